Context: an optimization exercise on an open-source flow, tuned for small area. The choices shown serve that exercise and are no tape-out recipe.
RTL that was checked went through simulation tests only; none was proved equivalent to the original.
Order is by start time. A run may have started before the one above it ended, and the first run may already hold edits.
The series may have gaps, and a smaller design here may also do less where the tests do not look.
Function not checked in runs 2 to 5: the RTL went through the layout flow alone.
In runs 5 to 17 the design's own scripts or RTL, not TritonCTS, make the clock network.
The clock input has no modelled driver; a real chip could not lean on it and would need a root buffer or a full tree.
Power figures rest on the tool's default switching activity, not on a simulated workload.

==> design/flow/design.v <==
module sync_fifo(input clk,reset,we,re,input [7:0]data_in, output empty,full,output reg [7:0]data_out);
reg [7:0] mem [15:0];
reg [4:0] count;
integer i;
assign full  = count[4];
assign empty = (count == 5'd0);
wire wr = we & ~full;
wire rd = re & ~empty;
always @(posedge clk) begin
  if (wr) begin
    mem[0] <= data_in;
    for (i = 1; i < 16; i = i + 1) mem[i] <= mem[i-1];
  end
end
always @(posedge clk or posedge reset) begin
  if (reset) count <= 5'd0;
  else if (wr & ~rd) count <= count + 5'd1;
  else if (rd & ~wr) count <= count - 5'd1;
end
always @(posedge clk or posedge reset) begin
  if (reset) data_out <= 8'd0;
  else if (rd) data_out <= mem[count[3:0] - 4'd1];
end
endmodule
==> design/flow/run.sh <==
#!/bin/bash
# synth_recipe.tcl (not shown) runs the flow's synth.tcl, then flattens the netlist and writes it again
# the make line also repeats each setting of config.mk as NAME=value (left out here)
make -C /OpenROAD-flow-scripts/flow DESIGN_CONFIG=/design/flow/config.mk WORK_HOME=/design/flow/orfs CLKGATE_MAP_FILE= SYNTH_SCRIPT=/design/flow/synth_recipe.tcl finish
==> design/flow/config.mk <==
export PLATFORM = sky130hd
export DESIGN_NAME = sync_fifo
export DESIGN_NICKNAME = sync_fifo
export VERILOG_FILES = /design/flow/design.v
export SDC_FILE = /design/flow/constraint.sdc
export NUM_CORES = 4
export LEC_CHECK = 0
export ABC_AREA = 1
export CAP_MARGIN = 20
export CORE_MARGIN = 2
export CORE_UTILIZATION = 40
export SLEW_MARGIN = 20
==> design/flow/constraint.sdc <==
create_clock -name core_clock -period 4.0 [get_ports {clk}]
set_input_delay 0.8000 -clock core_clock [delete_from_list [all_inputs] [get_ports {clk}]]
set_output_delay 0.8000 -clock core_clock [all_outputs]
set_load 0.01 [all_outputs]
==> load_flow_metrics.sql, run 1 <==
INSERT INTO impl_metrics (metric_group, metric, value, unit) VALUES
('run_status', 'run_status', 'complete, no violations', ''),
('drt', 'wl_per_cell', '15.1', 'um'),
('worst_setup_path', 'critical_path_buffers_and_inverters', '1', ''),
('yosys', 'post-synth-top-count-cell', 'sky130_fd_sc_hd__nor2_1', ''),
('yosys', 'synth_seq_cells', '141', ''),
('sta', 'max_slew_margin', '47.9', '%'),
('clock_network', 'clk_latency', '0.42', 'ns'),
('pwr', 'p_leak', '2.91', 'nW'),
('final_layout', 'nFillCells', '1340', ''),
('clock_network', 'cts_htree_levels', '4', ''),
('yosys', 'ys.warnings.count', '2', ''),
('worst_setup_path', 'critical_path.slowest_cell', 'sky130_fd_sc_hd__o21ai_2', ''),
('sta', 'rsz_0062_raised_after_global_routing', 'false', ''),
('final_layout', 'layout.cells.non_filler', '766', ''),
('worst_setup_path', 'startpoint_type', 'flip-flop', ''),
('place', 'routabilityCongestion', '0.849', ''),
('sta', 'worst_pin_slew', '0.781', 'ns'),
('yosys', 'synth_area', '0.00585', 'sq mm'),
('clock_network', 'cts-buffers-inserted', '17', ''),
('yosys', 'postSynthAreaPerCell', '10.9', 'sq um'),
('global_routing', 'global_route.overflow_total', '0', ''),
('pwr', 'vdd.ir_drop.worst', '0.617', 'mV'),
('worst_setup_path', 'cp_max_fo', '17', ''),
('sta', 'setup-violations-final', '0', ''),
('floorplan', 'core.rowCount', '44', ''),
('sta', 'period_minus_slack', '3.19', 'ns'),
('yosys', 'synth_enable_flop_cells', '128', ''),
('global_routing', 'first_global_vias', '3554', ''),
('drt', 'drcViolationCount', '0', ''),
('yosys', 'async_set_or_reset_flop_fraction_in_the_synthesized_netlist', '9.22', '%'),
('drt', 'first_iter_violations', '434', ''),
('worst_setup_path', 'max_stage_delay', '0.56', 'ns'),
('final_layout', 'final_nets', '586', ''),
('drt', 'drt-total-wl', '11.6', 'mm'),
('hold_path', 'timing.hold.worst_path_depth', '0', ''),
('drt', 'via_count_normalized_by_instance_count', '4.74', ''),
('floorplan', 'starting_density', '40.5', '%'),
('clock_network', 'clockBufferDepth', '2', ''),
('worst_setup_path', 'worstPathRequired', '4.30', 'ns'),
('yosys', 'netlist_instances', '535', ''),
('sta', 'pins_over_slew_limit', '0', ''),
('clock_network', 'cts_tree', 'done', ''),
('global_routing', 'initial_antenna_violation_count', '0', ''),
('global_routing', 'grt_max_degree', '129', ''),
('final_layout', 'num_antenna_cells', '0', ''),
('floorplan', 'die_height', '125', 'um'),
('yosys', 'ys_dominant_reg_cell', 'sky130_fd_sc_hd__edfxtp_1', ''),
('drt', 'ant_nets', '0', ''),
('yosys', 'synth_sequential_area_ratio', '71.3', '%'),
('worst_setup_path', 'worst-path-stages', '11', ''),
('sta', 'clock.fmax', '0.313', 'GHz'),
('floorplan', 'num_io_pins', '22', ''),
('floorplan', 'floorplan_core_area', '0.0144', 'sq mm'),
('clock_network', 'ctsResizeCount', '0', ''),
('clock_network', 'clock_sink_count', '141', ''),
('yosys', 'synthDistinctLibCells', '21', ''),
('yosys', 'synth_top_cell_by_area', 'sky130_fd_sc_hd__edfxtp_1', ''),
('final_layout', 'area_delta_synth_final', '18.3', '%'),
('worst_setup_path', 'timing.critical_path.max_delay_family', 'compound AO/OA/AOI/OAI gates', ''),
('final_layout', 'final-seq-area', '0.00417', 'sq mm'),
('clock_network', 'clock_tree.root_cell', 'sky130_fd_sc_hd__clkbuf_16', ''),
('hold_path', 'timing.hold.worst.class', 'flip-flop to flip-flop', ''),
('drt', 'routed-via-count', '3634', ''),
('place', 'dp_hpwl', '7.61', 'mm'),
('final_layout', 'multi_input_area', '0.00135', 'sq mm'),
('sta', 'fin_skew', '0.00778', 'ns'),
('drt', 'dr.pass1.iters', '5', ''),
('worst_setup_path', 'crit_path_end_kind', 'flip-flop', ''),
('global_routing', 'grt_usage', '16.0', '%'),
('pwr', 'power_density', '757', 'mW/mm^2'),
('yosys', 'syn-num-nets', '552', '');
-- power by group --
group / internal [mW] / switching (mW) / total [mW] / leakage [nW]
Clock: 1.05 / 0.600 / 1.65 / 0.304
Sequential: 2.09 / 0.255 / 2.34 / 1.36
Combinational: 0.415 / 0.830 / 1.25 / 1.25
Total: 3.55 / 1.69 / 5.24 / 2.91
-- path summary, 6_finish.rpt --
| kind | slack [ns] | endpoint | startpoint |
|---|---|---|---|
| setup / recovery | 0.81 | count[4] | count[2] |
| hold / removal | 0.45 | mem[10][3] | mem[9][3] |
| setup reg to reg | 0.81 | count[4] | count[2] |
| hold reg to reg | 0.45 | mem[10][3] | mem[9][3] |
| max in group asynchronous | 2.96 | data_out[6] | reset |
| min in group asynchronous | 0.71 | data_out[4] | reset |
-- registers in the layout, indices dropped and copies added (netlist names) --
name	count
count	5
data_out	8
mem	128
-- cell families after synthesis --
group / after synthesis / synth area share (%)
buffers and inverters: 92 / 6.19
and+or+nand+nor: 283 / 19.9
AOI/OAI and AO/OA: 12 / 1.13
DFF: 141 / 71.3
xor gates and xnor gates: 2 / 0.300
adders and majority gates: 5 / 1.20
-- cell usage in the layout (no fill, tap or decap), drive strengths merged --
cell / n
clkinv: 4
clkbuf: 23
nand3b: 4
clkinvlp: 1
bufinv: 3
buf: 1
a21oi: 5
nand4: 10
nor3: 1
dfrtp: 13
edfxtp: 128
clkdlybuf4s50: 21
o21a: 1
ha: 4
nand3: 34
xnor2: 2
o21ai: 6
inv: 86
fa: 1
nand2: 89
nor2: 145
-- routing by layer --
metal / global-route usage [%] / routed length (um)
met5: 0 / 0
met4: 7.06 / 260
met3: 5.54 / 647
met2: 22.6 / 4970
met1: 22.3 / 5690
-- metrics by stage --
step / power, mW / setup WS, ns / TNS, ns / utilization [%] / instance area (sq um)
CTS: 5.27 / 0.808 / 0 / 48.0 / 6920
detailed placement: 3.60 / 0.826 / 0 / 43.6 / 6290
floorplan: 3.14 / -0.232 / -0.232 / - / 5880
global placement: 3.57 / 0.946 / 0 / 43.6 / 6290
finish: 5.24 / 0.805 / 0 / 48.0 / 6920
global route: 5.54 / 0.499 / 0 / 48.0 / 6920
-- layout make-up --
type / count / area share [%]
clock buffer: 23 / 7.05
clock inverter: 9 / 1.94
inverter: 85 / 4.61
multi-input combinational: 302 / 19.5
sequential: 141 / 60.3
tap: 184 / 3.33
timing repair buffer: 22 / 3.33
==> inputs of run 2 (changes only) <==
--- a/design/flow/design.v
+++ b/design/flow/design.v
@@ -17,8 +17,18 @@
   else if (wr & ~rd) count <= count + 5'd1;
   else if (rd & ~wr) count <= count - 5'd1;
 end
+wire [15:0] sel;
+genvar k;
+generate for (k = 0; k < 16; k = k + 1) begin : g
+  assign sel[k] = (count[3:0] == ((k + 1) % 16));
+end endgenerate
+reg [7:0] rdata;
+always @* begin
+  rdata = 8'd0;
+  for (i = 0; i < 16; i = i + 1) rdata = rdata | (mem[i] & {8{sel[i]}});
+end
 always @(posedge clk or posedge reset) begin
   if (reset) data_out <= 8'd0;
-  else if (rd) data_out <= mem[count[3:0] - 4'd1];
+  else if (rd) data_out <= rdata;
 end
 endmodule
--- a/design/flow/config.mk
+++ b/design/flow/config.mk
@@ -8,5 +8,8 @@
 export ABC_AREA = 1
 export CAP_MARGIN = 20
 export CORE_MARGIN = 2
-export CORE_UTILIZATION = 40
+export CORE_UTILIZATION = 60
+export CTS_BUF_LIST = sky130_fd_sc_hd__clkbuf_8
+export CTS_CLUSTER_DIAMETER = 100
+export CTS_CLUSTER_SIZE = 30
 export SLEW_MARGIN = 20
==> run 2 against run 1 <==
Effect of this change:
- routed wire length is 3.9% higher
- non-clock buffer count is 2 higher
- sequential power hardly changed
- worst hold slack hardly changed
- sequential cell count stayed put
- critical path type is now flip-flop to primary output
- critical endpoint is now empty
- largest cell class unchanged
==> load_flow_metrics.sql, run 2 <==
INSERT INTO impl_metrics (metric_group, metric, value, unit) VALUES
('worst_setup_path', 'startpoint_type', 'flip-flop', ''),
('sta', 'max_slew_margin', '35.5', '%'),
('yosys', 'synthMuxAreaShare', '0', '%'),
('sta', 'setup-violations-final', '0', ''),
('pwr', 'seq_power_share', '47.6', '%'),
('final_layout', 'largestRegisters', 'mem: 128 flops, data_out: 8 flops, count: 5 flops', ''),
('sta', 'pins_over_slew_limit', '0', ''),
('pwr', 'vdd.ir_drop.worst', '0.550', 'mV'),
('drt', 'wl_per_cell', '18.3', 'um'),
('drt', 'dr.pass1.iters', '5', ''),
('floorplan', 'floorplan.die_area', '0.0103', 'sq mm'),
('pwr', 'netSwitchingFraction', '34.7', '%'),
('yosys', 'synth_enable_flop_cells', '128', ''),
('yosys', 'simple_gate_share_of_the_synthesized_area', '22.0', '%'),
('final_layout', 'largest_reg_flops', '128', ''),
('pwr', 'power_switching', '1.70', 'mW'),
('global_routing', 'grt_max_degree', '129', ''),
('final_layout', 'layout_common_cells', '139 x sky130_fd_sc_hd__nand2_1, 128 x sky130_fd_sc_hd__edfxtp_1, 87 x sky130_fd_sc_hd__nand3_1', ''),
('floorplan', 'die_height', '101', 'um'),
('sta', 'final-hold-violation-count', '0', ''),
('yosys', 'synth.top_cell.area_share', '67.5', '%'),
('yosys', 'synth_xor_area_share', '0.462', '%'),
('yosys', 'synthTopCellsByArea', 'sky130_fd_sc_hd__edfxtp_1 68%, sky130_fd_sc_hd__nand2_1 9.2%, sky130_fd_sc_hd__nand3_1 7.6%', ''),
('final_layout', 'final_nets', '532', ''),
('drt', 'via_count_normalized_by_instance_count', '5.62', ''),
('yosys', 'netlist_instances', '485', ''),
('sta', 'finalHoldWorstSlack', '0.446', 'ns'),
('worst_setup_path', 'reg2regPathDepth', '15', ''),
('worst_setup_path', 'path_class', 'flip-flop to primary output', ''),
('clock_network', 'cts.clk_slew.worst_paths', '0.07', 'ns'),
('global_routing', 'grt_first_pass_wirelength', '18.9', 'mm'),
('yosys', 'async_set_or_reset_flop_fraction_in_the_synthesized_netlist', '9.22', '%'),
('hold_path', 'timing.hold.worst_path_depth', '0', ''),
('sta', 'period_minus_slack', '3.12', 'ns'),
('yosys', 'largest_family_of_logic_cells_by_synthesized_area', 'simple AND/OR/NAND/NOR gates', ''),
('drt', 'ant_nets', '0', ''),
('yosys', 'syn-num-nets', '502', ''),
('drt', 'drt-total-wl', '12.0', 'mm'),
('pwr', 'internal_power', '3.21', 'mW'),
('sta', 'fin_skew', '0.00631', 'ns'),
('yosys', 'ys.warnings.count', '2', ''),
('drt', 'drcViolationCount', '0', ''),
('place', 'routabilityCongestion', '0.827', ''),
('clock_network', 'clk_latency', '0.44', 'ns'),
('pwr', 'power_density', '757', 'mW/mm^2'),
('clock_network', 'clock_tree.root_cell', 'sky130_fd_sc_hd__clkbuf_8', ''),
('drt', 'first_iter_violations', '368', ''),
('yosys', 'yosys-top-cells-count', '139 x sky130_fd_sc_hd__nand2_1, 128 x sky130_fd_sc_hd__edfxtp_1, 87 x sky130_fd_sc_hd__nand3_1, 70 x sky130_fd_sc_hd__nor2_1', ''),
('clock_network', 'ctsResizeCount', '0', ''),
('clock_network', 'cts-buffers-inserted', '17', ''),
('yosys', 'synth_compound_gate_area_share', '0.615', '%'),
('clock_network', 'cts_hold_repair.buffers', '0', ''),
('clock_network', 'cts_setup_buffers', '0', ''),
('floorplan', 'core.rowCount', '35', ''),
('final_layout', 'utilization', '70.1', '%'),
('pwr', 'power.share.combinational', '27.7', '%'),
('worst_setup_path', 'worstPathRequired', '3.20', 'ns'),
('job', 'maxCapViolations', '0', ''),
('worst_setup_path', 'cp_max_fo', '33', ''),
('sta', 'min_period_over_period', '78.0', '%'),
('run_status', 'run_status', 'complete, no violations', ''),
('final_layout', 'most_frequent_standard_cell_in_the_layout_excluding_fill_and_tap_cells', 'sky130_fd_sc_hd__nand2_1', ''),
('final_layout', 'register_ranked_first_by_flip_flop_count', 'mem', ''),
('global_routing', 'grt_usage', '25.6', '%'),
('yosys', 'synth_seq_cells', '141', ''),
('floorplan', 'starting_density', '61.6', '%'),
('hold_path', 'timing.hold.worst.class', 'flip-flop to flip-flop', ''),
('worst_setup_path', 'crit_path_end_kind', 'primary output', ''),
('clock_network', 'clockBufferDepth', '2', ''),
('place', 'dp_hpwl', '6.99', 'mm'),
('global_routing', 'initial_antenna_violation_count', '0', ''),
('drt', 'routed-via-count', '3691', ''),
('sta', 'rsz_0062_raised_after_global_routing', 'false', ''),
('yosys', 'synthDistinctLibCells', '20', ''),
('yosys', 'synth_sequential_area_ratio', '73.2', '%'),
('yosys', 'post-synth-top-count-cell', 'sky130_fd_sc_hd__nand2_1', ''),
('yosys', 'synth-adder-area-share', '1.23', '%'),
('clock_network', 'cts_htree_levels', '4', ''),
('global_routing', 'global_route.overflow_total', '0', ''),
('floorplan', 'floorplan_core_area', '0.00924', 'sq mm'),
('final_layout', 'num_antenna_cells', '0', ''),
('clock_network', 'clock_sink_count', '141', ''),
('yosys', 'postSynthAreaPerCell', '11.7', 'sq um'),
('sta', 'worst_pin_slew', '0.967', 'ns'),
('yosys', 'ys_dominant_reg_cell', 'sky130_fd_sc_hd__edfxtp_1', ''),
('yosys', 'synth_top_cell_by_area', 'sky130_fd_sc_hd__edfxtp_1', ''),
('global_routing', 'first_global_vias', '3552', ''),
('worst_setup_path', 'arrival_time_of_the_worst_setup_path', '2.32', 'ns'),
('floorplan', 'num_io_pins', '22', ''),
('yosys', 'synth_area', '0.00569', 'sq mm'),
('pwr', 'p_leak', '2.57', 'nW'),
('sta', 'clock.fmax', '0.321', 'GHz'),
('final_layout', 'drive_above_1_share', '8.90', '%'),
('floorplan', 'chipWidth', '101', 'um'),
('pwr', 'p_clk_share', '24.7', '%'),
('clock_network', 'cts_tree', 'done', ''),
('final_layout', 'area_delta_synth_final', '13.8', '%'),
('place', 'port_buffers', '21', '');
-- run 2: cell types whose count changed after synthesis, moves of 4 or more --
cell,change
sky130_fd_sc_hd__nor2_1,-72
sky130_fd_sc_hd__inv_1,-72
sky130_fd_sc_hd__inv_2,+4
sky130_fd_sc_hd__nand2_1,+51
sky130_fd_sc_hd__nand4_1,-10
sky130_fd_sc_hd__nand3_1,+53
sky130_fd_sc_hd__nand3b_1,-4
sky130_fd_sc_hd__buf_2,+7
-- run 2: area by class of cell --
cell class | instances | area, sq um
timing repair buffer | 24 | 245
sequential | 141 | 4170
clock buffer | 18 | 248
inverter | 17 | 66.3
multi-input combinational | 314 | 1420
fill | 665 | 2760
tap | 129 | 161
clock inverter | 14 | 176
-- run 2: logic make-up (layout without fill, tap and decap cells) --
group / Yosys count / after routing
AND/OR/NAND/NOR: 300 / 300
flip-flops: 141 / 141
buffers and inverters: 30 / 73
AO/OA/AOI/OAI: 6 / 6
adder cells (fa/ha/maj): 5 / 5
XOR/XNOR: 3 / 3
-- run 2: path summary, 6_finish.rpt --
| kind | from | endpoint | slack (ns) |
|---|---|---|---|
| max | count[0] | empty | 0.88 |
| min | mem[13][3] | mem[14][3] | 0.45 |
| max reg2reg | count[0] | count[4] | 1.33 |
| min reg2reg | mem[13][3] | mem[14][3] | 0.45 |
| max in group asynchronous | reset | data_out[3] | 2.78 |
| min in group asynchronous | reset | data_out[2] | 0.77 |
-- run 2: through the flow --
stage	setup TNS (ns)	instance area, sq um	cells	setup slack [ns]	total power, mW
after floorplan	-0.162	5720	485	-0.162	3.21
after global placement	0	6060	625	1.28	3.66
after detailed placement	0	6060	625	1.23	3.71
after CTS	0	6480	657	0.863	4.92
after global routing	0	6480	657	0.716	5.18
final	0	6480	657	0.880	4.91
-- run 2: routing by layer --
metal  share of wire [%]  routed length, um  vias up  track usage, %
met5                   0                  0        -               0
met2                  44               5310      156            36.4
met3                 7.2                870       31            7.04
met1                  45               5470     1774            37.6
li1                    -                  -     1730               -
met4                 3.2                380        0            11.5
-- run 2: power by group through the flow --
| stage | Sequential, mW | Combinational (mW) | Clock, mW |
|---|---|---|---|
| after floorplan | 2.30 | 0.910 | 0 |
| after global placement | 2.34 | 1.32 | 0 |
| after detailed placement | 2.36 | 1.35 | 0 |
| after CTS | 2.33 | 1.35 | 1.23 |
| after global routing | 2.38 | 1.51 | 1.29 |
| final | 2.33 | 1.36 | 1.21 |
-- run 2: critical path: stages (launching register included) --
cell and delay (ns):
sky130_fd_sc_hd__dfrtp_1 0.52, sky130_fd_sc_hd__nor2_2 0.17, sky130_fd_sc_hd__buf_4 0.38, sky130_fd_sc_hd__inv_2 0.04, sky130_fd_sc_hd__nor2_1 0.12, sky130_fd_sc_hd__nand2_1 0.08
sky130_fd_sc_hd__inv_1 0.06, sky130_fd_sc_hd__clkdlybuf4s50_1 0.52
==> inputs of run 3 (changes only) <==
--- a/design/flow/design.v
+++ b/design/flow/design.v
@@ -3,24 +3,33 @@
 reg [4:0] count;
 integer i;
 assign full  = count[4];
-assign empty = (count == 5'd0);
+assign empty = ~|count;
 wire wr = we & ~full;
 wire rd = re & ~empty;
+wire up = wr & ~rd;
+wire dn = rd & ~wr;
 always @(posedge clk) begin
   if (wr) begin
     mem[0] <= data_in;
     for (i = 1; i < 16; i = i + 1) mem[i] <= mem[i-1];
   end
 end
+wire [4:0] t;
+assign t[0] = up | dn;
+assign t[1] = (up &  count[0])             | (dn & ~count[0]);
+assign t[2] = (up & &count[1:0])           | (dn & ~|count[1:0]);
+assign t[3] = (up & &count[2:0])           | (dn & ~|count[2:0]);
+assign t[4] = (up & &count[3:0])           | (dn & ~|count[3:0]);
 always @(posedge clk or posedge reset) begin
   if (reset) count <= 5'd0;
-  else if (wr & ~rd) count <= count + 5'd1;
-  else if (rd & ~wr) count <= count - 5'd1;
+  else count <= count ^ t;
 end
+wire [3:0] lo = {count[1:0] == 2'd3, count[1:0] == 2'd2, count[1:0] == 2'd1, count[1:0] == 2'd0};
+wire [3:0] hi = {count[3:2] == 2'd3, count[3:2] == 2'd2, count[3:2] == 2'd1, count[3:2] == 2'd0};
 wire [15:0] sel;
 genvar k;
 generate for (k = 0; k < 16; k = k + 1) begin : g
-  assign sel[k] = (count[3:0] == ((k + 1) % 16));
+  assign sel[k] = lo[(k + 1) % 4] & hi[((k + 1) % 16) / 4];
 end endgenerate
 reg [7:0] rdata;
 always @* begin
==> design/flow/flow/run.sh (new file) <==
#!/bin/bash
# Own layout flow: the standard ORFS flow, with
#  - an area-oriented ABC mapping script (ORFS's abc_area.script maps for delay),
#  - port buffers of the smallest buffer, buf_1,
#  - CTS without dummy loads and with one clock buffer type.
# Each step's full output goes to a log file in the work folder.
set -euo pipefail
W=$PWD
rm -rf "$W/scripts"
cp -r "$FLOW_HOME/scripts" "$W/scripts"
cp "$W/flow/abc_area.script" "$W/scripts/abc_area.script"
export BUFFER_PORTS_ARGS="-buffer_cell sky130_fd_sc_hd__buf_1"
export CTS_ARGS="-sink_clustering_enable -repair_clock_nets -dont_use_dummy_load -buf_list sky130_fd_sc_hd__clkbuf_8"
bash standard.sh SCRIPTS_DIR="$W/scripts" synth > "$W/synth.log" 2>&1
bash standard.sh SCRIPTS_DIR="$W/scripts" finish > "$W/finish.log" 2>&1
==> design/flow/flow/abc_area.script (new file) <==
strash
&get -n
&fraig -x
&put
scorr
dc2
strash
&get -n
&dch -f
&nf
&put
==> design/flow/standard.sh (new file) <==
#!/bin/bash
# synth_recipe.tcl (not shown) runs the flow's synth.tcl, then flattens the netlist and writes it again
# the make line also repeats each setting of config.mk as NAME=value (left out here)
make -C /OpenROAD-flow-scripts/flow DESIGN_CONFIG=/design/flow/config.mk WORK_HOME=/design/flow/orfs CLKGATE_MAP_FILE= SYNTH_SCRIPT=/design/flow/synth_recipe.tcl "${@:-finish}"
--- a/design/flow/config.mk
+++ b/design/flow/config.mk
@@ -9,7 +9,4 @@
 export CAP_MARGIN = 20
 export CORE_MARGIN = 2
 export CORE_UTILIZATION = 60
-export CTS_BUF_LIST = sky130_fd_sc_hd__clkbuf_8
-export CTS_CLUSTER_DIAMETER = 100
-export CTS_CLUSTER_SIZE = 30
 export SLEW_MARGIN = 20
removed: design/flow/run.sh
==> run 3 against run 2 <==
Effect of this change:
- sequential power rose by 2%
- first-iteration DRC count rose by 14%
- register-to-register slack got worse by 0.27 ns
- worst hold slack got worse by 0.090 ns
- clock power fell by 33%
- design area fell by 12%
- count of clock-buffer cells in the layout fell by 1
- critical path type is now flip-flop to flip-flop
- global-route usage rose by 0.54 points
- die area fell by 9.9%
- largest cell class unchanged
- combinational power fell by 36%
==> load_flow_metrics.sql, run 3 <==
INSERT INTO impl_metrics (metric_group, metric, value, unit) VALUES
('drt', 'via_count_normalized_by_instance_count', '6.84', ''),
('yosys', 'synth_sequential_area_ratio', '81.7', '%'),
('worst_setup_path', 'regToRegSetupSlack', '1.06', 'ns'),
('job', 'maxCapViolations', '0', ''),
('worst_setup_path', 'worstPathRequired', '4.26', 'ns'),
('floorplan', 'starting_density', '62.1', '%'),
('clock_network', 'cts.clk_slew.worst_paths', '0.07', 'ns'),
('clock_network', 'clock_sink_count', '141', ''),
('worst_setup_path', 'cp_max_fo', '20', ''),
('floorplan', 'chipWidth', '96.2', 'um'),
('sta', 'min_period_over_period', '73.5', '%'),
('worst_setup_path', 'crit_path_frequent_cell', 'sky130_fd_sc_hd__a21oi_1', ''),
('drt', 'ant_nets', '0', ''),
('sta', 'worst_pin_slew', '1.05', 'ns'),
('final_layout', 'final_design_area_no_fill', '0.00568', 'sq mm'),
('pwr', 'power_density', '716', 'mW/mm^2'),
('sta', 'clock.fmax', '0.340', 'GHz'),
('clock_network', 'cts_tree', 'done', ''),
('final_layout', 'nFillCells', '538', ''),
('floorplan', 'die_height', '96.2', 'um'),
('clock_network', 'clockBufferDepth', '2', ''),
('sta', 'finalHoldWorstSlack', '0.356', 'ns'),
('final_layout', 'final_nets', '337', ''),
('yosys', 'synth.top_cell.area_share', '75.3', '%'),
('final_layout', 'register_ranked_first_by_flip_flop_count', 'mem', ''),
('worst_setup_path', 'path_class', 'flip-flop to flip-flop', ''),
('sta', 'fin_skew', '0.0255', 'ns'),
('worst_setup_path', 'worst_path_cell_chain', 'or4_1 > o21ai_0 > buf_4 > clkinv_1 > ha_1 > a21oi_1 > a21oi_1 > xor2_1', ''),
('sta', 'period_minus_slack', '2.94', 'ns'),
('yosys', 'synth_top_cell_by_area', 'sky130_fd_sc_hd__edfxtp_1', ''),
('floorplan', 'floorplan_core_area', '0.00822', 'sq mm'),
('floorplan', 'num_io_pins', '22', ''),
('drt', 'drt-total-wl', '11.0', 'mm'),
('final_layout', 'final-seq-area', '0.00417', 'sq mm'),
('place', 'place_inst', '409', ''),
('drt', 'dr.pass1.iters', '5', ''),
('yosys', 'synthDistinctLibCells', '26', ''),
('global_routing', 'global_route.overflow_total', '0', ''),
('clock_network', 'cts_setup_buffers', '0', ''),
('worst_setup_path', 'reg2regPathDepth', '8', ''),
('yosys', 'netlist_instances', '270', ''),
('final_layout', 'largestRegisters', 'mem: 128 flops, data_out: 8 flops, count: 5 flops', ''),
('yosys', 'post-synth-top-count-cell', 'sky130_fd_sc_hd__edfxtp_1', ''),
('floorplan', 'floorplan.die_area', '0.00926', 'sq mm'),
('yosys', 'postSynthAreaPerCell', '18.9', 'sq um'),
('sta', 'setup-violations-final', '0', ''),
('run_status', 'run_status', 'complete, no violations', ''),
('place', 'routabilityCongestion', '0.827', ''),
('yosys', 'synth_enable_flop_cells', '128', ''),
('global_routing', 'first_global_vias', '2807', ''),
('yosys', 'ys_dominant_reg_cell', 'sky130_fd_sc_hd__edfxtp_1', ''),
('global_routing', 'grt_max_degree', '81', ''),
('pwr', 'vdd.ir_drop.worst', '0.351', 'mV'),
('yosys', 'ys.warnings.count', '2', ''),
('drt', 'first_iter_violations', '418', ''),
('final_layout', 'largest_reg_flops', '128', ''),
('sta', 'final-hold-violation-count', '0', ''),
('sta', 'max_slew_margin', '29.0', '%'),
('pwr', 'p_leak', '1.89', 'nW'),
('yosys', 'synth_area', '0.00510', 'sq mm'),
('clock_network', 'cts-buffers-inserted', '17', ''),
('place', 'port_buffers', '21', ''),
('floorplan', 'core.rowCount', '33', ''),
('final_layout', 'drive_above_1_share', '10.6', '%'),
('global_routing', 'grt_usage', '26.2', '%'),
('drt', 'drcViolationCount', '0', ''),
('global_routing', 'initial_antenna_violation_count', '0', ''),
('final_layout', 'layout.cells.non_filler', '426', ''),
('worst_setup_path', 'max_stage_delay', '0.61', 'ns'),
('final_layout', 'num_antenna_cells', '0', ''),
('yosys', 'yosys-top-cells-count', '128 x sky130_fd_sc_hd__edfxtp_1, 24 x sky130_fd_sc_hd__a222oi_1, 18 x sky130_fd_sc_hd__a22oi_1, 13 x sky130_fd_sc_hd__dfrtp_1', ''),
('sta', 'rsz_0062_raised_after_global_routing', 'false', ''),
('clock_network', 'clk_latency', '0.43', 'ns'),
('clock_network', 'ctsResizeCount', '0', ''),
('yosys', 'synthTopCellsByArea', 'sky130_fd_sc_hd__edfxtp_1 75%, sky130_fd_sc_hd__dfrtp_1 6.4%, sky130_fd_sc_hd__a222oi_1 4.7%', ''),
('yosys', 'synth_seq_cells', '141', ''),
('sta', 'finalSetupTns', '0', 'ns'),
('clock_network', 'clock_tree.root_cell', 'sky130_fd_sc_hd__clkbuf_8', ''),
('global_routing', 'grt_first_pass_wirelength', '16.6', 'mm'),
('worst_setup_path', 'arrival_time_of_the_worst_setup_path', '3.20', 'ns'),
('final_layout', 'multi_input_area', '942', 'sq um'),
('place', 'placed_instance_area', '0.00545', 'sq mm'),
('final_layout', 'layout_common_cells', '128 x sky130_fd_sc_hd__edfxtp_1, 24 x sky130_fd_sc_hd__a222oi_1, 21 x sky130_fd_sc_hd__buf_1', ''),
('drt', 'routed-via-count', '2912', ''),
('hold_path', 'timing.hold.worst.class', 'input pin to asynchronous set/reset pin', ''),
('final_layout', 'area_delta_synth_final', '11.3', '%'),
('drt', 'wl_per_cell', '25.7', 'um'),
('sta', 'pins_over_slew_limit', '0', ''),
('clock_network', 'cts_hold_repair.buffers', '0', ''),
('yosys', 'syn-num-nets', '284', ''),
('clock_network', 'cts_htree_levels', '4', ''),
('yosys', 'async_set_or_reset_flop_fraction_in_the_synthesized_netlist', '9.22', '%'),
('place', 'dp_hpwl', '6.60', 'mm'),
('worst_setup_path', 'startpoint_type', 'flip-flop', ''),
('worst_setup_path', 'critical_path.slowest_cell', 'sky130_fd_sc_hd__or4_1', ''),
('worst_setup_path', 'crit_path_end_kind', 'flip-flop', ''),
('final_layout', 'most_frequent_standard_cell_in_the_layout_excluding_fill_and_tap_cells', 'sky130_fd_sc_hd__edfxtp_1', '');
-- run 3: logic make-up (layout without fill, tap and decap cells) --
family	after synthesis	count (layout)	share of synthesized area (%)
AOI/OAI and AO/OA	64	64	10.2
xor gates and xnor gates	5	5	0.858
adders and majority gates	2	2	0.490
buffers and inverters	3	54	0.221
DFF	141	141	81.7
muxes	1	1	0.196
and+or+nand+nor	54	54	6.35
-- run 3: report_power, final --
group          internal (mW)  switching [mW]
registers               2.09           0.289
logic                  0.341           0.535
clock network          0.375           0.435
-- run 3: cell type report --
class                           instances  share of cell area [%]
Clock buffer                           17                    4.12
Inverter                                3                   0.242
Multi-Input combinational cell        126                    16.6
Sequential cell                       141                    73.4
Tap cell                              105                    2.31
Timing Repair Buffer                   34                    3.33
-- run 3: layer usage --
layer / routed length [um] / share of wire, % / vias up / global-route usage [%]
met2: 4990 / 46 / 171 / 36.3
met4: 159 / 1.5 / 0 / 9.17
met5: 0 / 0 / - / 0
li1: - / - / 1270 / -
met3: 1130 / 10 / 14 / 7.44
met1: 4670 / 43 / 1457 / 40.1
-- run 3: stage by stage --
step | power, mW | setup slack [ns] | utilization [%]
global placement | 3.24 | 1.22 | 66.3
floorplan | 2.86 | 0.699 | -
finish | 4.07 | 1.06 | 69.1
detailed placement | 3.27 | 1.15 | 66.3
global route | 4.27 | 0.834 | 69.1
CTS | 4.07 | 1.12 | 69.1
-- run 3: path summary, 6_finish.rpt --
check                           start     endpoint
max                          count[1]     count[3]
min                             reset  data_out[0]
max reg2reg                  count[1]     count[3]
min reg2reg                mem[12][1]   mem[13][1]
max in group asynchronous       reset     count[0]
min in group core_clock    mem[12][1]   mem[13][1]
-- run 3: worst max-delay path, delay by kind of cell, from the launching register on --
| kind | cells | cell delay, ns |
|---|---|---|
| XOR/XNOR | 1 | 0.17 |
| AND/OR/NAND/NOR | 1 | 0.61 |
| flip-flops | 1 | 0.58 |
| adder cells (fa/ha/maj) | 1 | 0.43 |
| AO/OA/AOI/OAI | 3 | 0.39 |
| buffers and inverters | 2 | 0.61 |
==> inputs of run 4 (changes only) <==
==> design/flow/design.v (replaced) <==
module sync_fifo(input clk,reset,we,re,input [7:0]data_in, output empty,full,output reg [7:0]data_out);
reg [7:0] mem [15:0];
reg [4:0] count;
integer i;
assign full  = count[4];
assign empty = (count == 5'd0);
wire wr = we & ~full;
wire rd = re & ~empty;
always @(posedge clk) begin
  if (wr) begin
    mem[0] <= data_in;
    for (i = 1; i < 16; i = i + 1) mem[i] <= mem[i-1];
  end
end
always @(posedge clk or posedge reset) begin
  if (reset) count <= 5'd0;
  else if (wr & ~rd) count <= count + 5'd1;
  else if (rd & ~wr) count <= count - 5'd1;
end
wire [15:0] sel;
genvar k;
generate for (k = 0; k < 16; k = k + 1) begin : g
  assign sel[k] = (count[3:0] == ((k + 1) % 16));
end endgenerate
reg [7:0] rdata;
always @* begin
  rdata = 8'd0;
  for (i = 0; i < 16; i = i + 1) rdata = rdata | (mem[i] & {8{sel[i]}});
end
always @(posedge clk or posedge reset) begin
  if (reset) data_out <= 8'd0;
  else if (rd) data_out <= rdata;
end
endmodule
==> run 4 against run 3 <==
Effect of this change:
- area after synthesis is 0.66% higher
- sequential cell count did not move
- core utilization rose by 0.46 points
- still clean
- design area grew 1.2%
==> load_flow_metrics.sql, run 4 <==
INSERT INTO impl_metrics (metric_group, metric, value, unit) VALUES
('sta', 'setup-violations-final', '0', ''),
('floorplan', 'chipWidth', '96.5', 'um'),
('yosys', 'synthMuxAreaShare', '0.219', '%'),
('drt', 'dr.pass1.iters', '5', ''),
('drt', 'ant_nets', '0', ''),
('global_routing', 'grt_max_degree', '73', ''),
('yosys', 'netlist_instances', '263', ''),
('run_status', 'run_status', 'complete, no violations', ''),
('yosys', 'synth_top_cell_by_area', 'sky130_fd_sc_hd__edfxtp_1', ''),
('worst_setup_path', 'worstPathRequired', '4.35', 'ns'),
('yosys', 'synth_sequential_area_ratio', '81.1', '%'),
('drt', 'wl_per_cell', '26.0', 'um'),
('final_layout', 'most_frequent_standard_cell_in_the_layout_excluding_fill_and_tap_cells', 'sky130_fd_sc_hd__edfxtp_1', ''),
('clock_network', 'clock_sink_count', '141', ''),
('yosys', 'ys.warnings.count', '2', ''),
('worst_setup_path', 'critical_path.reg2reg.startpoint', 'count[0]', ''),
('worst_setup_path', 'worst_setup_path_startpoint', 'count[0]', ''),
('floorplan', 'starting_density', '62.2', '%'),
('yosys', 'synth_area', '0.00514', 'sq mm'),
('drt', 'routed-via-count', '2937', ''),
('place', 'dp_hpwl', '6.80', 'mm'),
('yosys', 'async_set_or_reset_flop_fraction_in_the_synthesized_netlist', '9.22', '%'),
('yosys', 'synth-adder-area-share', '1.36', '%'),
('yosys', 'synth_enable_flop_cells', '128', ''),
('final_layout', 'final_design_area_no_fill', '0.00575', 'sq mm'),
('yosys', 'synth_xor_area_share', '0.682', '%'),
('sta', 'max_slew_margin', '33.6', '%'),
('clock_network', 'ctsResizeCount', '0', ''),
('worst_setup_path', 'crit_path_end_kind', 'flip-flop', ''),
('sta', 'worst_pin_slew', '0.982', 'ns'),
('yosys', 'ys_dominant_reg_cell', 'sky130_fd_sc_hd__edfxtp_1', ''),
('pwr', 'netSwitchingFraction', '31.3', '%'),
('final_layout', 'largestRegisters', 'mem: 128 flops, data_out: 8 flops, count: 5 flops', ''),
('worst_setup_path', 'path_class', 'flip-flop to flip-flop', ''),
('clock_network', 'cts_setup_buffers', '0', ''),
('final_layout', 'layout_common_cells', '128 x sky130_fd_sc_hd__edfxtp_1, 31 x sky130_fd_sc_hd__a222oi_1, 21 x sky130_fd_sc_hd__buf_1', ''),
('clock_network', 'cts_htree_levels', '4', ''),
('yosys', 'largest_family_of_logic_cells_by_synthesized_area', 'compound AO/OA/AOI/OAI gates', ''),
('yosys', 'postSynthAreaPerCell', '19.5', 'sq um'),
('pwr', 'power_switching', '1.31', 'mW'),
('pwr', 'power_density', '727', 'mW/mm^2'),
('global_routing', 'global_route.overflow_total', '0', ''),
('sta', 'layout_setup_ws', '0.746', 'ns'),
('pwr', 'internal_power', '2.87', 'mW'),
('global_routing', 'grt_first_pass_wirelength', '16.3', 'mm'),
('final_layout', 'register_ranked_first_by_flip_flop_count', 'mem', ''),
('pwr', 'seq_power_share', '57.1', '%'),
('drt', 'drt-total-wl', '11.0', 'mm'),
('sta', 'rsz_0062_raised_after_global_routing', 'false', ''),
('yosys', 'synthTopCellsByArea', 'sky130_fd_sc_hd__edfxtp_1 75%, sky130_fd_sc_hd__dfrtp_1 6.3%, sky130_fd_sc_hd__a222oi_1 6.0%', ''),
('yosys', 'post-synth-top-count-cell', 'sky130_fd_sc_hd__edfxtp_1', ''),
('floorplan', 'num_io_pins', '22', ''),
('clock_network', 'clockBufferDepth', '2', ''),
('yosys', 'synth.top_cell.area_share', '74.8', '%'),
('place', 'placement.setup.worst_slack', '0.749', 'ns'),
('worst_setup_path', 'arrival_time_of_the_worst_setup_path', '3.60', 'ns'),
('yosys', 'simple_gate_share_of_the_synthesized_area', '5.58', '%'),
('yosys', 'syn-num-nets', '280', ''),
('floorplan', 'die_height', '96.5', 'um'),
('clock_network', 'clk_latency', '0.44', 'ns'),
('drt', 'first_iter_violations', '448', ''),
('clock_network', 'clock_tree.root_cell', 'sky130_fd_sc_hd__clkbuf_8', ''),
('clock_network', 'cts.clk_slew.worst_paths', '0.08', 'ns'),
('sta', 'period_minus_slack', '3.25', 'ns'),
('final_layout', 'drive_above_1_share', '13.2', '%'),
('sta', 'finalSetupTns', '0', 'ns'),
('yosys', 'synth_seq_cells', '141', ''),
('sta', 'fin_skew', '0.0260', 'ns'),
('sta', 'min_period_over_period', '81.3', '%'),
('pwr', 'p_leak', '1.90', 'nW'),
('yosys', 'synthDistinctLibCells', '32', ''),
('pwr', 'power.share.combinational', '23.2', '%'),
('floorplan', 'floorplan.die_area', '0.00932', 'sq mm'),
('floorplan', 'core.rowCount', '33', ''),
('yosys', 'synth_compound_gate_area_share', '10.8', '%'),
('final_layout', 'final_nets', '336', ''),
('sta', 'final-hold-violation-count', '0', ''),
('pwr', 'p_clk_share', '19.7', '%'),
('final_layout', 'num_antenna_cells', '0', ''),
('sta', 'clock.fmax', '0.307', 'GHz'),
('worst_setup_path', 'startpoint_type', 'flip-flop', ''),
('yosys', 'yosys-top-cells-count', '128 x sky130_fd_sc_hd__edfxtp_1, 31 x sky130_fd_sc_hd__a222oi_1, 13 x sky130_fd_sc_hd__dfrtp_1, 12 x sky130_fd_sc_hd__nand2_1, 9 x sky130_fd_sc_hd__a22oi_1', ''),
('global_routing', 'first_global_vias', '2791', ''),
('global_routing', 'grt_usage', '25.8', '%'),
('floorplan', 'floorplan_core_area', '0.00826', 'sq mm'),
('worst_setup_path', 'cp_max_fo', '20', ''),
('final_layout', 'area_delta_synth_final', '11.8', '%'),
('global_routing', 'initial_antenna_violation_count', '0', ''),
('hold_path', 'timing.hold.worst.class', 'input pin to asynchronous set/reset pin', ''),
('job', 'maxCapViolations', '0', ''),
('sta', 'pins_over_slew_limit', '0', ''),
('clock_network', 'cts-buffers-inserted', '17', ''),
('place', 'placed_instance_area', '0.00551', 'sq mm'),
('clock_network', 'cts_hold_repair.buffers', '0', ''),
('place', 'routabilityCongestion', '0.803', ''),
('place', 'port_buffers', '21', ''),
('final_layout', 'largest_reg_flops', '128', ''),
('drt', 'drcViolationCount', '0', ''),
('pwr', 'vdd.ir_drop.worst', '0.372', 'mV'),
('drt', 'via_count_normalized_by_instance_count', '6.96', ''),
('clock_network', 'cts_tree', 'done', '');
## run 4: cell types whose count changed after synthesis, moves of 2 or more
| cell | delta |
|---|---|
| sky130_fd_sc_hd__a21oi_1 | -7 |
| sky130_fd_sc_hd__nand4_1 | +2 |
| sky130_fd_sc_hd__a22oi_1 | -9 |
| sky130_fd_sc_hd__nand2_1 | +4 |
| sky130_fd_sc_hd__o22a_1 | +2 |
| sky130_fd_sc_hd__a22o_1 | -2 |
| sky130_fd_sc_hd__nand3_1 | -7 |
| sky130_fd_sc_hd__a21o_1 | +2 |
| sky130_fd_sc_hd__nor2_1 | -8 |
| sky130_fd_sc_hd__a222oi_1 | +7 |
| sky130_fd_sc_hd__o21ai_0 | +2 |
| sky130_fd_sc_hd__ha_1 | +2 |
## run 4: per-layer routing
layer	track usage (%)	vias up	wire length (um)
li1	-	1272	-
met1	37.6	1457	4560
met2	37.3	185	5130
met3	6.67	23	1040
met4	11.0	0	235
met5	0	-	0
## run 4: cell families (layout without fill, tap and decap cells)
kind of cell             count (synthesis)  in the layout
XOR/XNOR                                 4              4
flip-flops                             141            141
AND/OR/NAND/NOR                         45             45
buffers and inverters                    3             57
adder cells (fa/ha/maj)                  5              5
multiplexers                             1              1
AO/OA/AOI/OAI                           64             64
## run 4: path summary, 6_finish.rpt
check / end / slack [ns] / depth (start not counted)
worst min-delay path: data_out[6] / 0.33 / 2
min in group core_clock: mem[2][7] / 0.43 / 0
worst min register to register: mem[2][7] / 0.43 / 0
worst max register to register: count[4] / 0.75 / 11
max in group asynchronous: data_out[0] / 3.32 / 2
worst max-delay path: count[4] / 0.75 / 11
## run 4: critical path, stage by stage (launching register included)
cell and delay [ns]:
sky130_fd_sc_hd__dfrtp_1 0.60, sky130_fd_sc_hd__or4_1 0.62, sky130_fd_sc_hd__o21a_1 0.40, sky130_fd_sc_hd__clkinv_1 0.21
sky130_fd_sc_hd__ha_1 0.23, sky130_fd_sc_hd__clkinv_2 0.12, sky130_fd_sc_hd__fa_2 0.38, sky130_fd_sc_hd__a21o_1 0.17
sky130_fd_sc_hd__a21oi_2 0.13, sky130_fd_sc_hd__a21oi_1 0.08, sky130_fd_sc_hd__o21ai_1 0.10, sky130_fd_sc_hd__xnor2_1 0.13
## run 4: power by group through the flow
stage	combinational (mW)	sequential [mW]	clock, mW
2_1_floorplan	0.619	2.32	0
3_3_place_gp	0.953	2.39	0
3_5_place_dp	0.969	2.40	0
4_1_cts	0.969	2.38	0.834
5_1_grt	1.05	2.43	0.891
6_report	0.969	2.38	0.823
## run 4: stage by stage
stage	hold slack (ns)	total power [mW]	util (%)	cells
2_1_floorplan	0.425	2.94	-	263
3_3_place_gp	0.430	3.34	66.7	405
6_report	0.328	4.18	69.6	422
4_1_cts	0.318	4.18	69.6	422
3_5_place_dp	0.431	3.37	66.7	405
5_1_grt	0.342	4.37	69.6	422
## run 4: cell type report
class                           count  area, sq um
Multi-Input combinational cell    119         1000
Clock buffer                       17          234
Timing Repair Buffer               37          199
Fill cell                         539         2510
Inverter                            3         12.5
Sequential cell                   141         4170
Tap cell                          105          131
==> inputs of run 5 (changes only) <==
--- a/design/flow/design.v
+++ b/design/flow/design.v
@@ -3,24 +3,33 @@
 reg [4:0] count;
 integer i;
 assign full  = count[4];
-assign empty = (count == 5'd0);
+assign empty = ~|count;
 wire wr = we & ~full;
 wire rd = re & ~empty;
+wire up = wr & ~rd;
+wire dn = rd & ~wr;
 always @(posedge clk) begin
   if (wr) begin
     mem[0] <= data_in;
     for (i = 1; i < 16; i = i + 1) mem[i] <= mem[i-1];
   end
 end
+wire [4:0] t;
+assign t[0] = up | dn;
+assign t[1] = (up &  count[0])             | (dn & ~count[0]);
+assign t[2] = (up & &count[1:0])           | (dn & ~|count[1:0]);
+assign t[3] = (up & &count[2:0])           | (dn & ~|count[2:0]);
+assign t[4] = (up & &count[3:0])           | (dn & ~|count[3:0]);
 always @(posedge clk or posedge reset) begin
   if (reset) count <= 5'd0;
-  else if (wr & ~rd) count <= count + 5'd1;
-  else if (rd & ~wr) count <= count - 5'd1;
+  else count <= count ^ t;
 end
+wire [3:0] lo = {count[1:0] == 2'd3, count[1:0] == 2'd2, count[1:0] == 2'd1, count[1:0] == 2'd0};
+wire [3:0] hi = {count[3:2] == 2'd3, count[3:2] == 2'd2, count[3:2] == 2'd1, count[3:2] == 2'd0};
 wire [15:0] sel;
 genvar k;
 generate for (k = 0; k < 16; k = k + 1) begin : g
-  assign sel[k] = (count[3:0] == ((k + 1) % 16));
+  assign sel[k] = lo[(k + 1) % 4] & hi[((k + 1) % 16) / 4];
 end endgenerate
 reg [7:0] rdata;
 always @* begin
==> design/flow/flow/run.sh (replaced) <==
#!/bin/bash
# Own layout flow: the standard ORFS flow (standard.sh), with
#  - an area-oriented ABC mapping script (ORFS's abc_area.script maps for delay),
#  - port buffers of the smallest buffer, buf_1,
#  - a one-level clock tree built by flow/manual_cts.tcl in place of TritonCTS:
#    the clock port drives one root inverter, which drives CTS_NBUF leaf
#    inverters, each at the centre of a cluster of flip-flops.
# Each step's full output goes to a log file in the work folder.
set -euo pipefail
W=$PWD
rm -rf "$W/scripts"
cp -r "$FLOW_HOME/scripts" "$W/scripts"
cp "$W/flow/abc_area.script" "$W/scripts/abc_area.script"
grep -q 'log_cmd clock_tree_synthesis {\*}$cts_args' "$W/scripts/cts.tcl"
sed -i "s#log_cmd clock_tree_synthesis {\*}\$cts_args#source $W/flow/manual_cts.tcl; manual_cts_sized \$::env(CTS_NBUF) \$::env(CTS_SIZES) \$::env(CTS_ROOT) \$::env(CTS_SLEW_TARGET)#" "$W/scripts/cts.tcl"
export BUFFER_PORTS_ARGS="-buffer_cell sky130_fd_sc_hd__buf_1"
export CTS_NBUF=8
export CTS_SIZES="sky130_fd_sc_hd__inv_6 sky130_fd_sc_hd__inv_8 sky130_fd_sc_hd__inv_12 sky130_fd_sc_hd__inv_16"
export CTS_ROOT=sky130_fd_sc_hd__inv_8
export CTS_SLEW_TARGET=0.105
bash standard.sh SCRIPTS_DIR="$W/scripts" synth > "$W/synth.log" 2>&1
bash standard.sh SCRIPTS_DIR="$W/scripts" finish > "$W/finish.log" 2>&1
==> design/flow/flow/manual_cts.tcl (new file) <==
# Manual one-level clock tree: the clock port drives NBUF clock buffers, each
# placed at the centre of a k-means cluster of flip-flop clock pins.
proc manual_cts {nbuf bufcell {rootcell ""}} {
  set block [ord::get_db_block]
  set clknet [$block findNet clk]
  set sinks {}
  foreach it [$clknet getITerms] {
    set inst [$it getInst]
    set bb [$inst getBBox]
    lappend sinks [list $it [expr {([$bb xMin]+[$bb xMax])/2.0}] [expr {([$bb yMin]+[$bb yMax])/2.0}]]
  }
  set n [llength $sinks]
  # initial centres: sinks spread along a sort by x+y
  set sorted [lsort -real -index 1 $sinks]
  set cx {}; set cy {}
  for {set k 0} {$k < $nbuf} {incr k} {
    set s [lindex $sorted [expr {int(($k + 0.5) * $n / $nbuf)}]]
    lappend cx [lindex $s 1]; lappend cy [lindex $s 2]
  }
  # size-capped k-means
  set cap [expr {int(ceil(double($n) / $nbuf * 1.15))}]
  for {set iter 0} {$iter < 30} {incr iter} {
    # assign sinks to nearest centre with capacity, in order of distance
    set pairs {}
    set i 0
    foreach s $sinks {
      for {set k 0} {$k < $nbuf} {incr k} {
        set d [expr {abs([lindex $s 1]-[lindex $cx $k]) + abs([lindex $s 2]-[lindex $cy $k])}]
        lappend pairs [list $i $k $d]
      }
      incr i
    }
    set pairs [lsort -real -index 2 $pairs]
    array unset asg; array unset cnt
    for {set k 0} {$k < $nbuf} {incr k} {set cnt($k) 0}
    foreach p $pairs {
      lassign $p i k d
      if {[info exists asg($i)]} continue
      if {$cnt($k) >= $cap} continue
      set asg($i) $k; incr cnt($k)
    }
    set ncx {}; set ncy {}
    for {set k 0} {$k < $nbuf} {incr k} {set sx($k) 0.0; set sy($k) 0.0}
    for {set i 0} {$i < $n} {incr i} {
      set k $asg($i); set s [lindex $sinks $i]
      set sx($k) [expr {$sx($k) + [lindex $s 1]}]; set sy($k) [expr {$sy($k) + [lindex $s 2]}]
    }
    for {set k 0} {$k < $nbuf} {incr k} {
      if {$cnt($k) > 0} {
        lappend ncx [expr {$sx($k)/$cnt($k)}]; lappend ncy [expr {$sy($k)/$cnt($k)}]
      } else { lappend ncx [lindex $cx $k]; lappend ncy [lindex $cy $k] }
    }
    set cx $ncx; set cy $ncy
  }
  set master [[ord::get_db] findMaster $bufcell]
  set dbu [$block getDbUnitsPerMicron]
  set srcnet $clknet
  if {$rootcell ne ""} {
    set rmaster [[ord::get_db] findMaster $rootcell]
    set rinst [odb::dbInst_create $block $rmaster "cts_root"]
    set srcnet [odb::dbNet_create $block "cts_clk_root"]
    $srcnet setSigType CLOCK
    [$rinst findITerm A] connect $clknet
    [$rinst getFirstOutput] connect $srcnet
    set mx 0.0; set my 0.0
    for {set k 0} {$k < $nbuf} {incr k} {set mx [expr {$mx + [lindex $cx $k]}]; set my [expr {$my + [lindex $cy $k]}]}
    $rinst setLocation [expr {int($mx/$nbuf)}] [expr {int($my/$nbuf)}]
    $rinst setPlacementStatus PLACED
  }
  for {set k 0} {$k < $nbuf} {incr k} {
    set inst [odb::dbInst_create $block $master "cts_buf_$k"]
    set net [odb::dbNet_create $block "cts_clk_$k"]
    $net setSigType CLOCK
    [$inst findITerm A] connect $srcnet
    [$inst getFirstOutput] connect $net
    $inst setLocation [expr {int([lindex $cx $k])}] [expr {int([lindex $cy $k])}]
    $inst setPlacementStatus PLACED
    set bnet($k) $net
  }
  for {set i 0} {$i < $n} {incr i} {
    set it [lindex [lindex $sinks $i] 0]
    $it disconnect
    $it connect $bnet($asg($i))
  }
  $clknet setSigType CLOCK
  for {set k 0} {$k < $nbuf} {incr k} { puts "cts_buf_$k: $cnt($k) sinks" }
}

# Worst slew over flip-flop clock pins, with placement parasitics.
proc cts_worst_clk_slew {} {
  estimate_parasitics -placement
  set worst 0
  foreach pin [get_pins -hierarchical */CLK] {
    set s [get_property $pin slew_max]
    if {$s > $worst} {set worst $s}
  }
  return $worst
}

# Build the tree, then step the leaf cells up a size list until the clock-pin
# slew estimate is below the target.
proc manual_cts_sized {nbuf sizes rootcell target} {
  manual_cts $nbuf [lindex $sizes 0] $rootcell
  set_propagated_clock [all_clocks]
  set db [ord::get_db]
  set block [ord::get_db_block]
  foreach cell $sizes {
    set master [$db findMaster $cell]
    for {set k 0} {$k < $nbuf} {incr k} { [$block findInst "cts_buf_$k"] swapMaster $master }
    set w [cts_worst_clk_slew]
    puts "manual CTS: $nbuf x $cell, worst clock-pin slew $w"
    if {$w <= $target} break
  }
}
==> run 5 against run 4 <==
Effect of this change:
- maximum frequency is 11% higher
- via count is 2.8% lower
- area after synthesis is 0.66% lower
- total power shrank 8.9%
- sequential share of layout area rose by 2.6 points
- critical path type unchanged
==> load_flow_metrics.sql, run 5 <==
INSERT INTO impl_metrics (metric_group, metric, value, unit) VALUES
('floorplan', 'chipWidth', '96.2', 'um'),
('yosys', 'yosys-top-cells-count', '128 x sky130_fd_sc_hd__edfxtp_1, 24 x sky130_fd_sc_hd__a222oi_1, 18 x sky130_fd_sc_hd__a22oi_1, 13 x sky130_fd_sc_hd__dfrtp_1', ''),
('floorplan', 'num_io_pins', '22', ''),
('worst_setup_path', 'worst_path_cell_chain', 'or4_1 > o21ai_0 > buf_4 > clkinv_1 > ha_1 > a21oi_1 > a21oi_1 > xor2_1', ''),
('yosys', 'synth.top_cell.area_share', '75.3', '%'),
('drt', 'drt-total-wl', '10.7', 'mm'),
('worst_setup_path', 'worstPathRequired', '4.06', 'ns'),
('yosys', 'syn-num-nets', '284', ''),
('place', 'port_buffers', '21', ''),
('drt', 'via_count_normalized_by_instance_count', '6.83', ''),
('final_layout', 'largestRegisters', 'mem: 128 flops, data_out: 8 flops, count: 5 flops', ''),
('final_layout', 'register_ranked_first_by_flip_flop_count', 'mem', ''),
('yosys', 'synthDistinctLibCells', '26', ''),
('global_routing', 'first_global_vias', '2740', ''),
('drt', 'dr.pass1.iters', '7', ''),
('clock_network', 'clk_latency', '0.22', 'ns'),
('yosys', 'synth_area', '0.00510', 'sq mm'),
('place', 'placed_instance_area', '0.00545', 'sq mm'),
('yosys', 'synthTopCellsByArea', 'sky130_fd_sc_hd__edfxtp_1 75%, sky130_fd_sc_hd__dfrtp_1 6.4%, sky130_fd_sc_hd__a222oi_1 4.7%', ''),
('worst_setup_path', 'path_class', 'flip-flop to flip-flop', ''),
('global_routing', 'initial_antenna_violation_count', '0', ''),
('sta', 'min_period_over_period', '73.3', '%'),
('final_layout', 'largest_reg_flops', '128', ''),
('final_layout', 'final_design_area_no_fill', '0.00555', 'sq mm'),
('global_routing', 'global_route.overflow_total', '0', ''),
('worst_setup_path', 'crit_path_frequent_cell', 'sky130_fd_sc_hd__a21oi_1', ''),
('floorplan', 'die_height', '96.2', 'um'),
('clock_network', 'cts.clk_slew.worst_paths', '0.10', 'ns'),
('sta', 'clock.fmax', '0.341', 'GHz'),
('sta', 'finalSetupTns', '0', 'ns'),
('final_layout', 'drive_above_1_share', '8.31', '%'),
('yosys', 'synth_top_cell_by_area', 'sky130_fd_sc_hd__edfxtp_1', ''),
('worst_setup_path', 'arrival_time_of_the_worst_setup_path', '3.00', 'ns'),
('worst_setup_path', 'worst_setup_path_startpoint', 'count[0]', ''),
('floorplan', 'core.rowCount', '33', ''),
('yosys', 'async_set_or_reset_flop_fraction_in_the_synthesized_netlist', '9.22', '%'),
('sta', 'rsz_0062_raised_after_global_routing', 'false', ''),
('global_routing', 'grt_first_pass_wirelength', '16.3', 'mm'),
('worst_setup_path', 'timing.critical_path.max_delay_family', 'flip-flops', ''),
('final_layout', 'area_delta_synth_final', '8.68', '%'),
('sta', 'worst_pin_slew', '1.08', 'ns'),
('sta', 'fin_skew', '0.0263', 'ns'),
('worst_setup_path', 'crit_path_end_kind', 'flip-flop', ''),
('place', 'routabilityCongestion', '0.827', ''),
('final_layout', 'utilization', '67.5', '%'),
('drt', 'first_iter_violations', '468', ''),
('final_layout', 'most_frequent_standard_cell_in_the_layout_excluding_fill_and_tap_cells', 'sky130_fd_sc_hd__edfxtp_1', ''),
('final_layout', 'num_antenna_cells', '0', ''),
('yosys', 'synth_sequential_area_ratio', '81.7', '%'),
('final_layout', 'layout.cells.non_filler', '418', ''),
('yosys', 'synth_seq_cells', '141', ''),
('sta', 'finalHoldWorstSlack', '0.447', 'ns'),
('global_routing', 'grt_max_degree', '81', ''),
('job', 'maxCapViolations', '0', ''),
('worst_setup_path', 'cp_max_fo', '21', ''),
('floorplan', 'floorplan_core_area', '0.00822', 'sq mm'),
('drt', 'wl_per_cell', '25.5', 'um'),
('pwr', 'power_density', '686', 'mW/mm^2'),
('floorplan', 'starting_density', '62.1', '%'),
('yosys', 'postSynthAreaPerCell', '18.9', 'sq um'),
('worst_setup_path', 'startpoint_type', 'flip-flop', ''),
('worst_setup_path', 'max_stage_delay', '0.61', 'ns'),
('sta', 'setup-violations-final', '0', ''),
('clock_network', 'cts_setup_buffers', '0', ''),
('yosys', 'ys.warnings.count', '2', ''),
('worst_setup_path', 'regToRegSetupSlack', '1.07', 'ns'),
('yosys', 'ys_dominant_reg_cell', 'sky130_fd_sc_hd__edfxtp_1', ''),
('place', 'place_inst', '409', ''),
('yosys', 'netlist_instances', '270', ''),
('clock_network', 'ctsResizeCount', '0', ''),
('sta', 'max_slew_margin', '27.6', '%'),
('final_layout', 'layout_common_cells', '128 x sky130_fd_sc_hd__edfxtp_1, 24 x sky130_fd_sc_hd__a222oi_1, 21 x sky130_fd_sc_hd__buf_1', ''),
('clock_network', 'cts_hold_repair.buffers', '0', ''),
('sta', 'pins_over_slew_limit', '0', ''),
('worst_setup_path', 'critical_path.slowest_cell', 'sky130_fd_sc_hd__dfrtp_1', ''),
('place', 'placement.setup.worst_slack', '1.15', 'ns'),
('yosys', 'synth_enable_flop_cells', '128', ''),
('run_status', 'run_status', 'complete, no violations', ''),
('hold_path', 'hold_path.startpoint', 'mem[13][3]', ''),
('drt', 'routed-via-count', '2855', ''),
('sta', 'layout_setup_ws', '1.07', 'ns'),
('sta', 'period_minus_slack', '2.93', 'ns'),
('pwr', 'vdd.ir_drop.worst', '0.361', 'mV'),
('hold_path', 'timing.hold.worst.class', 'flip-flop to flip-flop', ''),
('drt', 'drcViolationCount', '0', ''),
('global_routing', 'grt_usage', '24.2', '%'),
('final_layout', 'final_nets', '329', ''),
('place', 'dp_hpwl', '6.60', 'mm'),
('yosys', 'post-synth-top-count-cell', 'sky130_fd_sc_hd__edfxtp_1', ''),
('drt', 'ant_nets', '0', ''),
('floorplan', 'floorplan.die_area', '0.00926', 'sq mm'),
('pwr', 'total_power', '3.80', 'mW'),
('sta', 'final-hold-violation-count', '0', ''),
('worst_setup_path', 'critical_path.reg2reg.startpoint', 'count[0]', ''),
('pwr', 'p_leak', '1.82', 'nW'),
('worst_setup_path', 'critical_path_buffers_and_inverters', '2', '');
-- run 5: changes by cell type in the layout (fill, tap and decap cells not counted), moves of 4 or more --
cell	previous run	this run
sky130_fd_sc_hd__clkbuf_8	17	0
sky130_fd_sc_hd__a21oi_1	2	11
sky130_fd_sc_hd__a22oi_1	9	18
sky130_fd_sc_hd__inv_8	0	9
sky130_fd_sc_hd__nor2_1	4	12
sky130_fd_sc_hd__a222oi_1	31	24
sky130_fd_sc_hd__nand3_1	5	12
sky130_fd_sc_hd__buf_4	16	12
sky130_fd_sc_hd__nand2_1	12	8
-- run 5: kinds of logic after synthesis --
| family | count (synthesis) | synth area share (%) |
|---|---|---|
| AO/OA/AOI/OAI | 64 | 10.2 |
| AND/OR/NAND/NOR | 54 | 6.35 |
| flip-flops | 141 | 81.7 |
| XOR/XNOR | 5 | 0.858 |
| multiplexers | 1 | 0.196 |
| adder cells (fa/ha/maj) | 2 | 0.490 |
| buffers and inverters | 3 | 0.221 |
-- run 5: worst paths after layout --
path	end	cells after the start
worst max-delay path	count[3]	8
worst min-delay path	mem[14][3]	0
worst max register to register	count[3]	8
worst min register to register	mem[14][3]	0
max in group asynchronous	count[3]	2
min in group asynchronous	count[4]	2
-- run 5: power by group --
| group | internal, mW | switching [mW] | total, mW |
|---|---|---|---|
| Clock | 0.0795 | 0.475 | 0.555 |
| Combinational | 0.341 | 0.533 | 0.874 |
| Sequential | 2.09 | 0.289 | 2.38 |
-- run 5: area by class of cell --
| cell class | instances | area (sq um) |
|---|---|---|
| tap | 105 | 131 |
| inverter | 12 | 115 |
| timing repair buffer | 34 | 189 |
| multi-input combinational | 126 | 942 |
| fill | 557 | 2670 |
| sequential | 141 | 4170 |
-- run 5: per-layer routing --
layer,wire (um),GRT usage [%]
met1,4740,39.6
met3,874,2.27
met4,202,4.76
met5,0,0
met2,4850,36.2
==> inputs of run 6 (changes only) <==
--- a/design/flow/design.v
+++ b/design/flow/design.v
@@ -24,7 +24,7 @@
   if (reset) count <= 5'd0;
   else count <= count ^ t;
 end
-wire [3:0] lo = {count[1:0] == 2'd3, count[1:0] == 2'd2, count[1:0] == 2'd1, count[1:0] == 2'd0};
+wire [3:0] lo = {4{rd}} & {count[1:0] == 2'd3, count[1:0] == 2'd2, count[1:0] == 2'd1, count[1:0] == 2'd0};
 wire [3:0] hi = {count[3:2] == 2'd3, count[3:2] == 2'd2, count[3:2] == 2'd1, count[3:2] == 2'd0};
 wire [15:0] sel;
 genvar k;
@@ -33,11 +33,11 @@
 end endgenerate
 reg [7:0] rdata;
 always @* begin
-  rdata = 8'd0;
+  rdata = data_out & {8{~rd}};
   for (i = 0; i < 16; i = i + 1) rdata = rdata | (mem[i] & {8{sel[i]}});
 end
 always @(posedge clk or posedge reset) begin
   if (reset) data_out <= 8'd0;
-  else if (rd) data_out <= rdata;
+  else data_out <= rdata;
 end
 endmodule
--- a/design/flow/config.mk
+++ b/design/flow/config.mk
@@ -9,4 +9,5 @@
 export CAP_MARGIN = 20
 export CORE_MARGIN = 2
 export CORE_UTILIZATION = 60
+export GPL_TIMING_DRIVEN = 0
 export SLEW_MARGIN = 20
==> run 6 against run 5 <==
Effect of this change:
- sequential share of layout area increased by 1.6 points
- total power fell by 8.0%
- routed wire length down 4.5%
- register-to-register slack improved by 0.32 ns
- largest power group unchanged
- first-iteration DRC count down 13%
- synthesized cell count fell by 3.7%
- clock skew up 0.010 ns
- area after synthesis decreased by 1.0%
- sequential power decreased by 3%
- design area down 2.1%
- setup slack gained 0.32 ns
==> load_flow_metrics.sql, run 6 <==
INSERT INTO impl_metrics (metric_group, metric, value, unit) VALUES
('run_status', 'run_status', 'complete, no violations', ''),
('sta', 'finalHoldWorstSlack', '0.447', 'ns'),
('sta', 'layout_setup_ws', '1.39', 'ns'),
('clock_network', 'clk_latency', '0.22', 'ns'),
('global_routing', 'initial_antenna_violation_count', '0', ''),
('drt', 'routed-via-count', '2704', ''),
('sta', 'rsz_0062_raised_after_global_routing', 'false', ''),
('global_routing', 'grt_usage', '23.1', '%'),
('worst_setup_path', 'worst-path-stages', '7', ''),
('global_routing', 'first_global_vias', '2678', ''),
('worst_setup_path', 'reg2regPathDepth', '7', ''),
('place', 'dp_hpwl', '6.30', 'mm'),
('yosys', 'ys_dominant_reg_cell', 'sky130_fd_sc_hd__edfxtp_1', ''),
('place', 'port_buffers', '21', ''),
('clock_network', 'cts_hold_repair.buffers', '0', ''),
('final_layout', 'register_ranked_first_by_flip_flop_count', 'mem', ''),
('yosys', 'synthTopCellsByArea', 'sky130_fd_sc_hd__edfxtp_1 76%, sky130_fd_sc_hd__dfrtp_1 6.4%, sky130_fd_sc_hd__a222oi_1 4.8%', ''),
('sta', 'max_slew_margin', '35.7', '%'),
('clock_network', 'ctsResizeCount', '0', ''),
('yosys', 'synth.top_cell.area_share', '76.1', '%'),
('sta', 'min_period_over_period', '65.4', '%'),
('pwr', 'vdd.ir_drop.worst', '0.420', 'mV'),
('final_layout', 'largestRegisters', 'mem: 128 flops, data_out: 8 flops, count: 5 flops', ''),
('yosys', 'async_set_or_reset_flop_fraction_in_the_synthesized_netlist', '9.22', '%'),
('yosys', 'synth_top_cell_by_area', 'sky130_fd_sc_hd__edfxtp_1', ''),
('sta', 'setup-violations-final', '0', ''),
('place', 'routabilityCongestion', '0.769', ''),
('pwr', 'p_leak', '1.71', 'nW'),
('sta', 'final-hold-violation-count', '0', ''),
('worst_setup_path', 'critical_path.slowest_cell', 'sky130_fd_sc_hd__or4_1', ''),
('worst_setup_path', 'path_class', 'flip-flop to flip-flop', ''),
('sta', 'clock.fmax', '0.382', 'GHz'),
('yosys', 'simple_gate_share_of_the_synthesized_area', '5.15', '%'),
('drt', 'drt-total-wl', '10.2', 'mm'),
('floorplan', 'floorplan_core_area', '0.00818', 'sq mm'),
('final_layout', 'largest_reg_flops', '128', ''),
('yosys', 'synth_area', '0.00505', 'sq mm'),
('yosys', 'synth_xor_area_share', '0.867', '%'),
('worst_setup_path', 'worst_path_cell_chain', 'or4_1 > o21ai_1 > buf_4 > ha_1 > nand3_1 > a21oi_1 > xor2_1', ''),
('floorplan', 'core.rowCount', '33', ''),
('final_layout', 'layout_common_cells', '128 x sky130_fd_sc_hd__edfxtp_1, 24 x sky130_fd_sc_hd__a222oi_1, 21 x sky130_fd_sc_hd__buf_1', ''),
('yosys', 'post-synth-top-count-cell', 'sky130_fd_sc_hd__edfxtp_1', ''),
('final_layout', 'layout.cells.non_filler', '398', ''),
('floorplan', 'die_height', '95.8', 'um'),
('yosys', 'postSynthAreaPerCell', '19.4', 'sq um'),
('yosys', 'synth_enable_flop_cells', '128', ''),
('clock_network', 'cts.clk_slew.worst_paths', '0.10', 'ns'),
('floorplan', 'floorplan.die_area', '0.00917', 'sq mm'),
('sta', 'fin_skew', '0.0367', 'ns'),
('hold_path', 'timing.hold.worst_path_depth', '0', ''),
('clock_network', 'cts_setup_buffers', '0', ''),
('place', 'place_inst', '389', ''),
('yosys', 'netlist_instances', '260', ''),
('yosys', 'synth_compound_gate_area_share', '10.3', '%'),
('final_layout', 'most_frequent_standard_cell_in_the_layout_excluding_fill_and_tap_cells', 'sky130_fd_sc_hd__edfxtp_1', ''),
('pwr', 'total_power', '3.50', 'mW'),
('worst_setup_path', 'max_stage_delay', '0.61', 'ns'),
('yosys', 'synth_sequential_area_ratio', '82.5', '%'),
('final_layout', 'utilization', '66.4', '%'),
('worst_setup_path', 'arrival_time_of_the_worst_setup_path', '2.76', 'ns'),
('final_layout', 'drive_above_1_share', '5.80', '%'),
('final_layout', 'final_nets', '309', ''),
('floorplan', 'num_io_pins', '22', ''),
('sta', 'worst_pin_slew', '0.961', 'ns'),
('job', 'maxCapViolations', '0', ''),
('yosys', 'synthMuxAreaShare', '0.198', '%'),
('yosys', 'syn-num-nets', '274', ''),
('final_layout', 'num_antenna_cells', '0', ''),
('drt', 'dr.pass1.iters', '6', ''),
('yosys', 'synth_seq_cells', '141', ''),
('floorplan', 'starting_density', '61.8', '%'),
('worst_setup_path', 'timing.critical_path.max_delay_family', 'simple AND/OR/NAND/NOR gates', ''),
('worst_setup_path', 'critical_path_buffers_and_inverters', '1', ''),
('worst_setup_path', 'startpoint_type', 'flip-flop', ''),
('pwr', 'power_density', '645', 'mW/mm^2'),
('global_routing', 'grt_first_pass_wirelength', '15.4', 'mm'),
('drt', 'first_iter_violations', '409', ''),
('sta', 'pins_over_slew_limit', '0', ''),
('drt', 'via_count_normalized_by_instance_count', '6.79', ''),
('yosys', 'yosys-top-cells-count', '128 x sky130_fd_sc_hd__edfxtp_1, 24 x sky130_fd_sc_hd__a222oi_1, 16 x sky130_fd_sc_hd__a22oi_1, 13 x sky130_fd_sc_hd__dfrtp_1, 11 x sky130_fd_sc_hd__nor2_1', ''),
('yosys', 'ys.warnings.count', '2', ''),
('drt', 'ant_nets', '0', ''),
('global_routing', 'global_route.overflow_total', '0', ''),
('global_routing', 'grt_max_degree', '79', ''),
('worst_setup_path', 'worstPathRequired', '4.15', 'ns'),
('worst_setup_path', 'regToRegSetupSlack', '1.39', 'ns'),
('yosys', 'synth-adder-area-share', '0.495', '%'),
('yosys', 'synthDistinctLibCells', '23', ''),
('sta', 'period_minus_slack', '2.61', 'ns'),
('floorplan', 'chipWidth', '95.8', 'um'),
('drt', 'drcViolationCount', '0', ''),
('worst_setup_path', 'cp_max_fo', '11', ''),
('yosys', 'largest_family_of_logic_cells_by_synthesized_area', 'compound AO/OA/AOI/OAI gates', ''),
('place', 'placement.setup.worst_slack', '1.23', 'ns'),
('final_layout', 'area_delta_synth_final', '7.50', '%'),
('hold_path', 'timing.hold.worst.class', 'flip-flop to flip-flop', ''),
('drt', 'wl_per_cell', '25.6', 'um'),
('worst_setup_path', 'crit_path_end_kind', 'flip-flop', '');
## run 6: changes by cell type in the layout (fill, tap and decap cells not counted), sizes merged, moves of 3 or more
| cell | delta |
|---|---|
| nand2 | -4 |
| a22o | +5 |
| nand4 | -4 |
| a221oi | +5 |
| o22a | -3 |
| buf | -10 |
| and4 | +8 |
| a21oi | -9 |
| nor3 | +4 |
| nor4bb | -6 |
| nor4b | -4 |
| clkinv | +4 |
## run 6: power breakdown
group,switching (mW),total [mW],leakage (nW),internal (mW)
Sequential,0.232,2.31,1.36,2.08
Clock,0.478,0.557,0.0545,0.0796
Combinational,0.408,0.630,0.297,0.222
Total,1.12,3.50,1.71,2.38
## run 6: cell families (layout without fill, tap and decap cells)
logic type | Yosys count | count (layout)
buffers and inverters | 6 | 39
XOR/XNOR | 5 | 5
flip-flops | 141 | 141
adder cells (fa/ha/maj) | 2 | 2
AO/OA/AOI/OAI | 60 | 60
AND/OR/NAND/NOR | 45 | 45
multiplexers | 1 | 1
## run 6: worst paths after layout
path                             from          to
max                          count[3]    count[3]
min                        mem[14][1]  mem[15][1]
max reg2reg                  count[3]    count[3]
min reg2reg                mem[14][1]  mem[15][1]
max in group asynchronous       reset    count[1]
min in group asynchronous       reset    count[4]
## run 6: cell type report
class	count	area (sq um)
fillers	575	2740
inverters	15	129
multi-input cells	113	881
flip-flops and latches	141	4170
well taps	105	131
repair buffers	24	121
## run 6: worst reg2reg max path, cell delays in order, from the launching register on
cell                      delay (ns)
sky130_fd_sc_hd__dfrtp_1        0.52
sky130_fd_sc_hd__or4_1          0.61
sky130_fd_sc_hd__o21ai_1        0.44
sky130_fd_sc_hd__buf_4          0.27
sky130_fd_sc_hd__ha_1           0.19
sky130_fd_sc_hd__nand3_1        0.13
sky130_fd_sc_hd__a21oi_1        0.21
sky130_fd_sc_hd__xor2_1         0.16
## run 6: layer usage
metal  vias to the layer above  GRT usage, %  wire length, um
met3                        16          2.82              859
met4                         0          3.57              206
li1                       1201             -                -
met5                         -             0                0
met1                      1354          35.6             4290
met2                       133          36.9             4820
## run 6: through the flow
step | instance area, sq um | setup TNS, ns
after floorplan | 5050 | 0
after global placement | 5260 | -0.0183
after detailed placement | 5330 | 0
after CTS | 5430 | 0
after global routing | 5430 | 0
final | 5430 | 0
==> inputs of run 7 (changes only) <==
--- a/design/flow/config.mk
+++ b/design/flow/config.mk
@@ -8,6 +8,6 @@
 export ABC_AREA = 1
 export CAP_MARGIN = 20
 export CORE_MARGIN = 2
-export CORE_UTILIZATION = 60
+export CORE_UTILIZATION = 75
 export GPL_TIMING_DRIVEN = 0
 export SLEW_MARGIN = 20
==> run 7 against run 6 <==
Effect of this change:
- die area down 19%
- area after synthesis did not move
- setup slack better by 0.038 ns
- core utilization grew 17 points
==> load_flow_metrics.sql, run 7 <==
INSERT INTO impl_metrics (metric_group, metric, value, unit) VALUES
('run_status', 'run_status', 'complete, no violations', ''),
('sta', 'finalHoldWorstSlack', '0.440', 'ns'),
('worst_setup_path', 'startpoint_type', 'input pin', ''),
('drt', 'drt-total-wl', '10.1', 'mm'),
('final_layout', 'register_ranked_first_by_flip_flop_count', 'mem', ''),
('yosys', 'synth_seq_cells', '141', ''),
('yosys', 'synth_xor_area_share', '0.867', '%'),
('sta', 'min_period_over_period', '64.4', '%'),
('sta', 'worst_pin_slew', '1.04', 'ns'),
('yosys', 'postSynthAreaPerCell', '19.4', 'sq um'),
('floorplan', 'num_io_pins', '22', ''),
('final_layout', 'final_design_area_no_fill', '0.00539', 'sq mm'),
('yosys', 'synth_compound_gate_area_share', '10.3', '%'),
('clock_network', 'clk_latency', '0.21', 'ns'),
('yosys', 'synthMuxAreaShare', '0.198', '%'),
('yosys', 'synthDistinctLibCells', '23', ''),
('place', 'routabilityCongestion', '0.828', ''),
('floorplan', 'floorplan.die_area', '0.00741', 'sq mm'),
('sta', 'clock.fmax', '0.388', 'GHz'),
('yosys', 'post-synth-top-count-cell', 'sky130_fd_sc_hd__edfxtp_1', ''),
('global_routing', 'first_global_vias', '2710', ''),
('final_layout', 'area_delta_synth_final', '6.66', '%'),
('yosys', 'synthTopCellsByArea', 'sky130_fd_sc_hd__edfxtp_1 76%, sky130_fd_sc_hd__dfrtp_1 6.4%, sky130_fd_sc_hd__a222oi_1 4.8%', ''),
('place', 'placed_instance_area', '0.00529', 'sq mm'),
('pwr', 'power_switching', '1.12', 'mW'),
('worst_setup_path', 'worstPathRequired', '4.12', 'ns'),
('worst_setup_path', 'arrival_time_of_the_worst_setup_path', '2.70', 'ns'),
('yosys', 'yosys-top-cells-count', '128 x sky130_fd_sc_hd__edfxtp_1, 24 x sky130_fd_sc_hd__a222oi_1, 16 x sky130_fd_sc_hd__a22oi_1, 13 x sky130_fd_sc_hd__dfrtp_1, 11 x sky130_fd_sc_hd__nor2_1', ''),
('pwr', 'vdd.ir_drop.worst', '0.412', 'mV'),
('place', 'port_buffers', '21', ''),
('hold_path', 'timing.hold.worst.class', 'flip-flop to flip-flop', ''),
('yosys', 'simple_gate_share_of_the_synthesized_area', '5.15', '%'),
('place', 'place_inst', '360', ''),
('sta', 'rsz_0062_raised_after_global_routing', 'false', ''),
('yosys', 'synth_sequential_area_ratio', '82.5', '%'),
('clock_network', 'ctsResizeCount', '0', ''),
('place', 'placement.setup.worst_slack', '1.34', 'ns'),
('yosys', 'ys_dominant_reg_cell', 'sky130_fd_sc_hd__edfxtp_1', ''),
('final_layout', 'final_nets', '308', ''),
('final_layout', 'layout_common_cells', '128 x sky130_fd_sc_hd__edfxtp_1, 24 x sky130_fd_sc_hd__a222oi_1, 21 x sky130_fd_sc_hd__buf_1', ''),
('pwr', 'p_leak', '1.70', 'nW'),
('floorplan', 'die_height', '86.1', 'um'),
('floorplan', 'chipWidth', '86.1', 'um'),
('worst_setup_path', 'path_class', 'input pin to flip-flop', ''),
('sta', 'pins_over_slew_limit', '0', ''),
('yosys', 'synth-adder-area-share', '0.495', '%'),
('drt', 'ant_nets', '0', ''),
('pwr', 'netSwitchingFraction', '32.0', '%'),
('final_layout', 'num_antenna_cells', '0', ''),
('clock_network', 'cts_setup_buffers', '0', ''),
('yosys', 'syn-num-nets', '274', ''),
('final_layout', 'layout.cells.non_filler', '369', ''),
('job', 'maxCapViolations', '0', ''),
('drt', 'dr.pass1.iters', '6', ''),
('yosys', 'largest_family_of_logic_cells_by_synthesized_area', 'compound AO/OA/AOI/OAI gates', ''),
('sta', 'max_slew_margin', '30.2', '%'),
('drt', 'wl_per_cell', '27.4', 'um'),
('yosys', 'netlist_instances', '260', ''),
('final_layout', 'nFillCells', '296', ''),
('clock_network', 'cts_hold_repair.buffers', '0', ''),
('pwr', 'power_density', '651', 'mW/mm^2'),
('drt', 'drcViolationCount', '0', ''),
('floorplan', 'starting_density', '78.7', '%'),
('yosys', 'synth_top_cell_by_area', 'sky130_fd_sc_hd__edfxtp_1', ''),
('pwr', 'p_clk_share', '15.4', '%'),
('final_layout', 'final-seq-area', '0.00417', 'sq mm'),
('pwr', 'power.share.combinational', '18.3', '%'),
('floorplan', 'core.rowCount', '29', ''),
('final_layout', 'largest_reg_flops', '128', ''),
('drt', 'via_count_normalized_by_instance_count', '7.61', ''),
('sta', 'final-hold-violation-count', '0', ''),
('yosys', 'synth_area', '0.00505', 'sq mm'),
('sta', 'layout_setup_ws', '1.42', 'ns'),
('clock_network', 'cts.clk_slew.worst_paths', '0.10', 'ns'),
('final_layout', 'most_frequent_standard_cell_in_the_layout_excluding_fill_and_tap_cells', 'sky130_fd_sc_hd__edfxtp_1', ''),
('global_routing', 'grt_usage', '27.8', '%'),
('final_layout', 'utilization', '83.9', '%'),
('worst_setup_path', 'crit_path_end_kind', 'flip-flop', ''),
('yosys', 'async_set_or_reset_flop_fraction_in_the_synthesized_netlist', '9.22', '%'),
('global_routing', 'global_route.overflow_total', '0', ''),
('global_routing', 'grt_max_degree', '68', ''),
('floorplan', 'floorplan_core_area', '0.00642', 'sq mm'),
('yosys', 'synth_enable_flop_cells', '128', ''),
('drt', 'first_iter_violations', '485', ''),
('global_routing', 'grt_first_pass_wirelength', '15.1', 'mm'),
('sta', 'period_minus_slack', '2.58', 'ns'),
('yosys', 'ys.warnings.count', '2', ''),
('sta', 'fin_skew', '0.0311', 'ns'),
('drt', 'routed-via-count', '2808', ''),
('pwr', 'seq_power_share', '66.3', '%'),
('sta', 'finalSetupTns', '0', 'ns'),
('final_layout', 'drive_above_1_share', '5.48', '%'),
('final_layout', 'multi_input_area', '881', 'sq um'),
('worst_setup_path', 'cp_max_fo', '8', ''),
('sta', 'setup-violations-final', '0', ''),
('final_layout', 'largestRegisters', 'mem: 128 flops, data_out: 8 flops, count: 5 flops', ''),
('yosys', 'synth.top_cell.area_share', '76.1', '%'),
('pwr', 'total_power', '3.51', 'mW'),
('place', 'dp_hpwl', '6.25', 'mm'),
('pwr', 'internal_power', '2.38', 'mW'),
('global_routing', 'initial_antenna_violation_count', '0', '');
## run 7: cell counts after synthesis
No cell type changed its count.
## run 7: worst max-delay path: stages
cell and delay (ns):
sky130_fd_sc_hd__buf_1 0.24, sky130_fd_sc_hd__nand3b_1 0.20, sky130_fd_sc_hd__nor2_1 0.84, sky130_fd_sc_hd__a222oi_1 0.26
sky130_fd_sc_hd__and4_1 0.27, sky130_fd_sc_hd__nand3_1 0.08
## run 7: final timing paths
path | startpoint | to | cells past startpoint | slack [ns]
max in group asynchronous | reset | data_out[6] | 2 | 3.15
min in group asynchronous | reset | count[4] | 2 | 0.53
worst min-delay path | mem[10][2] | mem[11][2] | 0 | 0.44
worst max register to register | count[3] | count[3] | 8 | 1.45
worst max-delay path | re | data_out[4] | 6 | 1.42
worst min register to register | mem[10][2] | mem[11][2] | 0 | 0.44
## run 7: cell type report
class                   count  area share [%]
inverters                  15            2.39
multi-input cells         113            16.3
flip-flops and latches    141            77.4
well taps                  77            1.79
repair buffers             23            2.11
## run 7: logic make-up (layout without fill, tap and decap cells)
logic type / Yosys count / count (layout)
AOI/OAI and AO/OA: 60 / 60
xor gates and xnor gates: 5 / 5
adders and majority gates: 2 / 2
buffers and inverters: 6 / 38
DFF: 141 / 141
muxes: 1 / 1
and+or+nand+nor: 45 / 45
## run 7: power groups by stage
stage	clock network [mW]	logic, mW	registers [mW]
after floorplan	0	0.402	2.29
after global placement	0	0.574	2.34
after detailed placement	0	0.635	2.34
after CTS	0.550	0.635	2.32
after global routing	0.595	0.694	2.36
final	0.540	0.642	2.32
## run 7: routing by layer
metal,track usage (%),routed length [um],vias to the layer above
li1,-,-,1200
met1,41.6,3800,1391
met2,41.8,4900,193
met3,4.43,1170,24
met4,12.6,244,0
met5,0,0,-
==> inputs of run 8 (changes only) <==
--- a/design/flow/design.v
+++ b/design/flow/design.v
@@ -24,20 +24,29 @@
   if (reset) count <= 5'd0;
   else count <= count ^ t;
 end
-wire [3:0] lo = {4{rd}} & {count[1:0] == 2'd3, count[1:0] == 2'd2, count[1:0] == 2'd1, count[1:0] == 2'd0};
-wire [3:0] hi = {count[3:2] == 2'd3, count[3:2] == 2'd2, count[3:2] == 2'd1, count[3:2] == 2'd0};
+wire [3:0] lo_n, hi_n;
+genvar k;
+generate for (k = 0; k < 4; k = k + 1) begin : pd
+  assign lo_n[k] = ~(rd & (count[1:0] == k));
+  assign hi_n[k] = ~(count[3:2] == k);
+end endgenerate
 wire [15:0] sel;
-genvar k;
 generate for (k = 0; k < 16; k = k + 1) begin : g
-  assign sel[k] = lo[(k + 1) % 4] & hi[((k + 1) % 16) / 4];
+  assign sel[k] = ~(lo_n[(k + 1) % 4] | hi_n[((k + 1) % 16) / 4]);
 end endgenerate
-reg [7:0] rdata;
+wire hold = ~rd;
+reg [7:0] next_out;
 always @* begin
-  rdata = data_out & {8{~rd}};
-  for (i = 0; i < 16; i = i + 1) rdata = rdata | (mem[i] & {8{sel[i]}});
+  for (i = 0; i < 8; i = i + 1)
+    next_out[i] = ~(~((mem[0][i] & sel[0]) | (mem[1][i] & sel[1]) | (mem[2][i] & sel[2])) &
+                    ~((mem[3][i] & sel[3]) | (mem[4][i] & sel[4]) | (mem[5][i] & sel[5])) &
+                    ~((mem[6][i] & sel[6]) | (mem[7][i] & sel[7]) | (mem[8][i] & sel[8]))) |
+                  ~(~((mem[9][i] & sel[9]) | (mem[10][i] & sel[10]) | (mem[11][i] & sel[11])) &
+                    ~((mem[12][i] & sel[12]) | (mem[13][i] & sel[13]) | (mem[14][i] & sel[14])) &
+                    ~((mem[15][i] & sel[15]) | (data_out[i] & hold)));
 end
 always @(posedge clk or posedge reset) begin
   if (reset) data_out <= 8'd0;
-  else data_out <= rdata;
+  else data_out <= next_out;
 end
 endmodule
--- a/design/flow/flow/run.sh
+++ b/design/flow/flow/run.sh
@@ -1,6 +1,7 @@
 #!/bin/bash
 # Own layout flow: the standard ORFS flow (standard.sh), with
-#  - an area-oriented ABC mapping script (ORFS's abc_area.script maps for delay),
+#  - an area-oriented ABC mapping script that keeps the RTL's logic structure
+#    (ORFS's abc_area.script maps for delay),
 #  - port buffers of the smallest buffer, buf_1,
 #  - a one-level clock tree built by flow/manual_cts.tcl in place of TritonCTS:
 #    the clock port drives one root inverter, which drives CTS_NBUF leaf
==> design/flow/flow/abc_area.script (replaced) <==
strash
&get -n
&nf -R 1000
&put
==> run 8 against run 7 <==
Effect of this change:
- still clean on timing, DRC and antenna
- clock power fell by 1%
- synthesized cell count fell by 3.1%
- worst hold slack improved by 0.0055 ns
- critical path type is now flip-flop to flip-flop
- largest cell class unchanged
==> load_flow_metrics.sql, run 8 <==
INSERT INTO impl_metrics (metric_group, metric, value, unit) VALUES
('worst_setup_path', 'startpoint_type', 'flip-flop', ''),
('floorplan', 'floorplan.die_area', '0.00731', 'sq mm'),
('worst_setup_path', 'critical_path.reg2reg.startpoint', 'count[2]', ''),
('drt', 'via_count_normalized_by_instance_count', '7.16', ''),
('final_layout', 'drive_above_1_share', '3.89', '%'),
('run_status', 'run_status', 'complete, no violations', ''),
('final_layout', 'largestRegisters', 'mem: 128 flops, data_out: 8 flops, count: 5 flops', ''),
('worst_setup_path', 'crit_path_end_kind', 'flip-flop', ''),
('pwr', 'vdd.ir_drop.worst', '0.649', 'mV'),
('worst_setup_path', 'worstPathRequired', '4.06', 'ns'),
('sta', 'setup-violations-final', '0', ''),
('job', 'maxCapViolations', '0', ''),
('global_routing', 'global_route.usage.met1', '34.5', '%'),
('clock_network', 'cts.clk_slew.worst_paths', '0.09', 'ns'),
('clock_network', 'ctsResizeCount', '0', ''),
('sta', 'clock.fmax', '0.311', 'GHz'),
('final_layout', 'nFillCells', '302', ''),
('worst_setup_path', 'worst_setup_path_startpoint', 'count[2]', ''),
('final_layout', 'final_nets', '299', ''),
('place', 'placed_instance_area', '0.00519', 'sq mm'),
('final_layout', 'area_delta_synth_final', '6.20', '%'),
('hold_path', 'timing.hold.worst.class', 'flip-flop to flip-flop', ''),
('global_routing', 'grt_first_pass_wirelength', '12.6', 'mm'),
('sta', 'period_minus_slack', '3.22', 'ns'),
('worst_setup_path', 'worst_path_cell_chain', 'nor2_1 > nand2_1 > o21ai_1 > clkinv_1 > nand2_1 > nor2_1 > a222oi_1 > nand2_1 > a221oi_1 > nand4_1', ''),
('yosys', 'synthTopCellsByArea', 'sky130_fd_sc_hd__edfxtp_1 77%, sky130_fd_sc_hd__a222oi_1 8.0%, sky130_fd_sc_hd__dfrtp_1 6.5%', ''),
('worst_setup_path', 'timing.critical_path.max_delay_family', 'compound AO/OA/AOI/OAI gates', ''),
('floorplan', 'core.rowCount', '29', ''),
('global_routing', 'grt_usage', '21.9', '%'),
('worst_setup_path', 'max_stage_delay', '0.65', 'ns'),
('clock_network', 'cts_hold_repair.buffers', '0', ''),
('yosys', 'synthDistinctLibCells', '19', ''),
('sta', 'worst_pin_slew', '0.965', 'ns'),
('final_layout', 'register_ranked_first_by_flip_flop_count', 'mem', ''),
('global_routing', 'initial_antenna_violation_count', '0', ''),
('yosys', 'ys_dominant_reg_cell', 'sky130_fd_sc_hd__edfxtp_1', ''),
('drt', 'routed-via-count', '2578', ''),
('yosys', 'post-synth-top-count-cell', 'sky130_fd_sc_hd__edfxtp_1', ''),
('floorplan', 'starting_density', '78.0', '%'),
('floorplan', 'num_io_pins', '22', ''),
('yosys', 'postSynthAreaPerCell', '19.8', 'sq um'),
('worst_setup_path', 'regToRegSetupSlack', '0.78', 'ns'),
('floorplan', 'chipWidth', '85.5', 'um'),
('worst_setup_path', 'reg2regPathDepth', '10', ''),
('sta', 'fin_skew', '0.0122', 'ns'),
('place', 'port_buffers', '21', ''),
('global_routing', 'global_route.overflow_total', '0', ''),
('pwr', 'total_power', '3.43', 'mW'),
('pwr', 'power_density', '649', 'mW/mm^2'),
('worst_setup_path', 'crit_path_frequent_cell', 'sky130_fd_sc_hd__nand2_1', ''),
('sta', 'pins_over_slew_limit', '0', ''),
('global_routing', 'grt_max_degree', '97', ''),
('drt', 'first_iter_violations', '305', ''),
('place', 'place_inst', '351', ''),
('yosys', 'synth_enable_flop_cells', '128', ''),
('worst_setup_path', 'path_class', 'flip-flop to flip-flop', ''),
('yosys', 'synth.top_cell.area_share', '77.1', '%'),
('yosys', 'async_set_or_reset_flop_fraction_in_the_synthesized_netlist', '9.22', '%'),
('worst_setup_path', 'critical_path_buffers_and_inverters', '1', ''),
('floorplan', 'die_height', '85.5', 'um'),
('final_layout', 'num_antenna_cells', '0', ''),
('global_routing', 'gr-usage-met3', '2.50', '%'),
('place', 'dp_hpwl', '5.54', 'mm'),
('sta', 'final-hold-violation-count', '0', ''),
('drt', 'wl_per_cell', '22.3', 'um'),
('yosys', 'synth_top_cell_by_area', 'sky130_fd_sc_hd__edfxtp_1', ''),
('sta', 'layout_setup_ws', '0.783', 'ns'),
('clock_network', 'cts_setup_buffers', '0', ''),
('pwr', 'p_leak', '1.71', 'nW'),
('place', 'routabilityCongestion', '0.801', ''),
('final_layout', 'most_frequent_standard_cell_in_the_layout_excluding_fill_and_tap_cells', 'sky130_fd_sc_hd__edfxtp_1', ''),
('yosys', 'synth_sequential_area_ratio', '83.7', '%'),
('drt', 'ant_nets', '0', ''),
('yosys', 'netlist_instances', '252', ''),
('sta', 'min_period_over_period', '80.4', '%'),
('yosys', 'synth_area', '0.00498', 'sq mm'),
('clock_network', 'clk_latency', '0.20', 'ns'),
('worst_setup_path', 'worst_r2r_endpoint', 'data_out[7]', ''),
('worst_setup_path', 'critical_path.slowest_cell', 'sky130_fd_sc_hd__o21ai_1', ''),
('drt', 'dr.pass1.iters', '5', ''),
('hold_path', 'timing.hold.worst_path_depth', '0', ''),
('yosys', 'ys.warnings.count', '2', ''),
('floorplan', 'floorplan_core_area', '0.00639', 'sq mm'),
('hold_path', 'timing.hold.worst_endpoint', 'mem[4][6]', ''),
('sta', 'rsz_0062_raised_after_global_routing', 'false', ''),
('sta', 'finalSetupTns', '0', 'ns'),
('final_layout', 'largest_reg_flops', '128', ''),
('hold_path', 'hold_path.startpoint', 'mem[3][6]', ''),
('final_layout', 'layout.cells.non_filler', '360', ''),
('drt', 'drt-total-wl', '8.01', 'mm'),
('place', 'placement.setup.worst_slack', '0.810', 'ns'),
('drt', 'drcViolationCount', '0', ''),
('global_routing', 'met2_usage', '35.2', '%'),
('final_layout', 'final_design_area_no_fill', '0.00529', 'sq mm'),
('sta', 'max_slew_margin', '35.1', '%'),
('yosys', 'syn-num-nets', '266', ''),
('global_routing', 'first_global_vias', '2439', ''),
('yosys', 'synth_seq_cells', '141', ''),
('global_routing', 'grt_busiest_layer', 'met2', ''),
('worst_setup_path', 'arrival_time_of_the_worst_setup_path', '3.28', 'ns'),
('yosys', 'yosys-top-cells-count', '128 x sky130_fd_sc_hd__edfxtp_1, 40 x sky130_fd_sc_hd__a222oi_1, 15 x sky130_fd_sc_hd__nor2_1, 13 x sky130_fd_sc_hd__dfrtp_1, 12 x sky130_fd_sc_hd__nand2_1', ''),
('worst_setup_path', 'cp_max_fo', '12', ''),
('final_layout', 'layout_common_cells', '128 x sky130_fd_sc_hd__edfxtp_1, 40 x sky130_fd_sc_hd__a222oi_1, 21 x sky130_fd_sc_hd__buf_1', '');
[run 8: changes by cell type in the layout (fill, tap and decap cells not counted), sizes merged, moves of 2 or more]
cell and change:
a222oi +16, a22oi -15, nand3 -10, and4 -9, nand4 +9, a22o -8, nand2 +8, nor2 +4
a21oi -2, and4b -2, clkinv -2
[run 8: how the worst max path moves through the flow]
stage	to	slack, ns	cells past startpoint
6_report	data_out[7]	0.78	10
5_1_grt	data_out[7]	0.44	10
4_1_cts	data_out[3]	0.77	10
3_5_place_dp	data_out[3]	0.81	10
3_3_place_gp	count[3]	0.07	6
2_1_floorplan	count[4]	0.70	6
[run 8: logic make-up (layout without fill, tap and decap cells)]
group,Yosys count,in the layout,share of synthesized area [%]
simple gates,47,47,4.47
xor+xnor,5,5,0.879
compound gates,52,52,9.97
buf+inv,4,35,0.301
fa+ha+maj,2,2,0.502
mux,1,1,0.201
flops,141,141,83.7
[run 8: power by group]
part	total (mW)	internal (mW)	switching, mW
clock	0.533	0.0796	0.453
combinational	0.590	0.205	0.385
sequential	2.31	2.09	0.223
[run 8: layout make-up]
type                            instances  area, sq um  share of cell area, %
Tap cell                               77         96.3                   1.82
Sequential cell                       141         4170                   78.8
Timing Repair Buffer                   22          106                   2.01
Inverter                               13          121                   2.29
Multi-Input combinational cell        107          798                   15.1
[run 8: metrics by stage]
| step | utilization (%) | hold WS (ns) |
|---|---|---|
| finish | 82.9 | 0.445 |
| global route | 82.9 | 0.460 |
| CTS | 82.9 | 0.453 |
| detailed placement | 81.3 | 0.433 |
| global placement | 80.8 | 0.427 |
| floorplan | - | 0.425 |
[run 8: per-layer routing]
| layer | wire (um) | share of wire, % | vias to the layer above |
|---|---|---|---|
| met5 | 0 | 0 | - |
| met4 | 96 | 1.2 | 0 |
| met3 | 506 | 6.3 | 6 |
| met2 | 4020 | 50 | 107 |
| met1 | 3390 | 42 | 1293 |
| li1 | - | - | 1172 |
==> inputs of run 9 (changes only) <==
==> design/flow/flow/run.sh (replaced) <==
#!/bin/bash
# Own layout flow: the standard ORFS flow (standard.sh), with
#  - an area-oriented ABC mapping script that keeps the RTL's logic structure
#    (ORFS's abc_area.script maps for delay),
#  - port buffers of the smallest buffer, buf_1,
#  - a two-level inverter clock tree built by flow/manual_cts.tcl in place of
#    TritonCTS: the clock port drives one root inverter, which drives leaf
#    inverters, each at the centre of a cluster of flip-flops. The leaf count
#    and the cell sizes are the smallest that keep the estimated flip-flop
#    clock-pin slew under CTS_SLEW_TARGET (ns).
# Each step's full output goes to a log file in the work folder.
set -euo pipefail
W=$PWD
rm -rf "$W/scripts"
cp -r "$FLOW_HOME/scripts" "$W/scripts"
cp "$W/flow/abc_area.script" "$W/scripts/abc_area.script"
grep -q 'log_cmd clock_tree_synthesis {\*}$cts_args' "$W/scripts/cts.tcl"
sed -i "s#log_cmd clock_tree_synthesis {\*}\$cts_args#source $W/flow/manual_cts.tcl; manual_cts_search \$::env(CTS_NBUFS) \$::env(CTS_SIZES) \$::env(CTS_SLEW_TARGET)#" "$W/scripts/cts.tcl"
export BUFFER_PORTS_ARGS="-buffer_cell sky130_fd_sc_hd__buf_1"
export CTS_NBUFS="4 5 6 7 8 9 10 12"
export CTS_SIZES="sky130_fd_sc_hd__inv_2 sky130_fd_sc_hd__inv_4 sky130_fd_sc_hd__inv_6 sky130_fd_sc_hd__inv_8 sky130_fd_sc_hd__inv_12 sky130_fd_sc_hd__inv_16"
export CTS_SLEW_TARGET=0.110
bash standard.sh SCRIPTS_DIR="$W/scripts" synth > "$W/synth.log" 2>&1
bash standard.sh SCRIPTS_DIR="$W/scripts" finish > "$W/finish.log" 2>&1
--- a/design/flow/flow/manual_cts.tcl
+++ b/design/flow/flow/manual_cts.tcl
@@ -7,11 +7,12 @@
   foreach it [$clknet getITerms] {
     set inst [$it getInst]
     set bb [$inst getBBox]
-    lappend sinks [list $it [expr {([$bb xMin]+[$bb xMax])/2.0}] [expr {([$bb yMin]+[$bb yMax])/2.0}]]
-  }
+    lappend sinks [list $it [expr {([$bb xMin]+[$bb xMax])/2.0}] [expr {([$bb yMin]+[$bb yMax])/2.0}] [$inst getName]]
+  }
+  set sinks [lsort -dictionary -index 3 $sinks]
   set n [llength $sinks]
   # initial centres: sinks spread along a sort by x+y
-  set sorted [lsort -real -index 1 $sinks]
+  set sorted [lsort -real -index 1 [lsort -dictionary -index 3 $sinks]]
   set cx {}; set cy {}
   for {set k 0} {$k < $nbuf} {incr k} {
     set s [lindex $sorted [expr {int(($k + 0.5) * $n / $nbuf)}]]
@@ -112,3 +113,96 @@
     if {$w <= $target} break
   }
 }
+
+# Undo manual_cts: sinks back on the clock net, tree cells and nets removed.
+proc manual_cts_undo {} {
+  set block [ord::get_db_block]
+  set clknet [$block findNet clk]
+  foreach inst [$block getInsts] {
+    set name [$inst getName]
+    if {![string match cts_buf_* $name]} continue
+    set onet [[$inst getFirstOutput] getNet]
+    foreach it [$onet getITerms] {
+      if {[$it getInst] eq $inst} continue
+      $it disconnect
+      $it connect $clknet
+    }
+  }
+  foreach inst [$block getInsts] {
+    if {[string match cts_* [$inst getName]]} { odb::dbInst_destroy $inst }
+  }
+  foreach net [$block getNets] {
+    if {[string match cts_clk_* [$net getName]]} { odb::dbNet_destroy $net }
+  }
+}
+
+proc cts_leaf_worst {block k} {
+  set inst [$block findInst "cts_buf_$k"]
+  set onet [[$inst getFirstOutput] getNet]
+  set worst 0
+  foreach it [$onet getITerms] {
+    if {[$it getInst] eq $inst} continue
+    set pin [get_pins "[[$it getInst] getName]/[[$it getMTerm] getName]"]
+    set s [get_property $pin slew_max]
+    if {$s > $worst} {set worst $s}
+  }
+  return $worst
+}
+
+# Build a tree of nbuf leaves and size each leaf, then the root, to the
+# smallest cells from sizes that keep every flip-flop clock-pin slew at or
+# below target. Returns the tree's cell area, or -1 if no sizing meets target.
+proc cts_build_sized {nbuf sizes target} {
+  set db [ord::get_db]
+  set block [ord::get_db_block]
+  manual_cts $nbuf [lindex $sizes 0] [lindex $sizes end]
+  set_propagated_clock [all_clocks]
+  for {set k 0} {$k < $nbuf} {incr k} { set lvl($k) 0 }
+  set ok 0
+  for {set pass 0} {$pass < 20} {incr pass} {
+    estimate_parasitics -placement
+    set changed 0; set stuck 0
+    for {set k 0} {$k < $nbuf} {incr k} {
+      if {[cts_leaf_worst $block $k] > $target} {
+        if {$lvl($k) < [llength $sizes] - 1} {
+          incr lvl($k)
+          [$block findInst "cts_buf_$k"] swapMaster [$db findMaster [lindex $sizes $lvl($k)]]
+          set changed 1
+        } else { set stuck 1 }
+      }
+    }
+    if {!$changed} { set ok [expr {!$stuck}]; break }
+  }
+  if {!$ok} { return -1 }
+  # smallest root that still meets target
+  set root [$block findInst cts_root]
+  for {set r 0} {$r < [llength $sizes]} {incr r} {
+    $root swapMaster [$db findMaster [lindex $sizes $r]]
+    if {[cts_worst_clk_slew] <= $target} break
+  }
+  if {[cts_worst_clk_slew] > $target} {
+    $root swapMaster [$db findMaster [lindex $sizes end]]
+  }
+  set area 0.0
+  foreach inst [$block getInsts] {
+    if {[string match cts_* [$inst getName]]} {
+      set m [$inst getMaster]
+      set area [expr {$area + [$m getWidth] * [$m getHeight] / 1e6}]
+    }
+  }
+  return $area
+}
+
+# Try each leaf count in nbufs; keep the tree with the least area.
+proc manual_cts_search {nbufs sizes target} {
+  set best -1; set bestn 0
+  foreach n $nbufs {
+    set a [cts_build_sized $n $sizes $target]
+    puts "manual CTS: $n leaves, tree area $a"
+    if {$a > 0 && ($best < 0 || $a < $best)} { set best $a; set bestn $n }
+    manual_cts_undo
+  }
+  if {$bestn == 0} { error "manual CTS: no tree meets the slew target" }
+  set a [cts_build_sized $bestn $sizes $target]
+  puts "manual CTS: chose $bestn leaves, tree area $a, worst clock-pin slew [cts_worst_clk_slew]"
+}
==> run 9 against run 8 <==
Effect of this change:
- worst hold slack gained 0.0018 ns
- area after synthesis is the same
- die area unchanged
- via count increased by 0.58%
- cell count is the same
- clock power shrank 6.4%
- sequential cell count unchanged
- synthesized cell count unchanged
- clock skew grew 0.0016 ns
- total power shrank 0.70%
- maximum frequency decreased by 1.6%
- largest cell class unchanged
- highest routed layer unchanged
==> load_flow_metrics.sql, run 9 <==
INSERT INTO impl_metrics (metric_group, metric, value, unit) VALUES
('hold_path', 'timing.hold.worst_endpoint', 'mem[2][5]', ''),
('worst_setup_path', 'crit_path_end_kind', 'flip-flop', ''),
('pwr', 'netSwitchingFraction', '30.8', '%'),
('drt', 'ant_nets', '0', ''),
('yosys', 'synth_seq_cells', '141', ''),
('global_routing', 'global_route.overflow_total', '0', ''),
('worst_setup_path', 'worstPathRequired', '4.06', 'ns'),
('hold_path', 'timing.hold.worst_path_depth', '0', ''),
('yosys', 'synthTopCellsByArea', 'sky130_fd_sc_hd__edfxtp_1 77%, sky130_fd_sc_hd__a222oi_1 8.0%, sky130_fd_sc_hd__dfrtp_1 6.5%', ''),
('worst_setup_path', 'worst_path_cell_chain', 'nor2_1 > nand2_1 > o21ai_1 > clkinv_1 > nand2_1 > nor2_1 > a222oi_1 > nand2_1 > a221oi_1 > nand4_1', ''),
('worst_setup_path', 'critical_path.reg2reg.startpoint', 'count[0]', ''),
('yosys', 'post-synth-top-count-cell', 'sky130_fd_sc_hd__edfxtp_1', ''),
('drt', 'wl_per_cell', '23.0', 'um'),
('pwr', 'power_switching', '1.05', 'mW'),
('job', 'maxCapViolations', '0', ''),
('worst_setup_path', 'reg2regPathDepth', '10', ''),
('yosys', 'synthDistinctLibCells', '19', ''),
('worst_setup_path', 'regToRegSetupSlack', '0.73', 'ns'),
('final_layout', 'largest_reg_flops', '128', ''),
('yosys', 'ys_dominant_reg_cell', 'sky130_fd_sc_hd__edfxtp_1', ''),
('yosys', 'synth_sequential_area_ratio', '83.7', '%'),
('drt', 'via_count_normalized_by_instance_count', '7.20', ''),
('final_layout', 'largestRegisters', 'mem: 128 flops, data_out: 8 flops, count: 5 flops', ''),
('pwr', 'p_leak', '1.71', 'nW'),
('floorplan', 'die_height', '85.5', 'um'),
('worst_setup_path', 'max_stage_delay', '0.65', 'ns'),
('clock_network', 'cts_setup_buffers', '0', ''),
('worst_setup_path', 'worst_r2r_endpoint', 'data_out[3]', ''),
('floorplan', 'starting_density', '78.0', '%'),
('pwr', 'internal_power', '2.36', 'mW'),
('yosys', 'syn-num-nets', '266', ''),
('worst_setup_path', 'timing.critical_path.max_delay_family', 'compound AO/OA/AOI/OAI gates', ''),
('final_layout', 'drive_above_1_share', '3.89', '%'),
('global_routing', 'initial_antenna_violation_count', '0', ''),
('place', 'routabilityCongestion', '0.801', ''),
('final_layout', 'num_antenna_cells', '0', ''),
('worst_setup_path', 'cp_max_fo', '10', ''),
('pwr', 'vdd.ir_drop.worst', '0.646', 'mV'),
('drt', 'dr_wl_met2', '4.12', 'mm'),
('hold_path', 'timing.hold.worst.class', 'flip-flop to flip-flop', ''),
('global_routing', 'grt_max_degree', '97', ''),
('sta', 'final-hold-violation-count', '0', ''),
('yosys', 'async_set_or_reset_flop_fraction_in_the_synthesized_netlist', '9.22', '%'),
('floorplan', 'floorplan.die_area', '0.00731', 'sq mm'),
('run_status', 'run_status', 'complete, no violations', ''),
('place', 'placed_instance_area', '0.00519', 'sq mm'),
('sta', 'finalSetupTns', '0', 'ns'),
('sta', 'max_slew_margin', '27.8', '%'),
('pwr', 'power_density', '646', 'mW/mm^2'),
('sta', 'worst_pin_slew', '1.07', 'ns'),
('yosys', 'yosys-top-cells-count', '128 x sky130_fd_sc_hd__edfxtp_1, 40 x sky130_fd_sc_hd__a222oi_1, 15 x sky130_fd_sc_hd__nor2_1, 13 x sky130_fd_sc_hd__dfrtp_1, 12 x sky130_fd_sc_hd__nand2_1', ''),
('yosys', 'synth_top_cell_by_area', 'sky130_fd_sc_hd__edfxtp_1', ''),
('global_routing', 'first_global_vias', '2483', ''),
('global_routing', 'grt_usage', '22.8', '%'),
('final_layout', 'final_nets', '299', ''),
('floorplan', 'num_io_pins', '22', ''),
('pwr', 'seq_power_share', '67.9', '%'),
('final_layout', 'register_ranked_first_by_flip_flop_count', 'mem', ''),
('clock_network', 'ctsResizeCount', '0', ''),
('place', 'port_buffers', '21', ''),
('worst_setup_path', 'arrival_time_of_the_worst_setup_path', '3.32', 'ns'),
('yosys', 'synth.top_cell.area_share', '77.1', '%'),
('worst_setup_path', 'crit_path_frequent_cell', 'sky130_fd_sc_hd__nand2_1', ''),
('clock_network', 'clk_latency', '0.19', 'ns'),
('floorplan', 'chipWidth', '85.5', 'um'),
('drt', 'dr.max_layer_used', 'met4', ''),
('worst_setup_path', 'critical_path.slowest_cell', 'sky130_fd_sc_hd__o21ai_1', ''),
('sta', 'setup-violations-final', '0', ''),
('worst_setup_path', 'startpoint_type', 'flip-flop', ''),
('yosys', 'netlist_instances', '252', ''),
('floorplan', 'core.rowCount', '29', ''),
('drt', 'drcViolationCount', '0', ''),
('sta', 'fin_skew', '0.0138', 'ns'),
('pwr', 'p_clk_share', '14.6', '%'),
('sta', 'min_period_over_period', '81.7', '%'),
('sta', 'rsz_0062_raised_after_global_routing', 'false', ''),
('drt', 'drt-total-wl', '8.29', 'mm'),
('place', 'place_inst', '351', ''),
('yosys', 'synth_area', '0.00498', 'sq mm'),
('yosys', 'synth_enable_flop_cells', '128', ''),
('worst_setup_path', 'critical_path_buffers_and_inverters', '1', ''),
('drt', 'first_iter_violations', '311', ''),
('floorplan', 'floorplan_core_area', '0.00639', 'sq mm'),
('sta', 'pins_over_slew_limit', '0', ''),
('final_layout', 'most_frequent_standard_cell_in_the_layout_excluding_fill_and_tap_cells', 'sky130_fd_sc_hd__edfxtp_1', ''),
('clock_network', 'cts_hold_repair.buffers', '0', ''),
('final_layout', 'layout.cells.non_filler', '360', ''),
('hold_path', 'hold_path.startpoint', 'mem[1][5]', ''),
('final_layout', 'final_design_area_no_fill', '0.00528', 'sq mm'),
('drt', 'dr.pass1.iters', '5', ''),
('drt', 'metal_1_wl', '3.53', 'mm'),
('sta', 'clock.fmax', '0.306', 'GHz'),
('clock_network', 'cts.clk_slew.worst_paths', '0.10', 'ns'),
('drt', 'routed-via-count', '2593', ''),
('global_routing', 'grt_first_pass_wirelength', '13.0', 'mm'),
('drt', 'met3RoutedLength', '471', 'um'),
('sta', 'period_minus_slack', '3.27', 'ns'),
('yosys', 'ys.warnings.count', '2', ''),
('worst_setup_path', 'path_class', 'flip-flop to flip-flop', ''),
('pwr', 'power.share.combinational', '17.5', '%'),
('yosys', 'postSynthAreaPerCell', '19.8', 'sq um'),
('final_layout', 'area_delta_synth_final', '5.90', '%'),
('place', 'dp_hpwl', '5.54', 'mm'),
('final_layout', 'layout_common_cells', '128 x sky130_fd_sc_hd__edfxtp_1, 40 x sky130_fd_sc_hd__a222oi_1, 21 x sky130_fd_sc_hd__buf_1', '');
## run 9: cell types whose count changed in the layout (fill, tap and decap cells not counted)
cell                    delta
sky130_fd_sc_hd__inv_6     +6
sky130_fd_sc_hd__inv_8     -6
## run 9: power groups by stage
| stage | logic (mW) | registers [mW] | clock network, mW |
|---|---|---|---|
| floorplan | 0.391 | 2.29 | 0 |
| global placement | 0.548 | 2.33 | 0 |
| detailed placement | 0.597 | 2.34 | 0 |
| CTS | 0.598 | 2.31 | 0.515 |
| global route | 0.652 | 2.35 | 0.556 |
| finish | 0.595 | 2.31 | 0.499 |
## run 9: worst reg2reg max path, delay by kind of cell (launching register included)
| kind | cells | cell delay (ns) |
|---|---|---|
| DFF | 1 | 0.48 |
| and+or+nand+nor | 6 | 0.95 |
| buffers and inverters | 1 | 0.30 |
| AOI/OAI and AO/OA | 3 | 1.41 |
## run 9: final cells by class
type                       count  area [sq um]
sequential                   141          4170
timing repair buffer          22           106
fill                         301          1110
tap                           77          96.3
inverter                      13           106
multi-input combinational    107           798
## run 9: worst max-delay path by stage
stage / from / depth (start not counted) / end
2_1_floorplan: we / 6 / count[4]
3_3_place_gp: we / 6 / count[3]
3_5_place_dp: count[2] / 10 / data_out[3]
4_1_cts: count[0] / 10 / data_out[7]
5_1_grt: count[0] / 10 / data_out[7]
6_report: count[0] / 10 / data_out[3]
## run 9: cells by family (layout without fill, tap and decap cells)
logic type	Yosys count	count (layout)	synth area share [%]
AO/OA/AOI/OAI	52	52	9.97
AND/OR/NAND/NOR	47	47	4.47
XOR/XNOR	5	5	0.879
multiplexers	1	1	0.201
adder cells (fa/ha/maj)	2	2	0.502
buffers and inverters	4	35	0.301
flip-flops	141	141	83.7
## run 9: per-stage QoR
step	hold WS, ns	setup slack (ns)	utilization [%]	total power [mW]
floorplan	0.425	0.696	-	2.69
detailed placement	0.433	0.810	81.3	2.93
global route	0.468	0.417	82.6	3.56
finish	0.447	0.731	82.6	3.41
global placement	0.427	0.0748	80.8	2.88
CTS	0.452	0.779	82.6	3.42
## run 9: layer usage
| metal | global-route usage, % | vias up |
|---|---|---|
| li1 | - | 1174 |
| met1 | 34.9 | 1314 |
| met2 | 37.4 | 93 |
| met3 | 2.31 | 12 |
| met4 | 4.76 | 0 |
| met5 | 0 | - |
==> inputs of run 10 (changes only) <==
--- a/design/flow/flow/run.sh
+++ b/design/flow/flow/run.sh
@@ -8,6 +8,8 @@
 #    inverters, each at the centre of a cluster of flip-flops. The leaf count
 #    and the cell sizes are the smallest that keep the estimated flip-flop
 #    clock-pin slew under CTS_SLEW_TARGET (ns).
+#  - after CTS, repair_timing's power recovery (flow/post_cts.tcl), which
+#    downsizes cells that have slack to spare.
 # Each step's full output goes to a log file in the work folder.
 set -euo pipefail
 W=$PWD
@@ -20,5 +22,6 @@
 export CTS_NBUFS="4 5 6 7 8 9 10 12"
 export CTS_SIZES="sky130_fd_sc_hd__inv_2 sky130_fd_sc_hd__inv_4 sky130_fd_sc_hd__inv_6 sky130_fd_sc_hd__inv_8 sky130_fd_sc_hd__inv_12 sky130_fd_sc_hd__inv_16"
 export CTS_SLEW_TARGET=0.110
+export POST_CTS_TCL="$W/flow/post_cts.tcl"
 bash standard.sh SCRIPTS_DIR="$W/scripts" synth > "$W/synth.log" 2>&1
 bash standard.sh SCRIPTS_DIR="$W/scripts" finish > "$W/finish.log" 2>&1
==> design/flow/flow/post_cts.tcl (new file) <==
# After CTS: downsize cells on paths with positive slack (repair_timing's
# power recovery, which also gives back area), then legalize again.
log_cmd repair_timing -recover_power 100 -verbose
detailed_placement
check_placement -verbose
==> run 10 against run 9 <==
Effect of this change:
- combinational power is 2% lower
- clock skew is 0.0014 ns lower
- critical path depth stayed put
- sequential power hardly changed
- first-iteration DRC count is 8.7% lower
- setup slack better by 0.050 ns
- sequential cell count stayed put
- die area stayed put
- clock power hardly changed
- total power is 0.28% lower
==> load_flow_metrics.sql, run 10 <==
INSERT INTO impl_metrics (metric_group, metric, value, unit) VALUES
('yosys', 'synth_top_cell_by_area', 'sky130_fd_sc_hd__edfxtp_1', ''),
('yosys', 'synthDistinctLibCells', '19', ''),
('sta', 'min_period_over_period', '80.5', '%'),
('floorplan', 'chipWidth', '85.5', 'um'),
('place', 'port_buffers', '21', ''),
('floorplan', 'core.rowCount', '29', ''),
('floorplan', 'floorplan.die_area', '0.00731', 'sq mm'),
('global_routing', 'first_global_vias', '2478', ''),
('sta', 'pins_over_slew_limit', '0', ''),
('worst_setup_path', 'reg2regPathDepth', '10', ''),
('sta', 'max_slew_margin', '29.4', '%'),
('place', 'place_inst', '351', ''),
('drt', 'drt-total-wl', '8.30', 'mm'),
('yosys', 'synth_enable_flop_cells', '128', ''),
('yosys', 'synth_area', '0.00498', 'sq mm'),
('yosys', 'ys_dominant_reg_cell', 'sky130_fd_sc_hd__edfxtp_1', ''),
('clock_network', 'clk_latency', '0.19', 'ns'),
('final_layout', 'largest_reg_flops', '128', ''),
('global_routing', 'global_route.overflow_total', '0', ''),
('yosys', 'async_set_or_reset_flop_fraction_in_the_synthesized_netlist', '9.22', '%'),
('place', 'routabilityCongestion', '0.801', ''),
('pwr', 'p_leak', '1.70', 'nW'),
('sta', 'clock.fmax', '0.311', 'GHz'),
('worst_setup_path', 'crit_path_end_kind', 'flip-flop', ''),
('yosys', 'synth.top_cell.area_share', '77.1', '%'),
('sta', 'period_minus_slack', '3.22', 'ns'),
('job', 'maxCapViolations', '0', ''),
('final_layout', 'area_delta_synth_final', '5.55', '%'),
('final_layout', 'layout_common_cells', '128 x sky130_fd_sc_hd__edfxtp_1, 40 x sky130_fd_sc_hd__a222oi_1, 21 x sky130_fd_sc_hd__buf_1', ''),
('global_routing', 'grt_usage', '22.7', '%'),
('clock_network', 'cts.clk_slew.worst_paths', '0.10', 'ns'),
('drt', 'routed-via-count', '2603', ''),
('worst_setup_path', 'path_class', 'flip-flop to flip-flop', ''),
('worst_setup_path', 'startpoint_type', 'flip-flop', ''),
('drt', 'dr.pass1.iters', '6', ''),
('sta', 'worst_pin_slew', '1.05', 'ns'),
('yosys', 'syn-num-nets', '266', ''),
('drt', 'via_count_normalized_by_instance_count', '7.23', ''),
('yosys', 'postSynthAreaPerCell', '19.8', 'sq um'),
('final_layout', 'num_antenna_cells', '0', ''),
('worst_setup_path', 'regToRegSetupSlack', '0.78', 'ns'),
('drt', 'drcViolationCount', '0', ''),
('worst_setup_path', 'worst_r2r_endpoint', 'data_out[3]', ''),
('worst_setup_path', 'arrival_time_of_the_worst_setup_path', '3.28', 'ns'),
('hold_path', 'timing.hold.worst_endpoint', 'mem[2][5]', ''),
('floorplan', 'floorplan_core_area', '0.00639', 'sq mm'),
('sta', 'setup-violations-final', '0', ''),
('worst_setup_path', 'worstPathRequired', '4.06', 'ns'),
('sta', 'rsz_0062_raised_after_global_routing', 'false', ''),
('hold_path', 'timing.hold.worst_path_depth', '0', ''),
('worst_setup_path', 'cp_max_fo', '10', ''),
('sta', 'finalSetupTns', '0', 'ns'),
('pwr', 'power_density', '646', 'mW/mm^2'),
('worst_setup_path', 'critical_path.reg2reg.startpoint', 'count[0]', ''),
('run_status', 'run_status', 'complete, no violations', ''),
('pwr', 'vdd.ir_drop.worst', '0.582', 'mV'),
('yosys', 'netlist_instances', '252', ''),
('floorplan', 'starting_density', '78.0', '%'),
('floorplan', 'num_io_pins', '22', ''),
('sta', 'fin_skew', '0.0124', 'ns'),
('drt', 'wl_per_cell', '23.0', 'um'),
('yosys', 'yosys-top-cells-count', '128 x sky130_fd_sc_hd__edfxtp_1, 40 x sky130_fd_sc_hd__a222oi_1, 15 x sky130_fd_sc_hd__nor2_1, 13 x sky130_fd_sc_hd__dfrtp_1, 12 x sky130_fd_sc_hd__nand2_1', ''),
('floorplan', 'die_height', '85.5', 'um'),
('yosys', 'ys.warnings.count', '2', ''),
('final_layout', 'largestRegisters', 'mem: 128 flops, data_out: 8 flops, count: 5 flops', ''),
('place', 'dp_hpwl', '5.54', 'mm'),
('yosys', 'post-synth-top-count-cell', 'sky130_fd_sc_hd__edfxtp_1', ''),
('global_routing', 'grt_max_degree', '97', ''),
('final_layout', 'nFillCells', '304', ''),
('yosys', 'synth_seq_cells', '141', ''),
('global_routing', 'initial_antenna_violation_count', '0', ''),
('final_layout', 'layout.cells.non_filler', '360', ''),
('yosys', 'synth_sequential_area_ratio', '83.7', '%'),
('final_layout', 'register_ranked_first_by_flip_flop_count', 'mem', ''),
('hold_path', 'hold_path.startpoint', 'mem[1][5]', ''),
('final_layout', 'final_nets', '299', ''),
('drt', 'first_iter_violations', '284', ''),
('final_layout', 'drive_above_1_share', '3.89', '%'),
('drt', 'ant_nets', '0', ''),
('yosys', 'synthTopCellsByArea', 'sky130_fd_sc_hd__edfxtp_1 77%, sky130_fd_sc_hd__a222oi_1 8.0%, sky130_fd_sc_hd__dfrtp_1 6.5%', ''),
('final_layout', 'most_frequent_standard_cell_in_the_layout_excluding_fill_and_tap_cells', 'sky130_fd_sc_hd__edfxtp_1', ''),
('global_routing', 'grt_first_pass_wirelength', '12.9', 'mm'),
('hold_path', 'timing.hold.worst.class', 'flip-flop to flip-flop', ''),
('sta', 'final-hold-violation-count', '0', '');
[run 10: cell counts after synthesis]
No cell type changed its count.
[run 10: cell type report]
cell class	instances	area [sq um]	share of cell area [%]
Inverter	13	105	2.00
Multi-Input combinational cell	107	798	15.2
Sequential cell	141	4170	79.3
Tap cell	77	96.3	1.83
Timing Repair Buffer	22	90.1	1.71
[run 10: worst max-delay path by stage]
stage          startpoint           to  slack (ns)
2_1_floorplan          we     count[4]        0.70
3_3_place_gp           we     count[3]        0.07
3_5_place_dp     count[2]  data_out[3]        0.81
5_1_grt          count[0]  data_out[7]        0.42
6_report         count[0]  data_out[3]        0.78
[run 10: stage by stage]
stage	utilization [%]	hold WS (ns)	cell area, sq um	total power [mW]	worst slack (ns)
global placement	80.8	0.427	5160	2.88	0.0748
floorplan	-	0.425	4980	2.69	0.696
global route	82.3	0.468	5260	3.55	0.417
detailed placement	81.3	0.433	5190	2.93	0.810
finish	82.3	0.450	5260	3.40	0.781
[run 10: where the power goes]
group          switching (mW)  internal, mW
clock network           0.432        0.0668
logic                   0.387         0.196
registers               0.227          2.09
[run 10: worst max-delay path, cell delays in order, from the launching register on]
cell and delay [ns]:
sky130_fd_sc_hd__dfrtp_1 0.47, sky130_fd_sc_hd__nor2_1 0.18, sky130_fd_sc_hd__nand2_1 0.10, sky130_fd_sc_hd__o21ai_1 0.64, sky130_fd_sc_hd__clkinv_1 0.30, sky130_fd_sc_hd__nand2_1 0.25, sky130_fd_sc_hd__nor2_1 0.19, sky130_fd_sc_hd__a222oi_1 0.39
sky130_fd_sc_hd__nand2_1 0.09, sky130_fd_sc_hd__a221oi_1 0.32, sky130_fd_sc_hd__nand4_1 0.15
[run 10: kinds of logic (layout without fill, tap and decap cells)]
kind of cell             count (synthesis)  in the layout  share of synthesized area, %
buffers and inverters                    4             35                         0.301
flip-flops                             141            141                          83.7
AO/OA/AOI/OAI                           52             52                          9.97
adder cells (fa/ha/maj)                  2              2                         0.502
XOR/XNOR                                 5              5                         0.879
AND/OR/NAND/NOR                         47             47                          4.47
multiplexers                             1              1                         0.201
[run 10: layer usage]
layer  share of wire (%)  vias to the layer above  GRT usage [%]
met1                  41                     1292           34.8
met4                 2.3                        0           4.76
met2                  49                      124           37.3
li1                    -                     1173              -
met5                   0                        -              0
met3                 7.4                       14           2.31
==> inputs of run 11 (changes only) <==
--- a/design/flow/flow/run.sh
+++ b/design/flow/flow/run.sh
@@ -21,7 +21,7 @@
 export BUFFER_PORTS_ARGS="-buffer_cell sky130_fd_sc_hd__buf_1"
 export CTS_NBUFS="4 5 6 7 8 9 10 12"
 export CTS_SIZES="sky130_fd_sc_hd__inv_2 sky130_fd_sc_hd__inv_4 sky130_fd_sc_hd__inv_6 sky130_fd_sc_hd__inv_8 sky130_fd_sc_hd__inv_12 sky130_fd_sc_hd__inv_16"
-export CTS_SLEW_TARGET=0.110
+export CTS_SLEW_TARGET=0.122
 export POST_CTS_TCL="$W/flow/post_cts.tcl"
 bash standard.sh SCRIPTS_DIR="$W/scripts" synth > "$W/synth.log" 2>&1
 bash standard.sh SCRIPTS_DIR="$W/scripts" finish > "$W/finish.log" 2>&1
==> run 11 against run 10 <==
Effect of this change:
- still clean on timing, DRC and antenna
- critical path depth unchanged
- maximum frequency decreased by 1.6%
- core utilization decreased by 0.16 points
- cell count unchanged
- global-route usage decreased by 0.14 points
- sequential share of layout area increased by 0.15 points
- register-to-register slack got worse by 0.05 ns
- design area decreased by 0.19%
- combinational power about the same
- via count about the same
- critical endpoint unchanged
- largest cell class unchanged
==> load_flow_metrics.sql, run 11 <==
INSERT INTO impl_metrics (metric_group, metric, value, unit) VALUES
('run_status', 'run_status', 'complete, no violations', ''),
('sta', 'min_period_over_period', '81.8', '%'),
('worst_setup_path', 'max_stage_delay', '0.65', 'ns'),
('yosys', 'synth_sequential_area_ratio', '83.7', '%'),
('place', 'placed_instance_area', '0.00519', 'sq mm'),
('yosys', 'synthTopCellsByArea', 'sky130_fd_sc_hd__edfxtp_1 77%, sky130_fd_sc_hd__a222oi_1 8.0%, sky130_fd_sc_hd__dfrtp_1 6.5%', ''),
('pwr', 'vdd.ir_drop.worst', '0.577', 'mV'),
('final_layout', 'largestRegisters', 'mem: 128 flops, data_out: 8 flops, count: 5 flops', ''),
('worst_setup_path', 'worstPathRequired', '4.08', 'ns'),
('drt', 'drt-total-wl', '8.21', 'mm'),
('sta', 'fin_skew', '0.0210', 'ns'),
('yosys', 'yosys-top-cells-count', '128 x sky130_fd_sc_hd__edfxtp_1, 40 x sky130_fd_sc_hd__a222oi_1, 15 x sky130_fd_sc_hd__nor2_1, 13 x sky130_fd_sc_hd__dfrtp_1, 12 x sky130_fd_sc_hd__nand2_1', ''),
('pwr', 'power_density', '644', 'mW/mm^2'),
('floorplan', 'chipWidth', '85.5', 'um'),
('yosys', 'synth.top_cell.area_share', '77.1', '%'),
('yosys', 'syn-num-nets', '266', ''),
('sta', 'max_slew_margin', '29.9', '%'),
('worst_setup_path', 'regToRegSetupSlack', '0.73', 'ns'),
('final_layout', 'area_delta_synth_final', '5.35', '%'),
('final_layout', 'num_antenna_cells', '0', ''),
('floorplan', 'die_height', '85.5', 'um'),
('worst_setup_path', 'crit_path_frequent_cell', 'sky130_fd_sc_hd__nand2_1', ''),
('sta', 'final-hold-violation-count', '0', ''),
('global_routing', 'global_route.overflow_total', '0', ''),
('yosys', 'synth_seq_cells', '141', ''),
('yosys', 'synthDistinctLibCells', '19', ''),
('yosys', 'ys.warnings.count', '2', ''),
('sta', 'finalSetupTns', '0', 'ns'),
('global_routing', 'initial_antenna_violation_count', '0', ''),
('clock_network', 'cts.clk_slew.worst_paths', '0.12', 'ns'),
('worst_setup_path', 'arrival_time_of_the_worst_setup_path', '3.35', 'ns'),
('final_layout', 'layout_common_cells', '128 x sky130_fd_sc_hd__edfxtp_1, 40 x sky130_fd_sc_hd__a222oi_1, 21 x sky130_fd_sc_hd__buf_1', ''),
('final_layout', 'most_frequent_standard_cell_in_the_layout_excluding_fill_and_tap_cells', 'sky130_fd_sc_hd__edfxtp_1', ''),
('drt', 'routed-via-count', '2602', ''),
('hold_path', 'timing.hold.worst.class', 'flip-flop to flip-flop', ''),
('hold_path', 'timing.hold.worst_path_depth', '0', ''),
('drt', 'via_count_normalized_by_instance_count', '7.23', ''),
('floorplan', 'core.rowCount', '29', ''),
('worst_setup_path', 'worst_path_cell_chain', 'nor2_1 > nand2_1 > o21ai_1 > clkinv_1 > nand2_1 > nor2_1 > a222oi_1 > nand2_1 > a221oi_1 > nand4_1', ''),
('worst_setup_path', 'startpoint_type', 'flip-flop', ''),
('yosys', 'synth_enable_flop_cells', '128', ''),
('worst_setup_path', 'crit_path_end_kind', 'flip-flop', ''),
('yosys', 'synth_top_cell_by_area', 'sky130_fd_sc_hd__edfxtp_1', ''),
('floorplan', 'floorplan.die_area', '0.00731', 'sq mm'),
('yosys', 'post-synth-top-count-cell', 'sky130_fd_sc_hd__edfxtp_1', ''),
('place', 'dp_hpwl', '5.54', 'mm'),
('floorplan', 'num_io_pins', '22', ''),
('global_routing', 'grt_usage', '22.6', '%'),
('drt', 'drcViolationCount', '0', ''),
('worst_setup_path', 'cp_max_fo', '12', ''),
('final_layout', 'register_ranked_first_by_flip_flop_count', 'mem', ''),
('sta', 'clock.fmax', '0.306', 'GHz'),
('worst_setup_path', 'worst-path-stages', '10', ''),
('worst_setup_path', 'path_class', 'flip-flop to flip-flop', ''),
('yosys', 'postSynthAreaPerCell', '19.8', 'sq um'),
('worst_setup_path', 'critical_path_buffers_and_inverters', '1', ''),
('yosys', 'synth_area', '0.00498', 'sq mm'),
('job', 'maxCapViolations', '0', ''),
('final_layout', 'drive_above_1_share', '3.89', '%'),
('pwr', 'p_leak', '1.69', 'nW'),
('sta', 'setup-violations-final', '0', ''),
('final_layout', 'final_nets', '299', ''),
('place', 'routabilityCongestion', '0.801', ''),
('sta', 'period_minus_slack', '3.27', 'ns'),
('sta', 'rsz_0062_raised_after_global_routing', 'false', ''),
('drt', 'dr.pass1.iters', '5', ''),
('worst_setup_path', 'reg2regPathDepth', '10', ''),
('drt', 'wl_per_cell', '22.8', 'um'),
('clock_network', 'clk_latency', '0.23', 'ns'),
('global_routing', 'first_global_vias', '2469', ''),
('global_routing', 'grt_max_degree', '97', ''),
('yosys', 'ys_dominant_reg_cell', 'sky130_fd_sc_hd__edfxtp_1', ''),
('sta', 'worst_pin_slew', '1.04', 'ns'),
('drt', 'first_iter_violations', '309', ''),
('drt', 'ant_nets', '0', ''),
('yosys', 'netlist_instances', '252', ''),
('worst_setup_path', 'critical_path.slowest_cell', 'sky130_fd_sc_hd__o21ai_1', ''),
('floorplan', 'starting_density', '78.0', '%'),
('place', 'port_buffers', '21', ''),
('yosys', 'async_set_or_reset_flop_fraction_in_the_synthesized_netlist', '9.22', '%'),
('global_routing', 'grt_first_pass_wirelength', '12.9', 'mm'),
('sta', 'finalHoldWorstSlack', '0.449', 'ns'),
('sta', 'pins_over_slew_limit', '0', ''),
('final_layout', 'final_design_area_no_fill', '0.00525', 'sq mm'),
('floorplan', 'floorplan_core_area', '0.00639', 'sq mm'),
('worst_setup_path', 'timing.critical_path.max_delay_family', 'compound AO/OA/AOI/OAI gates', ''),
('final_layout', 'largest_reg_flops', '128', '');
run 11: cell counts after synthesis:
Identical to the previous run, type by type.
run 11: where the power goes:
group / switching [mW] / leakage (nW) / internal, mW
registers: 0.227 / 1.37 / 2.09
logic: 0.387 / 0.275 / 0.196
clock network: 0.423 / 0.0422 / 0.0560
total: 1.04 / 1.69 / 2.34
run 11: path summary, 6_finish.rpt:
| path | from | endpoint |
|---|---|---|
| max in group asynchronous | reset | count[4] |
| worst max-delay path | count[2] | data_out[3] |
| worst min-delay path | mem[8][1] | mem[9][1] |
| min in group asynchronous | reset | data_out[5] |
| worst max register to register | count[2] | data_out[3] |
| worst min register to register | mem[8][1] | mem[9][1] |
run 11: kinds of logic (layout without fill, tap and decap cells):
kind of cell / count (synthesis) / after routing / share of synthesized area (%)
AND/OR/NAND/NOR: 47 / 47 / 4.47
flip-flops: 141 / 141 / 83.7
AO/OA/AOI/OAI: 52 / 52 / 9.97
adder cells (fa/ha/maj): 2 / 2 / 0.502
buffers and inverters: 4 / 35 / 0.301
multiplexers: 1 / 1 / 0.201
XOR/XNOR: 5 / 5 / 0.879
run 11: worst reg2reg max path: stages, from the launching register on:
cell,delay (ns)
sky130_fd_sc_hd__dfrtp_1,0.54
sky130_fd_sc_hd__nor2_1,0.15
sky130_fd_sc_hd__nand2_1,0.09
sky130_fd_sc_hd__o21ai_1,0.65
sky130_fd_sc_hd__clkinv_1,0.30
sky130_fd_sc_hd__nand2_1,0.23
sky130_fd_sc_hd__nor2_1,0.18
sky130_fd_sc_hd__a222oi_1,0.42
sky130_fd_sc_hd__nand2_1,0.09
sky130_fd_sc_hd__a221oi_1,0.33
sky130_fd_sc_hd__nand4_1,0.15
run 11: cell type report:
cell class / count / area [sq um]
timing repair buffer: 22 / 90.1
tap: 77 / 96.3
inverter: 13 / 95.1
sequential: 141 / 4170
multi-input combinational: 107 / 798
fill: 303 / 1140
run 11: metal layers:
layer / vias to the layer above / track usage [%] / share of wire (%)
met5: - / 0 / 0
met4: 0 / 4.76 / 2.5
met3: 15 / 2.31 / 6.9
met2: 127 / 36.9 / 49
met1: 1285 / 34.7 / 42
li1: 1175 / - / -
run 11: per-stage QoR:
stage / total power, mW / setup slack, ns / instances / util, %
final: 3.38 / 0.730 / 360 / 82.2
after global placement: 2.88 / 0.0748 / 350 / 80.8
after floorplan: 2.69 / 0.696 / 252 / -
after detailed placement: 2.93 / 0.810 / 351 / 81.3
after global routing: 3.53 / 0.414 / 360 / 82.2
==> inputs of run 12 (changes only) <==
--- a/design/flow/flow/run.sh
+++ b/design/flow/flow/run.sh
@@ -2,6 +2,8 @@
 # Own layout flow: the standard ORFS flow (standard.sh), with
 #  - an area-oriented ABC mapping script that keeps the RTL's logic structure
 #    (ORFS's abc_area.script maps for delay),
+#  - no adder extraction before ABC (ADDER_MAP_FILE empty): it turned the
+#    counter's XOR/AND pairs into half-adder cells ABC cannot optimise,
 #  - port buffers of the smallest buffer, buf_1,
 #  - a two-level inverter clock tree built by flow/manual_cts.tcl in place of
 #    TritonCTS: the clock port drives one root inverter, which drives leaf
@@ -23,5 +25,5 @@
 export CTS_SIZES="sky130_fd_sc_hd__inv_2 sky130_fd_sc_hd__inv_4 sky130_fd_sc_hd__inv_6 sky130_fd_sc_hd__inv_8 sky130_fd_sc_hd__inv_12 sky130_fd_sc_hd__inv_16"
 export CTS_SLEW_TARGET=0.122
 export POST_CTS_TCL="$W/flow/post_cts.tcl"
-bash standard.sh SCRIPTS_DIR="$W/scripts" synth > "$W/synth.log" 2>&1
+bash standard.sh SCRIPTS_DIR="$W/scripts" ADDER_MAP_FILE= synth > "$W/synth.log" 2>&1
 bash standard.sh SCRIPTS_DIR="$W/scripts" finish > "$W/finish.log" 2>&1
==> run 12 against run 11 <==
Effect of this change:
- global-route usage is 0.85 points higher
- total power is 3.2% higher
- cell count down 0.56%
- still clean
- sequential cell count did not move
- design area is 2.7% higher
- sequential share of layout area down 2.1 points
- clock power hardly changed
- area after synthesis is 0.48% lower
- combinational power increased by 21%
- register-to-register slack worse by 0.25 ns
- critical path type unchanged
- largest power group unchanged
==> load_flow_metrics.sql, run 12 <==
INSERT INTO impl_metrics (metric_group, metric, value, unit) VALUES
('run_status', 'run_status', 'complete, no violations', ''),
('final_layout', 'layout_common_cells', '128 x sky130_fd_sc_hd__edfxtp_1, 40 x sky130_fd_sc_hd__a222oi_1, 21 x sky130_fd_sc_hd__buf_1', ''),
('global_routing', 'grt_usage', '23.5', '%'),
('yosys', 'synth_area', '0.00496', 'sq mm'),
('worst_setup_path', 'crit_path_frequent_cell', 'sky130_fd_sc_hd__or2_0', ''),
('place', 'place_inst', '352', ''),
('place', 'placement.setup.worst_slack', '0.607', 'ns'),
('drt', 'drt-total-wl', '8.51', 'mm'),
('sta', 'setup-violations-final', '0', ''),
('floorplan', 'starting_density', '77.6', '%'),
('final_layout', 'area_delta_synth_final', '8.73', '%'),
('yosys', 'async_set_or_reset_flop_fraction_in_the_synthesized_netlist', '9.22', '%'),
('worst_setup_path', 'crit_path_end_kind', 'flip-flop', ''),
('yosys', 'synth_sequential_area_ratio', '84.1', '%'),
('pwr', 'internal_power', '2.41', 'mW'),
('yosys', 'synthTopCellsByArea', 'sky130_fd_sc_hd__edfxtp_1 78%, sky130_fd_sc_hd__a222oi_1 8.1%, sky130_fd_sc_hd__dfrtp_1 6.6%', ''),
('sta', 'period_minus_slack', '3.52', 'ns'),
('sta', 'fin_skew', '0.00745', 'ns'),
('worst_setup_path', 'reg2regPathDepth', '9', ''),
('hold_path', 'timing.hold.worst.class', 'input pin to asynchronous set/reset pin', ''),
('floorplan', 'die_height', '85.3', 'um'),
('drt', 'wl_per_cell', '23.8', 'um'),
('global_routing', 'grt_busiest_layer', 'met2', ''),
('final_layout', 'final_nets', '295', ''),
('worst_setup_path', 'worst_r2r_endpoint', 'data_out[3]', ''),
('global_routing', 'met2_usage', '38.6', '%'),
('worst_setup_path', 'worst_path_cell_chain', 'or2_0 > or3_1 > o21ai_1 > or2_0 > nor2_1 > a222oi_1 > nand2_1 > a221oi_1 > nand4_1', ''),
('yosys', 'largest_family_of_logic_cells_by_synthesized_area', 'compound AO/OA/AOI/OAI gates', ''),
('worst_setup_path', 'startpoint_type', 'flip-flop', ''),
('final_layout', 'final_design_area_no_fill', '0.00539', 'sq mm'),
('yosys', 'netlist_instances', '248', ''),
('place', 'placed_instance_area', '0.00531', 'sq mm'),
('floorplan', 'floorplan.die_area', '0.00728', 'sq mm'),
('pwr', 'seq_power_share', '66.0', '%'),
('yosys', 'ys_dominant_reg_cell', 'sky130_fd_sc_hd__edfxtp_1', ''),
('global_routing', 'initial_antenna_violation_count', '0', ''),
('pwr', 'netSwitchingFraction', '30.8', '%'),
('place', 'port_buffers', '21', ''),
('worst_setup_path', 'worstPathRequired', '4.13', 'ns'),
('pwr', 'power_switching', '1.07', 'mW'),
('worst_setup_path', 'max_stage_delay', '0.69', 'ns'),
('pwr', 'vdd.ir_drop.worst', '0.528', 'mV'),
('sta', 'max_slew_margin', '31.4', '%'),
('sta', 'worst_pin_slew', '1.02', 'ns'),
('pwr', 'power_density', '647', 'mW/mm^2'),
('global_routing', 'grt_max_degree', '40', ''),
('sta', 'rsz_0062_raised_after_global_routing', 'false', ''),
('final_layout', 'most_frequent_standard_cell_in_the_layout_excluding_fill_and_tap_cells', 'sky130_fd_sc_hd__edfxtp_1', ''),
('floorplan', 'num_io_pins', '22', ''),
('final_layout', 'largestRegisters', 'mem: 128 flops, data_out: 8 flops, count: 5 flops', ''),
('sta', 'min_period_over_period', '88.1', '%'),
('worst_setup_path', 'regToRegSetupSlack', '0.48', 'ns'),
('final_layout', 'layout.cells.non_filler', '358', ''),
('worst_setup_path', 'critical_path.slowest_cell', 'sky130_fd_sc_hd__o21ai_1', ''),
('clock_network', 'clk_latency', '0.28', 'ns'),
('sta', 'finalSetupTns', '0', 'ns'),
('floorplan', 'chipWidth', '85.3', 'um'),
('worst_setup_path', 'worst_setup_path_startpoint', 'count[0]', ''),
('yosys', 'synth-adder-area-share', '0', '%'),
('floorplan', 'floorplan_core_area', '0.00639', 'sq mm'),
('sta', 'clock.fmax', '0.284', 'GHz'),
('yosys', 'synth_xor_area_share', '0.883', '%'),
('floorplan', 'core.rowCount', '29', ''),
('clock_network', 'cts.clk_slew.worst_paths', '0.11', 'ns'),
('yosys', 'synth_compound_gate_area_share', '10.1', '%'),
('final_layout', 'drive_above_1_share', '4.63', '%'),
('drt', 'drcViolationCount', '0', ''),
('global_routing', 'global_route.overflow_total', '0', ''),
('worst_setup_path', 'timing.critical_path.max_delay_family', 'simple AND/OR/NAND/NOR gates', ''),
('global_routing', 'gr-usage-met3', '2.14', '%'),
('pwr', 'power.share.combinational', '20.3', '%'),
('place', 'dp_hpwl', '6.22', 'mm'),
('final_layout', 'utilization', '84.4', '%'),
('yosys', 'syn-num-nets', '260', ''),
('worst_setup_path', 'critical_path_buffers_and_inverters', '0', ''),
('worst_setup_path', 'critical_path.reg2reg.startpoint', 'count[0]', ''),
('sta', 'layout_setup_ws', '0.478', 'ns'),
('global_routing', 'first_global_vias', '2498', ''),
('global_routing', 'grt_first_pass_wirelength', '13.4', 'mm'),
('final_layout', 'register_ranked_first_by_flip_flop_count', 'mem', ''),
('yosys', 'synth.top_cell.area_share', '77.5', '%'),
('worst_setup_path', 'path_class', 'flip-flop to flip-flop', ''),
('drt', 'dr.pass1.iters', '8', ''),
('yosys', 'synth_seq_cells', '141', ''),
('sta', 'pins_over_slew_limit', '0', ''),
('yosys', 'ys.warnings.count', '2', ''),
('final_layout', 'num_antenna_cells', '0', ''),
('pwr', 'p_leak', '1.74', 'nW'),
('yosys', 'postSynthAreaPerCell', '20.0', 'sq um'),
('drt', 'routed-via-count', '2639', ''),
('drt', 'ant_nets', '0', ''),
('worst_setup_path', 'cp_max_fo', '11', ''),
('sta', 'final-hold-violation-count', '0', ''),
('yosys', 'synthMuxAreaShare', '0.202', '%'),
('yosys', 'yosys-top-cells-count', '128 x sky130_fd_sc_hd__edfxtp_1, 40 x sky130_fd_sc_hd__a222oi_1, 13 x sky130_fd_sc_hd__dfrtp_1, 13 x sky130_fd_sc_hd__nor2_1, 12 x sky130_fd_sc_hd__nand2_1', ''),
('yosys', 'simple_gate_share_of_the_synthesized_area', '4.69', '%'),
('global_routing', 'global_route.usage.met1', '36.2', '%'),
('drt', 'first_iter_violations', '318', ''),
('worst_setup_path', 'arrival_time_of_the_worst_setup_path', '3.66', 'ns'),
('final_layout', 'largest_reg_flops', '128', ''),
('yosys', 'synth_top_cell_by_area', 'sky130_fd_sc_hd__edfxtp_1', ''),
('drt', 'via_count_normalized_by_instance_count', '7.37', ''),
('place', 'routabilityCongestion', '0.837', ''),
('pwr', 'p_clk_share', '13.7', '%'),
('yosys', 'post-synth-top-count-cell', 'sky130_fd_sc_hd__edfxtp_1', ''),
('yosys', 'synthDistinctLibCells', '20', ''),
('yosys', 'synth_enable_flop_cells', '128', ''),
('job', 'maxCapViolations', '0', '');
run 12: cell types whose count changed in the layout (fill, tap and decap cells not counted), moves of 3 or more:
cell	before	now
sky130_fd_sc_hd__xor2_1	1	5
sky130_fd_sc_hd__inv_12	0	3
sky130_fd_sc_hd__buf_16	0	6
sky130_fd_sc_hd__inv_6	6	0
sky130_fd_sc_hd__xnor2_1	4	0
sky130_fd_sc_hd__or2_0	0	3
run 12: how the worst max path moves through the flow:
stage          slack [ns]  depth (start not counted)           to
2_1_floorplan        0.26                          4     count[4]
3_3_place_gp        -0.53                          5     count[4]
3_5_place_dp         0.61                          9  data_out[3]
5_1_grt              0.21                          9  data_out[3]
6_report             0.48                          9  data_out[3]
run 12: kinds of logic after synthesis:
kind of cell	count (synthesis)
flops	141
xor+xnor	5
mux	1
buf+inv	1
simple gates	48
compound gates	52
run 12: power groups by stage:
stage	registers (mW)	clock network (mW)	logic (mW)
after global routing	2.34	0.526	0.767
after global placement	2.32	0	0.545
after floorplan	2.29	0	0.384
after detailed placement	2.33	0	0.698
final	2.30	0.478	0.708
run 12: cell type report:
| type | count | area [sq um] |
|---|---|---|
| tap | 77 | 96.3 |
| fill | 304 | 995 |
| inverter | 6 | 78.8 |
| sequential | 141 | 4170 |
| multi-input combinational | 106 | 788 |
| timing repair buffer | 28 | 259 |
run 12: routing by layer:
layer  part of all wire (%)  up-vias
met5                      0        -
met4                    1.8        0
met3                    7.4       17
met2                     49      147
met1                     42     1308
li1                       -     1167
run 12: through the flow:
stage	power [mW]	hold slack, ns
after floorplan	2.67	0.425
after global placement	2.86	0.427
after detailed placement	3.03	0.433
after global routing	3.63	0.469
final	3.49	0.436
==> inputs of run 13 (changes only) <==
--- a/design/flow/design.v
+++ b/design/flow/design.v
@@ -27,8 +27,8 @@
 wire [3:0] lo_n, hi_n;
 genvar k;
 generate for (k = 0; k < 4; k = k + 1) begin : pd
-  assign lo_n[k] = ~(rd & (count[1:0] == k));
-  assign hi_n[k] = ~(count[3:2] == k);
+  assign lo_n[k] = ~(count[1:0] == k);
+  assign hi_n[k] = ~(rd & (count[3:2] == k));
 end endgenerate
 wire [15:0] sel;
 generate for (k = 0; k < 16; k = k + 1) begin : g
--- a/design/flow/flow/run.sh
+++ b/design/flow/flow/run.sh
@@ -23,7 +23,7 @@
 export BUFFER_PORTS_ARGS="-buffer_cell sky130_fd_sc_hd__buf_1"
 export CTS_NBUFS="4 5 6 7 8 9 10 12"
 export CTS_SIZES="sky130_fd_sc_hd__inv_2 sky130_fd_sc_hd__inv_4 sky130_fd_sc_hd__inv_6 sky130_fd_sc_hd__inv_8 sky130_fd_sc_hd__inv_12 sky130_fd_sc_hd__inv_16"
-export CTS_SLEW_TARGET=0.122
+export CTS_SLEW_TARGET=0.116
 export POST_CTS_TCL="$W/flow/post_cts.tcl"
 bash standard.sh SCRIPTS_DIR="$W/scripts" ADDER_MAP_FILE= synth > "$W/synth.log" 2>&1
 bash standard.sh SCRIPTS_DIR="$W/scripts" finish > "$W/finish.log" 2>&1
==> run 13 against run 12 <==
Effect of this change:
- still clean on timing, DRC and antenna
- register-to-register slack better by 0.29 ns
- design area is 1.6% lower
- via count down 0.64%
- cell count unchanged
- clock skew is essentially flat
- die area about the same
- clock power grew 3%
- critical path depth down 2
- sequential power hardly changed
- combinational power is 8.1% lower
- worst hold slack improved by 0.023 ns
- global-route usage shrank 0.69 points
- critical endpoint is now data_out[6]
- highest routed layer unchanged
==> load_flow_metrics.sql, run 13 <==
INSERT INTO impl_metrics (metric_group, metric, value, unit) VALUES
('floorplan', 'starting_density', '77.6', '%'),
('drt', 'wl_per_cell', '23.1', 'um'),
('final_layout', 'area_delta_synth_final', '7.10', '%'),
('pwr', 'vdd.ir_drop.worst', '0.447', 'mV'),
('floorplan', 'chipWidth', '85.3', 'um'),
('drt', 'routed-via-count', '2622', ''),
('sta', 'finalHoldWorstSlack', '0.459', 'ns'),
('place', 'port_buffers', '21', ''),
('final_layout', 'largest_reg_flops', '128', ''),
('final_layout', 'final_nets', '295', ''),
('sta', 'clock.fmax', '0.309', 'GHz'),
('drt', 'ant_nets', '0', ''),
('yosys', 'syn-num-nets', '260', ''),
('worst_setup_path', 'cp_max_fo', '11', ''),
('sta', 'fin_skew', '0.00754', 'ns'),
('sta', 'min_period_over_period', '80.8', '%'),
('drt', 'drt-total-wl', '8.27', 'mm'),
('worst_setup_path', 'arrival_time_of_the_worst_setup_path', '3.29', 'ns'),
('yosys', 'synth_sequential_area_ratio', '84.2', '%'),
('sta', 'max_slew_margin', '44.1', '%'),
('drt', 'first_iter_violations', '425', ''),
('yosys', 'ys_dominant_reg_cell', 'sky130_fd_sc_hd__edfxtp_1', ''),
('global_routing', 'global_route.overflow_total', '0', ''),
('clock_network', 'clk_latency', '0.19', 'ns'),
('final_layout', 'most_frequent_standard_cell_in_the_layout_excluding_fill_and_tap_cells', 'sky130_fd_sc_hd__edfxtp_1', ''),
('yosys', 'netlist_instances', '248', ''),
('drt', 'dr.pass1.iters', '7', ''),
('drt', 'drcViolationCount', '0', ''),
('place', 'dp_hpwl', '5.70', 'mm'),
('run_status', 'run_status', 'complete, no violations', ''),
('yosys', 'synth_area', '0.00495', 'sq mm'),
('final_layout', 'register_ranked_first_by_flip_flop_count', 'mem', ''),
('global_routing', 'grt_first_pass_wirelength', '12.9', 'mm'),
('sta', 'final-hold-violation-count', '0', ''),
('worst_setup_path', 'worstPathRequired', '4.06', 'ns'),
('drt', 'via_count_normalized_by_instance_count', '7.32', ''),
('final_layout', 'layout_common_cells', '128 x sky130_fd_sc_hd__edfxtp_1, 40 x sky130_fd_sc_hd__a222oi_1, 21 x sky130_fd_sc_hd__buf_1', ''),
('sta', 'pins_over_slew_limit', '0', ''),
('global_routing', 'first_global_vias', '2409', ''),
('floorplan', 'floorplan.die_area', '0.00727', 'sq mm'),
('yosys', 'yosys-top-cells-count', '128 x sky130_fd_sc_hd__edfxtp_1, 40 x sky130_fd_sc_hd__a222oi_1, 17 x sky130_fd_sc_hd__nor2_1, 13 x sky130_fd_sc_hd__dfrtp_1, 12 x sky130_fd_sc_hd__nand2_1', ''),
('global_routing', 'grt_max_degree', '32', ''),
('place', 'placed_instance_area', '0.00526', 'sq mm'),
('sta', 'period_minus_slack', '3.23', 'ns'),
('global_routing', 'grt_usage', '22.8', '%'),
('final_layout', 'drive_above_1_share', '4.27', '%'),
('yosys', 'post-synth-top-count-cell', 'sky130_fd_sc_hd__edfxtp_1', ''),
('sta', 'rsz_0062_raised_after_global_routing', 'false', ''),
('yosys', 'synthTopCellsByArea', 'sky130_fd_sc_hd__edfxtp_1 78%, sky130_fd_sc_hd__a222oi_1 8.1%, sky130_fd_sc_hd__dfrtp_1 6.6%', ''),
('yosys', 'synth_seq_cells', '141', ''),
('floorplan', 'core.rowCount', '29', ''),
('yosys', 'ys.warnings.count', '2', ''),
('sta', 'worst_pin_slew', '0.833', 'ns'),
('pwr', 'power_density', '645', 'mW/mm^2'),
('worst_setup_path', 'path_class', 'flip-flop to flip-flop', ''),
('pwr', 'p_leak', '1.71', 'nW'),
('yosys', 'postSynthAreaPerCell', '20.0', 'sq um'),
('pwr', 'total_power', '3.42', 'mW'),
('final_layout', 'final_design_area_no_fill', '0.00531', 'sq mm'),
('yosys', 'synthDistinctLibCells', '19', ''),
('job', 'maxCapViolations', '0', ''),
('floorplan', 'floorplan_core_area', '0.00639', 'sq mm'),
('sta', 'setup-violations-final', '0', ''),
('floorplan', 'num_io_pins', '22', ''),
('final_layout', 'num_antenna_cells', '0', ''),
('place', 'routabilityCongestion', '0.795', ''),
('final_layout', 'largestRegisters', 'mem: 128 flops, data_out: 8 flops, count: 5 flops', ''),
('global_routing', 'initial_antenna_violation_count', '0', ''),
('worst_setup_path', 'startpoint_type', 'flip-flop', ''),
('worst_setup_path', 'crit_path_end_kind', 'flip-flop', ''),
('yosys', 'synth_enable_flop_cells', '128', ''),
('clock_network', 'cts.clk_slew.worst_paths', '0.11', 'ns'),
('yosys', 'synth.top_cell.area_share', '77.6', '%'),
('yosys', 'synth_top_cell_by_area', 'sky130_fd_sc_hd__edfxtp_1', ''),
('hold_path', 'timing.hold.worst.class', 'flip-flop to flip-flop', ''),
('floorplan', 'die_height', '85.3', 'um'),
('yosys', 'async_set_or_reset_flop_fraction_in_the_synthesized_netlist', '9.22', '%');
==> run 13: cell count changes in the layout (fill, tap and decap cells not counted), moves of 2 or more <==
cell,change
sky130_fd_sc_hd__nor2_1,+4
sky130_fd_sc_hd__nor3_1,-4
sky130_fd_sc_hd__inv_12,-3
sky130_fd_sc_hd__inv_8,+6
sky130_fd_sc_hd__buf_12,+2
sky130_fd_sc_hd__buf_16,-4
==> run 13: where the power goes <==
part	internal, mW	switching [mW]
Combinational	0.232	0.420
Clock	0.0629	0.428
Sequential	2.08	0.205
==> run 13: area by class of cell <==
| type | instances | area (sq um) |
|---|---|---|
| tap | 77 | 96.3 |
| timing repair buffer | 26 | 179 |
| multi-input combinational | 106 | 781 |
| sequential | 141 | 4170 |
| inverter | 8 | 80.1 |
| fill | 313 | 1080 |
==> run 13: logic make-up (layout without fill, tap and decap cells) <==
| family | Yosys count | count (layout) | share of synthesized area, % |
|---|---|---|---|
| AND/OR/NAND/NOR | 48 | 48 | 4.60 |
| buffers and inverters | 1 | 34 | 0.0757 |
| multiplexers | 1 | 1 | 0.202 |
| XOR/XNOR | 5 | 5 | 0.884 |
| flip-flops | 141 | 141 | 84.2 |
| AO/OA/AOI/OAI | 52 | 52 | 10.1 |
==> run 13: worst max-delay path: stages, from the launching register on <==
cell                       delay [ns]
sky130_fd_sc_hd__dfrtp_1         0.47
sky130_fd_sc_hd__or2_0           0.39
sky130_fd_sc_hd__or3_1           0.40
sky130_fd_sc_hd__o21ai_1         0.67
sky130_fd_sc_hd__or3_1           0.31
sky130_fd_sc_hd__nor2_1          0.18
sky130_fd_sc_hd__a222oi_1        0.53
sky130_fd_sc_hd__nand4_1         0.16
==> run 13: final timing paths <==
kind	start	end	slack, ns	depth (start not counted)
max in group asynchronous	reset	count[1]	3.22	2
setup / recovery	count[0]	data_out[6]	0.77	7
hold reg to reg	mem[5][5]	mem[6][5]	0.46	0
hold / removal	mem[5][5]	mem[6][5]	0.46	0
min in group asynchronous	reset	data_out[3]	0.52	2
setup reg to reg	count[0]	data_out[6]	0.77	7
==> run 13: per-stage QoR <==
step / utilization, % / std cells / TNS (ns) / worst slack [ns]
after global placement: 80.4 / 346 / -2.05 / -0.564
after detailed placement: 82.3 / 351 / 0 / 0.852
final: 83.1 / 358 / 0 / 0.768
after global routing: 83.1 / 358 / 0 / 0.552
after floorplan: - / 248 / 0 / 0.258
==> run 13: metal layers <==
metal / part of all wire (%) / vias to the layer above / track usage, %
met5: 0 / - / 0
met4: 1.7 / 0 / 3.75
met3: 9.9 / 13 / 3.02
met2: 48 / 163 / 36.4
met1: 41 / 1281 / 35.7
li1: - / 1165 / -
==> inputs of run 14 (changes only) <==
--- a/design/flow/flow/run.sh
+++ b/design/flow/flow/run.sh
@@ -10,6 +10,9 @@
 #    inverters, each at the centre of a cluster of flip-flops. The leaf count
 #    and the cell sizes are the smallest that keep the estimated flip-flop
 #    clock-pin slew under CTS_SLEW_TARGET (ns).
+#  - before repair_design, one buffer of the smallest adequate size on each
+#    net with 32 or more loads (flow/hfn.tcl); repair_design's own buffer
+#    trees for the shift register's write-enable net were several buf_16s,
 #  - after CTS, repair_timing's power recovery (flow/post_cts.tcl), which
 #    downsizes cells that have slack to spare.
 # Each step's full output goes to a log file in the work folder.
@@ -25,5 +28,7 @@
 export CTS_SIZES="sky130_fd_sc_hd__inv_2 sky130_fd_sc_hd__inv_4 sky130_fd_sc_hd__inv_6 sky130_fd_sc_hd__inv_8 sky130_fd_sc_hd__inv_12 sky130_fd_sc_hd__inv_16"
 export CTS_SLEW_TARGET=0.116
 export POST_CTS_TCL="$W/flow/post_cts.tcl"
+export PRE_RESIZE_TCL="$W/flow/pre_resize.tcl"
+export FLOW_DIR_OWN="$W/flow"
 bash standard.sh SCRIPTS_DIR="$W/scripts" ADDER_MAP_FILE= synth > "$W/synth.log" 2>&1
 bash standard.sh SCRIPTS_DIR="$W/scripts" finish > "$W/finish.log" 2>&1
==> design/flow/flow/hfn.tcl (new file) <==
# Buffer high-fanout signal nets before repair_design: each net with at least
# min_fanout loads gets one buffer at the centre of its loads, sized to the
# smallest cell of sizes whose load-pin slew estimate stays under slew_target
# (ns). repair_design's own buffering of such nets was far larger.
proc hfn_worst_load_slew {net} {
  set worst 0
  foreach it [$net getITerms] {
    if {[$it isOutputSignal]} continue
    set pin [get_pins "[[$it getInst] getName]/[[$it getMTerm] getName]"]
    set s [get_property $pin slew_max]
    if {$s > $worst} {set worst $s}
  }
  return $worst
}

proc buffer_high_fanout {min_fanout sizes slew_target} {
  set db [ord::get_db]
  set block [ord::get_db_block]
  set targets {}
  foreach net [$block getNets] {
    if {[$net getSigType] ne "SIGNAL"} continue
    if {[$net isSpecial]} continue
    set loads {}
    set has_driver 0
    foreach it [$net getITerms] {
      if {[$it isOutputSignal]} { set has_driver 1 } else { lappend loads $it }
    }
    if {!$has_driver || [llength $loads] < $min_fanout} continue
    # leave clock nets alone
    set is_clock 0
    foreach it $loads { if {[[$it getMTerm] getSigType] eq "CLOCK"} { set is_clock 1; break } }
    if {$is_clock} continue
    lappend targets [list $net $loads]
  }
  set n 0
  foreach t $targets {
    lassign $t net loads
    set sx 0.0; set sy 0.0
    foreach it $loads {
      set bb [[$it getInst] getBBox]
      set sx [expr {$sx + ([$bb xMin] + [$bb xMax]) / 2.0}]
      set sy [expr {$sy + ([$bb yMin] + [$bb yMax]) / 2.0}]
    }
    set cnt [llength $loads]
    set inst [odb::dbInst_create $block [$db findMaster [lindex $sizes 0]] "hfn_buf_$n"]
    set onet [odb::dbNet_create $block "hfn_net_$n"]
    foreach it $loads { $it disconnect; $it connect $onet }
    [$inst findITerm A] connect $net
    [$inst getFirstOutput] connect $onet
    $inst setLocation [expr {int($sx / $cnt)}] [expr {int($sy / $cnt)}]
    $inst setPlacementStatus PLACED
    foreach cell $sizes {
      $inst swapMaster [$db findMaster $cell]
      estimate_parasitics -placement
      set w [hfn_worst_load_slew $onet]
      puts "hfn: [$net getName] ($cnt loads) buffered by $cell, worst load slew $w"
      if {$w <= $slew_target} break
    }
    incr n
  }
}
==> design/flow/flow/pre_resize.tcl (new file) <==
# Before repair_design: one right-sized buffer on each high-fanout net.
source $::env(FLOW_DIR_OWN)/hfn.tcl
buffer_high_fanout 32 {sky130_fd_sc_hd__buf_2 sky130_fd_sc_hd__buf_4 sky130_fd_sc_hd__buf_6 sky130_fd_sc_hd__buf_8 sky130_fd_sc_hd__buf_12 sky130_fd_sc_hd__buf_16} 1.1
detailed_placement
==> run 14 against run 13 <==
Effect of this change:
- routed wire length shrank 4.1%
- synthesized cell count unchanged
- register-to-register slack better by 0.05 ns
- die area is the same
- design area shrank 1.6%
- clock power is essentially flat
- setup slack improved by 0.049 ns
==> load_flow_metrics.sql, run 14 <==
INSERT INTO impl_metrics (metric_group, metric, value, unit) VALUES
('run_status', 'run_status', 'complete, no violations', ''),
('final_layout', 'largestRegisters', 'mem: 128 flops, data_out: 8 flops, count: 5 flops', ''),
('yosys', 'simple_gate_share_of_the_synthesized_area', '4.60', '%'),
('drt', 'via_count_normalized_by_instance_count', '7.27', ''),
('clock_network', 'cts.clk_slew.worst_paths', '0.11', 'ns'),
('place', 'port_buffers', '21', ''),
('sta', 'final-hold-violation-count', '0', ''),
('worst_setup_path', 'worst_setup_path_startpoint', 'count[0]', ''),
('drt', 'first_iter_violations', '347', ''),
('floorplan', 'num_io_pins', '22', ''),
('global_routing', 'initial_antenna_violation_count', '0', ''),
('yosys', 'synthMuxAreaShare', '0.202', '%'),
('floorplan', 'die_height', '85.3', 'um'),
('floorplan', 'starting_density', '77.6', '%'),
('final_layout', 'num_antenna_cells', '0', ''),
('global_routing', 'grt_max_degree', '131', ''),
('worst_setup_path', 'startpoint_type', 'flip-flop', ''),
('sta', 'clock.fmax', '0.314', 'GHz'),
('yosys', 'synthDistinctLibCells', '19', ''),
('final_layout', 'nFillCells', '310', ''),
('yosys', 'synth_sequential_area_ratio', '84.2', '%'),
('sta', 'max_slew_margin', '29.3', '%'),
('drt', 'wl_per_cell', '22.5', 'um'),
('job', 'maxCapViolations', '0', ''),
('place', 'dp_hpwl', '5.44', 'mm'),
('yosys', 'synthTopCellsByArea', 'sky130_fd_sc_hd__edfxtp_1 78%, sky130_fd_sc_hd__a222oi_1 8.1%, sky130_fd_sc_hd__dfrtp_1 6.6%', ''),
('hold_path', 'hold_path.startpoint', 'mem[8][7]', ''),
('yosys', 'synth-adder-area-share', '0', '%'),
('sta', 'worst_pin_slew', '1.06', 'ns'),
('yosys', 'synth_compound_gate_area_share', '10.1', '%'),
('worst_setup_path', 'reg2regPathDepth', '7', ''),
('global_routing', 'grt_usage', '21.8', '%'),
('yosys', 'netlist_instances', '248', ''),
('worst_setup_path', 'worst_path_cell_chain', 'or2_0 > or3_1 > o21ai_1 > or3_1 > nor2_1 > a222oi_1 > nand4_1', ''),
('drt', 'dr.pass1.iters', '5', ''),
('drt', 'routed-via-count', '2559', ''),
('worst_setup_path', 'critical_path.slowest_cell', 'sky130_fd_sc_hd__o21ai_1', ''),
('yosys', 'synth_seq_cells', '141', ''),
('final_layout', 'largest_reg_flops', '128', ''),
('floorplan', 'floorplan.die_area', '0.00727', 'sq mm'),
('worst_setup_path', 'worstPathRequired', '4.10', 'ns'),
('floorplan', 'chipWidth', '85.3', 'um'),
('global_routing', 'grt_busiest_layer', 'met2', ''),
('global_routing', 'grt_first_pass_wirelength', '12.5', 'mm'),
('sta', 'rsz_0062_raised_after_global_routing', 'false', ''),
('hold_path', 'timing.hold.worst.class', 'flip-flop to flip-flop', ''),
('final_layout', 'drive_above_1_share', '2.18', '%'),
('yosys', 'yosys-top-cells-count', '128 x sky130_fd_sc_hd__edfxtp_1, 40 x sky130_fd_sc_hd__a222oi_1, 17 x sky130_fd_sc_hd__nor2_1, 13 x sky130_fd_sc_hd__dfrtp_1, 12 x sky130_fd_sc_hd__nand2_1', ''),
('global_routing', 'met2_usage', '36.6', '%'),
('yosys', 'ys_dominant_reg_cell', 'sky130_fd_sc_hd__edfxtp_1', ''),
('place', 'routabilityCongestion', '0.795', ''),
('sta', 'fin_skew', '0.0114', 'ns'),
('yosys', 'ys.warnings.count', '2', ''),
('yosys', 'largest_family_of_logic_cells_by_synthesized_area', 'compound AO/OA/AOI/OAI gates', ''),
('global_routing', 'global_route.overflow_total', '0', ''),
('worst_setup_path', 'crit_path_end_kind', 'flip-flop', ''),
('worst_setup_path', 'critical_path.reg2reg.startpoint', 'count[0]', ''),
('drt', 'drt-total-wl', '7.93', 'mm'),
('final_layout', 'final_nets', '289', ''),
('clock_network', 'clk_latency', '0.23', 'ns'),
('floorplan', 'floorplan_core_area', '0.00639', 'sq mm'),
('yosys', 'postSynthAreaPerCell', '20.0', 'sq um'),
('worst_setup_path', 'crit_path_frequent_cell', 'sky130_fd_sc_hd__or3_1', ''),
('pwr', 'power_density', '644', 'mW/mm^2'),
('worst_setup_path', 'regToRegSetupSlack', '0.82', 'ns'),
('final_layout', 'most_frequent_standard_cell_in_the_layout_excluding_fill_and_tap_cells', 'sky130_fd_sc_hd__edfxtp_1', ''),
('worst_setup_path', 'arrival_time_of_the_worst_setup_path', '3.28', 'ns'),
('yosys', 'synth_enable_flop_cells', '128', ''),
('sta', 'pins_over_slew_limit', '0', ''),
('global_routing', 'gr-usage-met3', '2.63', '%'),
('yosys', 'synth_area', '0.00495', 'sq mm'),
('pwr', 'p_leak', '1.67', 'nW'),
('final_layout', 'utilization', '81.8', '%'),
('sta', 'setup-violations-final', '0', ''),
('yosys', 'synth_top_cell_by_area', 'sky130_fd_sc_hd__edfxtp_1', ''),
('final_layout', 'layout_common_cells', '128 x sky130_fd_sc_hd__edfxtp_1, 40 x sky130_fd_sc_hd__a222oi_1, 21 x sky130_fd_sc_hd__buf_1', ''),
('floorplan', 'core.rowCount', '29', ''),
('worst_setup_path', 'path_class', 'flip-flop to flip-flop', ''),
('pwr', 'total_power', '3.36', 'mW'),
('sta', 'min_period_over_period', '79.6', '%'),
('worst_setup_path', 'max_stage_delay', '0.66', 'ns'),
('final_layout', 'register_ranked_first_by_flip_flop_count', 'mem', ''),
('pwr', 'vdd.ir_drop.worst', '0.550', 'mV'),
('yosys', 'post-synth-top-count-cell', 'sky130_fd_sc_hd__edfxtp_1', ''),
('yosys', 'synth_xor_area_share', '0.884', '%'),
('global_routing', 'global_route.usage.met1', '32.8', '%'),
('yosys', 'syn-num-nets', '260', ''),
('worst_setup_path', 'cp_max_fo', '11', ''),
('drt', 'ant_nets', '0', ''),
('sta', 'period_minus_slack', '3.18', 'ns'),
('global_routing', 'first_global_vias', '2443', ''),
('drt', 'drcViolationCount', '0', ''),
('yosys', 'synth.top_cell.area_share', '77.6', '%'),
('final_layout', 'area_delta_synth_final', '5.41', '%'),
('yosys', 'async_set_or_reset_flop_fraction_in_the_synthesized_netlist', '9.22', '%'),
('hold_path', 'timing.hold.worst_path_depth', '0', '');
-- run 14: per-stage QoR --
step                instance area, sq um  TNS, ns  hold slack, ns  worst slack, ns  cells
finish                              5220        0           0.456            0.817    352
global route                        5220        0           0.465            0.591    352
detailed placement                  5150        0           0.433            0.882    347
global placement                    5140    -2.05           0.429           -0.564    346
floorplan                           4960        0           0.425            0.258    248
-- run 14: worst paths after layout --
path / to
worst max-delay path: data_out[1]
worst min-delay path: mem[9][7]
worst max register to register: data_out[1]
worst min register to register: mem[9][7]
max in group asynchronous: count[3]
min in group asynchronous: data_out[2]
-- run 14: final cells by class --
cell class                      instances  area, sq um  share of cell area, %
Multi-Input combinational cell        106          781                   15.0
Buffer                                  1         11.3                  0.216
Inverter                                6         85.1                   1.63
Timing Repair Buffer                   21         78.8                   1.51
Sequential cell                       141         4170                   79.8
Tap cell                               77         96.3                   1.85
-- run 14: per-layer routing --
metal / routed length, um / vias to the layer above
met4: 131 / 0
met1: 3310 / 1281
li1: - / 1155
met5: 0 / -
met2: 3940 / 112
met3: 552 / 11
-- run 14: worst max-delay path: cells and delay by family, from the launching register on --
kind | cells | cell delay (ns)
compound gates | 2 | 1.17
flops | 1 | 0.46
simple gates | 5 | 1.42
-- run 14: kinds of logic after synthesis --
logic type | after synthesis
flops | 141
compound gates | 52
simple gates | 48
xor+xnor | 5
mux | 1
buf+inv | 1
-- run 14: report_power, final --
part / internal [mW] / switching, mW / total, mW
clock: 0.0654 / 0.428 / 0.494
combinational: 0.183 / 0.393 / 0.576
sequential: 2.08 / 0.207 / 2.29
==> inputs of run 15 (changes only) <==
--- a/design/flow/config.mk
+++ b/design/flow/config.mk
@@ -8,6 +8,7 @@
 export ABC_AREA = 1
 export CAP_MARGIN = 20
 export CORE_MARGIN = 2
-export CORE_UTILIZATION = 75
+export CORE_UTILIZATION = 85
 export GPL_TIMING_DRIVEN = 0
+export PLACE_DENSITY = 0.92
 export SLEW_MARGIN = 20
==> run 15 against run 14 <==
Effect of this change:
- still clean on timing, DRC and antenna
- combinational power increased by 26%
- area after synthesis did not move
- design area hardly changed
- global-route usage grew 21 points
- critical path depth unchanged
- first-iteration DRC count up 130%
- sequential power up 5%
- sequential share of layout area up 0.058 points
- total power grew 8.2%
- setup slack got worse by 0.55 ns
- clock power rose by 3%
- via count rose by 23%
- critical endpoint is now data_out[4]
- highest routed layer unchanged
==> load_flow_metrics.sql, run 15 <==
INSERT INTO impl_metrics (metric_group, metric, value, unit) VALUES
('worst_setup_path', 'critical_path.reg2reg.startpoint', 'count[0]', ''),
('worst_setup_path', 'regToRegSetupSlack', '0.27', 'ns'),
('sta', 'setup-violations-final', '0', ''),
('final_layout', 'utilization', '93.6', '%'),
('worst_setup_path', 'max_stage_delay', '0.69', 'ns'),
('place', 'routabilityCongestion', '0.882', ''),
('floorplan', 'core.rowCount', '27', ''),
('yosys', 'synth_seq_cells', '141', ''),
('final_layout', 'nFillCells', '128', ''),
('sta', 'clock.fmax', '0.268', 'GHz'),
('worst_setup_path', 'reg2regPathDepth', '7', ''),
('global_routing', 'grt_first_pass_wirelength', '19.0', 'mm'),
('clock_network', 'cts.clk_slew.worst_paths', '0.12', 'ns'),
('place', 'placed_instance_area', '0.00514', 'sq mm'),
('worst_setup_path', 'timing.critical_path.max_delay_family', 'simple AND/OR/NAND/NOR gates', ''),
('sta', 'pins_over_slew_limit', '0', ''),
('final_layout', 'largestRegisters', 'mem: 128 flops, data_out: 8 flops, count: 5 flops', ''),
('sta', 'final-hold-violation-count', '0', ''),
('worst_setup_path', 'arrival_time_of_the_worst_setup_path', '3.75', 'ns'),
('drt', 'drcViolationCount', '0', ''),
('place', 'dp_hpwl', '8.00', 'mm'),
('yosys', 'yosys-top-cells-count', '128 x sky130_fd_sc_hd__edfxtp_1, 40 x sky130_fd_sc_hd__a222oi_1, 17 x sky130_fd_sc_hd__nor2_1, 13 x sky130_fd_sc_hd__dfrtp_1, 12 x sky130_fd_sc_hd__nand2_1', ''),
('floorplan', 'floorplan.die_area', '0.00645', 'sq mm'),
('yosys', 'synth_top_cell_by_area', 'sky130_fd_sc_hd__edfxtp_1', ''),
('final_layout', 'largest_reg_flops', '128', ''),
('clock_network', 'clk_latency', '0.25', 'ns'),
('sta', 'max_slew_margin', '37.0', '%'),
('hold_path', 'hold_path.startpoint', 'mem[6][7]', ''),
('final_layout', 'num_antenna_cells', '0', ''),
('worst_setup_path', 'startpoint_type', 'flip-flop', ''),
('floorplan', 'chipWidth', '80.3', 'um'),
('final_layout', 'layout.cells.non_filler', '350', ''),
('worst_setup_path', 'worst_r2r_endpoint', 'data_out[4]', ''),
('yosys', 'synth_enable_flop_cells', '128', ''),
('sta', 'fin_skew', '0.0203', 'ns'),
('worst_setup_path', 'crit_path_frequent_cell', 'sky130_fd_sc_hd__or3_1', ''),
('yosys', 'synthDistinctLibCells', '19', ''),
('worst_setup_path', 'worst_setup_path_startpoint', 'count[0]', ''),
('final_layout', 'most_frequent_standard_cell_in_the_layout_excluding_fill_and_tap_cells', 'sky130_fd_sc_hd__edfxtp_1', ''),
('worst_setup_path', 'crit_path_end_kind', 'flip-flop', ''),
('worst_setup_path', 'critical_path_buffers_and_inverters', '0', ''),
('final_layout', 'register_ranked_first_by_flip_flop_count', 'mem', ''),
('final_layout', 'layout_common_cells', '128 x sky130_fd_sc_hd__edfxtp_1, 40 x sky130_fd_sc_hd__a222oi_1, 21 x sky130_fd_sc_hd__buf_1', ''),
('pwr', 'vdd.ir_drop.worst', '0.504', 'mV'),
('yosys', 'netlist_instances', '248', ''),
('place', 'port_buffers', '21', ''),
('job', 'maxCapViolations', '0', ''),
('drt', 'drt-total-wl', '13.0', 'mm'),
('yosys', 'synthTopCellsByArea', 'sky130_fd_sc_hd__edfxtp_1 78%, sky130_fd_sc_hd__a222oi_1 8.1%, sky130_fd_sc_hd__dfrtp_1 6.6%', ''),
('yosys', 'synth.top_cell.area_share', '77.6', '%'),
('final_layout', 'final_nets', '292', ''),
('yosys', 'post-synth-top-count-cell', 'sky130_fd_sc_hd__edfxtp_1', ''),
('yosys', 'postSynthAreaPerCell', '20.0', 'sq um'),
('final_layout', 'final-seq-area', '0.00417', 'sq mm'),
('final_layout', 'drive_above_1_share', '3.60', '%'),
('yosys', 'synth_area', '0.00495', 'sq mm'),
('global_routing', 'initial_antenna_violation_count', '0', ''),
('yosys', 'ys_dominant_reg_cell', 'sky130_fd_sc_hd__edfxtp_1', ''),
('global_routing', 'first_global_vias', '2899', ''),
('hold_path', 'timing.hold.worst.class', 'flip-flop to flip-flop', ''),
('floorplan', 'starting_density', '88.9', '%'),
('global_routing', 'global_route.overflow_total', '0', ''),
('floorplan', 'floorplan_core_area', '0.00557', 'sq mm'),
('run_status', 'run_status', 'complete, no violations', ''),
('worst_setup_path', 'worst_path_cell_chain', 'or2_0 > or3_1 > o21ai_2 > or3_1 > nor2_1 > a222oi_1 > nand4_1', ''),
('floorplan', 'num_io_pins', '22', ''),
('drt', 'wl_per_cell', '37.1', 'um'),
('sta', 'worst_pin_slew', '0.946', 'ns'),
('final_layout', 'multi_input_area', '785', 'sq um'),
('final_layout', 'area_delta_synth_final', '5.33', '%'),
('floorplan', 'die_height', '80.3', 'um'),
('sta', 'rsz_0062_raised_after_global_routing', 'false', ''),
('global_routing', 'grt_max_degree', '131', ''),
('sta', 'period_minus_slack', '3.73', 'ns'),
('hold_path', 'timing.hold.worst_path_depth', '0', ''),
('worst_setup_path', 'path_class', 'flip-flop to flip-flop', ''),
('yosys', 'async_set_or_reset_flop_fraction_in_the_synthesized_netlist', '9.22', '%'),
('drt', 'via_count_normalized_by_instance_count', '9.02', ''),
('worst_setup_path', 'worstPathRequired', '4.02', 'ns'),
('place', 'place_inst', '342', ''),
('drt', 'ant_nets', '0', ''),
('drt', 'first_iter_violations', '803', ''),
('yosys', 'ys.warnings.count', '2', ''),
('yosys', 'synth_sequential_area_ratio', '84.2', '%'),
('sta', 'min_period_over_period', '93.2', '%'),
('global_routing', 'grt_usage', '43.0', '%'),
('yosys', 'syn-num-nets', '260', ''),
('drt', 'routed-via-count', '3158', ''),
('hold_path', 'timing.hold.worst_endpoint', 'mem[7][7]', ''),
('pwr', 'power_density', '697', 'mW/mm^2'),
('drt', 'dr.pass1.iters', '6', ''),
('worst_setup_path', 'cp_max_fo', '11', ''),
('pwr', 'p_leak', '1.67', 'nW'),
('final_layout', 'final_design_area_no_fill', '0.00522', 'sq mm'),
('worst_setup_path', 'critical_path.slowest_cell', 'sky130_fd_sc_hd__a222oi_1', '');
-- run 15: how the worst max path moves through the flow --
stage | slack, ns | to | depth (start not counted)
2_1_floorplan | 0.26 | count[4] | 4
3_3_place_gp | -0.50 | count[4] | 5
3_5_place_dp | 0.53 | data_out[4] | 7
5_1_grt | 0.22 | data_out[4] | 7
6_report | 0.27 | data_out[4] | 7
-- run 15: where the power goes --
group          internal [mW]  total, mW  leakage, nW  switching (mW)
Combinational          0.185      0.725        0.276           0.540
Sequential              2.09       2.40         1.36           0.311
Clock                 0.0583      0.509       0.0408           0.451
-- run 15: final cells by class --
cell class / instances / area share (%)
multi-input combinational: 106 / 15.0
inverter: 9 / 1.56
sequential: 141 / 79.9
timing repair buffer: 21 / 1.51
tap: 72 / 1.73
buffer: 1 / 0.264
-- run 15: per-stage QoR --
step	TNS (ns)	power, mW	setup WS, ns	hold slack [ns]
finish	0	3.63	0.270	0.450
global route	0	3.70	0.218	0.470
detailed placement	0	3.02	0.534	0.436
global placement	-1.72	2.85	-0.504	0.428
floorplan	0	2.67	0.258	0.425
-- run 15: worst register-to-register path: cells and delay by family, from the launching register on --
family / cells / cell delay, ns
flops: 1 / 0.51
compound gates: 2 / 1.22
simple gates: 5 / 1.79
-- run 15: metal layers --
layer  GRT usage (%)  part of all wire (%)
met1            55.2                    28
met2            70.5                    48
met3            12.1                    15
met4            18.6                   8.4
met5               0                     0
-- run 15: cells by family after synthesis --
logic type      count (synthesis)  share of synthesized area (%)
compound gates                 52                           10.1
xor+xnor                        5                          0.884
buf+inv                         1                         0.0757
flops                         141                           84.2
mux                             1                          0.202
simple gates                   48                           4.60
==> inputs of run 16 (changes only) <==
--- a/design/flow/flow/run.sh
+++ b/design/flow/flow/run.sh
@@ -24,9 +24,9 @@
 grep -q 'log_cmd clock_tree_synthesis {\*}$cts_args' "$W/scripts/cts.tcl"
 sed -i "s#log_cmd clock_tree_synthesis {\*}\$cts_args#source $W/flow/manual_cts.tcl; manual_cts_search \$::env(CTS_NBUFS) \$::env(CTS_SIZES) \$::env(CTS_SLEW_TARGET)#" "$W/scripts/cts.tcl"
 export BUFFER_PORTS_ARGS="-buffer_cell sky130_fd_sc_hd__buf_1"
-export CTS_NBUFS="4 5 6 7 8 9 10 12"
+export CTS_NBUFS="2 3 4 5 6 7 8 9 10 12"
 export CTS_SIZES="sky130_fd_sc_hd__inv_2 sky130_fd_sc_hd__inv_4 sky130_fd_sc_hd__inv_6 sky130_fd_sc_hd__inv_8 sky130_fd_sc_hd__inv_12 sky130_fd_sc_hd__inv_16"
-export CTS_SLEW_TARGET=0.116
+export CTS_SLEW_TARGET=0.120
 export POST_CTS_TCL="$W/flow/post_cts.tcl"
 export PRE_RESIZE_TCL="$W/flow/pre_resize.tcl"
 export FLOW_DIR_OWN="$W/flow"
--- a/design/flow/config.mk
+++ b/design/flow/config.mk
@@ -8,7 +8,6 @@
 export ABC_AREA = 1
 export CAP_MARGIN = 20
 export CORE_MARGIN = 2
-export CORE_UTILIZATION = 85
+export CORE_UTILIZATION = 75
 export GPL_TIMING_DRIVEN = 0
-export PLACE_DENSITY = 0.92
 export SLEW_MARGIN = 20
==> run 16 against run 15 <==
Effect of this change:
- still clean on timing, DRC and antenna
- total power is 7.6% lower
- global-route usage is 21 points lower
- sequential share of layout area is 0.058 points lower
- combinational power is 21% lower
- via count is 19% lower
- area after synthesis stayed put
- register-to-register slack better by 0.55 ns
- design area hardly changed
- setup slack better by 0.55 ns
- largest power group unchanged
==> load_flow_metrics.sql, run 16 <==
INSERT INTO impl_metrics (metric_group, metric, value, unit) VALUES
('run_status', 'run_status', 'complete, no violations', ''),
('sta', 'final-hold-violation-count', '0', ''),
('pwr', 'p_clk_share', '14.7', '%'),
('final_layout', 'layout_common_cells', '128 x sky130_fd_sc_hd__edfxtp_1, 40 x sky130_fd_sc_hd__a222oi_1, 21 x sky130_fd_sc_hd__buf_1', ''),
('place', 'routabilityCongestion', '0.795', ''),
('final_layout', 'largest_reg_flops', '128', ''),
('yosys', 'async_set_or_reset_flop_fraction_in_the_synthesized_netlist', '9.22', '%'),
('worst_setup_path', 'crit_path_end_kind', 'flip-flop', ''),
('drt', 'wl_per_cell', '22.5', 'um'),
('worst_setup_path', 'worst_r2r_endpoint', 'data_out[1]', ''),
('yosys', 'synth_seq_cells', '141', ''),
('floorplan', 'starting_density', '77.6', '%'),
('worst_setup_path', 'critical_path.reg2reg.startpoint', 'count[0]', ''),
('pwr', 'internal_power', '2.33', 'mW'),
('sta', 'period_minus_slack', '3.18', 'ns'),
('yosys', 'yosys-top-cells-count', '128 x sky130_fd_sc_hd__edfxtp_1, 40 x sky130_fd_sc_hd__a222oi_1, 17 x sky130_fd_sc_hd__nor2_1, 13 x sky130_fd_sc_hd__dfrtp_1, 12 x sky130_fd_sc_hd__nand2_1', ''),
('worst_setup_path', 'critical_path.slowest_cell', 'sky130_fd_sc_hd__o21ai_1', ''),
('drt', 'via_count_normalized_by_instance_count', '7.27', ''),
('floorplan', 'num_io_pins', '22', ''),
('pwr', 'power_density', '644', 'mW/mm^2'),
('floorplan', 'floorplan.die_area', '0.00727', 'sq mm'),
('sta', 'clock.fmax', '0.314', 'GHz'),
('yosys', 'postSynthAreaPerCell', '20.0', 'sq um'),
('floorplan', 'core.rowCount', '29', ''),
('yosys', 'synth_area', '0.00495', 'sq mm'),
('global_routing', 'initial_antenna_violation_count', '0', ''),
('yosys', 'synth.top_cell.area_share', '77.6', '%'),
('sta', 'min_period_over_period', '79.6', '%'),
('sta', 'worst_pin_slew', '1.06', 'ns'),
('worst_setup_path', 'path_class', 'flip-flop to flip-flop', ''),
('place', 'placed_instance_area', '0.00515', 'sq mm'),
('global_routing', 'first_global_vias', '2443', ''),
('yosys', 'ys_dominant_reg_cell', 'sky130_fd_sc_hd__edfxtp_1', ''),
('drt', 'drcViolationCount', '0', ''),
('drt', 'ant_nets', '0', ''),
('drt', 'dr.pass1.iters', '5', ''),
('final_layout', 'largestRegisters', 'mem: 128 flops, data_out: 8 flops, count: 5 flops', ''),
('final_layout', 'final-seq-area', '0.00417', 'sq mm'),
('final_layout', 'final_nets', '289', ''),
('sta', 'setup-violations-final', '0', ''),
('hold_path', 'timing.hold.worst_endpoint', 'mem[9][7]', ''),
('floorplan', 'chipWidth', '85.3', 'um'),
('worst_setup_path', 'max_stage_delay', '0.66', 'ns'),
('global_routing', 'global_route.overflow_total', '0', ''),
('final_layout', 'most_frequent_standard_cell_in_the_layout_excluding_fill_and_tap_cells', 'sky130_fd_sc_hd__edfxtp_1', ''),
('worst_setup_path', 'reg2regPathDepth', '7', ''),
('yosys', 'synth_enable_flop_cells', '128', ''),
('yosys', 'post-synth-top-count-cell', 'sky130_fd_sc_hd__edfxtp_1', ''),
('hold_path', 'hold_path.startpoint', 'mem[8][7]', ''),
('clock_network', 'cts.clk_slew.worst_paths', '0.11', 'ns'),
('yosys', 'synth_top_cell_by_area', 'sky130_fd_sc_hd__edfxtp_1', ''),
('yosys', 'syn-num-nets', '260', ''),
('global_routing', 'grt_max_degree', '131', ''),
('yosys', 'ys.warnings.count', '2', ''),
('sta', 'max_slew_margin', '29.3', '%'),
('worst_setup_path', 'arrival_time_of_the_worst_setup_path', '3.28', 'ns'),
('sta', 'rsz_0062_raised_after_global_routing', 'false', ''),
('final_layout', 'multi_input_area', '781', 'sq um'),
('worst_setup_path', 'worst_path_cell_chain', 'or2_0 > or3_1 > o21ai_1 > or3_1 > nor2_1 > a222oi_1 > nand4_1', ''),
('pwr', 'vdd.ir_drop.worst', '0.550', 'mV'),
('sta', 'fin_skew', '0.0114', 'ns'),
('yosys', 'synth_sequential_area_ratio', '84.2', '%'),
('clock_network', 'clk_latency', '0.23', 'ns'),
('global_routing', 'grt_first_pass_wirelength', '12.5', 'mm'),
('worst_setup_path', 'cp_max_fo', '11', ''),
('worst_setup_path', 'startpoint_type', 'flip-flop', ''),
('yosys', 'netlist_instances', '248', ''),
('worst_setup_path', 'crit_path_frequent_cell', 'sky130_fd_sc_hd__or3_1', ''),
('worst_setup_path', 'worstPathRequired', '4.10', 'ns'),
('floorplan', 'floorplan_core_area', '0.00639', 'sq mm'),
('pwr', 'seq_power_share', '68.2', '%'),
('place', 'port_buffers', '21', ''),
('yosys', 'synthTopCellsByArea', 'sky130_fd_sc_hd__edfxtp_1 78%, sky130_fd_sc_hd__a222oi_1 8.1%, sky130_fd_sc_hd__dfrtp_1 6.6%', ''),
('sta', 'layout_setup_ws', '0.817', 'ns'),
('final_layout', 'num_antenna_cells', '0', ''),
('drt', 'routed-via-count', '2559', ''),
('final_layout', 'nFillCells', '310', ''),
('drt', 'first_iter_violations', '347', ''),
('final_layout', 'area_delta_synth_final', '5.41', '%'),
('hold_path', 'timing.hold.worst_path_depth', '0', ''),
('yosys', 'synthDistinctLibCells', '19', ''),
('final_layout', 'register_ranked_first_by_flip_flop_count', 'mem', ''),
('pwr', 'p_leak', '1.67', 'nW'),
('hold_path', 'timing.hold.worst.class', 'flip-flop to flip-flop', ''),
('job', 'maxCapViolations', '0', ''),
('place', 'dp_hpwl', '5.44', 'mm'),
('place', 'placement.setup.worst_slack', '0.882', 'ns'),
('pwr', 'total_power', '3.36', 'mW'),
('global_routing', 'grt_usage', '21.8', '%'),
('drt', 'drt-total-wl', '7.93', 'mm'),
('sta', 'pins_over_slew_limit', '0', ''),
('worst_setup_path', 'regToRegSetupSlack', '0.82', 'ns'),
('floorplan', 'die_height', '85.3', 'um'),
('pwr', 'netSwitchingFraction', '30.6', '%'),
('pwr', 'power.share.combinational', '17.1', '%'),
('final_layout', 'final_design_area_no_fill', '0.00522', 'sq mm'),
('final_layout', 'drive_above_1_share', '2.18', '%'),
('final_layout', 'utilization', '81.8', '%'),
('pwr', 'power_switching', '1.03', 'mW');
run 16: worst max-delay path by stage:
| stage | end | start | slack, ns |
|---|---|---|---|
| 6_report | data_out[1] | count[0] | 0.82 |
| 5_1_grt | data_out[5] | count[0] | 0.59 |
| 3_5_place_dp | data_out[1] | count[0] | 0.88 |
| 3_3_place_gp | count[4] | we | -0.56 |
| 2_1_floorplan | count[4] | we | 0.26 |
run 16: cell type report:
| type | count | share of cell area [%] |
|---|---|---|
| well taps | 77 | 1.85 |
| flip-flops and latches | 141 | 79.8 |
| plain buffers | 1 | 0.216 |
| multi-input cells | 106 | 15.0 |
| repair buffers | 21 | 1.51 |
| inverters | 6 | 1.63 |
run 16: worst max-delay path: cells and delay by family (launching register included):
| family | cells | cell delay [ns] |
|---|---|---|
| AOI/OAI and AO/OA | 2 | 1.17 |
| DFF | 1 | 0.46 |
| and+or+nand+nor | 5 | 1.42 |
run 16: cells by family (layout without fill, tap and decap cells):
logic type	count (synthesis)	count (layout)	synth area share, %
AO/OA/AOI/OAI	52	52	10.1
XOR/XNOR	5	5	0.884
buffers and inverters	1	28	0.0757
flip-flops	141	141	84.2
multiplexers	1	1	0.202
AND/OR/NAND/NOR	48	48	4.60
run 16: metal layers:
| layer | GRT usage, % | part of all wire [%] | up-vias | routed length [um] |
|---|---|---|---|---|
| met4 | 3.17 | 1.7 | 0 | 131 |
| li1 | - | - | 1155 | - |
| met1 | 32.8 | 42 | 1281 | 3310 |
| met3 | 2.63 | 7.0 | 11 | 552 |
| met2 | 36.6 | 50 | 112 | 3940 |
| met5 | 0 | 0 | - | 0 |
run 16: power by group through the flow:
stage	registers, mW	clock network, mW	logic (mW)
floorplan	2.28	0	0.387
finish	2.29	0.494	0.576
detailed placement	2.32	0	0.579
global placement	2.31	0	0.553
global route	2.33	0.539	0.635
run 16: through the flow:
step,TNS [ns],instances,hold slack (ns)
final,0,352,0.456
after global routing,0,352,0.465
after detailed placement,0,347,0.433
after global placement,-2.05,346,0.429
after floorplan,0,248,0.425
==> inputs of run 17 (changes only) <==
--- a/design/flow/flow/run.sh
+++ b/design/flow/flow/run.sh
@@ -26,7 +26,7 @@
 export BUFFER_PORTS_ARGS="-buffer_cell sky130_fd_sc_hd__buf_1"
 export CTS_NBUFS="2 3 4 5 6 7 8 9 10 12"
 export CTS_SIZES="sky130_fd_sc_hd__inv_2 sky130_fd_sc_hd__inv_4 sky130_fd_sc_hd__inv_6 sky130_fd_sc_hd__inv_8 sky130_fd_sc_hd__inv_12 sky130_fd_sc_hd__inv_16"
-export CTS_SLEW_TARGET=0.120
+export CTS_SLEW_TARGET=0.116
 export POST_CTS_TCL="$W/flow/post_cts.tcl"
 export PRE_RESIZE_TCL="$W/flow/pre_resize.tcl"
 export FLOW_DIR_OWN="$W/flow"
--- a/design/flow/config.mk
+++ b/design/flow/config.mk
@@ -8,6 +8,6 @@
 export ABC_AREA = 1
 export CAP_MARGIN = 20
 export CORE_MARGIN = 2
-export CORE_UTILIZATION = 75
+export CORE_UTILIZATION = 68
 export GPL_TIMING_DRIVEN = 0
 export SLEW_MARGIN = 20
==> run 17 against run 16 <==
Effect of this change:
- still clean
- global-route usage fell by 2.2 points
- area after synthesis did not move
- clock skew rose by 0.0058 ns
- design area rose by 0.58%
- die area rose by 9.8%
==> load_flow_metrics.sql, run 17 <==
INSERT INTO impl_metrics (metric_group, metric, value, unit) VALUES
('run_status', 'run_status', 'complete, no violations', ''),
('global_routing', 'grt_usage', '19.6', '%'),
('sta', 'layout_setup_ws', '0.841', 'ns'),
('place', 'place_inst', '369', ''),
('final_layout', 'utilization', '73.6', '%'),
('worst_setup_path', 'arrival_time_of_the_worst_setup_path', '3.25', 'ns'),
('global_routing', 'first_global_vias', '2267', ''),
('yosys', 'synth_seq_cells', '141', ''),
('yosys', 'synth_top_cell_by_area', 'sky130_fd_sc_hd__edfxtp_1', ''),
('final_layout', 'register_ranked_first_by_flip_flop_count', 'mem', ''),
('sta', 'pins_over_slew_limit', '0', ''),
('worst_setup_path', 'path_class', 'flip-flop to flip-flop', ''),
('pwr', 'total_power', '3.37', 'mW'),
('yosys', 'postSynthAreaPerCell', '20.0', 'sq um'),
('yosys', 'syn-num-nets', '260', ''),
('global_routing', 'grt_max_degree', '131', ''),
('drt', 'via_count_normalized_by_instance_count', '6.68', ''),
('floorplan', 'num_io_pins', '22', ''),
('worst_setup_path', 'crit_path_frequent_cell', 'sky130_fd_sc_hd__or3_1', ''),
('final_layout', 'largest_reg_flops', '128', ''),
('drt', 'ant_nets', '0', ''),
('drt', 'routed-via-count', '2499', ''),
('yosys', 'yosys-top-cells-count', '128 x sky130_fd_sc_hd__edfxtp_1, 40 x sky130_fd_sc_hd__a222oi_1, 17 x sky130_fd_sc_hd__nor2_1, 13 x sky130_fd_sc_hd__dfrtp_1, 12 x sky130_fd_sc_hd__nand2_1', ''),
('final_layout', 'final_nets', '289', ''),
('yosys', 'synth_enable_flop_cells', '128', ''),
('global_routing', 'grt_first_pass_wirelength', '12.0', 'mm'),
('drt', 'dr.pass1.iters', '7', ''),
('yosys', 'async_set_or_reset_flop_fraction_in_the_synthesized_netlist', '9.22', '%'),
('pwr', 'p_clk_share', '15.1', '%'),
('yosys', 'synth.top_cell.area_share', '77.6', '%'),
('pwr', 'power.share.combinational', '17.3', '%'),
('final_layout', 'drive_above_1_share', '2.18', '%'),
('pwr', 'netSwitchingFraction', '30.9', '%'),
('final_layout', 'final-seq-area', '0.00417', 'sq mm'),
('yosys', 'synthDistinctLibCells', '19', ''),
('sta', 'max_slew_margin', '36.6', '%'),
('hold_path', 'hold_path.startpoint', 'mem[7][5]', ''),
('sta', 'rsz_0062_raised_after_global_routing', 'false', ''),
('final_layout', 'nFillCells', '439', ''),
('floorplan', 'core.rowCount', '31', ''),
('sta', 'min_period_over_period', '79.0', '%'),
('yosys', 'synthTopCellsByArea', 'sky130_fd_sc_hd__edfxtp_1 78%, sky130_fd_sc_hd__a222oi_1 8.1%, sky130_fd_sc_hd__dfrtp_1 6.6%', ''),
('final_layout', 'final_design_area_no_fill', '0.00525', 'sq mm'),
('sta', 'finalHoldWorstSlack', '0.446', 'ns'),
('sta', 'finalSetupTns', '0', 'ns'),
('yosys', 'synth_area', '0.00495', 'sq mm'),
('sta', 'clock.fmax', '0.317', 'GHz'),
('worst_setup_path', 'crit_path_end_kind', 'flip-flop', ''),
('pwr', 'vdd.ir_drop.worst', '0.369', 'mV'),
('worst_setup_path', 'worst_setup_path_startpoint', 'count[0]', ''),
('final_layout', 'largestRegisters', 'mem: 128 flops, data_out: 8 flops, count: 5 flops', ''),
('sta', 'fin_skew', '0.0172', 'ns'),
('floorplan', 'starting_density', '69.4', '%'),
('worst_setup_path', 'worst_path_cell_chain', 'or2_0 > or3_1 > o21ai_1 > or3_1 > nor2_1 > a222oi_1 > nand4_1', ''),
('drt', 'drt-total-wl', '7.92', 'mm'),
('floorplan', 'floorplan.die_area', '0.00798', 'sq mm'),
('place', 'placement.setup.worst_slack', '0.884', 'ns'),
('place', 'port_buffers', '21', ''),
('clock_network', 'cts.clk_slew.worst_paths', '0.11', 'ns'),
('floorplan', 'die_height', '89.4', 'um'),
('worst_setup_path', 'startpoint_type', 'flip-flop', ''),
('pwr', 'power_switching', '1.04', 'mW'),
('sta', 'period_minus_slack', '3.16', 'ns'),
('worst_setup_path', 'critical_path.reg2reg.startpoint', 'count[0]', ''),
('sta', 'worst_pin_slew', '0.951', 'ns'),
('yosys', 'netlist_instances', '248', ''),
('pwr', 'seq_power_share', '67.7', '%'),
('place', 'placed_instance_area', '0.00517', 'sq mm'),
('drt', 'first_iter_violations', '360', ''),
('hold_path', 'timing.hold.worst.class', 'flip-flop to flip-flop', ''),
('final_layout', 'num_antenna_cells', '0', ''),
('place', 'dp_hpwl', '5.36', 'mm'),
('sta', 'final-hold-violation-count', '0', ''),
('pwr', 'internal_power', '2.33', 'mW'),
('yosys', 'ys_dominant_reg_cell', 'sky130_fd_sc_hd__edfxtp_1', ''),
('yosys', 'ys.warnings.count', '2', ''),
('worst_setup_path', 'cp_max_fo', '11', ''),
('worst_setup_path', 'timing.critical_path.max_delay_family', 'simple AND/OR/NAND/NOR gates', ''),
('global_routing', 'global_route.overflow_total', '0', ''),
('place', 'routabilityCongestion', '0.800', ''),
('worst_setup_path', 'max_stage_delay', '0.64', 'ns'),
('worst_setup_path', 'critical_path.slowest_cell', 'sky130_fd_sc_hd__o21ai_1', ''),
('floorplan', 'floorplan_core_area', '0.00714', 'sq mm'),
('worst_setup_path', 'worstPathRequired', '4.10', 'ns'),
('drt', 'drcViolationCount', '0', ''),
('global_routing', 'initial_antenna_violation_count', '0', ''),
('sta', 'setup-violations-final', '0', ''),
('job', 'maxCapViolations', '0', ''),
('pwr', 'p_leak', '1.67', 'nW'),
('pwr', 'power_density', '643', 'mW/mm^2'),
('final_layout', 'area_delta_synth_final', '6.01', '%'),
('floorplan', 'chipWidth', '89.4', 'um'),
('yosys', 'post-synth-top-count-cell', 'sky130_fd_sc_hd__edfxtp_1', ''),
('yosys', 'synth_sequential_area_ratio', '84.2', '%'),
('final_layout', 'most_frequent_standard_cell_in_the_layout_excluding_fill_and_tap_cells', 'sky130_fd_sc_hd__edfxtp_1', ''),
('final_layout', 'layout_common_cells', '128 x sky130_fd_sc_hd__edfxtp_1, 40 x sky130_fd_sc_hd__a222oi_1, 21 x sky130_fd_sc_hd__buf_1', ''),
('drt', 'wl_per_cell', '21.2', 'um'),
('final_layout', 'layout.cells.non_filler', '374', ''),
('final_layout', 'multi_input_area', '781', 'sq um'),
('worst_setup_path', 'critical_path_buffers_and_inverters', '0', ''),
('clock_network', 'clk_latency', '0.24', 'ns');
[run 17: cell types whose count changed in the layout (fill, tap and decap cells not counted)]
cell                       previous run  this run
sky130_fd_sc_hd__clkbuf_8             0         1
sky130_fd_sc_hd__buf_6                1         0
[run 17: worst register-to-register path, cell delays in order, from the launching register on]
cell and delay (ns):
sky130_fd_sc_hd__dfrtp_1 0.46, sky130_fd_sc_hd__or2_0 0.38, sky130_fd_sc_hd__or3_1 0.40, sky130_fd_sc_hd__o21ai_1 0.64
sky130_fd_sc_hd__or3_1 0.30, sky130_fd_sc_hd__nor2_1 0.18, sky130_fd_sc_hd__a222oi_1 0.49, sky130_fd_sc_hd__nand4_1 0.18
[run 17: final cells by class]
cell class | instances | area share (%)
buffer | 1 | 0.262
inverter | 6 | 1.62
multi-input combinational | 106 | 14.9
sequential | 141 | 79.4
tap | 99 | 2.36
timing repair buffer | 21 | 1.50
[run 17: worst paths after layout]
check | endpoint | slack (ns) | cells past startpoint
hold reg to reg | mem[8][5] | 0.45 | 0
min in group asynchronous | count[4] | 0.47 | 2
hold / removal | mem[8][5] | 0.45 | 0
setup reg to reg | data_out[0] | 0.84 | 7
max in group asynchronous | count[0] | 3.26 | 2
setup / recovery | data_out[0] | 0.84 | 7
[run 17: metal layers]
layer	vias up	share of wire [%]	wire [um]	GRT usage, %
met2	82	49	3910	32.3
li1	1149	-	-	-
met5	-	0	0	0
met3	6	5.7	454	1.75
met1	1262	44	3490	30.8
met4	0	0.96	76	1.63
[run 17: power groups by stage]
stage                     registers [mW]  clock network (mW)  logic, mW
after floorplan                     2.28                   0      0.387
after global placement              2.31                   0      0.559
after detailed placement            2.32                   0      0.585
after global routing                2.32               0.572      0.638
final                               2.28               0.509      0.582
[run 17: kinds of logic after synthesis]
logic type / count (synthesis) / share of synthesized area (%)
compound gates: 52 / 10.1
flops: 141 / 84.2
simple gates: 48 / 4.60
buf+inv: 1 / 0.0757
xor+xnor: 5 / 0.884
mux: 1 / 0.202

[port drivers added, routing unchanged]
The results above use ideal ports. As a check the final layouts listed here were re-extracted and re-timed, cells and wires unchanged. Step 1 sets driving cells, clkbuf_16 on the clock port and buf_2 on the other inputs (assumed; they add their load-dependent delay and slew). Step 2 times the ports against the registers' clock, not the clock port: input delays grow and output delays shrink by t, the midpoint of the rising clock arrivals with the driver on. Slacks: no drivers / after step 1 / after step 2; pairs: no drivers / after step 1.
run | t (ns) | slack for setup (ns) | latest minus earliest clock arrival (ns)
run 1 | 0.458 | 0.805 / 0.805 / 0.805 | 0.008 / 0.007
run 2 | 0.467 | 0.880 / 0.847 / 1.219 | 0.007 / 0.007
run 3 | 0.447 | 1.061 / 1.061 / 1.061 | 0.031 / 0.031
run 4 | 0.458 | 0.746 / 0.746 / 0.746 | 0.027 / 0.027
run 5 | 0.254 | 1.067 / 1.067 / 1.067 | 0.027 / 0.027
run 6 | 0.251 | 1.385 / 1.385 / 1.224 | 0.037 / 0.037
run 7 | 0.246 | 1.423 / 1.445 / 1.199 | 0.032 / 0.032
run 8 | 0.244 | 0.783 / 0.783 / 0.783 | 0.017 / 0.018
run 9 | 0.235 | 0.731 / 0.731 / 0.731 | 0.020 / 0.019
run 10 | 0.236 | 0.781 / 0.781 / 0.781 | 0.020 / 0.020
run 11 | 0.261 | 0.730 / 0.730 / 0.730 | 0.022 / 0.022
run 12 | 0.315 | 0.478 / 0.478 / 0.478 | 0.009 / 0.009
run 13 | 0.238 | 0.768 / 0.768 / 0.768 | 0.009 / 0.008
run 14 | 0.267 | 0.817 / 0.817 / 0.817 | 0.012 / 0.012
run 15 | 0.277 | 0.270 / 0.270 / 0.270 | 0.021 / 0.021
run 16 | 0.267 | 0.817 / 0.817 / 0.817 | 0.012 / 0.012
run 17 | 0.271 | 0.841 / 0.841 / 0.841 | 0.018 / 0.017
After both steps setup and hold are still met in every run listed. The setup slack of run 7, which loses most, moves by +0.022 ns with the drivers and by -0.224 ns with both steps.
